Background: an optimization exercise with open tools, aiming at small area. Do not read the settings as production practice. Where RTL was checked, it was by simulation tests only, not by an equivalence proof against the original. Order is by start time. A run may have started before the one above it ended, and the first run may already hold edits. Not every run is shown, and edits may drop behaviour that the tests do not exercise. The RTL of run 4 was laid out without a check of its function.

==> design/flow/design.v <==
module DinoSprite(input wire [5:0] ps, input wire kv, input wire [6:0] k, input wire [9:0] hc,
                  output wire g, output wire w);
  wire gr, wr;
  assign gr =
      (ps[2] | ps[3] | ps[4]) & (k >= 4) & (k <= 47) & (hc >= 219) & (hc <= 221)
    | ps[0] & (k >= 4) & (k <= 7) & (hc >= 221) & (hc <= 227)
    | ps[0] & (k >= 4) & (k <= 19) & (hc >= 221) & (hc <= 223)
    | (ps[0] | ps[2] | ps[3] | ps[4]) & (k >= 4) & (k <= 19) & (hc >= 221) & (hc <= 221)
    | (ps[0] | ps[2] | ps[3] | ps[4]) & (k >= 4) & (k <= 7) & (hc >= 221) & (hc <= 225)
    | ps[5] & (k >= 4) & (k <= 7) & (hc >= 233) & (hc <= 239)
    | ps[5] & (k >= 4) & (k <= 51) & (hc >= 233) & (hc <= 235)
    | (ps[1] | ps[2] | ps[3]) & (k >= 4) & (k <= 7) & (hc >= 239) & (hc <= 245)
    | (ps[1] | ps[2] | ps[3]) & (k >= 4) & (k <= 85) & (hc >= 239) & (hc <= 241)
    | (ps[2] | ps[3] | ps[4] | ps[5]) & (k >= 12) & (k <= 19) & (hc >= 221) & (hc <= 223)
    | ps[1] & (k >= 12) & (k <= 15) & (hc >= 223) & (hc <= 229)
    | (ps[1] | ps[5]) & (k >= 12) & (k <= 15) & (hc >= 223) & (hc <= 227)
    | ps[0] & (k >= 12) & (k <= 47) & (hc >= 223) & (hc <= 227)
    | (ps[0] | ps[1] | ps[2] | ps[3] | ps[4]) & (k >= 12) & (k <= 47) & (hc >= 223) & (hc <= 225)
    | ps[5] & (k >= 12) & (k <= 51) & (hc >= 233) & (hc <= 239)
    | (ps[0] | ps[5]) & (k >= 14) & (k <= 17) & (hc >= 257) & (hc <= 263)
    | (ps[0] | ps[5]) & (k >= 14) & (k <= 51) & (hc >= 257) & (hc <= 259)
    | (ps[1] | ps[2] | ps[3] | ps[4]) & (k >= 16) & (k <= 47) & (hc >= 219) & (hc <= 225)
    | (ps[0] | ps[2] | ps[3] | ps[4]) & (k >= 16) & (k <= 47) & (hc >= 223) & (hc <= 229)
    | ps[0] & (k >= 16) & (k <= 51) & (hc >= 227) & (hc <= 231)
    | (ps[1] | ps[2] | ps[3] | ps[5]) & (k >= 16) & (k <= 51) & (hc >= 235) & (hc <= 241)
    | ps[4] & (k >= 16) & (k <= 85) & (hc >= 239) & (hc <= 241)
    | ps[0] & (k >= 16) & (k <= 19) & (hc >= 241) & (hc <= 249)
    | (ps[0] | ps[4]) & (k >= 16) & (k <= 19) & (hc >= 241) & (hc <= 247)
    | (ps[0] | ps[5]) & (k >= 16) & (k <= 51) & (hc >= 241) & (hc <= 243)
    | (ps[1] | ps[2] | ps[3] | ps[4]) & (k >= 20) & (k <= 43) & (hc >= 215) & (hc <= 241)
    | (ps[1] | ps[5]) & (k >= 20) & (k <= 47) & (hc >= 223) & (hc <= 241)
    | (ps[0] | ps[5]) & (k >= 20) & (k <= 51) & (hc >= 227) & (hc <= 245)
    | (k >= 20) & (k <= 51) & (hc >= 227) & (hc <= 241)
    | (ps[0] | ps[5]) & (k >= 22) & (k <= 47) & (hc >= 223) & (hc <= 263)
    | (ps[0] | ps[5]) & (k >= 22) & (k <= 51) & (hc >= 227) & (hc <= 259)
    | (ps[1] | ps[2] | ps[3] | ps[4]) & (k >= 24) & (k <= 43) & (hc >= 211) & (hc <= 245)
    | (k >= 24) & (k <= 47) & (hc >= 219) & (hc <= 245)
    | (ps[1] | ps[2] | ps[3] | ps[4]) & (k >= 24) & (k <= 59) & (hc >= 235) & (hc <= 245)
    | (ps[1] | ps[2] | ps[3] | ps[4]) & (k >= 24) & (k <= 85) & (hc >= 239) & (hc <= 245)
    | (ps[0] | ps[5]) & (k >= 24) & (k <= 27) & (hc >= 273) & (hc <= 299)
    | (ps[0] | ps[5]) & (k >= 24) & (k <= 43) & (hc >= 273) & (hc <= 287)
    | (ps[1] | ps[2] | ps[3] | ps[4]) & (k >= 28) & (k <= 43) & (hc >= 207) & (hc <= 249)
    | (k >= 28) & (k <= 43) & (hc >= 215) & (hc <= 249)
    | (ps[0] | ps[5]) & (k >= 28) & (k <= 47) & (hc >= 215) & (hc <= 275)
    | (ps[1] | ps[2] | ps[3] | ps[4]) & (k >= 28) & (k <= 51) & (hc >= 223) & (hc <= 249)
    | (ps[1] | ps[2] | ps[3] | ps[4]) & (k >= 28) & (k <= 75) & (hc >= 239) & (hc <= 249)
    | (ps[1] | ps[2] | ps[3] | ps[4]) & (k >= 32) & (k <= 43) & (hc >= 203) & (hc <= 249)
    | (k >= 32) & (k <= 43) & (hc >= 211) & (hc <= 249)
    | (ps[0] | ps[5]) & (k >= 32) & (k <= 49) & (hc >= 281) & (hc <= 307)
    | (ps[1] | ps[2] | ps[3] | ps[4]) & (k >= 34) & (k <= 55) & (hc >= 229) & (hc <= 253)
    | ps[2] & (k >= 34) & (k <= 59) & (hc >= 235) & (hc <= 253)
    | ps[2] & (k >= 34) & (k <= 75) & (hc >= 239) & (hc <= 253)
    | (ps[1] | ps[3] | ps[4]) & (k >= 34) & (k <= 79) & (hc >= 239) & (hc <= 253)
    | (ps[1] | ps[2] | ps[3] | ps[4]) & (k >= 36) & (k <= 59) & (hc >= 199) & (hc <= 201)
    | (ps[1] | ps[2] | ps[3] | ps[4]) & (k >= 36) & (k <= 47) & (hc >= 199) & (hc <= 209)
    | (k >= 36) & (k <= 43) & (hc >= 207) & (hc <= 253)
    | (ps[0] | ps[5]) & (k >= 40) & (k <= 47) & (hc >= 203) & (hc <= 275)
    | (k >= 40) & (k <= 47) & (hc >= 203) & (hc <= 209)
    | (ps[0] | ps[5]) & (k >= 44) & (k <= 51) & (hc >= 199) & (hc <= 209)
    | (k >= 44) & (k <= 55) & (hc >= 199) & (hc <= 201)
    | (k >= 44) & (k <= 51) & (hc >= 199) & (hc <= 205)
    | (ps[1] | ps[2] | ps[3] | ps[4]) & (k >= 44) & (k <= 51) & (hc >= 259) & (hc <= 261)
    | (ps[1] | ps[2] | ps[3] | ps[4]) & (k >= 48) & (k <= 51) & (hc >= 223) & (hc <= 261)
    | (ps[0] | ps[5]) & (k >= 48) & (k <= 49) & (hc >= 269) & (hc <= 307)
    | (ps[0] | ps[5]) & (k >= 48) & (k <= 53) & (hc >= 273) & (hc <= 303)
    | (ps[1] | ps[2] | ps[3] | ps[4]) & (k >= 60) & (k <= 63) & (hc >= 239) & (hc <= 269)
    | (ps[1] | ps[3] | ps[4]) & (k >= 60) & (k <= 89) & (hc >= 251) & (hc <= 257)
    | ps[2] & (k >= 64) & (k <= 75) & (hc >= 239) & (hc <= 277)
    | (ps[1] | ps[2] | ps[3] | ps[4]) & (k >= 68) & (k <= 85) & (hc >= 255) & (hc <= 277)
    | ps[2] & (k >= 78) & (k <= 81) & (hc >= 249) & (hc <= 251)
    | (ps[1] | ps[2] | ps[3] | ps[4]) & (k >= 84) & (k <= 89) & (hc >= 243) & (hc <= 273);
  assign wr =
      (ps[2] | ps[3] | ps[4]) & (k >= 1) & (k <= 19) & (hc >= 214) & (hc <= 218)
    | ps[0] & (k >= 1) & (k <= 23) & (hc >= 216) & (hc <= 220)
    | (ps[0] | ps[2] | ps[3] | ps[4]) & (k >= 1) & (k <= 3) & (hc >= 216) & (hc <= 230)
    | (ps[0] | ps[2] | ps[3] | ps[4]) & (k >= 1) & (k <= 19) & (hc >= 216) & (hc <= 218)
    | (ps[2] | ps[3] | ps[4]) & (k >= 1) & (k <= 7) & (hc >= 226) & (hc <= 230)
    | ps[5] & (k >= 1) & (k <= 3) & (hc >= 228) & (hc <= 244)
    | (ps[0] | ps[5]) & (k >= 1) & (k <= 15) & (hc >= 228) & (hc <= 232)
    | ps[5] & (k >= 1) & (k <= 7) & (hc >= 240) & (hc <= 244)
    | ps[5] & (k >= 8) & (k <= 23) & (hc >= 216) & (hc <= 220)
    | ps[5] & (k >= 8) & (k <= 23) & (hc >= 216) & (hc <= 220)
    | ps[1] & (k >= 8) & (k <= 15) & (hc >= 218) & (hc <= 222)
    | (ps[1] | ps[5]) & (k >= 8) & (k <= 11) & (hc >= 218) & (hc <= 230)
    | (ps[2] | ps[3] | ps[4]) & (k >= 8) & (k <= 11) & (hc >= 222) & (hc <= 226)
    | (ps[0] | ps[1] | ps[5]) & (k >= 8) & (k <= 11) & (hc >= 224) & (hc <= 230)
    | (k >= 8) & (k <= 11) & (hc >= 224) & (hc <= 226)
    | ps[5] & (k >= 8) & (k <= 11) & (hc >= 236) & (hc <= 240)
    | (ps[0] | ps[5]) & (k >= 10) & (k <= 13) & (hc >= 252) & (hc <= 262)
    | (ps[0] | ps[5]) & (k >= 10) & (k <= 21) & (hc >= 252) & (hc <= 256)
    | (ps[1] | ps[2] | ps[3] | ps[4]) & (k >= 12) & (k <= 19) & (hc >= 214) & (hc <= 218)
    | (ps[1] | ps[5]) & (k >= 12) & (k <= 15) & (hc >= 216) & (hc <= 220)
    | (ps[2] | ps[3] | ps[4]) & (k >= 12) & (k <= 15) & (hc >= 226) & (hc <= 230)
    | (ps[1] | ps[5]) & (k >= 12) & (k <= 19) & (hc >= 230) & (hc <= 232)
    | ps[5] & (k >= 12) & (k <= 15) & (hc >= 240) & (hc <= 244)
    | ps[0] & (k >= 12) & (k <= 15) & (hc >= 240) & (hc <= 256)
    | ps[0] & (k >= 12) & (k <= 21) & (hc >= 250) & (hc <= 256)
    | (ps[0] | ps[5]) & (k >= 14) & (k <= 17) & (hc >= 212) & (hc <= 220)
    | (ps[1] | ps[2] | ps[3] | ps[4]) & (k >= 16) & (k <= 23) & (hc >= 210) & (hc <= 214)
    | ps[5] & (k >= 16) & (k <= 19) & (hc >= 224) & (hc <= 232)
    | (ps[1] | ps[5]) & (k >= 16) & (k <= 19) & (hc >= 226) & (hc <= 232)
    | (ps[2] | ps[3] | ps[4]) & (k >= 16) & (k <= 19) & (hc >= 230) & (hc <= 232)
    | ps[0] & (k >= 16) & (k <= 19) & (hc >= 232) & (hc <= 240)
    | ps[5] & (k >= 16) & (k <= 19) & (hc >= 244) & (hc <= 248)
    | ps[5] & (k >= 18) & (k <= 21) & (hc >= 246) & (hc <= 256)
    | (ps[0] | ps[5]) & (k >= 18) & (k <= 21) & (hc >= 260) & (hc <= 262)
    | (ps[0] | ps[5]) & (k >= 20) & (k <= 23) & (hc >= 216) & (hc <= 222)
    | (ps[0] | ps[5]) & (k >= 20) & (k <= 21) & (hc >= 246) & (hc <= 256)
    | (ps[1] | ps[2] | ps[3] | ps[4]) & (k >= 24) & (k <= 27) & (hc >= 206) & (hc <= 210)
    | (ps[0] | ps[5]) & (k >= 24) & (k <= 27) & (hc >= 210) & (hc <= 218)
    | (ps[0] | ps[5]) & (k >= 24) & (k <= 31) & (hc >= 210) & (hc <= 214)
    | (ps[1] | ps[2] | ps[3] | ps[4]) & (k >= 28) & (k <= 31) & (hc >= 202) & (hc <= 206)
    | (ps[0] | ps[5]) & (k >= 28) & (k <= 35) & (hc >= 206) & (hc <= 210)
    | (ps[1] | ps[2] | ps[3] | ps[4]) & (k >= 32) & (k <= 35) & (hc >= 198) & (hc <= 202)
    | (ps[0] | ps[5]) & (k >= 32) & (k <= 39) & (hc >= 202) & (hc <= 206)
    | (ps[1] | ps[2] | ps[3] | ps[4]) & (k >= 36) & (k <= 59) & (hc >= 195) & (hc <= 198)
    | (ps[0] | ps[5]) & (k >= 36) & (k <= 43) & (hc >= 198) & (hc <= 202)
    | (k >= 36) & (k <= 60) & (hc >= 198) & (hc <= 198)
    | (k >= 40) & (k <= 59) & (hc >= 195) & (hc <= 198)
    | (ps[1] | ps[2] | ps[3] | ps[4]) & (k >= 44) & (k <= 51) & (hc >= 210) & (hc <= 218)
    | (ps[1] | ps[2] | ps[3] | ps[4]) & (k >= 48) & (k <= 51) & (hc >= 206) & (hc <= 222)
    | (k >= 48) & (k <= 51) & (hc >= 210) & (hc <= 222)
    | (ps[0] | ps[5]) & (k >= 48) & (k <= 55) & (hc >= 222) & (hc <= 226)
    | (ps[0] | ps[5]) & (k >= 48) & (k <= 55) & (hc >= 260) & (hc <= 262)
    | (ps[0] | ps[5]) & (k >= 52) & (k <= 55) & (hc >= 202) & (hc <= 214)
    | (k >= 52) & (k <= 60) & (hc >= 202) & (hc <= 206)
    | (ps[1] | ps[2] | ps[3] | ps[4]) & (k >= 52) & (k <= 55) & (hc >= 218) & (hc <= 228)
    | (ps[0] | ps[5]) & (k >= 52) & (k <= 55) & (hc >= 222) & (hc <= 262)
    | (ps[0] | ps[5]) & (k >= 56) & (k <= 60) & (hc >= 195) & (hc <= 206)
    | (ps[0] | ps[5]) & (k >= 56) & (k <= 60) & (hc >= 195) & (hc <= 206)
    | (ps[1] | ps[2] | ps[3] | ps[4]) & (k >= 56) & (k <= 59) & (hc >= 224) & (hc <= 232)
    | (ps[1] | ps[2] | ps[3] | ps[4]) & (k >= 56) & (k <= 63) & (hc >= 230) & (hc <= 232)
    | (ps[0] | ps[5]) & (k >= 60) & (k <= 60) & (hc >= 195) & (hc <= 262)
    | (ps[1] | ps[2] | ps[3] | ps[4]) & (k >= 60) & (k <= 63) & (hc >= 198) & (hc <= 206);
  assign g = kv & gr;
  assign w = kv & wr;
endmodule
module ObstacleSprite(input wire cv, input wire [5:0] c, input wire [9:0] vc,
                      output wire g, output wire w);
  wire gr, wr;
  assign gr =
      (vc <= 389) & (vc >= 326) & (c >= 13) & (c <= 21)
    | (vc <= 389) & (vc >= 324) & (c >= 15) & (c <= 19)
    | (vc <= 367) & (vc >= 362) & (c >= 7) & (c <= 21)
    | (vc <= 365) & (vc >= 340) & (c >= 5) & (c <= 5)
    | (vc <= 365) & (vc >= 342) & (c >= 5) & (c <= 7)
    | (vc <= 363) & (vc >= 342) & (c >= 3) & (c <= 7)
    | (vc <= 359) & (vc >= 354) & (c >= 13) & (c <= 27)
    | (vc <= 357) & (vc >= 334) & (c >= 27) & (c <= 29)
    | (vc <= 357) & (vc >= 332) & (c >= 29) & (c <= 29)
    | (vc <= 355) & (vc >= 334) & (c >= 27) & (c <= 31);
  assign wr =
      (vc <= 390) & (vc >= 390) & (c >= 12) & (c <= 22)
    | (vc <= 390) & (vc >= 368) & (c >= 12) & (c <= 12)
    | (vc <= 390) & (vc >= 264) & (c >= 34) & (c <= 34)
    | (vc <= 389) & (vc >= 368) & (c >= 10) & (c <= 12)
    | (vc <= 389) & (vc >= 360) & (c >= 22) & (c <= 24)
    | (vc <= 369) & (vc >= 368) & (c >= 6) & (c <= 12)
    | (vc <= 367) & (vc >= 366) & (c >= 4) & (c <= 6)
    | (vc <= 365) & (vc >= 364) & (c >= 2) & (c <= 4);
  assign g = cv & gr;
  assign w = cv & wr;
endmodule
module GroundSprite(input wire [11:0] v, input wire [9:0] vc, output wire g);
  assign g =
      (vc <= 389) & (vc >= 388) & (v >= 1) & (v <= 7)
    | (vc <= 389) & (vc >= 388) & (v >= 29) & (v <= 31)
    | (vc <= 389) & (vc >= 388) & (v >= 97) & (v <= 103)
    | (vc <= 389) & (vc >= 388) & (v >= 245) & (v <= 245)
    | (vc <= 389) & (vc >= 388) & (v >= 671) & (v <= 675)
    | (vc <= 389) & (vc >= 388) & (v >= 833) & (v <= 839)
    | (vc <= 389) & (vc >= 388) & (v >= 857) & (v <= 857)
    | (vc <= 389) & (vc >= 388) & (v >= 1049) & (v <= 1051)
    | (vc <= 389) & (vc >= 388) & (v >= 1177) & (v <= 1177)
    | (vc <= 389) & (vc >= 388) & (v >= 1201) & (v <= 1207)
    | (vc <= 389) & (vc >= 388) & (v >= 1229) & (v <= 1231)
    | (vc <= 389) & (vc >= 388) & (v >= 1297) & (v <= 1303)
    | (vc <= 389) & (vc >= 388) & (v >= 1445) & (v <= 1445)
    | (vc <= 389) & (vc >= 388) & (v >= 1871) & (v <= 1875)
    | (vc <= 389) & (vc >= 388) & (v >= 2033) & (v <= 2039)
    | (vc <= 389) & (vc >= 388) & (v >= 2057) & (v <= 2057)
    | (vc <= 389) & (vc >= 388) & (v >= 2249) & (v <= 2251)
    | (vc <= 389) & (vc >= 388) & (v >= 2377) & (v <= 2377)
    | (vc <= 387) & (vc >= 386) & (v >= 83) & (v <= 83)
    | (vc <= 387) & (vc >= 386) & (v >= 141) & (v <= 143)
    | (vc <= 387) & (vc >= 386) & (v >= 181) & (v <= 187)
    | (vc <= 387) & (vc >= 386) & (v >= 275) & (v <= 277)
    | (vc <= 387) & (vc >= 386) & (v >= 357) & (v <= 357)
    | (vc <= 387) & (vc >= 386) & (v >= 377) & (v <= 381)
    | (vc <= 387) & (vc >= 386) & (v >= 525) & (v <= 525)
    | (vc <= 387) & (vc >= 386) & (v >= 533) & (v <= 535)
    | (vc <= 387) & (vc >= 386) & (v >= 565) & (v <= 569)
    | (vc <= 387) & (vc >= 386) & (v >= 929) & (v <= 931)
    | (vc <= 387) & (vc >= 386) & (v >= 1145) & (v <= 1145)
    | (vc <= 387) & (vc >= 386) & (v >= 1283) & (v <= 1283)
    | (vc <= 387) & (vc >= 386) & (v >= 1341) & (v <= 1343)
    | (vc <= 387) & (vc >= 386) & (v >= 1381) & (v <= 1387)
    | (vc <= 387) & (vc >= 386) & (v >= 1475) & (v <= 1477)
    | (vc <= 387) & (vc >= 386) & (v >= 1557) & (v <= 1557)
    | (vc <= 387) & (vc >= 386) & (v >= 1577) & (v <= 1581)
    | (vc <= 387) & (vc >= 386) & (v >= 1725) & (v <= 1725)
    | (vc <= 387) & (vc >= 386) & (v >= 1733) & (v <= 1735)
    | (vc <= 387) & (vc >= 386) & (v >= 1765) & (v <= 1769)
    | (vc <= 387) & (vc >= 386) & (v >= 2129) & (v <= 2131)
    | (vc <= 387) & (vc >= 386) & (v >= 2345) & (v <= 2345)
    | (vc <= 385) & (vc >= 384) & (v >= 463) & (v <= 463)
    | (vc <= 385) & (vc >= 384) & (v >= 599) & (v <= 599)
    | (vc <= 385) & (vc >= 384) & (v >= 821) & (v <= 823)
    | (vc <= 385) & (vc >= 384) & (v >= 983) & (v <= 983)
    | (vc <= 385) & (vc >= 384) & (v >= 1031) & (v <= 1035)
    | (vc <= 385) & (vc >= 384) & (v >= 1663) & (v <= 1663)
    | (vc <= 385) & (vc >= 384) & (v >= 1799) & (v <= 1799)
    | (vc <= 385) & (vc >= 384) & (v >= 2021) & (v <= 2023)
    | (vc <= 385) & (vc >= 384) & (v >= 2183) & (v <= 2183)
    | (vc <= 385) & (vc >= 384) & (v >= 2231) & (v <= 2235)
    | (vc <= 383) & (vc >= 382) & (v >= 13) & (v <= 19)
    | (vc <= 383) & (vc >= 382) & (v >= 171) & (v <= 171)
    | (vc <= 383) & (vc >= 382) & (v >= 205) & (v <= 207)
    | (vc <= 383) & (vc >= 382) & (v >= 365) & (v <= 367)
    | (vc <= 383) & (vc >= 382) & (v >= 431) & (v <= 431)
    | (vc <= 383) & (vc >= 382) & (v >= 493) & (v <= 493)
    | (vc <= 383) & (vc >= 382) & (v >= 643) & (v <= 645)
    | (vc <= 383) & (vc >= 382) & (v >= 725) & (v <= 725)
    | (vc <= 383) & (vc >= 382) & (v >= 763) & (v <= 767)
    | (vc <= 383) & (vc >= 382) & (v >= 877) & (v <= 881)
    | (vc <= 383) & (vc >= 382) & (v >= 995) & (v <= 999)
    | (vc <= 383) & (vc >= 382) & (v >= 1091) & (v <= 1091)
    | (vc <= 383) & (vc >= 382) & (v >= 1099) & (v <= 1101)
    | (vc <= 383) & (vc >= 382) & (v >= 1127) & (v <= 1131)
    | (vc <= 383) & (vc >= 382) & (v >= 1213) & (v <= 1219)
    | (vc <= 383) & (vc >= 382) & (v >= 1371) & (v <= 1371)
    | (vc <= 383) & (vc >= 382) & (v >= 1405) & (v <= 1407)
    | (vc <= 383) & (vc >= 382) & (v >= 1565) & (v <= 1567)
    | (vc <= 383) & (vc >= 382) & (v >= 1631) & (v <= 1631)
    | (vc <= 383) & (vc >= 382) & (v >= 1693) & (v <= 1693)
    | (vc <= 383) & (vc >= 382) & (v >= 1843) & (v <= 1845)
    | (vc <= 383) & (vc >= 382) & (v >= 1925) & (v <= 1925)
    | (vc <= 383) & (vc >= 382) & (v >= 1963) & (v <= 1967)
    | (vc <= 383) & (vc >= 382) & (v >= 2077) & (v <= 2081)
    | (vc <= 383) & (vc >= 382) & (v >= 2195) & (v <= 2199)
    | (vc <= 383) & (vc >= 382) & (v >= 2291) & (v <= 2291)
    | (vc <= 383) & (vc >= 382) & (v >= 2299) & (v <= 2301)
    | (vc <= 383) & (vc >= 382) & (v >= 2327) & (v <= 2331)
    | (vc <= 381) & (vc >= 380) & (v >= 111) & (v <= 115)
    | (vc <= 381) & (vc >= 380) & (v >= 303) & (v <= 309)
    | (vc <= 381) & (vc >= 380) & (v >= 453) & (v <= 457)
    | (vc <= 381) & (vc >= 380) & (v >= 707) & (v <= 713)
    | (vc <= 381) & (vc >= 380) & (v >= 1151) & (v <= 1157)
    | (vc <= 381) & (vc >= 380) & (v >= 1311) & (v <= 1315)
    | (vc <= 381) & (vc >= 380) & (v >= 1503) & (v <= 1509)
    | (vc <= 381) & (vc >= 380) & (v >= 1653) & (v <= 1657)
    | (vc <= 381) & (vc >= 380) & (v >= 1907) & (v <= 1913)
    | (vc <= 381) & (vc >= 380) & (v >= 2351) & (v <= 2357)
    | (vc <= 379) & (vc >= 378) & (v >= 1520) & (v <= 1545)
    | (vc <= 377) & (vc >= 376) & (v >= 1517) & (v <= 1521)
    | (vc <= 377) & (vc >= 376) & (v >= 1544) & (v <= 1548)
    | (vc <= 375) & (vc >= 374) & (v >= 1) & (v <= 1199)
    | (vc <= 375) & (vc >= 374) & (v >= 1201) & (v <= 1459)
    | (vc <= 375) & (vc >= 374) & (v >= 1486) & (v <= 1518)
    | (vc <= 375) & (vc >= 374) & (v >= 1547) & (v <= 2101)
    | (vc <= 375) & (vc >= 374) & (v >= 2128) & (v <= 2149)
    | (vc <= 375) & (vc >= 374) & (v >= 2176)
    | (vc <= 373) & (vc >= 372) & (v >= 1459) & (v <= 1461)
    | (vc <= 373) & (vc >= 372) & (v >= 1482) & (v <= 1486)
    | (vc <= 373) & (vc >= 372) & (v >= 2101) & (v <= 2103)
    | (vc <= 373) & (vc >= 372) & (v >= 2124) & (v <= 2128)
    | (vc <= 373) & (vc >= 372) & (v >= 2149) & (v <= 2151)
    | (vc <= 373) & (vc >= 372) & (v >= 2172) & (v <= 2176)
    | (vc <= 371) & (vc >= 370) & (v >= 1461) & (v <= 1465)
    | (vc <= 371) & (vc >= 370) & (v >= 1480) & (v <= 1482)
    | (vc <= 371) & (vc >= 370) & (v >= 2103) & (v <= 2107)
    | (vc <= 371) & (vc >= 370) & (v >= 2122) & (v <= 2124)
    | (vc <= 371) & (vc >= 370) & (v >= 2151) & (v <= 2155)
    | (vc <= 371) & (vc >= 370) & (v >= 2170) & (v <= 2172)
    | (vc <= 369) & (vc >= 368) & (v >= 1465) & (v <= 1467)
    | (vc <= 369) & (vc >= 368) & (v >= 1478) & (v <= 1480)
    | (vc <= 369) & (vc >= 368) & (v >= 2107) & (v <= 2109)
    | (vc <= 369) & (vc >= 368) & (v >= 2120) & (v <= 2122)
    | (vc <= 369) & (vc >= 368) & (v >= 2155) & (v <= 2157)
    | (vc <= 369) & (vc >= 368) & (v >= 2168) & (v <= 2170)
    | (vc <= 367) & (vc >= 366) & (v >= 1467) & (v <= 1478)
    | (vc <= 367) & (vc >= 366) & (v >= 2109) & (v <= 2120)
    | (vc <= 367) & (vc >= 366) & (v >= 2157) & (v <= 2168);
endmodule
module DigitSprite(input wire [3:0] d, input wire [4:0] cg, input wire [9:0] vc, output wire g);
  assign g =
      ((d == 4'd2)) & (vc >= 77) & (cg <= 6)
    | ((d == 4'd1) | (d == 4'd2)) & (vc >= 80) & (cg >= 2) & (cg <= 16)
    | ((d == 4'd1) | (d == 4'd2) | (d == 4'd3) | (d == 4'd5) | (d == 4'd6) | (d == 4'd8) | (d == 4'd9)) & (vc >= 80) & (cg >= 2) & (cg <= 11)
    | ((d == 4'd7)) & (vc >= 74) & (cg >= 5) & (cg <= 8)
    | ((d == 4'd0) | (d == 4'd1) | (d == 4'd2) | (d == 4'd3) | (d == 4'd5) | (d == 4'd6) | (d == 4'd8) | (d == 4'd9)) & (vc >= 80) & (cg >= 5) & (cg <= 11)
    | ((d == 4'd1)) & (cg >= 7) & (cg <= 11)
    | ((d == 4'd4) | (d == 4'd9)) & (vc >= 77) & (cg >= 10) & (cg <= 11)
    | ((d == 4'd1) | (d == 4'd2) | (d == 4'd3) | (d == 4'd4) | (d == 4'd5) | (d == 4'd6) | (d == 4'd8)) & (vc >= 80) & (cg >= 10) & (cg <= 13)
    | ((d == 4'd8)) & (vc <= 79) & (vc >= 74) & (cg <= 1)
    | ((d == 4'd3) | (d == 4'd5) | (d == 4'd6)) & (vc <= 79) & (vc >= 77) & (cg <= 3)
    | ((d == 4'd0) | (d == 4'd2)) & (vc <= 79) & (vc >= 77) & (cg >= 2) & (cg <= 6)
    | ((d == 4'd0) | (d == 4'd6)) & (vc <= 79) & (vc >= 65) & (cg >= 2) & (cg <= 3)
    | ((d == 4'd5)) & (vc <= 79) & (vc >= 71) & (cg >= 12) & (cg <= 16)
    | ((d == 4'd3) | (d == 4'd5) | (d == 4'd6) | (d == 4'd8)) & (vc <= 79) & (vc >= 74) & (cg >= 12) & (cg <= 16)
    | ((d == 4'd0) | (d == 4'd3) | (d == 4'd4) | (d == 4'd5) | (d == 4'd6) | (d == 4'd9)) & (vc <= 79) & (vc >= 71) & (cg >= 12) & (cg <= 13)
    | ((d == 4'd0) | (d == 4'd4) | (d == 4'd6)) & (vc <= 76) & (vc >= 71) & (cg <= 3)
    | ((d == 4'd2) | (d == 4'd4)) & (vc <= 76) & (vc >= 74) & (cg >= 2) & (cg <= 11)
    | ((d == 4'd8)) & (vc <= 76) & (vc >= 71) & (cg >= 7) & (cg <= 11)
    | ((d == 4'd0) | (d == 4'd9)) & (vc <= 76) & (vc >= 68) & (cg >= 12) & (cg <= 16)
    | ((d == 4'd0) | (d == 4'd3) | (d == 4'd4) | (d == 4'd5) | (d == 4'd6) | (d == 4'd8) | (d == 4'd9)) & (vc <= 76) & (vc >= 74) & (cg >= 12) & (cg <= 16)
    | ((d == 4'd6) | (d == 4'd8) | (d == 4'd9)) & (vc <= 73) & (vc >= 71) & (cg >= 2) & (cg <= 11)
    | ((d == 4'd2) | (d == 4'd3) | (d == 4'd6) | (d == 4'd8) | (d == 4'd9)) & (vc <= 73) & (vc >= 71) & (cg >= 5) & (cg <= 11)
    | ((d == 4'd7)) & (vc <= 73) & (vc >= 71) & (cg >= 7) & (cg <= 11)
    | ((d == 4'd2) | (d == 4'd4)) & (vc <= 73) & (vc >= 68) & (cg >= 10) & (cg <= 13)
    | ((d == 4'd0) | (d == 4'd5) | (d == 4'd6) | (d == 4'd8) | (d == 4'd9)) & (vc <= 70) & (vc >= 68) & (cg <= 3)
    | ((d == 4'd4) | (d == 4'd5) | (d == 4'd8)) & (vc <= 70) & (vc >= 68) & (cg >= 2) & (cg <= 6)
    | ((d == 4'd3) | (d == 4'd5)) & (vc <= 70) & (vc >= 68) & (cg >= 7) & (cg <= 11)
    | ((d == 4'd5) | (d == 4'd7)) & (vc <= 70) & (vc >= 68) & (cg >= 10) & (cg <= 13)
    | ((d == 4'd2) | (d == 4'd9)) & (vc <= 70) & (vc >= 65) & (cg >= 12) & (cg <= 16)
    | ((d == 4'd0) | (d == 4'd2) | (d == 4'd4) | (d == 4'd7) | (d == 4'd8) | (d == 4'd9)) & (vc <= 70) & (vc >= 65) & (cg >= 12) & (cg <= 13)
    | ((d == 4'd5) | (d == 4'd7)) & (vc <= 67) & (cg <= 3)
    | ((d == 4'd2) | (d == 4'd5) | (d == 4'd7) | (d == 4'd8) | (d == 4'd9)) & (vc <= 67) & (vc >= 65) & (cg <= 3)
    | ((d == 4'd6)) & (vc <= 67) & (vc >= 65) & (cg >= 2) & (cg <= 6)
    | ((d == 4'd1) | (d == 4'd4)) & (vc <= 67) & (vc >= 65) & (cg >= 5) & (cg <= 11)
    | ((d == 4'd4)) & (vc <= 67) & (cg >= 7) & (cg <= 13)
    | ((d == 4'd3)) & (vc <= 67) & (cg >= 10) & (cg <= 13)
    | ((d == 4'd0) | (d == 4'd1) | (d == 4'd3) | (d == 4'd4)) & (vc <= 67) & (cg >= 10) & (cg <= 11)
    | ((d == 4'd7)) & (vc <= 67) & (cg >= 12) & (cg <= 16)
    | ((d == 4'd3) | (d == 4'd7)) & (vc <= 64) & (cg >= 2) & (cg <= 16)
    | ((d == 4'd2) | (d == 4'd3) | (d == 4'd5) | (d == 4'd7) | (d == 4'd8) | (d == 4'd9)) & (vc <= 64) & (cg >= 2) & (cg <= 11)
    | ((d == 4'd0) | (d == 4'd2) | (d == 4'd3) | (d == 4'd5) | (d == 4'd6) | (d == 4'd7) | (d == 4'd8) | (d == 4'd9)) & (vc <= 64) & (cg >= 5) & (cg <= 11)
    | ((d == 4'd2) | (d == 4'd3) | (d == 4'd4) | (d == 4'd5) | (d == 4'd6) | (d == 4'd7) | (d == 4'd9)) & (vc <= 64) & (cg >= 7) & (cg <= 13);
endmodule
module TRexTop(
    input  wire       clk,
    input  wire       btnR,
    input  wire       duckButton,
    input  wire       jumpButton,
    input  wire       restart,
    output wire       Hsync,
    output wire       Vsync,
    output wire [2:0] vgaRed,
    output wire [2:0] vgaGreen,
    output wire [1:0] vgaBlue,
    output wire       led,
    output wire       run,
    output wire       dead);
   wire rst = btnR;
   reg [9:0] hc;    
   reg [9:0] vc;    
   wire hend = (hc == 10'd799);
   always @(posedge clk) begin
      if (rst) begin
         hc <= 10'd0;
         vc <= 10'd0;
      end else if (hend) begin
         hc <= 10'd0;
         vc <= (vc == 10'd520) ? 10'd0 : vc + 10'd1;
      end else
         hc <= hc + 10'd1;
   end
   assign Hsync = (hc >= 10'd96);
   assign Vsync = (vc >= 10'd2);
   reg [2:0] q;
   reg [1:0] m3;
   always @(posedge clk) begin
      if (rst) begin
         q  <= 3'd0;
         m3 <= 2'd0;
      end else begin
         if (hend) q <= q + 3'd1;
         m3 <= (m3 == 2'd2) ? 2'd0 : m3 + 2'd1;
      end
   end
   wire anim      = q[0];                                   
   wire released  = q[2];                                   
   wire lo31      = (hc[4:0] == 5'd31);
   wire scoreTick = lo31 & ~(q[0] ^ hc[5]);                  
   wire [1:0] fph = q[1:0] + hc[6:5];
   wire frameTick = lo31 & (fph == 2'd1);                    
   wire moveTick  = (hc[1:0] == 2'd1) & (m3 == 2'd2);        
   reg js0, js1, jump; reg [5:0] jcnt;
   reg ds0, ds1, duck; reg [5:0] dcnt;
   always @(posedge clk) begin
      if (rst) begin
         js0 <= 1'b0; js1 <= 1'b0; ds0 <= 1'b0; ds1 <= 1'b0;
      end else begin
         js0 <= jumpButton; js1 <= js0;
         ds0 <= duckButton; ds1 <= ds0;
      end
   end
   always @(posedge clk) begin
      if (rst) begin
         jcnt <= 6'd0; jump <= 1'b0;
      end else if (js1 == jump)
         jcnt <= 6'd0;
      else begin
         jcnt <= jcnt + 6'd1;
         if (jcnt == 6'h3f) jump <= ~jump;
      end
   end
   always @(posedge clk) begin
      if (rst) begin
         dcnt <= 6'd0; duck <= 1'b0;
      end else if (ds1 == duck)
         dcnt <= 6'd0;
      else begin
         dcnt <= dcnt + 6'd1;
         if (dcnt == 6'h3f) duck <= ~duck;
      end
   end
   reg [1:0] st;      
   reg collided;
   always @(posedge clk) begin
      if (rst)
         st <= 2'b00;
      else case (st)
         2'b00: if (jump) st <= 2'b10;
         2'b10: if (collided) st <= 2'b01;
         2'b01: if (restart) st <= 2'b00;
         default: st <= 2'b00;
      endcase
   end
   assign run  = st[1];
   assign dead = st[0];
   assign led  = collided;
   reg [8:0] dy;
   reg signed [5:0] vel;
   reg isJumping;
   wire onGround = (dy >= 9'd391);
   always @(posedge clk) begin
      if (rst) begin
         dy <= 9'd391; isJumping <= 1'b0; vel <= 6'sd0;
      end else if (frameTick) begin
         case (st)
            2'b00: dy <= 9'd391;
            2'b10: begin
               if (isJumping) begin
                  if (onGround) begin
                     dy <= 9'd391; vel <= 6'sd0; isJumping <= 1'b0;
                  end else begin
                     vel <= vel + 6'sd1;
                     dy <= dy + {{3{vel[5]}}, vel};
                  end
               end else if (jump) begin
                  isJumping <= 1'b1; vel <= -6'sd17; dy <= dy - 9'd17;
               end else
                  dy <= 9'd391;
            end
            default: ;
         endcase
      end
   end
   wire runPose = ~rst & (st == 2'b10) & onGround;
   wire [5:0] pose;
   assign pose[0] = rst | (runPose & ~anim & duck);
   assign pose[1] = runPose & anim & ~duck;
   assign pose[2] = ~rst & (st == 2'b01);
   assign pose[3] = ~rst & ~(st == 2'b01) & ~runPose;
   assign pose[4] = runPose & ~anim & ~duck;
   assign pose[5] = runPose & anim & duck;
   wire [9:0] kd = {1'b0, dy} - vc;
   wire dkv = (kd[9:7] == 3'b000);
   wire dino_g, dino_w;
   DinoSprite dino(.ps(pose), .kv(dkv), .k(kd[6:0]), .hc(hc), .g(dino_g), .w(dino_w));
   reg [10:0] ox;
   wire oxInRange = (ox != 11'd0) && (ox <= 11'd640);
   always @(posedge clk) begin
      if (rst)
         ox <= 11'd680;
      else if (moveTick) begin
         case (st)
            2'b00: ox <= 11'd680;
            2'b10: if (oxInRange || released) ox <= ox - 11'd1;
                   else ox <= 11'd640;
            default: ;
         endcase
      end
   end
   wire [12:0] oc = {3'b000, hc} - 13'd144 - {2'b00, ox};
   wire ocv = (oc[12:6] == 7'd0) & (oc[5:0] != 6'd0);
   wire obs_g, obs_w0;
   ObstacleSprite obs(.cv(ocv), .c(oc[5:0]), .vc(vc), .g(obs_g), .w(obs_w0));
   wire obs_w = obs_w0 & (hc <= 10'd178);    
   reg [11:0] gp;
   always @(posedge clk) begin
      if (rst)
         gp <= 12'd2256;
      else if (moveTick) begin
         case (st)
            2'b10: gp <= (gp == 12'd2399) ? 12'd0 : gp + 12'd1;
            2'b01: ;
            default: gp <= 12'd2256;
         endcase
      end
   end
   wire [12:0] gs = {3'b000, hc} + {1'b0, gp};
   wire gwrap = (gs >= 13'd2400);
   wire [11:0] gv = gwrap ? (gs[11:0] - 12'd2400) : gs[11:0];
   wire gnd_g;
   GroundSprite gnd(.v(gv), .vc(vc), .g(gnd_g));
   reg [3:0] n1, n2, n3, n4;    
   always @(posedge clk) begin
      if (rst) begin
         n1 <= 4'd0; n2 <= 4'd0; n3 <= 4'd0; n4 <= 4'd0;
      end else if (scoreTick & st[1]) begin
         if (n4 == 4'd9) begin
            n4 <= 4'd0;
            if (n3 == 4'd9) begin
               n3 <= 4'd0;
               if (n2 == 4'd9) begin
                  n2 <= 4'd0;
                  n1 <= (n1 == 4'd9) ? 4'd0 : n1 + 4'd1;
               end else n2 <= n2 + 4'd1;
            end else n3 <= n3 + 4'd1;
         end else n4 <= n4 + 4'd1;
      end
   end
   wire [9:0] du = hc - 10'd645;
   wire r1 = (hc >= 10'd675), r2 = (hc >= 10'd705), r3 = (hc >= 10'd735);
   wire [6:0] dcg = du[6:0] - (r3 ? 7'd90 : r2 ? 7'd60 : r1 ? 7'd30 : 7'd0);
   wire [3:0] dsel = r3 ? n4 : r2 ? n3 : r1 ? n2 : n1;
   wire dval = (hc >= 10'd645) & (hc <= 10'd754) & (dcg <= 7'd19) & (vc >= 10'd62) & (vc <= 10'd82);
   wire num_g0;
   DigitSprite num(.d(dsel), .cg(dcg[4:0]), .vc(vc), .g(num_g0));
   wire num_g = dval & num_g0;
   wire inScreen = (hc >= 10'd145) & (hc <= 10'd784) & (vc >= 10'd32) & (vc <= 10'd511);
   wire grey  = dino_g | obs_g | gnd_g | num_g;
   wire white = dino_w | obs_w;
   reg pix;
   always @(posedge clk) begin
      pix <= inScreen & (white | ~grey);
      if (rst) collided <= 1'b0;
      else     collided <= dino_g & obs_g;
   end
   assign vgaRed   = {3{pix}};
   assign vgaGreen = {3{pix}};
   assign vgaBlue  = {2{pix}};
endmodule
==> design/flow/run.sh <==
#!/bin/bash
# synth_recipe.tcl (not shown) runs the flow's synth.tcl, then flattens the netlist and writes it again
# the make line also repeats each setting of config.mk as NAME=value (left out here)
make -C /OpenROAD-flow-scripts/flow DESIGN_CONFIG=/design/flow/config.mk WORK_HOME=/design/flow/orfs CLKGATE_MAP_FILE= SYNTH_SCRIPT=/design/flow/synth_recipe.tcl finish
==> design/flow/config.mk <==
export PLATFORM = sky130hd
export DESIGN_NAME = TRexTop
export DESIGN_NICKNAME = TRexTop
export VERILOG_FILES = /design/flow/design.v
export SDC_FILE = /design/flow/constraint.sdc
export NUM_CORES = 4
export LEC_CHECK = 0
export CAP_MARGIN = 35
export CORE_MARGIN = 2
export CORE_UTILIZATION = 30
export SLEW_MARGIN = 35
==> design/flow/constraint.sdc <==
create_clock -name core_clock -period 40.0 [get_ports {clk}]
set_input_delay 8.0000 -clock core_clock [delete_from_list [all_inputs] [get_ports {clk}]]
set_output_delay 8.0000 -clock core_clock [all_outputs]
set_load 0.01 [all_outputs]
==> results.ini, run 1 <==
[critical_path]
cpPeakStageDelay_ns=0.71
worst_setup_path_start_kind=input pin
worstPathBufferInverterCount=2
path_cells=buf_4 > buf_6 > a41oi_1 > a211oi_1 > o21ai_0 > a211o_1 > o2111ai_1 > a2111oi_0 > a41oi_1 > a41o_1 > nor3_1 > nand4_1 > nor3_1 > nand3b_1 > o21ai_1
timing.setup.critical_path_class=in -> reg
cpMaxStageDelayCell=a41oi_1
cp_top_family=compound AO/OA/AOI/OAI gates
path_max_fanout=81
required_time_at_the_endpoint_of_the_critical_path_ns=40.31
worstSetupEndpointType=flop
timing.critical_path.arrival_ns=11.99

[placed_design]
placedInstanceArea_mm2=0.0175
detailedPlacementHpwl_mm=57.6
place_congestion=1.01
port_buffers=17

[grt]
grt_antenna_before_repair=1
grt_first_pass_wirelength_mm=118
grt.overflow.total=0
global_route.usage.total_pct=26.4
via_count_of_the_first_global_routing_pass=19066
grt_start_max_net_pins=82

[die]
die_x_um=239
num_rows=86
total_core_area_mm2=0.0548
floorplan.io_pins=18
design.die.area_mm2=0.0571
die_boundary_height_um=239
floorplan.initialDensity_pct=30.2

[timing]
max_freq_ghz=0.0856
grt_setup_unrepaired=no
layout_worst_path_cycle_share_pct=29.2
tns_ns=0
maxSlewHeadroom_pct=28.0
timing.final.hold_violations=0
fin_worst_skew_ns=0.0108
finalSetupViolCount=0
final.min_clock_period_ns=11.68
slew_violations=0
worst_pin_slew_ns=1.08

[outcome]
outcome=timing/DRC/antenna clean

[clock_network]
cts_max_path_buffers=2
clockRootBuffer=clkbuf_16
cts_buffers=9
clock-sinks=102
postCtsSetupRepairBufs=0
cts_tree=done
cts-htree-levels=3
post_cts.resized_instances=0
path_clk_slew_ns=0.07
cts_hold_buf=0
clk-insertion-delay-late_ns=0.39

[route]
dr_total_vias=20858
drc_viols=0
drt_iter0_markers=3072
post_drt_wl_per_cell_um=24.7
route.antenna.remaining_nets=0
initial_drt_pass_iterations=6
detail_route.wirelength_mm=77.7
routed_via_density=6.64

[yosys]
post_synth_inst_count=2511
ys_seq_area_share_pct=12.3
synth_area_per_inst_um2=6.59
ys.warnings.count=1
ys_ff_latch=102
netlist_area_mm2=0.0165
synth.net_count=2598
ys_types=109
synth-edff-count=0
postSynth.asyncResetShare_pct=0
synth_ff_type=dfxtp_1

[run]
maxCapViolations=0

[layout]
stdcell_area_mm2=0.0178
diodes=0
nets=2523
layout_commonest_cell=nor2_1
layout_common_cells=nor2_1 (291), nand2_1 (219), a21oi_1 (188)
post_route_cells_drive_above_1_share_pct=7.01
area_delta_synth_final_pct=7.48

[min_path]
hold_class=reg -> reg

## stage by stage
step	hold slack [ns]	cells	util [%]	worst slack, ns
finish	0.421	3143	32.5	28.32
global route	0.435	3143	32.5	28.15
CTS	0.425	3143	32.5	28.49
detailed placement	0.414	3129	31.9	28.09
global placement	0.410	3129	31.8	27.80
floorplan	0.401	2511	-	29.40
## synthesized netlist by cell type (all sizes together) (21+ instances only)
master	count	area share [%]
or2	25	0.95
a2111oi	23	1.4
xnor2	49	2.6
ha	77	5.8
nand2	220	5.0
buf	42	1.4
xor2	33	1.7
nor3	120	3.9
clkbuf	125	2.8
and3	32	1.2
o2111ai	25	1.3
a21o	35	1.6
a21oi	192	5.9
mux2i	21	1.3
a211oi	42	2.1
nor4	42	1.8
dfxtp	102	12
o22ai	42	1.6
nand3	113	3.4
nand4	63	2.4
o21ai	196	5.9
o211ai	30	1.4
nor2b	29	1.1
nand2b	37	1.4
a31oi	55	2.1
inv	80	1.8
nor2	294	6.7
or3	21	0.79
a22oi	35	1.6
## registers in the layout (all words and copies together), names as in the netlist, 6 cells and up
| signal | count |
|---|---|
| dcnt | 6 |
| dy | 9 |
| gp | 12 |
| hc | 10 |
| jcnt | 6 |
| ox | 11 |
| vc | 10 |
| vel | 6 |
## cell type report
class | count | area (µm²)
inverters | 82 | 308
clock inverters | 4 | 57.6
clock buffers | 10 | 229
flip-flops and latches | 102 | 2040
well taps | 704 | 881
multi-input cells | 2160 | 13600
fillers | 6043 | 37000
repair buffers | 81 | 652
## per-layer routing
layer	global-route usage [%]	part of all wire (%)	wire length, µm
met1	36.2	42	33000
met2	38.4	41	31700
met3	6.93	12	9010
met4	11.7	5.1	3980
met5	0	0	0
## cells by family (layout without fill, tap and decap cells)
group / count (synthesis) / in the layout / share of synthesized area [%]
adder cells (fa/ha/maj): 82 / 82 / 6.43
AND/OR/NAND/NOR: 1078 / 1078 / 32.5
flip-flops: 102 / 102 / 12.3
AO/OA/AOI/OAI: 891 / 891 / 36.6
buffers and inverters: 249 / 177 / 6.08
multiplexers: 27 / 27 / 1.75
XOR/XNOR: 82 / 82 / 4.34
## final timing paths
path | from | endpoint | slack (ns) | cells past startpoint
setup / recovery | btnR | pix | 28.32 | 15
hold / removal | m3[0] | m3[0] | 0.42 | 1
setup reg to reg | hc[4] | pix | 32.12 | 25
hold reg to reg | m3[0] | m3[0] | 0.42 | 1
Power of run 1 is not shown: the default activity estimate is doubtful for this run.
==> run 2, diff against run 1 <==
==> design/flow/design.v (replaced) <==
module DinoSprite(input wire [5:0] ps, input wire kv, input wire [6:0] k, input wire [9:0] hc,
                  output wire g, output wire w);
  wire gr, wr;
  wire hc_ge194 = (hc[9] | (hc[8] | (hc[7] & (hc[6] & (hc[5] | (hc[4] | (hc[3] | (hc[2] | hc[1]))))))));
  wire hc_ge195 = (hc[9] | (hc[8] | (hc[7] & (hc[6] & (hc[5] | (hc[4] | (hc[3] | (hc[2] | (hc[1] & hc[0])))))))));
  wire hc_ge198 = (hc[9] | (hc[8] | (hc[7] & (hc[6] & (hc[5] | (hc[4] | (hc[3] | (hc[2] & hc[1]))))))));
  wire hc_ge199 = (hc[9] | (hc[8] | (hc[7] & (hc[6] & (hc[5] | (hc[4] | (hc[3] | (hc[2] & (hc[1] & hc[0])))))))));
  wire hc_ge202 = (hc[9] | (hc[8] | (hc[7] & (hc[6] & (hc[5] | (hc[4] | (hc[3] & (hc[2] | hc[1]))))))));
  wire hc_ge203 = (hc[9] | (hc[8] | (hc[7] & (hc[6] & (hc[5] | (hc[4] | (hc[3] & (hc[2] | (hc[1] & hc[0])))))))));
  wire hc_ge206 = (hc[9] | (hc[8] | (hc[7] & (hc[6] & (hc[5] | (hc[4] | (hc[3] & (hc[2] & hc[1]))))))));
  wire hc_ge207 = (hc[9] | (hc[8] | (hc[7] & (hc[6] & (hc[5] | (hc[4] | (hc[3] & (hc[2] & (hc[1] & hc[0])))))))));
  wire hc_ge210 = (hc[9] | (hc[8] | (hc[7] & (hc[6] & (hc[5] | (hc[4] & (hc[3] | (hc[2] | hc[1]))))))));
  wire hc_ge211 = (hc[9] | (hc[8] | (hc[7] & (hc[6] & (hc[5] | (hc[4] & (hc[3] | (hc[2] | (hc[1] & hc[0])))))))));
  wire hc_ge212 = (hc[9] | (hc[8] | (hc[7] & (hc[6] & (hc[5] | (hc[4] & (hc[3] | hc[2])))))));
  wire hc_ge214 = (hc[9] | (hc[8] | (hc[7] & (hc[6] & (hc[5] | (hc[4] & (hc[3] | (hc[2] & hc[1]))))))));
  wire hc_ge215 = (hc[9] | (hc[8] | (hc[7] & (hc[6] & (hc[5] | (hc[4] & (hc[3] | (hc[2] & (hc[1] & hc[0])))))))));
  wire hc_ge216 = (hc[9] | (hc[8] | (hc[7] & (hc[6] & (hc[5] | (hc[4] & hc[3]))))));
  wire hc_ge218 = (hc[9] | (hc[8] | (hc[7] & (hc[6] & (hc[5] | (hc[4] & (hc[3] & (hc[2] | hc[1]))))))));
  wire hc_ge219 = (hc[9] | (hc[8] | (hc[7] & (hc[6] & (hc[5] | (hc[4] & (hc[3] & (hc[2] | (hc[1] & hc[0])))))))));
  wire hc_ge221 = (hc[9] | (hc[8] | (hc[7] & (hc[6] & (hc[5] | (hc[4] & (hc[3] & (hc[2] & (hc[1] | hc[0])))))))));
  wire hc_ge222 = (hc[9] | (hc[8] | (hc[7] & (hc[6] & (hc[5] | (hc[4] & (hc[3] & (hc[2] & hc[1]))))))));
  wire hc_ge223 = (hc[9] | (hc[8] | (hc[7] & (hc[6] & (hc[5] | (hc[4] & (hc[3] & (hc[2] & (hc[1] & hc[0])))))))));
  wire hc_ge224 = (hc[9] | (hc[8] | (hc[7] & (hc[6] & hc[5]))));
  wire hc_ge226 = (hc[9] | (hc[8] | (hc[7] & (hc[6] & (hc[5] & (hc[4] | (hc[3] | (hc[2] | hc[1]))))))));
  wire hc_ge227 = (hc[9] | (hc[8] | (hc[7] & (hc[6] & (hc[5] & (hc[4] | (hc[3] | (hc[2] | (hc[1] & hc[0])))))))));
  wire hc_ge228 = (hc[9] | (hc[8] | (hc[7] & (hc[6] & (hc[5] & (hc[4] | (hc[3] | hc[2])))))));
  wire hc_ge229 = (hc[9] | (hc[8] | (hc[7] & (hc[6] & (hc[5] & (hc[4] | (hc[3] | (hc[2] & (hc[1] | hc[0])))))))));
  wire hc_ge230 = (hc[9] | (hc[8] | (hc[7] & (hc[6] & (hc[5] & (hc[4] | (hc[3] | (hc[2] & hc[1]))))))));
  wire hc_ge231 = (hc[9] | (hc[8] | (hc[7] & (hc[6] & (hc[5] & (hc[4] | (hc[3] | (hc[2] & (hc[1] & hc[0])))))))));
  wire hc_ge232 = (hc[9] | (hc[8] | (hc[7] & (hc[6] & (hc[5] & (hc[4] | hc[3]))))));
  wire hc_ge233 = (hc[9] | (hc[8] | (hc[7] & (hc[6] & (hc[5] & (hc[4] | (hc[3] & (hc[2] | (hc[1] | hc[0])))))))));
  wire hc_ge235 = (hc[9] | (hc[8] | (hc[7] & (hc[6] & (hc[5] & (hc[4] | (hc[3] & (hc[2] | (hc[1] & hc[0])))))))));
  wire hc_ge236 = (hc[9] | (hc[8] | (hc[7] & (hc[6] & (hc[5] & (hc[4] | (hc[3] & hc[2])))))));
  wire hc_ge239 = (hc[9] | (hc[8] | (hc[7] & (hc[6] & (hc[5] & (hc[4] | (hc[3] & (hc[2] & (hc[1] & hc[0])))))))));
  wire hc_ge240 = (hc[9] | (hc[8] | (hc[7] & (hc[6] & (hc[5] & hc[4])))));
  wire hc_ge241 = (hc[9] | (hc[8] | (hc[7] & (hc[6] & (hc[5] & (hc[4] & (hc[3] | (hc[2] | (hc[1] | hc[0])))))))));
  wire hc_ge242 = (hc[9] | (hc[8] | (hc[7] & (hc[6] & (hc[5] & (hc[4] & (hc[3] | (hc[2] | hc[1]))))))));
  wire hc_ge243 = (hc[9] | (hc[8] | (hc[7] & (hc[6] & (hc[5] & (hc[4] & (hc[3] | (hc[2] | (hc[1] & hc[0])))))))));
  wire hc_ge244 = (hc[9] | (hc[8] | (hc[7] & (hc[6] & (hc[5] & (hc[4] & (hc[3] | hc[2])))))));
  wire hc_ge245 = (hc[9] | (hc[8] | (hc[7] & (hc[6] & (hc[5] & (hc[4] & (hc[3] | (hc[2] & (hc[1] | hc[0])))))))));
  wire hc_ge246 = (hc[9] | (hc[8] | (hc[7] & (hc[6] & (hc[5] & (hc[4] & (hc[3] | (hc[2] & hc[1]))))))));
  wire hc_ge248 = (hc[9] | (hc[8] | (hc[7] & (hc[6] & (hc[5] & (hc[4] & hc[3]))))));
  wire hc_ge249 = (hc[9] | (hc[8] | (hc[7] & (hc[6] & (hc[5] & (hc[4] & (hc[3] & (hc[2] | (hc[1] | hc[0])))))))));
  wire hc_ge250 = (hc[9] | (hc[8] | (hc[7] & (hc[6] & (hc[5] & (hc[4] & (hc[3] & (hc[2] | hc[1]))))))));
  wire hc_ge251 = (hc[9] | (hc[8] | (hc[7] & (hc[6] & (hc[5] & (hc[4] & (hc[3] & (hc[2] | (hc[1] & hc[0])))))))));
  wire hc_ge252 = (hc[9] | (hc[8] | (hc[7] & (hc[6] & (hc[5] & (hc[4] & (hc[3] & hc[2])))))));
  wire hc_ge254 = (hc[9] | (hc[8] | (hc[7] & (hc[6] & (hc[5] & (hc[4] & (hc[3] & (hc[2] & hc[1]))))))));
  wire hc_ge255 = (hc[9] | (hc[8] | (hc[7] & (hc[6] & (hc[5] & (hc[4] & (hc[3] & (hc[2] & (hc[1] & hc[0])))))))));
  wire hc_ge257 = (hc[9] | (hc[8] & (hc[7] | (hc[6] | (hc[5] | (hc[4] | (hc[3] | (hc[2] | (hc[1] | hc[0])))))))));
  wire hc_ge258 = (hc[9] | (hc[8] & (hc[7] | (hc[6] | (hc[5] | (hc[4] | (hc[3] | (hc[2] | hc[1]))))))));
  wire hc_ge259 = (hc[9] | (hc[8] & (hc[7] | (hc[6] | (hc[5] | (hc[4] | (hc[3] | (hc[2] | (hc[1] & hc[0])))))))));
  wire hc_ge260 = (hc[9] | (hc[8] & (hc[7] | (hc[6] | (hc[5] | (hc[4] | (hc[3] | hc[2])))))));
  wire hc_ge262 = (hc[9] | (hc[8] & (hc[7] | (hc[6] | (hc[5] | (hc[4] | (hc[3] | (hc[2] & hc[1]))))))));
  wire hc_ge263 = (hc[9] | (hc[8] & (hc[7] | (hc[6] | (hc[5] | (hc[4] | (hc[3] | (hc[2] & (hc[1] & hc[0])))))))));
  wire hc_ge264 = (hc[9] | (hc[8] & (hc[7] | (hc[6] | (hc[5] | (hc[4] | hc[3]))))));
  wire hc_ge269 = (hc[9] | (hc[8] & (hc[7] | (hc[6] | (hc[5] | (hc[4] | (hc[3] & (hc[2] & (hc[1] | hc[0])))))))));
  wire hc_ge270 = (hc[9] | (hc[8] & (hc[7] | (hc[6] | (hc[5] | (hc[4] | (hc[3] & (hc[2] & hc[1]))))))));
  wire hc_ge273 = (hc[9] | (hc[8] & (hc[7] | (hc[6] | (hc[5] | (hc[4] & (hc[3] | (hc[2] | (hc[1] | hc[0])))))))));
  wire hc_ge274 = (hc[9] | (hc[8] & (hc[7] | (hc[6] | (hc[5] | (hc[4] & (hc[3] | (hc[2] | hc[1]))))))));
  wire hc_ge276 = (hc[9] | (hc[8] & (hc[7] | (hc[6] | (hc[5] | (hc[4] & (hc[3] | hc[2])))))));
  wire hc_ge278 = (hc[9] | (hc[8] & (hc[7] | (hc[6] | (hc[5] | (hc[4] & (hc[3] | (hc[2] & hc[1]))))))));
  wire hc_ge281 = (hc[9] | (hc[8] & (hc[7] | (hc[6] | (hc[5] | (hc[4] & (hc[3] & (hc[2] | (hc[1] | hc[0])))))))));
  wire hc_ge288 = (hc[9] | (hc[8] & (hc[7] | (hc[6] | hc[5]))));
  wire hc_ge300 = (hc[9] | (hc[8] & (hc[7] | (hc[6] | (hc[5] & (hc[4] | (hc[3] & hc[2])))))));
  wire hc_ge304 = (hc[9] | (hc[8] & (hc[7] | (hc[6] | (hc[5] & hc[4])))));
  wire hc_ge308 = (hc[9] | (hc[8] & (hc[7] | (hc[6] | (hc[5] & (hc[4] & (hc[3] | hc[2])))))));
  wire hc_ge322 = (hc[9] | (hc[8] & (hc[7] | (hc[6] & (hc[5] | (hc[4] | (hc[3] | (hc[2] | hc[1]))))))));
  wire k_ge1 = (k[6] | (k[5] | (k[4] | (k[3] | (k[2] | (k[1] | k[0]))))));
  wire k_ge10 = (k[6] | (k[5] | (k[4] | (k[3] & (k[2] | k[1])))));
  wire k_ge12 = (k[6] | (k[5] | (k[4] | (k[3] & k[2]))));
  wire k_ge14 = (k[6] | (k[5] | (k[4] | (k[3] & (k[2] & k[1])))));
  wire k_ge16 = (k[6] | (k[5] | k[4]));
  wire k_ge18 = (k[6] | (k[5] | (k[4] & (k[3] | (k[2] | k[1])))));
  wire k_ge20 = (k[6] | (k[5] | (k[4] & (k[3] | k[2]))));
  wire k_ge22 = (k[6] | (k[5] | (k[4] & (k[3] | (k[2] & k[1])))));
  wire k_ge24 = (k[6] | (k[5] | (k[4] & k[3])));
  wire k_ge28 = (k[6] | (k[5] | (k[4] & (k[3] & k[2]))));
  wire k_ge32 = (k[6] | k[5]);
  wire k_ge34 = (k[6] | (k[5] & (k[4] | (k[3] | (k[2] | k[1])))));
  wire k_ge36 = (k[6] | (k[5] & (k[4] | (k[3] | k[2]))));
  wire k_ge4 = (k[6] | (k[5] | (k[4] | (k[3] | k[2]))));
  wire k_ge40 = (k[6] | (k[5] & (k[4] | k[3])));
  wire k_ge44 = (k[6] | (k[5] & (k[4] | (k[3] & k[2]))));
  wire k_ge48 = (k[6] | (k[5] & k[4]));
  wire k_ge50 = (k[6] | (k[5] & (k[4] & (k[3] | (k[2] | k[1])))));
  wire k_ge52 = (k[6] | (k[5] & (k[4] & (k[3] | k[2]))));
  wire k_ge54 = (k[6] | (k[5] & (k[4] & (k[3] | (k[2] & k[1])))));
  wire k_ge56 = (k[6] | (k[5] & (k[4] & k[3])));
  wire k_ge60 = (k[6] | (k[5] & (k[4] & (k[3] & k[2]))));
  wire k_ge61 = (k[6] | (k[5] & (k[4] & (k[3] & (k[2] & (k[1] | k[0]))))));
  wire k_ge64 = k[6];
  wire k_ge68 = (k[6] & (k[5] | (k[4] | (k[3] | k[2]))));
  wire k_ge70 = (k[6] & (k[5] | (k[4] | (k[3] | (k[2] & k[1])))));
  wire k_ge76 = (k[6] & (k[5] | (k[4] | (k[3] & k[2]))));
  wire k_ge78 = (k[6] & (k[5] | (k[4] | (k[3] & (k[2] & k[1])))));
  wire k_ge8 = (k[6] | (k[5] | (k[4] | k[3])));
  wire k_ge80 = (k[6] & (k[5] | k[4]));
  wire k_ge82 = (k[6] & (k[5] | (k[4] & (k[3] | (k[2] | k[1])))));
  wire k_ge84 = (k[6] & (k[5] | (k[4] & (k[3] | k[2]))));
  wire k_ge86 = (k[6] & (k[5] | (k[4] & (k[3] | (k[2] & k[1])))));
  wire k_ge90 = (k[6] & (k[5] | (k[4] & (k[3] & (k[2] | k[1])))));
  assign gr =
      (ps[2] | ps[3] | ps[4]) & k_ge4 & ~k_ge48 & hc_ge219 & ~hc_ge222
    | ps[0] & k_ge4 & ~k_ge8 & hc_ge221 & ~hc_ge228
    | ps[0] & k_ge4 & ~k_ge20 & hc_ge221 & ~hc_ge224
    | (ps[0] | ps[2] | ps[3] | ps[4]) & k_ge4 & ~k_ge20 & hc_ge221 & ~hc_ge222
    | (ps[0] | ps[2] | ps[3] | ps[4]) & k_ge4 & ~k_ge8 & hc_ge221 & ~hc_ge226
    | ps[5] & k_ge4 & ~k_ge8 & hc_ge233 & ~hc_ge240
    | ps[5] & k_ge4 & ~k_ge52 & hc_ge233 & ~hc_ge236
    | (ps[1] | ps[2] | ps[3]) & k_ge4 & ~k_ge8 & hc_ge239 & ~hc_ge246
    | (ps[1] | ps[2] | ps[3]) & k_ge4 & ~k_ge86 & hc_ge239 & ~hc_ge242
    | (ps[2] | ps[3] | ps[4] | ps[5]) & k_ge12 & ~k_ge20 & hc_ge221 & ~hc_ge224
    | ps[1] & k_ge12 & ~k_ge16 & hc_ge223 & ~hc_ge230
    | (ps[1] | ps[5]) & k_ge12 & ~k_ge16 & hc_ge223 & ~hc_ge228
    | ps[0] & k_ge12 & ~k_ge48 & hc_ge223 & ~hc_ge228
    | (ps[0] | ps[1] | ps[2] | ps[3] | ps[4]) & k_ge12 & ~k_ge48 & hc_ge223 & ~hc_ge226
    | ps[5] & k_ge12 & ~k_ge52 & hc_ge233 & ~hc_ge240
    | (ps[0] | ps[5]) & k_ge14 & ~k_ge18 & hc_ge257 & ~hc_ge264
    | (ps[0] | ps[5]) & k_ge14 & ~k_ge52 & hc_ge257 & ~hc_ge260
    | (ps[1] | ps[2] | ps[3] | ps[4]) & k_ge16 & ~k_ge48 & hc_ge219 & ~hc_ge226
    | (ps[0] | ps[2] | ps[3] | ps[4]) & k_ge16 & ~k_ge48 & hc_ge223 & ~hc_ge230
    | ps[0] & k_ge16 & ~k_ge52 & hc_ge227 & ~hc_ge232
    | (ps[1] | ps[2] | ps[3] | ps[5]) & k_ge16 & ~k_ge52 & hc_ge235 & ~hc_ge242
    | ps[4] & k_ge16 & ~k_ge86 & hc_ge239 & ~hc_ge242
    | ps[0] & k_ge16 & ~k_ge20 & hc_ge241 & ~hc_ge250
    | (ps[0] | ps[4]) & k_ge16 & ~k_ge20 & hc_ge241 & ~hc_ge248
    | (ps[0] | ps[5]) & k_ge16 & ~k_ge52 & hc_ge241 & ~hc_ge244
    | (ps[1] | ps[2] | ps[3] | ps[4]) & k_ge20 & ~k_ge44 & hc_ge215 & ~hc_ge242
    | (ps[1] | ps[5]) & k_ge20 & ~k_ge48 & hc_ge223 & ~hc_ge242
    | (ps[0] | ps[5]) & k_ge20 & ~k_ge52 & hc_ge227 & ~hc_ge246
    | k_ge20 & ~k_ge52 & hc_ge227 & ~hc_ge242
    | (ps[0] | ps[5]) & k_ge22 & ~k_ge48 & hc_ge223 & ~hc_ge264
    | (ps[0] | ps[5]) & k_ge22 & ~k_ge52 & hc_ge227 & ~hc_ge260
    | (ps[1] | ps[2] | ps[3] | ps[4]) & k_ge24 & ~k_ge44 & hc_ge211 & ~hc_ge246
    | k_ge24 & ~k_ge48 & hc_ge219 & ~hc_ge246
    | (ps[1] | ps[2] | ps[3] | ps[4]) & k_ge24 & ~k_ge60 & hc_ge235 & ~hc_ge246
    | (ps[1] | ps[2] | ps[3] | ps[4]) & k_ge24 & ~k_ge86 & hc_ge239 & ~hc_ge246
    | (ps[0] | ps[5]) & k_ge24 & ~k_ge28 & hc_ge273 & ~hc_ge300
    | (ps[0] | ps[5]) & k_ge24 & ~k_ge44 & hc_ge273 & ~hc_ge288
    | (ps[1] | ps[2] | ps[3] | ps[4]) & k_ge28 & ~k_ge44 & hc_ge207 & ~hc_ge250
    | k_ge28 & ~k_ge44 & hc_ge215 & ~hc_ge250
    | (ps[0] | ps[5]) & k_ge28 & ~k_ge48 & hc_ge215 & ~hc_ge276
    | (ps[1] | ps[2] | ps[3] | ps[4]) & k_ge28 & ~k_ge52 & hc_ge223 & ~hc_ge250
    | (ps[1] | ps[2] | ps[3] | ps[4]) & k_ge28 & ~k_ge76 & hc_ge239 & ~hc_ge250
    | (ps[1] | ps[2] | ps[3] | ps[4]) & k_ge32 & ~k_ge44 & hc_ge203 & ~hc_ge250
    | k_ge32 & ~k_ge44 & hc_ge211 & ~hc_ge250
    | (ps[0] | ps[5]) & k_ge32 & ~k_ge50 & hc_ge281 & ~hc_ge308
    | (ps[1] | ps[2] | ps[3] | ps[4]) & k_ge34 & ~k_ge56 & hc_ge229 & ~hc_ge254
    | ps[2] & k_ge34 & ~k_ge60 & hc_ge235 & ~hc_ge254
    | ps[2] & k_ge34 & ~k_ge76 & hc_ge239 & ~hc_ge254
    | (ps[1] | ps[3] | ps[4]) & k_ge34 & ~k_ge80 & hc_ge239 & ~hc_ge254
    | (ps[1] | ps[2] | ps[3] | ps[4]) & k_ge36 & ~k_ge60 & hc_ge199 & ~hc_ge202
    | (ps[1] | ps[2] | ps[3] | ps[4]) & k_ge36 & ~k_ge48 & hc_ge199 & ~hc_ge210
    | k_ge36 & ~k_ge44 & hc_ge207 & ~hc_ge254
    | (ps[0] | ps[5]) & k_ge40 & ~k_ge48 & hc_ge203 & ~hc_ge276
    | k_ge40 & ~k_ge48 & hc_ge203 & ~hc_ge210
    | (ps[0] | ps[5]) & k_ge44 & ~k_ge52 & hc_ge199 & ~hc_ge210
    | k_ge44 & ~k_ge56 & hc_ge199 & ~hc_ge202
    | k_ge44 & ~k_ge52 & hc_ge199 & ~hc_ge206
    | (ps[1] | ps[2] | ps[3] | ps[4]) & k_ge44 & ~k_ge52 & hc_ge259 & ~hc_ge262
    | (ps[1] | ps[2] | ps[3] | ps[4]) & k_ge48 & ~k_ge52 & hc_ge223 & ~hc_ge262
    | (ps[0] | ps[5]) & k_ge48 & ~k_ge50 & hc_ge269 & ~hc_ge308
    | (ps[0] | ps[5]) & k_ge48 & ~k_ge54 & hc_ge273 & ~hc_ge304
    | (ps[1] | ps[2] | ps[3] | ps[4]) & k_ge60 & ~k_ge64 & hc_ge239 & ~hc_ge270
    | (ps[1] | ps[3] | ps[4]) & k_ge60 & ~k_ge90 & hc_ge251 & ~hc_ge258
    | ps[2] & k_ge64 & ~k_ge76 & hc_ge239 & ~hc_ge278
    | (ps[1] | ps[2] | ps[3] | ps[4]) & k_ge68 & ~k_ge86 & hc_ge255 & ~hc_ge278
    | ps[2] & k_ge78 & ~k_ge82 & hc_ge249 & ~hc_ge252
    | (ps[1] | ps[2] | ps[3] | ps[4]) & k_ge84 & ~k_ge90 & hc_ge243 & ~hc_ge274;
  assign wr =
      (ps[0] | ps[5]) & ~k_ge14 & hc_ge194 & ~hc_ge216
    | ps[1] & ~k_ge12 & hc_ge194 & ~hc_ge218
    | (ps[0] | ps[5]) & ~k_ge40 & hc_ge194 & ~hc_ge198
    | (ps[0] | ps[5]) & ~k_ge28 & hc_ge194 & ~hc_ge210
    | (ps[0] | ps[5]) & ~k_ge32 & hc_ge194 & ~hc_ge206
    | (ps[0] | ps[5]) & ~k_ge36 & hc_ge194 & ~hc_ge202
    | (ps[1] | ps[2] | ps[3] | ps[4]) & ~k_ge16 & hc_ge194 & ~hc_ge214
    | ps[1] & ~k_ge8 & hc_ge194 & ~hc_ge322
    | (ps[0] | ps[5]) & ~k_ge24 & hc_ge194 & ~hc_ge212
    | (ps[0] | ps[1] | ps[5]) & ~k_ge12 & hc_ge194 & ~hc_ge216
    | ~k_ge36 & hc_ge194 & ~hc_ge198
    | ~k_ge28 & hc_ge194 & ~hc_ge206
    | (ps[1] | ps[5]) & ~k_ge8 & hc_ge194 & ~hc_ge228
    | ~k_ge14 & hc_ge194 & ~hc_ge214
    | ~k_ge32 & hc_ge194 & ~hc_ge202
    | ~k_ge24 & hc_ge194 & ~hc_ge210
    | (ps[2] | ps[3] | ps[4]) & ~k_ge16 & hc_ge231 & ~hc_ge322
    | (ps[1] | ps[2] | ps[3] | ps[4]) & ~k_ge12 & hc_ge231 & ~hc_ge322
    | ps[0] & ~k_ge16 & hc_ge233 & ~hc_ge240
    | ps[0] & ~k_ge12 & hc_ge233 & ~hc_ge252
    | ps[5] & ~k_ge16 & hc_ge245 & ~hc_ge252
    | (ps[0] | ps[5]) & ~k_ge10 & hc_ge245 & ~hc_ge322
    | ps[5] & ~k_ge18 & hc_ge249 & ~hc_ge252
    | (ps[2] | ps[3] | ps[4]) & k_ge8 & ~k_ge12 & hc_ge227 & ~hc_ge322
    | ps[5] & k_ge8 & ~k_ge12 & hc_ge241 & ~hc_ge252
    | (ps[0] | ps[5]) & k_ge18 & ~k_ge24 & hc_ge194 & ~hc_ge216
    | (ps[1] | ps[2] | ps[3] | ps[4]) & k_ge52 & hc_ge207 & ~hc_ge218
    | (ps[0] | ps[5]) & k_ge52 & ~k_ge60 & hc_ge215 & ~hc_ge222
    | k_ge52 & ~k_ge60 & hc_ge215 & ~hc_ge218
    | k_ge56 & ~k_ge60 & hc_ge207 & ~hc_ge224
    | (ps[0] | ps[5]) & k_ge56 & ~k_ge60 & hc_ge207 & ~hc_ge322
    | (ps[1] | ps[2] | ps[3] | ps[4]) & k_ge56 & hc_ge207 & ~hc_ge224
    | (ps[1] | ps[2] | ps[3] | ps[4]) & k_ge60 & hc_ge194 & ~hc_ge198
    | (ps[1] | ps[2] | ps[3] | ps[4]) & k_ge60 & hc_ge207 & ~hc_ge230
    | (ps[1] | ps[2] | ps[3] | ps[4]) & k_ge64 & hc_ge194 & ~hc_ge322
    | (ps[1] | ps[2] | ps[3] | ps[4]) & k_ge64 & hc_ge194 & ~hc_ge322;
  wire hb = hc_ge195 & ((ps[0] | ps[5]) ? (~hc_ge263 & k_ge1 & ~k_ge61) : (~hc_ge233 & k_ge1 & ~k_ge70));
  assign g = kv & gr;
  assign w = kv & hb & ~gr & ~wr;
endmodule
module ObstacleSprite(input wire cv, input wire [5:0] c, input wire [9:0] vc,
                      output wire g, output wire w);
  wire gr, wr;
  wire c_ge10 = (c[5] | (c[4] | (c[3] & (c[2] | c[1]))));
  wire c_ge12 = (c[5] | (c[4] | (c[3] & c[2])));
  wire c_ge13 = (c[5] | (c[4] | (c[3] & (c[2] & (c[1] | c[0])))));
  wire c_ge15 = (c[5] | (c[4] | (c[3] & (c[2] & (c[1] & c[0])))));
  wire c_ge2 = (c[5] | (c[4] | (c[3] | (c[2] | c[1]))));
  wire c_ge20 = (c[5] | (c[4] & (c[3] | c[2])));
  wire c_ge22 = (c[5] | (c[4] & (c[3] | (c[2] & c[1]))));
  wire c_ge23 = (c[5] | (c[4] & (c[3] | (c[2] & (c[1] & c[0])))));
  wire c_ge25 = (c[5] | (c[4] & (c[3] & (c[2] | (c[1] | c[0])))));
  wire c_ge27 = (c[5] | (c[4] & (c[3] & (c[2] | (c[1] & c[0])))));
  wire c_ge28 = (c[5] | (c[4] & (c[3] & c[2])));
  wire c_ge29 = (c[5] | (c[4] & (c[3] & (c[2] & (c[1] | c[0])))));
  wire c_ge3 = (c[5] | (c[4] | (c[3] | (c[2] | (c[1] & c[0])))));
  wire c_ge30 = (c[5] | (c[4] & (c[3] & (c[2] & c[1]))));
  wire c_ge32 = c[5];
  wire c_ge34 = (c[5] & (c[4] | (c[3] | (c[2] | c[1]))));
  wire c_ge4 = (c[5] | (c[4] | (c[3] | c[2])));
  wire c_ge5 = (c[5] | (c[4] | (c[3] | (c[2] & (c[1] | c[0])))));
  wire c_ge6 = (c[5] | (c[4] | (c[3] | (c[2] & c[1]))));
  wire c_ge7 = (c[5] | (c[4] | (c[3] | (c[2] & (c[1] & c[0])))));
  wire c_ge8 = (c[5] | (c[4] | c[3]));
  wire vc_ge264 = (vc[9] | (vc[8] & (vc[7] | (vc[6] | (vc[5] | (vc[4] | vc[3]))))));
  wire vc_ge321 = (vc[9] | (vc[8] & (vc[7] | (vc[6] & (vc[5] | (vc[4] | (vc[3] | (vc[2] | (vc[1] | vc[0])))))))));
  wire vc_ge324 = (vc[9] | (vc[8] & (vc[7] | (vc[6] & (vc[5] | (vc[4] | (vc[3] | vc[2])))))));
  wire vc_ge326 = (vc[9] | (vc[8] & (vc[7] | (vc[6] & (vc[5] | (vc[4] | (vc[3] | (vc[2] & vc[1]))))))));
  wire vc_ge332 = (vc[9] | (vc[8] & (vc[7] | (vc[6] & (vc[5] | (vc[4] | (vc[3] & vc[2])))))));
  wire vc_ge334 = (vc[9] | (vc[8] & (vc[7] | (vc[6] & (vc[5] | (vc[4] | (vc[3] & (vc[2] & vc[1]))))))));
  wire vc_ge340 = (vc[9] | (vc[8] & (vc[7] | (vc[6] & (vc[5] | (vc[4] & (vc[3] | vc[2])))))));
  wire vc_ge342 = (vc[9] | (vc[8] & (vc[7] | (vc[6] & (vc[5] | (vc[4] & (vc[3] | (vc[2] & vc[1]))))))));
  wire vc_ge354 = (vc[9] | (vc[8] & (vc[7] | (vc[6] & (vc[5] & (vc[4] | (vc[3] | (vc[2] | vc[1]))))))));
  wire vc_ge356 = (vc[9] | (vc[8] & (vc[7] | (vc[6] & (vc[5] & (vc[4] | (vc[3] | vc[2])))))));
  wire vc_ge358 = (vc[9] | (vc[8] & (vc[7] | (vc[6] & (vc[5] & (vc[4] | (vc[3] | (vc[2] & vc[1]))))))));
  wire vc_ge360 = (vc[9] | (vc[8] & (vc[7] | (vc[6] & (vc[5] & (vc[4] | vc[3]))))));
  wire vc_ge362 = (vc[9] | (vc[8] & (vc[7] | (vc[6] & (vc[5] & (vc[4] | (vc[3] & (vc[2] | vc[1]))))))));
  wire vc_ge364 = (vc[9] | (vc[8] & (vc[7] | (vc[6] & (vc[5] & (vc[4] | (vc[3] & vc[2])))))));
  wire vc_ge366 = (vc[9] | (vc[8] & (vc[7] | (vc[6] & (vc[5] & (vc[4] | (vc[3] & (vc[2] & vc[1]))))))));
  wire vc_ge368 = (vc[9] | (vc[8] & (vc[7] | (vc[6] & (vc[5] & vc[4])))));
  wire vc_ge370 = (vc[9] | (vc[8] & (vc[7] | (vc[6] & (vc[5] & (vc[4] & (vc[3] | (vc[2] | vc[1]))))))));
  wire vc_ge390 = (vc[9] | (vc[8] & (vc[7] & (vc[6] | (vc[5] | (vc[4] | (vc[3] | (vc[2] & vc[1]))))))));
  wire vc_ge391 = (vc[9] | (vc[8] & (vc[7] & (vc[6] | (vc[5] | (vc[4] | (vc[3] | (vc[2] & (vc[1] & vc[0])))))))));
  wire vc_ge392 = (vc[9] | (vc[8] & (vc[7] & (vc[6] | (vc[5] | (vc[4] | vc[3]))))));
  assign gr =
      ~vc_ge390 & vc_ge326 & c_ge13 & ~c_ge22
    | ~vc_ge390 & vc_ge324 & c_ge15 & ~c_ge20
    | ~vc_ge368 & vc_ge362 & c_ge7 & ~c_ge22
    | ~vc_ge366 & vc_ge340 & c_ge5 & ~c_ge6
    | ~vc_ge366 & vc_ge342 & c_ge5 & ~c_ge8
    | ~vc_ge364 & vc_ge342 & c_ge3 & ~c_ge8
    | ~vc_ge360 & vc_ge354 & c_ge13 & ~c_ge28
    | ~vc_ge358 & vc_ge334 & c_ge27 & ~c_ge30
    | ~vc_ge358 & vc_ge332 & c_ge29 & ~c_ge30
    | ~vc_ge356 & vc_ge334 & c_ge27 & ~c_ge32;
  assign wr =
      ~vc_ge392 & vc_ge264 & ~c_ge2
    | ~vc_ge392 & vc_ge390 & ~c_ge12
    | ~vc_ge392 & vc_ge368 & ~c_ge6
    | ~vc_ge392 & vc_ge366 & ~c_ge4
    | ~vc_ge392 & vc_ge370 & ~c_ge10
    | ~vc_ge392 & vc_ge390 & c_ge23 & ~c_ge34
    | ~vc_ge392 & vc_ge264 & c_ge25 & ~c_ge34;
  assign g = cv & gr;
  assign w = cv & ~vc_ge391 & vc_ge321 & ~gr & ~wr;    
endmodule
module GroundSprite(input wire [10:0] u, input wire h, input wire [9:0] vc, output wire g);
  wire u_ge1 = (u[10] | (u[9] | (u[8] | (u[7] | (u[6] | (u[5] | (u[4] | (u[3] | (u[2] | (u[1] | u[0]))))))))));
  wire u_ge1000 = (u[10] | (u[9] & (u[8] & (u[7] & (u[6] & (u[5] & (u[4] | u[3])))))));
  wire u_ge1031 = (u[10] & (u[9] | (u[8] | (u[7] | (u[6] | (u[5] | (u[4] | (u[3] | (u[2] & (u[1] & u[0]))))))))));
  wire u_ge1036 = (u[10] & (u[9] | (u[8] | (u[7] | (u[6] | (u[5] | (u[4] | (u[3] & u[2]))))))));
  wire u_ge104 = (u[10] | (u[9] | (u[8] | (u[7] | (u[6] & (u[5] & (u[4] | u[3])))))));
  wire u_ge1049 = (u[10] & (u[9] | (u[8] | (u[7] | (u[6] | (u[5] | (u[4] & (u[3] & (u[2] | (u[1] | u[0]))))))))));
  wire u_ge1052 = (u[10] & (u[9] | (u[8] | (u[7] | (u[6] | (u[5] | (u[4] & (u[3] & u[2]))))))));
  wire u_ge1091 = (u[10] & (u[9] | (u[8] | (u[7] | (u[6] & (u[5] | (u[4] | (u[3] | (u[2] | (u[1] & u[0]))))))))));
  wire u_ge1092 = (u[10] & (u[9] | (u[8] | (u[7] | (u[6] & (u[5] | (u[4] | (u[3] | u[2]))))))));
  wire u_ge1099 = (u[10] & (u[9] | (u[8] | (u[7] | (u[6] & (u[5] | (u[4] | (u[3] & (u[2] | (u[1] & u[0]))))))))));
  wire u_ge1102 = (u[10] & (u[9] | (u[8] | (u[7] | (u[6] & (u[5] | (u[4] | (u[3] & (u[2] & u[1])))))))));
  wire u_ge111 = (u[10] | (u[9] | (u[8] | (u[7] | (u[6] & (u[5] & (u[4] | (u[3] & (u[2] & (u[1] & u[0]))))))))));
  wire u_ge1127 = (u[10] & (u[9] | (u[8] | (u[7] | (u[6] & (u[5] & (u[4] | (u[3] | (u[2] & (u[1] & u[0]))))))))));
  wire u_ge1132 = (u[10] & (u[9] | (u[8] | (u[7] | (u[6] & (u[5] & (u[4] | (u[3] & u[2]))))))));
  wire u_ge1145 = (u[10] & (u[9] | (u[8] | (u[7] | (u[6] & (u[5] & (u[4] & (u[3] & (u[2] | (u[1] | u[0]))))))))));
  wire u_ge1146 = (u[10] & (u[9] | (u[8] | (u[7] | (u[6] & (u[5] & (u[4] & (u[3] & (u[2] | u[1])))))))));
  wire u_ge1151 = (u[10] & (u[9] | (u[8] | (u[7] | (u[6] & (u[5] & (u[4] & (u[3] & (u[2] & (u[1] & u[0]))))))))));
  wire u_ge1158 = (u[10] & (u[9] | (u[8] | (u[7] & (u[6] | (u[5] | (u[4] | (u[3] | (u[2] & u[1])))))))));
  wire u_ge116 = (u[10] | (u[9] | (u[8] | (u[7] | (u[6] & (u[5] & (u[4] & (u[3] | u[2]))))))));
  wire u_ge1177 = (u[10] & (u[9] | (u[8] | (u[7] & (u[6] | (u[5] | (u[4] & (u[3] & (u[2] | (u[1] | u[0]))))))))));
  wire u_ge1178 = (u[10] & (u[9] | (u[8] | (u[7] & (u[6] | (u[5] | (u[4] & (u[3] & (u[2] | u[1])))))))));
  wire u_ge13 = (u[10] | (u[9] | (u[8] | (u[7] | (u[6] | (u[5] | (u[4] | (u[3] & (u[2] & (u[1] | u[0]))))))))));
  wire u_ge141 = (u[10] | (u[9] | (u[8] | (u[7] & (u[6] | (u[5] | (u[4] | (u[3] & (u[2] & (u[1] | u[0]))))))))));
  wire u_ge144 = (u[10] | (u[9] | (u[8] | (u[7] & (u[6] | (u[5] | u[4]))))));
  wire u_ge171 = (u[10] | (u[9] | (u[8] | (u[7] & (u[6] | (u[5] & (u[4] | (u[3] & (u[2] | (u[1] & u[0]))))))))));
  wire u_ge172 = (u[10] | (u[9] | (u[8] | (u[7] & (u[6] | (u[5] & (u[4] | (u[3] & u[2]))))))));
  wire u_ge181 = (u[10] | (u[9] | (u[8] | (u[7] & (u[6] | (u[5] & (u[4] & (u[3] | (u[2] & (u[1] | u[0]))))))))));
  wire u_ge188 = (u[10] | (u[9] | (u[8] | (u[7] & (u[6] | (u[5] & (u[4] & (u[3] & u[2]))))))));
  wire u_ge20 = (u[10] | (u[9] | (u[8] | (u[7] | (u[6] | (u[5] | (u[4] & (u[3] | u[2]))))))));
  wire u_ge205 = (u[10] | (u[9] | (u[8] | (u[7] & (u[6] & (u[5] | (u[4] | (u[3] & (u[2] & (u[1] | u[0]))))))))));
  wire u_ge208 = (u[10] | (u[9] | (u[8] | (u[7] & (u[6] & (u[5] | u[4]))))));
  wire u_ge245 = (u[10] | (u[9] | (u[8] | (u[7] & (u[6] & (u[5] & (u[4] & (u[3] | (u[2] & (u[1] | u[0]))))))))));
  wire u_ge246 = (u[10] | (u[9] | (u[8] | (u[7] & (u[6] & (u[5] & (u[4] & (u[3] | (u[2] & u[1])))))))));
  wire u_ge259 = (u[10] | (u[9] | (u[8] & (u[7] | (u[6] | (u[5] | (u[4] | (u[3] | (u[2] | (u[1] & u[0]))))))))));
  wire u_ge260 = (u[10] | (u[9] | (u[8] & (u[7] | (u[6] | (u[5] | (u[4] | (u[3] | u[2]))))))));
  wire u_ge261 = (u[10] | (u[9] | (u[8] & (u[7] | (u[6] | (u[5] | (u[4] | (u[3] | (u[2] & (u[1] | u[0]))))))))));
  wire u_ge262 = (u[10] | (u[9] | (u[8] & (u[7] | (u[6] | (u[5] | (u[4] | (u[3] | (u[2] & u[1])))))))));
  wire u_ge265 = (u[10] | (u[9] | (u[8] & (u[7] | (u[6] | (u[5] | (u[4] | (u[3] & (u[2] | (u[1] | u[0]))))))))));
  wire u_ge266 = (u[10] | (u[9] | (u[8] & (u[7] | (u[6] | (u[5] | (u[4] | (u[3] & (u[2] | u[1])))))))));
  wire u_ge267 = (u[10] | (u[9] | (u[8] & (u[7] | (u[6] | (u[5] | (u[4] | (u[3] & (u[2] | (u[1] & u[0]))))))))));
  wire u_ge268 = (u[10] | (u[9] | (u[8] & (u[7] | (u[6] | (u[5] | (u[4] | (u[3] & u[2]))))))));
  wire u_ge275 = (u[10] | (u[9] | (u[8] & (u[7] | (u[6] | (u[5] | (u[4] & (u[3] | (u[2] | (u[1] & u[0]))))))))));
  wire u_ge278 = (u[10] | (u[9] | (u[8] & (u[7] | (u[6] | (u[5] | (u[4] & (u[3] | (u[2] & u[1])))))))));
  wire u_ge279 = (u[10] | (u[9] | (u[8] & (u[7] | (u[6] | (u[5] | (u[4] & (u[3] | (u[2] & (u[1] & u[0]))))))))));
  wire u_ge280 = (u[10] | (u[9] | (u[8] & (u[7] | (u[6] | (u[5] | (u[4] & u[3])))))));
  wire u_ge281 = (u[10] | (u[9] | (u[8] & (u[7] | (u[6] | (u[5] | (u[4] & (u[3] & (u[2] | (u[1] | u[0]))))))))));
  wire u_ge282 = (u[10] | (u[9] | (u[8] & (u[7] | (u[6] | (u[5] | (u[4] & (u[3] & (u[2] | u[1])))))))));
  wire u_ge283 = (u[10] | (u[9] | (u[8] & (u[7] | (u[6] | (u[5] | (u[4] & (u[3] & (u[2] | (u[1] & u[0]))))))))));
  wire u_ge286 = (u[10] | (u[9] | (u[8] & (u[7] | (u[6] | (u[5] | (u[4] & (u[3] & (u[2] & u[1])))))))));
  wire u_ge287 = (u[10] | (u[9] | (u[8] & (u[7] | (u[6] | (u[5] | (u[4] & (u[3] & (u[2] & (u[1] & u[0]))))))))));
  wire u_ge29 = (u[10] | (u[9] | (u[8] | (u[7] | (u[6] | (u[5] | (u[4] & (u[3] & (u[2] & (u[1] | u[0]))))))))));
  wire u_ge303 = (u[10] | (u[9] | (u[8] & (u[7] | (u[6] | (u[5] & (u[4] | (u[3] & (u[2] & (u[1] & u[0]))))))))));
  wire u_ge310 = (u[10] | (u[9] | (u[8] & (u[7] | (u[6] | (u[5] & (u[4] & (u[3] | (u[2] & u[1])))))))));
  wire u_ge317 = (u[10] | (u[9] | (u[8] & (u[7] | (u[6] | (u[5] & (u[4] & (u[3] & (u[2] & (u[1] | u[0]))))))))));
  wire u_ge319 = (u[10] | (u[9] | (u[8] & (u[7] | (u[6] | (u[5] & (u[4] & (u[3] & (u[2] & (u[1] & u[0]))))))))));
  wire u_ge32 = (u[10] | (u[9] | (u[8] | (u[7] | (u[6] | u[5])))));
  wire u_ge320 = (u[10] | (u[9] | (u[8] & (u[7] | u[6]))));
  wire u_ge322 = (u[10] | (u[9] | (u[8] & (u[7] | (u[6] & (u[5] | (u[4] | (u[3] | (u[2] | u[1])))))))));
  wire u_ge344 = (u[10] | (u[9] | (u[8] & (u[7] | (u[6] & (u[5] | (u[4] & u[3])))))));
  wire u_ge346 = (u[10] | (u[9] | (u[8] & (u[7] | (u[6] & (u[5] | (u[4] & (u[3] & (u[2] | u[1])))))))));
  wire u_ge347 = (u[10] | (u[9] | (u[8] & (u[7] | (u[6] & (u[5] | (u[4] & (u[3] & (u[2] | (u[1] & u[0]))))))))));
  wire u_ge349 = (u[10] | (u[9] | (u[8] & (u[7] | (u[6] & (u[5] | (u[4] & (u[3] & (u[2] & (u[1] | u[0]))))))))));
  wire u_ge357 = (u[10] | (u[9] | (u[8] & (u[7] | (u[6] & (u[5] & (u[4] | (u[3] | (u[2] & (u[1] | u[0]))))))))));
  wire u_ge358 = (u[10] | (u[9] | (u[8] & (u[7] | (u[6] & (u[5] & (u[4] | (u[3] | (u[2] & u[1])))))))));
  wire u_ge365 = (u[10] | (u[9] | (u[8] & (u[7] | (u[6] & (u[5] & (u[4] | (u[3] & (u[2] & (u[1] | u[0]))))))))));
  wire u_ge368 = (u[10] | (u[9] | (u[8] & (u[7] | (u[6] & (u[5] & u[4]))))));
  wire u_ge377 = (u[10] | (u[9] | (u[8] & (u[7] | (u[6] & (u[5] & (u[4] & (u[3] & (u[2] | (u[1] | u[0]))))))))));
  wire u_ge382 = (u[10] | (u[9] | (u[8] & (u[7] | (u[6] & (u[5] & (u[4] & (u[3] & (u[2] & u[1])))))))));
  wire u_ge431 = (u[10] | (u[9] | (u[8] & (u[7] & (u[6] | (u[5] & (u[4] | (u[3] & (u[2] & (u[1] & u[0]))))))))));
  wire u_ge432 = (u[10] | (u[9] | (u[8] & (u[7] & (u[6] | (u[5] & u[4]))))));
  wire u_ge453 = (u[10] | (u[9] | (u[8] & (u[7] & (u[6] & (u[5] | (u[4] | (u[3] | (u[2] & (u[1] | u[0]))))))))));
  wire u_ge458 = (u[10] | (u[9] | (u[8] & (u[7] & (u[6] & (u[5] | (u[4] | (u[3] & (u[2] | u[1])))))))));
  wire u_ge463 = (u[10] | (u[9] | (u[8] & (u[7] & (u[6] & (u[5] | (u[4] | (u[3] & (u[2] & (u[1] & u[0]))))))))));
  wire u_ge464 = (u[10] | (u[9] | (u[8] & (u[7] & (u[6] & (u[5] | u[4]))))));
  wire u_ge493 = (u[10] | (u[9] | (u[8] & (u[7] & (u[6] & (u[5] & (u[4] | (u[3] & (u[2] & (u[1] | u[0]))))))))));
  wire u_ge494 = (u[10] | (u[9] | (u[8] & (u[7] & (u[6] & (u[5] & (u[4] | (u[3] & (u[2] & u[1])))))))));
  wire u_ge525 = (u[10] | (u[9] & (u[8] | (u[7] | (u[6] | (u[5] | (u[4] | (u[3] & (u[2] & (u[1] | u[0]))))))))));
  wire u_ge526 = (u[10] | (u[9] & (u[8] | (u[7] | (u[6] | (u[5] | (u[4] | (u[3] & (u[2] & u[1])))))))));
  wire u_ge533 = (u[10] | (u[9] & (u[8] | (u[7] | (u[6] | (u[5] | (u[4] & (u[3] | (u[2] & (u[1] | u[0]))))))))));
  wire u_ge536 = (u[10] | (u[9] & (u[8] | (u[7] | (u[6] | (u[5] | (u[4] & u[3])))))));
  wire u_ge565 = (u[10] | (u[9] & (u[8] | (u[7] | (u[6] | (u[5] & (u[4] & (u[3] | (u[2] & (u[1] | u[0]))))))))));
  wire u_ge570 = (u[10] | (u[9] & (u[8] | (u[7] | (u[6] | (u[5] & (u[4] & (u[3] & (u[2] | u[1])))))))));
  wire u_ge599 = (u[10] | (u[9] & (u[8] | (u[7] | (u[6] & (u[5] | (u[4] & (u[3] | (u[2] & (u[1] & u[0]))))))))));
  wire u_ge600 = (u[10] | (u[9] & (u[8] | (u[7] | (u[6] & (u[5] | (u[4] & u[3])))))));
  wire u_ge643 = (u[10] | (u[9] & (u[8] | (u[7] & (u[6] | (u[5] | (u[4] | (u[3] | (u[2] | (u[1] & u[0]))))))))));
  wire u_ge646 = (u[10] | (u[9] & (u[8] | (u[7] & (u[6] | (u[5] | (u[4] | (u[3] | (u[2] & u[1])))))))));
  wire u_ge671 = (u[10] | (u[9] & (u[8] | (u[7] & (u[6] | (u[5] | (u[4] & (u[3] & (u[2] & (u[1] & u[0]))))))))));
  wire u_ge676 = (u[10] | (u[9] & (u[8] | (u[7] & (u[6] | (u[5] & (u[4] | (u[3] | u[2]))))))));
  wire u_ge707 = (u[10] | (u[9] & (u[8] | (u[7] & (u[6] & (u[5] | (u[4] | (u[3] | (u[2] | (u[1] & u[0]))))))))));
  wire u_ge714 = (u[10] | (u[9] & (u[8] | (u[7] & (u[6] & (u[5] | (u[4] | (u[3] & (u[2] | u[1])))))))));
  wire u_ge725 = (u[10] | (u[9] & (u[8] | (u[7] & (u[6] & (u[5] | (u[4] & (u[3] | (u[2] & (u[1] | u[0]))))))))));
  wire u_ge726 = (u[10] | (u[9] & (u[8] | (u[7] & (u[6] & (u[5] | (u[4] & (u[3] | (u[2] & u[1])))))))));
  wire u_ge763 = (u[10] | (u[9] & (u[8] | (u[7] & (u[6] & (u[5] & (u[4] & (u[3] & (u[2] | (u[1] & u[0]))))))))));
  wire u_ge768 = (u[10] | (u[9] & u[8]));
  wire u_ge8 = (u[10] | (u[9] | (u[8] | (u[7] | (u[6] | (u[5] | (u[4] | u[3])))))));
  wire u_ge821 = (u[10] | (u[9] & (u[8] & (u[7] | (u[6] | (u[5] & (u[4] & (u[3] | (u[2] & (u[1] | u[0]))))))))));
  wire u_ge824 = (u[10] | (u[9] & (u[8] & (u[7] | (u[6] | (u[5] & (u[4] & u[3])))))));
  wire u_ge83 = (u[10] | (u[9] | (u[8] | (u[7] | (u[6] & (u[5] | (u[4] & (u[3] | (u[2] | (u[1] & u[0]))))))))));
  wire u_ge833 = (u[10] | (u[9] & (u[8] & (u[7] | (u[6] & (u[5] | (u[4] | (u[3] | (u[2] | (u[1] | u[0]))))))))));
  wire u_ge84 = (u[10] | (u[9] | (u[8] | (u[7] | (u[6] & (u[5] | (u[4] & (u[3] | u[2]))))))));
  wire u_ge840 = (u[10] | (u[9] & (u[8] & (u[7] | (u[6] & (u[5] | (u[4] | u[3])))))));
  wire u_ge857 = (u[10] | (u[9] & (u[8] & (u[7] | (u[6] & (u[5] | (u[4] & (u[3] & (u[2] | (u[1] | u[0]))))))))));
  wire u_ge858 = (u[10] | (u[9] & (u[8] & (u[7] | (u[6] & (u[5] | (u[4] & (u[3] & (u[2] | u[1])))))))));
  wire u_ge877 = (u[10] | (u[9] & (u[8] & (u[7] | (u[6] & (u[5] & (u[4] | (u[3] & (u[2] & (u[1] | u[0]))))))))));
  wire u_ge882 = (u[10] | (u[9] & (u[8] & (u[7] | (u[6] & (u[5] & (u[4] & (u[3] | (u[2] | u[1])))))))));
  wire u_ge901 = (u[10] | (u[9] & (u[8] & (u[7] & (u[6] | (u[5] | (u[4] | (u[3] | (u[2] & (u[1] | u[0]))))))))));
  wire u_ge902 = (u[10] | (u[9] & (u[8] & (u[7] & (u[6] | (u[5] | (u[4] | (u[3] | (u[2] & u[1])))))))));
  wire u_ge903 = (u[10] | (u[9] & (u[8] & (u[7] & (u[6] | (u[5] | (u[4] | (u[3] | (u[2] & (u[1] & u[0]))))))))));
  wire u_ge904 = (u[10] | (u[9] & (u[8] & (u[7] & (u[6] | (u[5] | (u[4] | u[3])))))));
  wire u_ge907 = (u[10] | (u[9] & (u[8] & (u[7] & (u[6] | (u[5] | (u[4] | (u[3] & (u[2] | (u[1] & u[0]))))))))));
  wire u_ge908 = (u[10] | (u[9] & (u[8] & (u[7] & (u[6] | (u[5] | (u[4] | (u[3] & u[2]))))))));
  wire u_ge909 = (u[10] | (u[9] & (u[8] & (u[7] & (u[6] | (u[5] | (u[4] | (u[3] & (u[2] & (u[1] | u[0]))))))))));
  wire u_ge910 = (u[10] | (u[9] & (u[8] & (u[7] & (u[6] | (u[5] | (u[4] | (u[3] & (u[2] & u[1])))))))));
  wire u_ge920 = (u[10] | (u[9] & (u[8] & (u[7] & (u[6] | (u[5] | (u[4] & u[3])))))));
  wire u_ge921 = (u[10] | (u[9] & (u[8] & (u[7] & (u[6] | (u[5] | (u[4] & (u[3] & (u[2] | (u[1] | u[0]))))))))));
  wire u_ge922 = (u[10] | (u[9] & (u[8] & (u[7] & (u[6] | (u[5] | (u[4] & (u[3] & (u[2] | u[1])))))))));
  wire u_ge923 = (u[10] | (u[9] & (u[8] & (u[7] & (u[6] | (u[5] | (u[4] & (u[3] & (u[2] | (u[1] & u[0]))))))))));
  wire u_ge924 = (u[10] | (u[9] & (u[8] & (u[7] & (u[6] | (u[5] | (u[4] & (u[3] & u[2]))))))));
  wire u_ge925 = (u[10] | (u[9] & (u[8] & (u[7] & (u[6] | (u[5] | (u[4] & (u[3] & (u[2] & (u[1] | u[0]))))))))));
  wire u_ge928 = (u[10] | (u[9] & (u[8] & (u[7] & (u[6] | u[5])))));
  wire u_ge929 = (u[10] | (u[9] & (u[8] & (u[7] & (u[6] | (u[5] & (u[4] | (u[3] | (u[2] | (u[1] | u[0]))))))))));
  wire u_ge932 = (u[10] | (u[9] & (u[8] & (u[7] & (u[6] | (u[5] & (u[4] | (u[3] | u[2]))))))));
  wire u_ge949 = (u[10] | (u[9] & (u[8] & (u[7] & (u[6] | (u[5] & (u[4] & (u[3] | (u[2] & (u[1] | u[0]))))))))));
  wire u_ge950 = (u[10] | (u[9] & (u[8] & (u[7] & (u[6] | (u[5] & (u[4] & (u[3] | (u[2] & u[1])))))))));
  wire u_ge951 = (u[10] | (u[9] & (u[8] & (u[7] & (u[6] | (u[5] & (u[4] & (u[3] | (u[2] & (u[1] & u[0]))))))))));
  wire u_ge952 = (u[10] | (u[9] & (u[8] & (u[7] & (u[6] | (u[5] & (u[4] & u[3])))))));
  wire u_ge955 = (u[10] | (u[9] & (u[8] & (u[7] & (u[6] | (u[5] & (u[4] & (u[3] & (u[2] | (u[1] & u[0]))))))))));
  wire u_ge956 = (u[10] | (u[9] & (u[8] & (u[7] & (u[6] | (u[5] & (u[4] & (u[3] & u[2]))))))));
  wire u_ge957 = (u[10] | (u[9] & (u[8] & (u[7] & (u[6] | (u[5] & (u[4] & (u[3] & (u[2] & (u[1] | u[0]))))))))));
  wire u_ge958 = (u[10] | (u[9] & (u[8] & (u[7] & (u[6] | (u[5] & (u[4] & (u[3] & (u[2] & u[1])))))))));
  wire u_ge968 = (u[10] | (u[9] & (u[8] & (u[7] & (u[6] & (u[5] | (u[4] | u[3])))))));
  wire u_ge969 = (u[10] | (u[9] & (u[8] & (u[7] & (u[6] & (u[5] | (u[4] | (u[3] & (u[2] | (u[1] | u[0]))))))))));
  wire u_ge97 = (u[10] | (u[9] | (u[8] | (u[7] | (u[6] & (u[5] & (u[4] | (u[3] | (u[2] | (u[1] | u[0]))))))))));
  wire u_ge970 = (u[10] | (u[9] & (u[8] & (u[7] & (u[6] & (u[5] | (u[4] | (u[3] & (u[2] | u[1])))))))));
  wire u_ge971 = (u[10] | (u[9] & (u[8] & (u[7] & (u[6] & (u[5] | (u[4] | (u[3] & (u[2] | (u[1] & u[0]))))))))));
  wire u_ge972 = (u[10] | (u[9] & (u[8] & (u[7] & (u[6] & (u[5] | (u[4] | (u[3] & u[2]))))))));
  wire u_ge973 = (u[10] | (u[9] & (u[8] & (u[7] & (u[6] & (u[5] | (u[4] | (u[3] & (u[2] & (u[1] | u[0]))))))))));
  wire u_ge976 = (u[10] | (u[9] & (u[8] & (u[7] & (u[6] & (u[5] | u[4]))))));
  wire u_ge977 = (u[10] | (u[9] & (u[8] & (u[7] & (u[6] & (u[5] | (u[4] & (u[3] | (u[2] | (u[1] | u[0]))))))))));
  wire u_ge983 = (u[10] | (u[9] & (u[8] & (u[7] & (u[6] & (u[5] | (u[4] & (u[3] | (u[2] & (u[1] & u[0]))))))))));
  wire u_ge984 = (u[10] | (u[9] & (u[8] & (u[7] & (u[6] & (u[5] | (u[4] & u[3])))))));
  wire u_ge995 = (u[10] | (u[9] & (u[8] & (u[7] & (u[6] & (u[5] & (u[4] | (u[3] | (u[2] | (u[1] & u[0]))))))))));
  wire vc_ge366 = (vc[9] | (vc[8] & (vc[7] | (vc[6] & (vc[5] & (vc[4] | (vc[3] & (vc[2] & vc[1]))))))));
  wire vc_ge368 = (vc[9] | (vc[8] & (vc[7] | (vc[6] & (vc[5] & vc[4])))));
  wire vc_ge370 = (vc[9] | (vc[8] & (vc[7] | (vc[6] & (vc[5] & (vc[4] & (vc[3] | (vc[2] | vc[1]))))))));
  wire vc_ge372 = (vc[9] | (vc[8] & (vc[7] | (vc[6] & (vc[5] & (vc[4] & (vc[3] | vc[2])))))));
  wire vc_ge374 = (vc[9] | (vc[8] & (vc[7] | (vc[6] & (vc[5] & (vc[4] & (vc[3] | (vc[2] & vc[1]))))))));
  wire vc_ge376 = (vc[9] | (vc[8] & (vc[7] | (vc[6] & (vc[5] & (vc[4] & vc[3]))))));
  wire vc_ge378 = (vc[9] | (vc[8] & (vc[7] | (vc[6] & (vc[5] & (vc[4] & (vc[3] & (vc[2] | vc[1]))))))));
  wire vc_ge380 = (vc[9] | (vc[8] & (vc[7] | (vc[6] & (vc[5] & (vc[4] & (vc[3] & vc[2])))))));
  wire vc_ge382 = (vc[9] | (vc[8] & (vc[7] | (vc[6] & (vc[5] & (vc[4] & (vc[3] & (vc[2] & vc[1]))))))));
  wire vc_ge384 = (vc[9] | (vc[8] & vc[7]));
  wire vc_ge386 = (vc[9] | (vc[8] & (vc[7] & (vc[6] | (vc[5] | (vc[4] | (vc[3] | (vc[2] | vc[1]))))))));
  wire vc_ge388 = (vc[9] | (vc[8] & (vc[7] & (vc[6] | (vc[5] | (vc[4] | (vc[3] | vc[2])))))));
  wire vc_ge390 = (vc[9] | (vc[8] & (vc[7] & (vc[6] | (vc[5] | (vc[4] | (vc[3] | (vc[2] & vc[1]))))))));
  assign g =
      ~vc_ge390 & vc_ge388 & u_ge1 & ~u_ge8
    | ~vc_ge390 & vc_ge388 & u_ge29 & ~u_ge32
    | ~vc_ge390 & vc_ge388 & u_ge97 & ~u_ge104
    | ~vc_ge390 & vc_ge388 & u_ge245 & ~u_ge246
    | ~vc_ge390 & vc_ge388 & u_ge671 & ~u_ge676
    | ~vc_ge390 & vc_ge388 & u_ge833 & ~u_ge840
    | ~vc_ge390 & vc_ge388 & u_ge857 & ~u_ge858
    | ~vc_ge390 & vc_ge388 & u_ge1049 & ~u_ge1052
    | ~vc_ge390 & vc_ge388 & u_ge1177 & ~u_ge1178
    | ~vc_ge388 & vc_ge386 & u_ge83 & ~u_ge84
    | ~vc_ge388 & vc_ge386 & u_ge141 & ~u_ge144
    | ~vc_ge388 & vc_ge386 & u_ge181 & ~u_ge188
    | ~vc_ge388 & vc_ge386 & u_ge275 & ~u_ge278
    | ~vc_ge388 & vc_ge386 & u_ge357 & ~u_ge358
    | ~vc_ge388 & vc_ge386 & u_ge377 & ~u_ge382
    | ~vc_ge388 & vc_ge386 & u_ge525 & ~u_ge526
    | ~vc_ge388 & vc_ge386 & u_ge533 & ~u_ge536
    | ~vc_ge388 & vc_ge386 & u_ge565 & ~u_ge570
    | ~vc_ge388 & vc_ge386 & u_ge929 & ~u_ge932
    | ~vc_ge388 & vc_ge386 & u_ge1145 & ~u_ge1146
    | ~vc_ge386 & vc_ge384 & u_ge463 & ~u_ge464
    | ~vc_ge386 & vc_ge384 & u_ge599 & ~u_ge600
    | ~vc_ge386 & vc_ge384 & u_ge821 & ~u_ge824
    | ~vc_ge386 & vc_ge384 & u_ge983 & ~u_ge984
    | ~vc_ge386 & vc_ge384 & u_ge1031 & ~u_ge1036
    | ~vc_ge384 & vc_ge382 & u_ge13 & ~u_ge20
    | ~vc_ge384 & vc_ge382 & u_ge171 & ~u_ge172
    | ~vc_ge384 & vc_ge382 & u_ge205 & ~u_ge208
    | ~vc_ge384 & vc_ge382 & u_ge365 & ~u_ge368
    | ~vc_ge384 & vc_ge382 & u_ge431 & ~u_ge432
    | ~vc_ge384 & vc_ge382 & u_ge493 & ~u_ge494
    | ~vc_ge384 & vc_ge382 & u_ge643 & ~u_ge646
    | ~vc_ge384 & vc_ge382 & u_ge725 & ~u_ge726
    | ~vc_ge384 & vc_ge382 & u_ge763 & ~u_ge768
    | ~vc_ge384 & vc_ge382 & u_ge877 & ~u_ge882
    | ~vc_ge384 & vc_ge382 & u_ge995 & ~u_ge1000
    | ~vc_ge384 & vc_ge382 & u_ge1091 & ~u_ge1092
    | ~vc_ge384 & vc_ge382 & u_ge1099 & ~u_ge1102
    | ~vc_ge384 & vc_ge382 & u_ge1127 & ~u_ge1132
    | ~vc_ge382 & vc_ge380 & u_ge111 & ~u_ge116
    | ~vc_ge382 & vc_ge380 & u_ge303 & ~u_ge310
    | ~vc_ge382 & vc_ge380 & u_ge453 & ~u_ge458
    | ~vc_ge382 & vc_ge380 & u_ge707 & ~u_ge714
    | ~vc_ge382 & vc_ge380 & u_ge1151 & ~u_ge1158
    | h & ~vc_ge380 & vc_ge378 & u_ge320 & ~u_ge346
    | h & ~vc_ge378 & vc_ge376 & u_ge317 & ~u_ge322
    | h & ~vc_ge378 & vc_ge376 & u_ge344 & ~u_ge349
    | h & ~vc_ge376 & vc_ge374 & u_ge1 & ~u_ge260
    | ~h & ~vc_ge376 & vc_ge374 & u_ge1
    | h & ~vc_ge376 & vc_ge374 & u_ge286 & ~u_ge319
    | h & ~vc_ge376 & vc_ge374 & u_ge347 & ~u_ge902
    | h & ~vc_ge376 & vc_ge374 & u_ge928 & ~u_ge950
    | h & ~vc_ge376 & vc_ge374 & u_ge976
    | h & ~vc_ge374 & vc_ge372 & u_ge259 & ~u_ge262
    | h & ~vc_ge374 & vc_ge372 & u_ge282 & ~u_ge287
    | h & ~vc_ge374 & vc_ge372 & u_ge901 & ~u_ge904
    | h & ~vc_ge374 & vc_ge372 & u_ge924 & ~u_ge929
    | h & ~vc_ge374 & vc_ge372 & u_ge949 & ~u_ge952
    | h & ~vc_ge374 & vc_ge372 & u_ge972 & ~u_ge977
    | h & ~vc_ge372 & vc_ge370 & u_ge261 & ~u_ge266
    | h & ~vc_ge372 & vc_ge370 & u_ge280 & ~u_ge283
    | h & ~vc_ge372 & vc_ge370 & u_ge903 & ~u_ge908
    | h & ~vc_ge372 & vc_ge370 & u_ge922 & ~u_ge925
    | h & ~vc_ge372 & vc_ge370 & u_ge951 & ~u_ge956
    | h & ~vc_ge372 & vc_ge370 & u_ge970 & ~u_ge973
    | h & ~vc_ge370 & vc_ge368 & u_ge265 & ~u_ge268
    | h & ~vc_ge370 & vc_ge368 & u_ge278 & ~u_ge281
    | h & ~vc_ge370 & vc_ge368 & u_ge907 & ~u_ge910
    | h & ~vc_ge370 & vc_ge368 & u_ge920 & ~u_ge923
    | h & ~vc_ge370 & vc_ge368 & u_ge955 & ~u_ge958
    | h & ~vc_ge370 & vc_ge368 & u_ge968 & ~u_ge971
    | h & ~vc_ge368 & vc_ge366 & u_ge267 & ~u_ge279
    | h & ~vc_ge368 & vc_ge366 & u_ge909 & ~u_ge921
    | h & ~vc_ge368 & vc_ge366 & u_ge957 & ~u_ge969;
endmodule
module DigitSprite(input wire [3:0] d, input wire [4:0] cg, input wire [9:0] vc, output wire g);
  wire cg_ge10 = (cg[4] | (cg[3] & (cg[2] | cg[1])));
  wire cg_ge12 = (cg[4] | (cg[3] & cg[2]));
  wire cg_ge14 = (cg[4] | (cg[3] & (cg[2] & cg[1])));
  wire cg_ge17 = (cg[4] & (cg[3] | (cg[2] | (cg[1] | cg[0]))));
  wire cg_ge2 = (cg[4] | (cg[3] | (cg[2] | cg[1])));
  wire cg_ge4 = (cg[4] | (cg[3] | cg[2]));
  wire cg_ge5 = (cg[4] | (cg[3] | (cg[2] & (cg[1] | cg[0]))));
  wire cg_ge7 = (cg[4] | (cg[3] | (cg[2] & (cg[1] & cg[0]))));
  wire cg_ge9 = (cg[4] | (cg[3] & (cg[2] | (cg[1] | cg[0]))));
  wire vc_ge65 = (vc[9] | (vc[8] | (vc[7] | (vc[6] & (vc[5] | (vc[4] | (vc[3] | (vc[2] | (vc[1] | vc[0])))))))));
  wire vc_ge68 = (vc[9] | (vc[8] | (vc[7] | (vc[6] & (vc[5] | (vc[4] | (vc[3] | vc[2])))))));
  wire vc_ge71 = (vc[9] | (vc[8] | (vc[7] | (vc[6] & (vc[5] | (vc[4] | (vc[3] | (vc[2] & (vc[1] & vc[0])))))))));
  wire vc_ge74 = (vc[9] | (vc[8] | (vc[7] | (vc[6] & (vc[5] | (vc[4] | (vc[3] & (vc[2] | vc[1]))))))));
  wire vc_ge77 = (vc[9] | (vc[8] | (vc[7] | (vc[6] & (vc[5] | (vc[4] | (vc[3] & (vc[2] & (vc[1] | vc[0])))))))));
  wire vc_ge80 = (vc[9] | (vc[8] | (vc[7] | (vc[6] & (vc[5] | vc[4])))));
  assign g =
      ((d == 4'd2)) & vc_ge77 & ~cg_ge7
    | ((d == 4'd1) | (d == 4'd2)) & vc_ge80 & cg_ge2 & ~cg_ge17
    | ((d == 4'd1) | (d == 4'd2) | (d == 4'd3) | (d == 4'd5) | (d == 4'd6) | (d == 4'd8) | (d == 4'd9)) & vc_ge80 & cg_ge2 & ~cg_ge12
    | ((d == 4'd7)) & vc_ge74 & cg_ge5 & ~cg_ge9
    | ((d == 4'd0) | (d == 4'd1) | (d == 4'd2) | (d == 4'd3) | (d == 4'd5) | (d == 4'd6) | (d == 4'd8) | (d == 4'd9)) & vc_ge80 & cg_ge5 & ~cg_ge12
    | ((d == 4'd1)) & cg_ge7 & ~cg_ge12
    | ((d == 4'd4) | (d == 4'd9)) & vc_ge77 & cg_ge10 & ~cg_ge12
    | ((d == 4'd1) | (d == 4'd2) | (d == 4'd3) | (d == 4'd4) | (d == 4'd5) | (d == 4'd6) | (d == 4'd8)) & vc_ge80 & cg_ge10 & ~cg_ge14
    | ((d == 4'd8)) & ~vc_ge80 & vc_ge74 & ~cg_ge2
    | ((d == 4'd3) | (d == 4'd5) | (d == 4'd6)) & ~vc_ge80 & vc_ge77 & ~cg_ge4
    | ((d == 4'd0) | (d == 4'd2)) & ~vc_ge80 & vc_ge77 & cg_ge2 & ~cg_ge7
    | ((d == 4'd0) | (d == 4'd6)) & ~vc_ge80 & vc_ge65 & cg_ge2 & ~cg_ge4
    | ((d == 4'd5)) & ~vc_ge80 & vc_ge71 & cg_ge12 & ~cg_ge17
    | ((d == 4'd3) | (d == 4'd5) | (d == 4'd6) | (d == 4'd8)) & ~vc_ge80 & vc_ge74 & cg_ge12 & ~cg_ge17
    | ((d == 4'd0) | (d == 4'd3) | (d == 4'd4) | (d == 4'd5) | (d == 4'd6) | (d == 4'd9)) & ~vc_ge80 & vc_ge71 & cg_ge12 & ~cg_ge14
    | ((d == 4'd0) | (d == 4'd4) | (d == 4'd6)) & ~vc_ge77 & vc_ge71 & ~cg_ge4
    | ((d == 4'd2) | (d == 4'd4)) & ~vc_ge77 & vc_ge74 & cg_ge2 & ~cg_ge12
    | ((d == 4'd8)) & ~vc_ge77 & vc_ge71 & cg_ge7 & ~cg_ge12
    | ((d == 4'd0) | (d == 4'd9)) & ~vc_ge77 & vc_ge68 & cg_ge12 & ~cg_ge17
    | ((d == 4'd0) | (d == 4'd3) | (d == 4'd4) | (d == 4'd5) | (d == 4'd6) | (d == 4'd8) | (d == 4'd9)) & ~vc_ge77 & vc_ge74 & cg_ge12 & ~cg_ge17
    | ((d == 4'd6) | (d == 4'd8) | (d == 4'd9)) & ~vc_ge74 & vc_ge71 & cg_ge2 & ~cg_ge12
    | ((d == 4'd2) | (d == 4'd3) | (d == 4'd6) | (d == 4'd8) | (d == 4'd9)) & ~vc_ge74 & vc_ge71 & cg_ge5 & ~cg_ge12
    | ((d == 4'd7)) & ~vc_ge74 & vc_ge71 & cg_ge7 & ~cg_ge12
    | ((d == 4'd2) | (d == 4'd4)) & ~vc_ge74 & vc_ge68 & cg_ge10 & ~cg_ge14
    | ((d == 4'd0) | (d == 4'd5) | (d == 4'd6) | (d == 4'd8) | (d == 4'd9)) & ~vc_ge71 & vc_ge68 & ~cg_ge4
    | ((d == 4'd4) | (d == 4'd5) | (d == 4'd8)) & ~vc_ge71 & vc_ge68 & cg_ge2 & ~cg_ge7
    | ((d == 4'd3) | (d == 4'd5)) & ~vc_ge71 & vc_ge68 & cg_ge7 & ~cg_ge12
    | ((d == 4'd5) | (d == 4'd7)) & ~vc_ge71 & vc_ge68 & cg_ge10 & ~cg_ge14
    | ((d == 4'd2) | (d == 4'd9)) & ~vc_ge71 & vc_ge65 & cg_ge12 & ~cg_ge17
    | ((d == 4'd0) | (d == 4'd2) | (d == 4'd4) | (d == 4'd7) | (d == 4'd8) | (d == 4'd9)) & ~vc_ge71 & vc_ge65 & cg_ge12 & ~cg_ge14
    | ((d == 4'd5) | (d == 4'd7)) & ~vc_ge68 & ~cg_ge4
    | ((d == 4'd2) | (d == 4'd5) | (d == 4'd7) | (d == 4'd8) | (d == 4'd9)) & ~vc_ge68 & vc_ge65 & ~cg_ge4
    | ((d == 4'd6)) & ~vc_ge68 & vc_ge65 & cg_ge2 & ~cg_ge7
    | ((d == 4'd1) | (d == 4'd4)) & ~vc_ge68 & vc_ge65 & cg_ge5 & ~cg_ge12
    | ((d == 4'd4)) & ~vc_ge68 & cg_ge7 & ~cg_ge14
    | ((d == 4'd3)) & ~vc_ge68 & cg_ge10 & ~cg_ge14
    | ((d == 4'd0) | (d == 4'd1) | (d == 4'd3) | (d == 4'd4)) & ~vc_ge68 & cg_ge10 & ~cg_ge12
    | ((d == 4'd7)) & ~vc_ge68 & cg_ge12 & ~cg_ge17
    | ((d == 4'd3) | (d == 4'd7)) & ~vc_ge65 & cg_ge2 & ~cg_ge17
    | ((d == 4'd2) | (d == 4'd3) | (d == 4'd5) | (d == 4'd7) | (d == 4'd8) | (d == 4'd9)) & ~vc_ge65 & cg_ge2 & ~cg_ge12
    | ((d == 4'd0) | (d == 4'd2) | (d == 4'd3) | (d == 4'd5) | (d == 4'd6) | (d == 4'd7) | (d == 4'd8) | (d == 4'd9)) & ~vc_ge65 & cg_ge5 & ~cg_ge12
    | ((d == 4'd2) | (d == 4'd3) | (d == 4'd4) | (d == 4'd5) | (d == 4'd6) | (d == 4'd7) | (d == 4'd9)) & ~vc_ge65 & cg_ge7 & ~cg_ge14;
endmodule
module TRexTop(
    input  wire       clk,
    input  wire       btnR,
    input  wire       duckButton,
    input  wire       jumpButton,
    input  wire       restart,
    output wire       Hsync,
    output wire       Vsync,
    output wire [2:0] vgaRed,
    output wire [2:0] vgaGreen,
    output wire [1:0] vgaBlue,
    output wire       led,
    output wire       run,
    output wire       dead);
   wire rst = btnR;
   reg [9:0] hc;    
   reg [9:0] vc;    
   wire hend = (hc == 10'd799);
   always @(posedge clk) begin
      if (rst) begin
         hc <= 10'd0;
         vc <= 10'd0;
      end else if (hend) begin
         hc <= 10'd0;
         vc <= (vc == 10'd520) ? 10'd0 : vc + 10'd1;
      end else
         hc <= hc + 10'd1;
   end
   assign Hsync = (hc >= 10'd96);
   assign Vsync = (vc >= 10'd2);
   reg [2:0] q;
   reg [1:0] m3;
   always @(posedge clk) begin
      if (rst) begin
         q  <= 3'd0;
         m3 <= 2'd0;
      end else begin
         if (hend) q <= q + 3'd1;
         m3 <= (m3 == 2'd2) ? 2'd0 : m3 + 2'd1;
      end
   end
   wire anim      = q[0];                                   
   wire released  = q[2];                                   
   wire lo31      = (hc[4:0] == 5'd31);
   wire scoreTick = lo31 & ~(q[0] ^ hc[5]);                  
   wire [1:0] fph = q[1:0] + hc[6:5];
   wire frameTick = lo31 & (fph == 2'd1);                    
   wire moveTick  = (hc[1:0] == 2'd1) & (m3 == 2'd2);        
   reg js0, js1, jump; reg [5:0] jcnt;
   reg ds0, ds1, duck; reg [5:0] dcnt;
   always @(posedge clk) begin
      if (rst) begin
         js0 <= 1'b0; js1 <= 1'b0; ds0 <= 1'b0; ds1 <= 1'b0;
      end else begin
         js0 <= jumpButton; js1 <= js0;
         ds0 <= duckButton; ds1 <= ds0;
      end
   end
   always @(posedge clk) begin
      if (rst) begin
         jcnt <= 6'd0; jump <= 1'b0;
      end else if (js1 == jump)
         jcnt <= 6'd0;
      else begin
         jcnt <= jcnt + 6'd1;
         if (jcnt == 6'h3f) jump <= ~jump;
      end
   end
   always @(posedge clk) begin
      if (rst) begin
         dcnt <= 6'd0; duck <= 1'b0;
      end else if (ds1 == duck)
         dcnt <= 6'd0;
      else begin
         dcnt <= dcnt + 6'd1;
         if (dcnt == 6'h3f) duck <= ~duck;
      end
   end
   reg [1:0] st;      
   reg collided;
   always @(posedge clk) begin
      if (rst)
         st <= 2'b00;
      else case (st)
         2'b00: if (jump) st <= 2'b10;
         2'b10: if (collided) st <= 2'b01;
         2'b01: if (restart) st <= 2'b00;
         default: st <= 2'b00;
      endcase
   end
   assign run  = st[1];
   assign dead = st[0];
   assign led  = collided;
   reg [8:0] dy;
   reg signed [5:0] vel;
   reg isJumping;
   wire onGround = (dy >= 9'd391);
   always @(posedge clk) begin
      if (rst) begin
         dy <= 9'd391; isJumping <= 1'b0; vel <= 6'sd0;
      end else if (frameTick) begin
         case (st)
            2'b00: dy <= 9'd391;
            2'b10: begin
               if (isJumping) begin
                  if (onGround) begin
                     dy <= 9'd391; vel <= 6'sd0; isJumping <= 1'b0;
                  end else begin
                     vel <= vel + 6'sd1;
                     dy <= dy + {{3{vel[5]}}, vel};
                  end
               end else if (jump) begin
                  isJumping <= 1'b1; vel <= -6'sd17; dy <= dy - 9'd17;
               end else
                  dy <= 9'd391;
            end
            default: ;
         endcase
      end
   end
   wire runPose = ~rst & (st == 2'b10) & onGround;
   wire [5:0] pose;
   assign pose[0] = rst | (runPose & ~anim & duck);
   assign pose[1] = runPose & anim & ~duck;
   assign pose[2] = ~rst & (st == 2'b01);
   assign pose[3] = ~rst & ~(st == 2'b01) & ~runPose;
   assign pose[4] = runPose & ~anim & ~duck;
   assign pose[5] = runPose & anim & duck;
   wire [9:0] kd = {1'b0, dy} - vc;
   wire dkv = (kd[9:7] == 3'b000);
   wire dino_g, dino_w;
   DinoSprite dino(.ps(pose), .kv(dkv), .k(kd[6:0]), .hc(hc), .g(dino_g), .w(dino_w));
   reg [11:0] oz;
   wire ozInRange = (oz >= 12'd145) && (oz <= 12'd784);    
   always @(posedge clk) begin
      if (rst)
         oz <= 12'd824;
      else if (moveTick) begin
         case (st)
            2'b00: oz <= 12'd824;
            2'b10: if (ozInRange || released) oz <= (oz == 12'd144) ? 12'd2191 : oz - 12'd1;
                   else oz <= 12'd784;
            default: ;
         endcase
      end
   end
   wire [12:0] oc = {3'b000, hc} - {1'b0, oz};
   wire ocv = (oc[12:6] == 7'd0) & (oc[5:0] != 6'd0);
   wire obs_g, obs_w0;
   ObstacleSprite obs(.cv(ocv), .c(oc[5:0]), .vc(vc), .g(obs_g), .w(obs_w0));
   wire obs_w = obs_w0 & (hc <= 10'd178);    
   reg        gh;
   reg [10:0] gq;
   always @(posedge clk) begin
      if (rst) begin
         gh <= 1'b1; gq <= 11'd1056;
      end else if (moveTick) begin
         case (st)
            2'b10: if (gq == 11'd1199) begin gq <= 11'd0; gh <= ~gh; end
                   else gq <= gq + 11'd1;
            2'b01: ;
            default: begin gh <= 1'b1; gq <= 11'd1056; end
         endcase
      end
   end
   wire [11:0] gs = {2'b00, hc} + {1'b0, gq};
   wire gwrap = (gs >= 12'd1200);
   wire [10:0] gu = gwrap ? (gs[10:0] - 11'd1200) : gs[10:0];
   wire gnd_g;
   GroundSprite gnd(.u(gu), .h(gh ^ gwrap), .vc(vc), .g(gnd_g));
   reg [3:0] n1, n2, n3, n4;    
   always @(posedge clk) begin
      if (rst) begin
         n1 <= 4'd0; n2 <= 4'd0; n3 <= 4'd0; n4 <= 4'd0;
      end else if (scoreTick & st[1]) begin
         if (n4 == 4'd9) begin
            n4 <= 4'd0;
            if (n3 == 4'd9) begin
               n3 <= 4'd0;
               if (n2 == 4'd9) begin
                  n2 <= 4'd0;
                  n1 <= (n1 == 4'd9) ? 4'd0 : n1 + 4'd1;
               end else n2 <= n2 + 4'd1;
            end else n3 <= n3 + 4'd1;
         end else n4 <= n4 + 4'd1;
      end
   end
   wire [9:0] du = hc - 10'd645;
   wire r1 = (hc >= 10'd675), r2 = (hc >= 10'd705), r3 = (hc >= 10'd735);
   wire [6:0] dcg = du[6:0] - (r3 ? 7'd90 : r2 ? 7'd60 : r1 ? 7'd30 : 7'd0);
   wire [3:0] dsel = r3 ? n4 : r2 ? n3 : r1 ? n2 : n1;
   wire dval = (hc >= 10'd645) & (hc <= 10'd754) & (dcg <= 7'd19) & (vc >= 10'd62) & (vc <= 10'd82);
   wire num_g0;
   DigitSprite num(.d(dsel), .cg(dcg[4:0]), .vc(vc), .g(num_g0));
   wire num_g = dval & num_g0;
   wire inScreen = (hc >= 10'd145) & (hc <= 10'd784) & (vc >= 10'd32) & (vc <= 10'd511);
   wire grey  = dino_g | obs_g | gnd_g | num_g;
   wire white = dino_w | obs_w;
   reg pix;
   always @(posedge clk) begin
      pix <= inScreen & (white | ~grey);
      if (rst) collided <= 1'b0;
      else     collided <= dino_g & obs_g;
   end
   assign vgaRed   = {3{pix}};
   assign vgaGreen = {3{pix}};
   assign vgaBlue  = {2{pix}};
endmodule
--- a/design/flow/config.mk
+++ b/design/flow/config.mk
@@ -9,3 +9,4 @@
 export CORE_MARGIN = 2
 export CORE_UTILIZATION = 30
 export SLEW_MARGIN = 35
+export SYNTH_HIERARCHICAL = 1
==> results.ini, run 2 <==
[timing]
final.min_clock_period_ns=11.03
tns_ns=0
timing.final.ws_setup_ns=28.97
layout_worst_path_cycle_share_pct=27.6
fin_worst_skew_ns=0.0200
grt_setup_unrepaired=no
finalSetupViolCount=0
maxSlewHeadroom_pct=35.6
max_freq_ghz=0.0907
slew_violations=0
timing.final.hold_violations=0
worst_pin_slew_ns=0.963

[die]
num_rows=78
total_core_area_mm2=0.0456
floorplan.io_pins=18
floorplan.initialDensity_pct=30.5
design.die.area_mm2=0.0480
die_x_um=219
die_boundary_height_um=219

[yosys]
synthXorXnorAreaFrac_pct=5.53
synth_area_per_inst_um2=6.99
post_synth_fa_ha_maj_area_fraction_pct=6.99
postSynth.asyncResetShare_pct=0
library_cell_with_the_largest_summed_area_after_synthesis=dfxtp_1
synth_ff_type=dfxtp_1
ys_ff_latch=103
synthTopCellsByArea=dfxtp_1 (15%), ha_1 (6.1%), nor2_1 (5.7%)
ys.warnings.count=7
synth-simple-area-share_pct=33.6
netlist_area_mm2=0.0139
ys_types=110
synth_commonest_cells=nor2_1 (211), a21oi_1 (148), nand2_1 (138)
largest_family_of_logic_cells_by_synthesized_area=simple AND/OR/NAND/NOR gates
synth-edff-count=0
post_synth_inst_count=1986
synth-compound-area-share_pct=29.9
ys_seq_area_share_pct=14.8
synth.area.mux_share_pct=1.22
synth.net_count=2064
synthMostInstantiatedCell=nor2_1
synth_top_area_share_pct=14.8

[layout]
fin_cells=2518
largest_register=oz
largest_reg_flops=12
utilization_pct=32.4
reg_top3=oz x12, gq x11
diodes=0
layout_commonest_cell=nor2_1
nets=1992
post_route_cells_drive_above_1_share_pct=7.56
area_delta_synth_final_pct=6.28
layout_common_cells=nor2_1 (209), a21oi_1 (143), nand2_1 (138)

[outcome]
outcome=timing/DRC/antenna clean

[critical_path]
timing.setup.critical_path_class=in -> reg
reg2reg_setup_slack_ns=33.37
path_cells=buf_2 > nor3_1 > and3_1 > nor2_2 > nor2_1 > a31oi_1 > o311ai_0 > a2111oi_0 > a31oi_1 > nor3_1 > o21ai_0 > a21oi_1
worst_setup_path_start_kind=input pin
ff2ff_path_depth=24
timing.critical_path.arrival_ns=11.32
reg2reg_from=hc[1]
cpMaxStageDelayCell=a2111oi_0
rr_endpoint=pix
cpPeakStageDelay_ns=0.74
required_time_at_the_endpoint_of_the_critical_path_ns=40.29
path_max_fanout=11
worstSetupEndpointType=flop

[grt]
global_route.usage.total_pct=22.0
grt.overflow.total=0
grt_use_met2_pct=34.0
grt_antenna_before_repair=0
via_count_of_the_first_global_routing_pass=14678
top_usage_layer=met2
global_route.usage.met3_pct=4.16
grt_start_max_net_pins=68
grt_first_pass_wirelength_mm=84.4
global_route.usage.met1_pct=30.2

[route]
initial_drt_pass_iterations=9
route.antenna.remaining_nets=0
drc_viols=0
routed_via_density=6.30
drt_iter0_markers=1957
post_drt_wl_per_cell_um=21.3
dr_total_vias=15859
detail_route.wirelength_mm=53.8

[placed_design]
place_congestion=1.01
port_buffers=17
setup_slack_after_placement_ns=28.58
dp_cells=2503
detailedPlacementHpwl_mm=39.0

[clock_network]
cts_tree=done
clk-insertion-delay-late_ns=0.38
cts_hold_buf=0
path_clk_slew_ns=0.08
cts_max_path_buffers=2
clockRootBuffer=clkbuf_16
post_cts.resized_instances=0
postCtsSetupRepairBufs=0
clock-sinks=103
cts_buffers=9
cts-htree-levels=3

[min_path]
holdPathStages=1
hold-path-endpoint=m3[0]
hold_class=reg -> reg
hp-start=m3[0]

[run]
maxCapViolations=0

-- run 2: worst max-delay path: cells and delay by family --
kind / cells / cell delay [ns]
AND/OR/NAND/NOR: 5 / 1.39
buffers and inverters: 1 / 0.17
AO/OA/AOI/OAI: 6 / 1.75
-- run 2: logic make-up (layout without fill, tap and decap cells) --
| logic type | Yosys count | count (layout) |
|---|---|---|
| AOI/OAI and AO/OA | 598 | 598 |
| xor gates and xnor gates | 86 | 86 |
| adders and majority gates | 75 | 75 |
| buffers and inverters | 237 | 169 |
| DFF | 103 | 103 |
| muxes | 16 | 16 |
| and+or+nand+nor | 871 | 871 |
-- run 2: layout make-up --
cell class	instances	area, µm²
Multi-Input combinational cell	1646	10800
Inverter	96	360
Timing Repair Buffer	58	473
Clock inverter	5	48.8
Sequential cell	103	2060
Fill cell	4900	30800
Clock buffer	10	239
Tap cell	600	751
-- run 2: worst max-delay path by stage --
| stage | from | to | slack (ns) |
|---|---|---|---|
| finish | btnR | pix | 28.97 |
| global route | btnR | pix | 28.86 |
| global placement | btnR | pix | 28.48 |
| CTS | btnR | pix | 28.91 |
| detailed placement | btnR | pix | 28.58 |
| floorplan | btnR | pix | 28.85 |
-- run 2: layer usage --
| metal | routed length [µm] | vias to the layer above | share of wire (%) |
|---|---|---|---|
| met5 | 0 | - | 0 |
| met4 | 1950 | 0 | 3.6 |
| met3 | 4880 | 156 | 9.1 |
| met2 | 23200 | 902 | 43 |
| met1 | 23700 | 7486 | 44 |
| li1 | - | 7315 | - |
-- run 2: per-stage QoR --
stage	hold slack (ns)	cell area, µm²
after floorplan	0.397	13900
after global placement	0.406	14400
after detailed placement	0.413	14500
after CTS	0.424	14700
after global routing	0.442	14800
final	0.419	14800
-- run 2: modules after synthesis (local to each module, per instance) --
module	flip-flops and latches	times used
ObstacleSprite	0	1
TRexTop	103	1
GroundSprite	0	1
DinoSprite	0	1
DigitSprite	0	1
Power of run 2 is not shown: the default activity estimate is doubtful for this run.
==> run 3, diff against run 2 <==
==> design/flow/config.mk (replaced) <==
export PLATFORM = sky130hd
export DESIGN_NAME = TRexTop
export DESIGN_NICKNAME = TRexTop
export VERILOG_FILES = /design/flow/design.v
export SDC_FILE = /design/flow/constraint.sdc
export NUM_CORES = 4
export LEC_CHECK = 0
export CAP_MARGIN = 10
export CORE_MARGIN = 2
export CORE_UTILIZATION = 60
export SLEW_MARGIN = 10
export SYNTH_HIERARCHICAL = 1
==> results.ini, run 3 <==
[outcome]
outcome=timing/DRC/antenna clean

[yosys]
synth-edff-count=0
library_cell_with_the_largest_summed_area_after_synthesis=dfxtp_1
synth_area_per_inst_um2=6.99
synth.net_count=2064
ys_ff_latch=103
ys.warnings.count=7
postSynth.asyncResetShare_pct=0
synthTopCellsByArea=dfxtp_1 (15%), ha_1 (6.1%), nor2_1 (5.7%)
ys_types=110
post_synth_inst_count=1986
synth_commonest_cells=nor2_1 (211), a21oi_1 (148), nand2_1 (138)
synth_top_area_share_pct=14.8
synthMostInstantiatedCell=nor2_1
netlist_area_mm2=0.0139
ys_seq_area_share_pct=14.8
synth_ff_type=dfxtp_1

[min_path]
hold_class=reg -> reg
hp-start=m3[0]

[timing]
maxSlewHeadroom_pct=24.4
slew_violations=0
tns_ns=0
finalSetupViolCount=0
timing.final.hold_violations=0
fin_worst_skew_ns=0.0153
worst_pin_slew_ns=1.12
max_freq_ghz=0.0841
final.min_clock_period_ns=11.89
layout_worst_path_cycle_share_pct=29.7
grt_setup_unrepaired=no

[placed_design]
dp_cells=2185
place_congestion=1.06
port_buffers=17
placedInstanceArea_mm2=0.0140
detailedPlacementHpwl_mm=36.0

[grt]
grt_antenna_before_repair=0
grt.overflow.total=0
global_route.usage.total_pct=40.7
grt_first_pass_wirelength_mm=80.3
grt_start_max_net_pins=72
via_count_of_the_first_global_routing_pass=14899

[clock_network]
cts_max_path_buffers=2
cts-htree-levels=3
cts_hold_buf=0
path_clk_slew_ns=0.08
postCtsSetupRepairBufs=0
clk-insertion-delay-late_ns=0.37
clockRootBuffer=clkbuf_16
cts_buffers=9
post_cts.resized_instances=0
clock-sinks=103
cts_tree=done

[layout]
fin_cells=2201
stdcell_area_mm2=0.0143
reg_top3=oz x12, gq x11
utilization_pct=63.1
nets=1989
area_delta_synth_final_pct=3.14
diodes=0
largest_register=oz
layout_commonest_cell=nor2_1
layout_common_cells=nor2_1 (211), a21oi_1 (143), nand2_1 (138)
post_route_cells_drive_above_1_share_pct=6.99
largest_reg_flops=12

[critical_path]
worst_setup_path_start_kind=input pin
path_max_fanout=71
timing.critical_path.arrival_ns=12.19
worstSetupEndpointType=flop
required_time_at_the_endpoint_of_the_critical_path_ns=40.30
reg2reg_from=hc[0]
crit_path_start=btnR
timing.setup.critical_path_class=in -> reg

[route]
post_drt_wl_per_cell_um=22.9
drt_iter0_markers=2711
dr_total_vias=16137
route.antenna.remaining_nets=0
initial_drt_pass_iterations=7
detail_route.wirelength_mm=50.4
drc_viols=0
routed_via_density=7.33

[run]
maxCapViolations=0

[die]
floorplan.initialDensity_pct=61.2
die_boundary_height_um=156
floorplan.io_pins=18
design.die.area_mm2=0.0244
num_rows=55
total_core_area_mm2=0.0227
die_x_um=156

-- run 3: cell counts after synthesis --
Identical to the previous run, type by type.
-- run 3: modules after synthesis, one instance, submodules excluded --
module	cells inside	flops+latches	copies in the design	area (µm²)
DinoSprite	420	0	1	2600
TRexTop	981	103	1	7640
GroundSprite	304	0	1	1890
DigitSprite	189	0	1	1130
ObstacleSprite	92	0	1	628
-- run 3: area by class of cell --
cell class	instances	area [µm²]
Inverter	96	360
Sequential cell	103	2060
Tap cell	285	357
Multi-Input combinational cell	1646	10800
Timing Repair Buffer	55	450
Clock buffer	9	225
Fill cell	2082	8380
Clock inverter	7	85.1
-- run 3: kinds of logic after synthesis --
| logic type | after synthesis | share of synthesized area, % |
|---|---|---|
| AO/OA/AOI/OAI | 598 | 29.9 |
| XOR/XNOR | 86 | 5.53 |
| adder cells (fa/ha/maj) | 75 | 6.99 |
| buffers and inverters | 237 | 7.94 |
| flip-flops | 103 | 14.8 |
| multiplexers | 16 | 1.22 |
| AND/OR/NAND/NOR | 871 | 33.6 |
-- run 3: final timing paths --
check             endpoint  slack, ns  cells past startpoint
setup reg to reg       pix      33.42                     23
setup / recovery       pix      28.11                     13
hold reg to reg      m3[0]       0.43                      1
hold / removal       m3[0]       0.43                      1
-- run 3: metrics by stage --
stage / hold slack [ns] / setup slack [ns]
after floorplan: 0.397 / 28.85
after global placement: 0.406 / 28.13
after detailed placement: 0.423 / 28.08
after CTS: 0.434 / 28.45
after global routing: 0.448 / 28.05
final: 0.433 / 28.11
-- run 3: critical path, stage by stage --
cell       delay [ns]
buf_2            0.08
buf_4            0.57
nor3_1           0.19
and3_1           0.34
nor2_1           0.77
nor2_1           0.26
a31oi_1          0.23
o311ai_0         0.16
a2111oi_0        0.78
a31oi_1          0.29
nor3_1           0.24
o21ai_0          0.12
a21oi_1          0.14
-- run 3: metal layers --
metal	track usage, %	wire length (µm)	up-vias
met5	0	0	-
met3	7.61	5200	270
li1	-	-	7308
met4	23.8	3280	0
met2	63.8	22100	1088
met1	52.1	19800	7471
Power of run 3 is not shown: the default activity estimate is doubtful for this run.
==> run 4, diff against run 3 <==
--- a/design/flow/design.v
+++ b/design/flow/design.v
@@ -101,109 +101,91 @@
   wire k_ge90 = (k[6] & (k[5] | (k[4] & (k[3] & (k[2] | k[1])))));
   assign gr =
       (ps[2] | ps[3] | ps[4]) & k_ge4 & ~k_ge48 & hc_ge219 & ~hc_ge222
+    | (ps[2] | ps[3] | ps[4]) & k_ge4 & ~k_ge8 & hc_ge219 & ~hc_ge226
     | ps[0] & k_ge4 & ~k_ge8 & hc_ge221 & ~hc_ge228
     | ps[0] & k_ge4 & ~k_ge20 & hc_ge221 & ~hc_ge224
-    | (ps[0] | ps[2] | ps[3] | ps[4]) & k_ge4 & ~k_ge20 & hc_ge221 & ~hc_ge222
-    | (ps[0] | ps[2] | ps[3] | ps[4]) & k_ge4 & ~k_ge8 & hc_ge221 & ~hc_ge226
-    | ps[5] & k_ge4 & ~k_ge8 & hc_ge233 & ~hc_ge240
     | ps[5] & k_ge4 & ~k_ge52 & hc_ge233 & ~hc_ge236
-    | (ps[1] | ps[2] | ps[3]) & k_ge4 & ~k_ge8 & hc_ge239 & ~hc_ge246
+    | ps[5] & k_ge4 & ~k_ge8 & hc_ge233 & ~hc_ge240
     | (ps[1] | ps[2] | ps[3]) & k_ge4 & ~k_ge86 & hc_ge239 & ~hc_ge242
-    | (ps[2] | ps[3] | ps[4] | ps[5]) & k_ge12 & ~k_ge20 & hc_ge221 & ~hc_ge224
+    | (ps[1] | ps[2] | ps[3]) & k_ge4 & ~k_ge8 & hc_ge239 & ~hc_ge246
+    | (ps[2] | ps[3] | ps[4]) & k_ge12 & ~k_ge48 & hc_ge219 & ~hc_ge226
+    | (ps[0] | ps[5]) & k_ge12 & ~k_ge16 & hc_ge221 & ~hc_ge228
     | ps[1] & k_ge12 & ~k_ge16 & hc_ge223 & ~hc_ge230
-    | (ps[1] | ps[5]) & k_ge12 & ~k_ge16 & hc_ge223 & ~hc_ge228
-    | ps[0] & k_ge12 & ~k_ge48 & hc_ge223 & ~hc_ge228
-    | (ps[0] | ps[1] | ps[2] | ps[3] | ps[4]) & k_ge12 & ~k_ge48 & hc_ge223 & ~hc_ge226
     | ps[5] & k_ge12 & ~k_ge52 & hc_ge233 & ~hc_ge240
-    | (ps[0] | ps[5]) & k_ge14 & ~k_ge18 & hc_ge257 & ~hc_ge264
     | (ps[0] | ps[5]) & k_ge14 & ~k_ge52 & hc_ge257 & ~hc_ge260
+    | (ps[0] | ps[5]) & k_ge14 & ~k_ge18 & hc_ge257 & ~hc_ge264
     | (ps[1] | ps[2] | ps[3] | ps[4]) & k_ge16 & ~k_ge48 & hc_ge219 & ~hc_ge226
-    | (ps[0] | ps[2] | ps[3] | ps[4]) & k_ge16 & ~k_ge48 & hc_ge223 & ~hc_ge230
-    | ps[0] & k_ge16 & ~k_ge52 & hc_ge227 & ~hc_ge232
-    | (ps[1] | ps[2] | ps[3] | ps[5]) & k_ge16 & ~k_ge52 & hc_ge235 & ~hc_ge242
-    | ps[4] & k_ge16 & ~k_ge86 & hc_ge239 & ~hc_ge242
+    | k_ge16 & ~k_ge20 & hc_ge221 & ~hc_ge224
+    | ps[0] & k_ge16 & ~k_ge48 & hc_ge223 & ~hc_ge232
+    | (ps[2] | ps[3] | ps[4]) & k_ge16 & ~k_ge52 & hc_ge223 & ~hc_ge230
+    | ps[5] & k_ge16 & ~k_ge52 & hc_ge233 & ~hc_ge244
+    | (ps[1] | ps[2] | ps[3]) & k_ge16 & ~k_ge60 & hc_ge235 & ~hc_ge242
+    | ps[4] & k_ge16 & ~k_ge20 & hc_ge239 & ~hc_ge248
     | ps[0] & k_ge16 & ~k_ge20 & hc_ge241 & ~hc_ge250
-    | (ps[0] | ps[4]) & k_ge16 & ~k_ge20 & hc_ge241 & ~hc_ge248
-    | (ps[0] | ps[5]) & k_ge16 & ~k_ge52 & hc_ge241 & ~hc_ge244
     | (ps[1] | ps[2] | ps[3] | ps[4]) & k_ge20 & ~k_ge44 & hc_ge215 & ~hc_ge242
-    | (ps[1] | ps[5]) & k_ge20 & ~k_ge48 & hc_ge223 & ~hc_ge242
-    | (ps[0] | ps[5]) & k_ge20 & ~k_ge52 & hc_ge227 & ~hc_ge246
-    | k_ge20 & ~k_ge52 & hc_ge227 & ~hc_ge242
+    | (ps[0] | ps[5]) & k_ge20 & ~k_ge48 & hc_ge223 & ~hc_ge246
+    | (ps[1] | ps[2] | ps[3] | ps[4]) & k_ge20 & ~k_ge56 & hc_ge229 & ~hc_ge242
     | (ps[0] | ps[5]) & k_ge22 & ~k_ge48 & hc_ge223 & ~hc_ge264
-    | (ps[0] | ps[5]) & k_ge22 & ~k_ge52 & hc_ge227 & ~hc_ge260
     | (ps[1] | ps[2] | ps[3] | ps[4]) & k_ge24 & ~k_ge44 & hc_ge211 & ~hc_ge246
     | k_ge24 & ~k_ge48 & hc_ge219 & ~hc_ge246
-    | (ps[1] | ps[2] | ps[3] | ps[4]) & k_ge24 & ~k_ge60 & hc_ge235 & ~hc_ge246
     | (ps[1] | ps[2] | ps[3] | ps[4]) & k_ge24 & ~k_ge86 & hc_ge239 & ~hc_ge246
     | (ps[0] | ps[5]) & k_ge24 & ~k_ge28 & hc_ge273 & ~hc_ge300
-    | (ps[0] | ps[5]) & k_ge24 & ~k_ge44 & hc_ge273 & ~hc_ge288
     | (ps[1] | ps[2] | ps[3] | ps[4]) & k_ge28 & ~k_ge44 & hc_ge207 & ~hc_ge250
-    | k_ge28 & ~k_ge44 & hc_ge215 & ~hc_ge250
-    | (ps[0] | ps[5]) & k_ge28 & ~k_ge48 & hc_ge215 & ~hc_ge276
-    | (ps[1] | ps[2] | ps[3] | ps[4]) & k_ge28 & ~k_ge52 & hc_ge223 & ~hc_ge250
-    | (ps[1] | ps[2] | ps[3] | ps[4]) & k_ge28 & ~k_ge76 & hc_ge239 & ~hc_ge250
-    | (ps[1] | ps[2] | ps[3] | ps[4]) & k_ge32 & ~k_ge44 & hc_ge203 & ~hc_ge250
+    | (ps[0] | ps[5]) & k_ge28 & ~k_ge44 & hc_ge215 & ~hc_ge288
+    | (ps[0] | ps[5]) & k_ge28 & ~k_ge50 & hc_ge269 & ~hc_ge276
+    | (ps[1] | ps[2] | ps[3] | ps[4]) & k_ge32 & ~k_ge48 & hc_ge203 & ~hc_ge210
     | k_ge32 & ~k_ge44 & hc_ge211 & ~hc_ge250
     | (ps[0] | ps[5]) & k_ge32 & ~k_ge50 & hc_ge281 & ~hc_ge308
-    | (ps[1] | ps[2] | ps[3] | ps[4]) & k_ge34 & ~k_ge56 & hc_ge229 & ~hc_ge254
-    | ps[2] & k_ge34 & ~k_ge60 & hc_ge235 & ~hc_ge254
-    | ps[2] & k_ge34 & ~k_ge76 & hc_ge239 & ~hc_ge254
+    | (ps[1] | ps[2] | ps[3] | ps[4]) & k_ge34 & ~k_ge60 & hc_ge235 & ~hc_ge254
     | (ps[1] | ps[3] | ps[4]) & k_ge34 & ~k_ge80 & hc_ge239 & ~hc_ge254
     | (ps[1] | ps[2] | ps[3] | ps[4]) & k_ge36 & ~k_ge60 & hc_ge199 & ~hc_ge202
-    | (ps[1] | ps[2] | ps[3] | ps[4]) & k_ge36 & ~k_ge48 & hc_ge199 & ~hc_ge210
+    | (ps[1] | ps[2] | ps[3] | ps[4]) & k_ge36 & ~k_ge52 & hc_ge199 & ~hc_ge206
     | k_ge36 & ~k_ge44 & hc_ge207 & ~hc_ge254
     | (ps[0] | ps[5]) & k_ge40 & ~k_ge48 & hc_ge203 & ~hc_ge276
-    | k_ge40 & ~k_ge48 & hc_ge203 & ~hc_ge210
-    | (ps[0] | ps[5]) & k_ge44 & ~k_ge52 & hc_ge199 & ~hc_ge210
     | k_ge44 & ~k_ge56 & hc_ge199 & ~hc_ge202
-    | k_ge44 & ~k_ge52 & hc_ge199 & ~hc_ge206
-    | (ps[1] | ps[2] | ps[3] | ps[4]) & k_ge44 & ~k_ge52 & hc_ge259 & ~hc_ge262
+    | (ps[0] | ps[5]) & k_ge44 & ~k_ge52 & hc_ge199 & ~hc_ge210
+    | k_ge44 & ~k_ge48 & hc_ge259 & ~hc_ge262
     | (ps[1] | ps[2] | ps[3] | ps[4]) & k_ge48 & ~k_ge52 & hc_ge223 & ~hc_ge262
-    | (ps[0] | ps[5]) & k_ge48 & ~k_ge50 & hc_ge269 & ~hc_ge308
+    | k_ge48 & ~k_ge52 & hc_ge227 & ~hc_ge260
     | (ps[0] | ps[5]) & k_ge48 & ~k_ge54 & hc_ge273 & ~hc_ge304
     | (ps[1] | ps[2] | ps[3] | ps[4]) & k_ge60 & ~k_ge64 & hc_ge239 & ~hc_ge270
-    | (ps[1] | ps[3] | ps[4]) & k_ge60 & ~k_ge90 & hc_ge251 & ~hc_ge258
-    | ps[2] & k_ge64 & ~k_ge76 & hc_ge239 & ~hc_ge278
-    | (ps[1] | ps[2] | ps[3] | ps[4]) & k_ge68 & ~k_ge86 & hc_ge255 & ~hc_ge278
+    | (ps[1] | ps[2] | ps[3] | ps[4]) & k_ge60 & ~k_ge76 & hc_ge239 & ~hc_ge258
+    | ps[2] & k_ge64 & ~k_ge86 & hc_ge255 & ~hc_ge278
+    | (ps[1] | ps[3] | ps[4]) & k_ge68 & ~k_ge86 & hc_ge251 & ~hc_ge278
     | ps[2] & k_ge78 & ~k_ge82 & hc_ge249 & ~hc_ge252
     | (ps[1] | ps[2] | ps[3] | ps[4]) & k_ge84 & ~k_ge90 & hc_ge243 & ~hc_ge274;
   assign wr =
-      (ps[0] | ps[5]) & ~k_ge14 & hc_ge194 & ~hc_ge216
-    | ps[1] & ~k_ge12 & hc_ge194 & ~hc_ge218
-    | (ps[0] | ps[5]) & ~k_ge40 & hc_ge194 & ~hc_ge198
-    | (ps[0] | ps[5]) & ~k_ge28 & hc_ge194 & ~hc_ge210
-    | (ps[0] | ps[5]) & ~k_ge32 & hc_ge194 & ~hc_ge206
+      (ps[0] | ps[5]) & ~k_ge32 & hc_ge194 & ~hc_ge206
     | (ps[0] | ps[5]) & ~k_ge36 & hc_ge194 & ~hc_ge202
-    | (ps[1] | ps[2] | ps[3] | ps[4]) & ~k_ge16 & hc_ge194 & ~hc_ge214
-    | ps[1] & ~k_ge8 & hc_ge194 & ~hc_ge322
+    | (ps[0] | ps[5]) & ~k_ge40 & hc_ge194 & ~hc_ge198
     | (ps[0] | ps[5]) & ~k_ge24 & hc_ge194 & ~hc_ge212
-    | (ps[0] | ps[1] | ps[5]) & ~k_ge12 & hc_ge194 & ~hc_ge216
-    | ~k_ge36 & hc_ge194 & ~hc_ge198
+    | (ps[0] | ps[5]) & ~k_ge14 & hc_ge194 & ~hc_ge216
+    | (ps[0] | ps[5]) & ~k_ge28 & hc_ge194 & ~hc_ge210
     | ~k_ge28 & hc_ge194 & ~hc_ge206
-    | (ps[1] | ps[5]) & ~k_ge8 & hc_ge194 & ~hc_ge228
-    | ~k_ge14 & hc_ge194 & ~hc_ge214
     | ~k_ge32 & hc_ge194 & ~hc_ge202
     | ~k_ge24 & hc_ge194 & ~hc_ge210
-    | (ps[2] | ps[3] | ps[4]) & ~k_ge16 & hc_ge231 & ~hc_ge322
+    | ps[1] & ~k_ge12 & hc_ge194 & ~hc_ge218
+    | ~k_ge36 & hc_ge194 & ~hc_ge198
+    | (ps[1] | ps[2] | ps[3] | ps[4]) & ~k_ge16 & hc_ge194 & ~hc_ge214
+    | ps[1] & ~k_ge8 & hc_ge194 & ~hc_ge322
+    | (ps[1] | ps[5]) & ~k_ge8 & hc_ge194 & ~hc_ge228
     | (ps[1] | ps[2] | ps[3] | ps[4]) & ~k_ge12 & hc_ge231 & ~hc_ge322
-    | ps[0] & ~k_ge16 & hc_ge233 & ~hc_ge240
-    | ps[0] & ~k_ge12 & hc_ge233 & ~hc_ge252
-    | ps[5] & ~k_ge16 & hc_ge245 & ~hc_ge252
-    | (ps[0] | ps[5]) & ~k_ge10 & hc_ge245 & ~hc_ge322
-    | ps[5] & ~k_ge18 & hc_ge249 & ~hc_ge252
+    | (ps[2] | ps[3] | ps[4]) & ~k_ge16 & hc_ge231 & ~hc_ge322
+    | (ps[0] | ps[1] | ps[2] | ps[3] | ps[4]) & ~k_ge16 & hc_ge233 & ~hc_ge240
+    | (ps[0] | ps[1] | ps[2] | ps[3] | ps[4]) & ~k_ge12 & hc_ge233 & ~hc_ge252
+    | ~k_ge10 & hc_ge245 & ~hc_ge322
+    | (ps[1] | ps[2] | ps[3] | ps[4] | ps[5]) & ~k_ge16 & hc_ge245 & ~hc_ge252
+    | (ps[1] | ps[2] | ps[3] | ps[4] | ps[5]) & ~k_ge18 & hc_ge249 & ~hc_ge252
     | (ps[2] | ps[3] | ps[4]) & k_ge8 & ~k_ge12 & hc_ge227 & ~hc_ge322
-    | ps[5] & k_ge8 & ~k_ge12 & hc_ge241 & ~hc_ge252
+    | k_ge8 & ~k_ge12 & hc_ge241 & ~hc_ge252
     | (ps[0] | ps[5]) & k_ge18 & ~k_ge24 & hc_ge194 & ~hc_ge216
     | (ps[1] | ps[2] | ps[3] | ps[4]) & k_ge52 & hc_ge207 & ~hc_ge218
     | (ps[0] | ps[5]) & k_ge52 & ~k_ge60 & hc_ge215 & ~hc_ge222
-    | k_ge52 & ~k_ge60 & hc_ge215 & ~hc_ge218
-    | k_ge56 & ~k_ge60 & hc_ge207 & ~hc_ge224
     | (ps[0] | ps[5]) & k_ge56 & ~k_ge60 & hc_ge207 & ~hc_ge322
-    | (ps[1] | ps[2] | ps[3] | ps[4]) & k_ge56 & hc_ge207 & ~hc_ge224
+    | k_ge56 & ~k_ge60 & hc_ge207 & ~hc_ge224
     | (ps[1] | ps[2] | ps[3] | ps[4]) & k_ge60 & hc_ge194 & ~hc_ge198
     | (ps[1] | ps[2] | ps[3] | ps[4]) & k_ge60 & hc_ge207 & ~hc_ge230
-    | (ps[1] | ps[2] | ps[3] | ps[4]) & k_ge64 & hc_ge194 & ~hc_ge322
-    | (ps[1] | ps[2] | ps[3] | ps[4]) & k_ge64 & hc_ge194 & ~hc_ge322;
+    | k_ge64 & hc_ge194 & ~hc_ge322;
   wire hb = hc_ge195 & ((ps[0] | ps[5]) ? (~hc_ge263 & k_ge1 & ~k_ge61) : (~hc_ge233 & k_ge1 & ~k_ge70));
   assign g = kv & gr;
   assign w = kv & hb & ~gr & ~wr;
@@ -257,18 +239,18 @@
     | ~vc_ge390 & vc_ge324 & c_ge15 & ~c_ge20
     | ~vc_ge368 & vc_ge362 & c_ge7 & ~c_ge22
     | ~vc_ge366 & vc_ge340 & c_ge5 & ~c_ge6
-    | ~vc_ge366 & vc_ge342 & c_ge5 & ~c_ge8
+    | ~vc_ge366 & vc_ge362 & c_ge5 & ~c_ge22
     | ~vc_ge364 & vc_ge342 & c_ge3 & ~c_ge8
     | ~vc_ge360 & vc_ge354 & c_ge13 & ~c_ge28
     | ~vc_ge358 & vc_ge334 & c_ge27 & ~c_ge30
     | ~vc_ge358 & vc_ge332 & c_ge29 & ~c_ge30
     | ~vc_ge356 & vc_ge334 & c_ge27 & ~c_ge32;
   assign wr =
-      ~vc_ge392 & vc_ge264 & ~c_ge2
-    | ~vc_ge392 & vc_ge390 & ~c_ge12
+      ~vc_ge392 & vc_ge390 & ~c_ge12
+    | ~vc_ge392 & vc_ge370 & ~c_ge10
+    | ~vc_ge392 & vc_ge264 & ~c_ge2
     | ~vc_ge392 & vc_ge368 & ~c_ge6
     | ~vc_ge392 & vc_ge366 & ~c_ge4
-    | ~vc_ge392 & vc_ge370 & ~c_ge10
     | ~vc_ge392 & vc_ge390 & c_ge23 & ~c_ge34
     | ~vc_ge392 & vc_ge264 & c_ge25 & ~c_ge34;
   assign g = cv & gr;
@@ -478,12 +460,12 @@
     | h & ~vc_ge380 & vc_ge378 & u_ge320 & ~u_ge346
     | h & ~vc_ge378 & vc_ge376 & u_ge317 & ~u_ge322
     | h & ~vc_ge378 & vc_ge376 & u_ge344 & ~u_ge349
-    | h & ~vc_ge376 & vc_ge374 & u_ge1 & ~u_ge260
     | ~h & ~vc_ge376 & vc_ge374 & u_ge1
-    | h & ~vc_ge376 & vc_ge374 & u_ge286 & ~u_ge319
-    | h & ~vc_ge376 & vc_ge374 & u_ge347 & ~u_ge902
-    | h & ~vc_ge376 & vc_ge374 & u_ge928 & ~u_ge950
-    | h & ~vc_ge376 & vc_ge374 & u_ge976
+    | ~vc_ge376 & vc_ge374 & u_ge1 & ~u_ge260
+    | ~vc_ge376 & vc_ge374 & u_ge286 & ~u_ge319
+    | ~vc_ge376 & vc_ge374 & u_ge347 & ~u_ge902
+    | ~vc_ge376 & vc_ge374 & u_ge928 & ~u_ge950
+    | ~vc_ge376 & vc_ge374 & u_ge976
     | h & ~vc_ge374 & vc_ge372 & u_ge259 & ~u_ge262
     | h & ~vc_ge374 & vc_ge372 & u_ge282 & ~u_ge287
     | h & ~vc_ge374 & vc_ge372 & u_ge901 & ~u_ge904
@@ -526,41 +508,36 @@
       ((d == 4'd2)) & vc_ge77 & ~cg_ge7
     | ((d == 4'd1) | (d == 4'd2)) & vc_ge80 & cg_ge2 & ~cg_ge17
     | ((d == 4'd1) | (d == 4'd2) | (d == 4'd3) | (d == 4'd5) | (d == 4'd6) | (d == 4'd8) | (d == 4'd9)) & vc_ge80 & cg_ge2 & ~cg_ge12
-    | ((d == 4'd7)) & vc_ge74 & cg_ge5 & ~cg_ge9
     | ((d == 4'd0) | (d == 4'd1) | (d == 4'd2) | (d == 4'd3) | (d == 4'd5) | (d == 4'd6) | (d == 4'd8) | (d == 4'd9)) & vc_ge80 & cg_ge5 & ~cg_ge12
+    | ((d == 4'd7)) & vc_ge74 & cg_ge5 & ~cg_ge9
     | ((d == 4'd1)) & cg_ge7 & ~cg_ge12
-    | ((d == 4'd4) | (d == 4'd9)) & vc_ge77 & cg_ge10 & ~cg_ge12
-    | ((d == 4'd1) | (d == 4'd2) | (d == 4'd3) | (d == 4'd4) | (d == 4'd5) | (d == 4'd6) | (d == 4'd8)) & vc_ge80 & cg_ge10 & ~cg_ge14
-    | ((d == 4'd8)) & ~vc_ge80 & vc_ge74 & ~cg_ge2
-    | ((d == 4'd3) | (d == 4'd5) | (d == 4'd6)) & ~vc_ge80 & vc_ge77 & ~cg_ge4
+    | ((d == 4'd1) | (d == 4'd4) | (d == 4'd9)) & vc_ge77 & cg_ge10 & ~cg_ge12
+    | ((d == 4'd3) | (d == 4'd4) | (d == 4'd5) | (d == 4'd6) | (d == 4'd8)) & vc_ge74 & cg_ge12 & ~cg_ge14
+    | ((d == 4'd2) | (d == 4'd3) | (d == 4'd5) | (d == 4'd6)) & ~vc_ge80 & vc_ge77 & ~cg_ge4
+    | ((d == 4'd6) | (d == 4'd8)) & ~vc_ge80 & vc_ge74 & ~cg_ge2
     | ((d == 4'd0) | (d == 4'd2)) & ~vc_ge80 & vc_ge77 & cg_ge2 & ~cg_ge7
-    | ((d == 4'd0) | (d == 4'd6)) & ~vc_ge80 & vc_ge65 & cg_ge2 & ~cg_ge4
-    | ((d == 4'd5)) & ~vc_ge80 & vc_ge71 & cg_ge12 & ~cg_ge17
     | ((d == 4'd3) | (d == 4'd5) | (d == 4'd6) | (d == 4'd8)) & ~vc_ge80 & vc_ge74 & cg_ge12 & ~cg_ge17
-    | ((d == 4'd0) | (d == 4'd3) | (d == 4'd4) | (d == 4'd5) | (d == 4'd6) | (d == 4'd9)) & ~vc_ge80 & vc_ge71 & cg_ge12 & ~cg_ge14
+    | ((d == 4'd0) | (d == 4'd4) | (d == 4'd5) | (d == 4'd9)) & ~vc_ge80 & vc_ge68 & cg_ge12 & ~cg_ge14
     | ((d == 4'd0) | (d == 4'd4) | (d == 4'd6)) & ~vc_ge77 & vc_ge71 & ~cg_ge4
     | ((d == 4'd2) | (d == 4'd4)) & ~vc_ge77 & vc_ge74 & cg_ge2 & ~cg_ge12
-    | ((d == 4'd8)) & ~vc_ge77 & vc_ge71 & cg_ge7 & ~cg_ge12
-    | ((d == 4'd0) | (d == 4'd9)) & ~vc_ge77 & vc_ge68 & cg_ge12 & ~cg_ge17
-    | ((d == 4'd0) | (d == 4'd3) | (d == 4'd4) | (d == 4'd5) | (d == 4'd6) | (d == 4'd8) | (d == 4'd9)) & ~vc_ge77 & vc_ge74 & cg_ge12 & ~cg_ge17
+    | ((d == 4'd4) | (d == 4'd8)) & ~vc_ge77 & vc_ge74 & cg_ge7 & ~cg_ge17
+    | ((d == 4'd0) | (d == 4'd5) | (d == 4'd9)) & ~vc_ge77 & vc_ge71 & cg_ge12 & ~cg_ge17
     | ((d == 4'd6) | (d == 4'd8) | (d == 4'd9)) & ~vc_ge74 & vc_ge71 & cg_ge2 & ~cg_ge12
-    | ((d == 4'd2) | (d == 4'd3) | (d == 4'd6) | (d == 4'd8) | (d == 4'd9)) & ~vc_ge74 & vc_ge71 & cg_ge5 & ~cg_ge12
-    | ((d == 4'd7)) & ~vc_ge74 & vc_ge71 & cg_ge7 & ~cg_ge12
-    | ((d == 4'd2) | (d == 4'd4)) & ~vc_ge74 & vc_ge68 & cg_ge10 & ~cg_ge14
+    | ((d == 4'd2) | (d == 4'd3) | (d == 4'd6) | (d == 4'd9)) & ~vc_ge74 & vc_ge71 & cg_ge5 & ~cg_ge14
+    | ((d == 4'd1) | (d == 4'd2) | (d == 4'd3) | (d == 4'd6) | (d == 4'd7) | (d == 4'd8) | (d == 4'd9)) & ~vc_ge74 & vc_ge71 & cg_ge7 & ~cg_ge12
+    | ((d == 4'd1) | (d == 4'd2) | (d == 4'd3) | (d == 4'd4) | (d == 4'd7)) & ~vc_ge74 & vc_ge68 & cg_ge10 & ~cg_ge12
     | ((d == 4'd0) | (d == 4'd5) | (d == 4'd6) | (d == 4'd8) | (d == 4'd9)) & ~vc_ge71 & vc_ge68 & ~cg_ge4
     | ((d == 4'd4) | (d == 4'd5) | (d == 4'd8)) & ~vc_ge71 & vc_ge68 & cg_ge2 & ~cg_ge7
-    | ((d == 4'd3) | (d == 4'd5)) & ~vc_ge71 & vc_ge68 & cg_ge7 & ~cg_ge12
-    | ((d == 4'd5) | (d == 4'd7)) & ~vc_ge71 & vc_ge68 & cg_ge10 & ~cg_ge14
-    | ((d == 4'd2) | (d == 4'd9)) & ~vc_ge71 & vc_ge65 & cg_ge12 & ~cg_ge17
+    | ((d == 4'd0) | (d == 4'd5) | (d == 4'd6) | (d == 4'd8) | (d == 4'd9)) & ~vc_ge71 & vc_ge65 & cg_ge2 & ~cg_ge4
+    | ((d == 4'd1) | (d == 4'd3) | (d == 4'd5)) & ~vc_ge71 & vc_ge68 & cg_ge7 & ~cg_ge12
     | ((d == 4'd0) | (d == 4'd2) | (d == 4'd4) | (d == 4'd7) | (d == 4'd8) | (d == 4'd9)) & ~vc_ge71 & vc_ge65 & cg_ge12 & ~cg_ge14
-    | ((d == 4'd5) | (d == 4'd7)) & ~vc_ge68 & ~cg_ge4
+    | ((d == 4'd0) | (d == 4'd2) | (d == 4'd9)) & ~vc_ge71 & vc_ge68 & cg_ge12 & ~cg_ge17
     | ((d == 4'd2) | (d == 4'd5) | (d == 4'd7) | (d == 4'd8) | (d == 4'd9)) & ~vc_ge68 & vc_ge65 & ~cg_ge4
+    | ((d == 4'd5) | (d == 4'd7)) & ~vc_ge68 & ~cg_ge4
     | ((d == 4'd6)) & ~vc_ge68 & vc_ge65 & cg_ge2 & ~cg_ge7
     | ((d == 4'd1) | (d == 4'd4)) & ~vc_ge68 & vc_ge65 & cg_ge5 & ~cg_ge12
-    | ((d == 4'd4)) & ~vc_ge68 & cg_ge7 & ~cg_ge14
-    | ((d == 4'd3)) & ~vc_ge68 & cg_ge10 & ~cg_ge14
-    | ((d == 4'd0) | (d == 4'd1) | (d == 4'd3) | (d == 4'd4)) & ~vc_ge68 & cg_ge10 & ~cg_ge12
-    | ((d == 4'd7)) & ~vc_ge68 & cg_ge12 & ~cg_ge17
+    | ((d == 4'd0) | (d == 4'd3) | (d == 4'd4)) & ~vc_ge68 & vc_ge65 & cg_ge10 & ~cg_ge14
+    | ((d == 4'd2) | (d == 4'd7) | (d == 4'd9)) & ~vc_ge68 & vc_ge65 & cg_ge12 & ~cg_ge17
     | ((d == 4'd3) | (d == 4'd7)) & ~vc_ge65 & cg_ge2 & ~cg_ge17
     | ((d == 4'd2) | (d == 4'd3) | (d == 4'd5) | (d == 4'd7) | (d == 4'd8) | (d == 4'd9)) & ~vc_ge65 & cg_ge2 & ~cg_ge12
     | ((d == 4'd0) | (d == 4'd2) | (d == 4'd3) | (d == 4'd5) | (d == 4'd6) | (d == 4'd7) | (d == 4'd8) | (d == 4'd9)) & ~vc_ge65 & cg_ge5 & ~cg_ge12
==> design/flow/flow/run.sh (new file) <==
#!/bin/bash
# Own layout flow: the standard ORFS flow, with one change in synthesis:
# the combinational logic is mapped by ABC with an area-oriented script
# (flow/abc.script) instead of ORFS's delay-oriented abc_speed script.
# Everything else (the yosys passes, flip-flop mapping, flattening and
# renaming, floorplan, placement, CTS, routing) is the standard flow.
set -euo pipefail
W=$(pwd)
LOG=$W/own_flow.log
{
  echo "own flow: $(date)"
  # ORFS's synth.tcl with the ABC script argument replaced
  python3 - "$FLOW_HOME/scripts/synth.tcl" "$W/own_synth_orfs.tcl" <<'PY'
import sys
s = open(sys.argv[1]).read()
old = "  log_cmd abc {*}$abc_args\n"
assert s.count(old) == 1, "synth.tcl abc call not found"
new = ("  set abc_args [lreplace $abc_args 1 1 $::env(OWN_ABC_SCRIPT)]\n"
       "  log_cmd abc {*}$abc_args\n")
open(sys.argv[2], "w").write(s.replace(old, new))
PY
  # The standard flow's synthesis script, sourcing the patched synth.tcl
  grep -q 'source $::env(SCRIPTS_DIR)/synth.tcl' synth_recipe.tcl
  sed 's#source $::env(SCRIPTS_DIR)/synth.tcl#source '"$W"'/own_synth_orfs.tcl#' synth_recipe.tcl > own_synth.tcl
  # The standard layout command, with our synthesis script
  grep -q 'SYNTH_SCRIPT=' standard.sh
  sed 's#SYNTH_SCRIPT=[^ ]*#SYNTH_SCRIPT='"$W"'/own_synth.tcl#' standard.sh > own_standard.sh
  cat own_synth.tcl own_standard.sh
} > "$LOG" 2>&1
export OWN_ABC_SCRIPT=$W/flow/abc.script
bash own_standard.sh finish > "$W/own_make.log" 2>&1
echo "own flow done: $(date)" >> "$LOG"
==> design/flow/flow/abc.script (new file) <==
strash
&get -n
&fraig -x
&put
scorr
dc2
dretime
strash
&get -n
&dch -f
&nf -R 1000 -p
&put
strash
dc2
&get -n
&dch -f
&nf -R 1000 -p
&put
strash
dc2
&get -n
&dch -f
&nf -R 1000 -p
&put
strash
dc2
&get -n
&dch -f
&nf -R 1000 -p
&put
==> design/flow/standard.sh (new file) <==
#!/bin/bash
# synth_recipe.tcl (not shown) runs the flow's synth.tcl, then flattens the netlist and writes it again
# the make line also repeats each setting of config.mk as NAME=value (left out here)
make -C /OpenROAD-flow-scripts/flow DESIGN_CONFIG=/design/flow/config.mk WORK_HOME=/design/flow/orfs CLKGATE_MAP_FILE= SYNTH_SCRIPT=/design/flow/synth_recipe.tcl "${@:-finish}"
removed: design/flow/run.sh
==> results.ini, run 4 <==
[outcome]
outcome=timing/DRC/antenna clean

[grt]
grt_first_pass_wirelength_mm=68.6
via_count_of_the_first_global_routing_pass=13206
grt.overflow.total=0
global_route.usage.total_pct=42.8
grt_start_max_net_pins=68
grt_antenna_before_repair=1

[die]
die_boundary_height_um=140
floorplan.initialDensity_pct=61.2
floorplan.io_pins=18
design.die.area_mm2=0.0195
num_rows=49
total_core_area_mm2=0.0180
die_x_um=140

[yosys]
synth_ff_type=dfxtp_1
ys_seq_area_share_pct=18.7
synth_commonest_cells=nor2_1 (199), a21oi_1 (150), nand2_1 (150)
netlist_area_mm2=0.0110
synth_area_per_inst_um2=6.84
postSynth.asyncResetShare_pct=0
synth-edff-count=0
ys_types=63
synthMostInstantiatedCell=nor2_1
ys_ff_latch=103
synth_top_area_share_pct=18.7
post_synth_inst_count=1613
ys.warnings.count=7
synth.net_count=1691
library_cell_with_the_largest_summed_area_after_synthesis=dfxtp_1
synthTopCellsByArea=dfxtp_1 (19%), ha_1 (7.7%), a21oi_1 (6.8%)

[clock_network]
clock-sinks=103
path_clk_slew_ns=0.07
post_cts.resized_instances=0
cts_buffers=9
postCtsSetupRepairBufs=0
clk-insertion-delay-late_ns=0.36
cts-htree-levels=3
cts_tree=done
cts_max_path_buffers=2
cts_hold_buf=0
clockRootBuffer=clkbuf_16

[critical_path]
timing.setup.critical_path_class=in -> reg
crit_path_start=btnR
worst_setup_path_start_kind=input pin
path_cells=buf_2 > buf_4 > nor3_1 > a31o_1 > nor2_1 > nor2_1 > a32o_1 > a221o_1 > a2111oi_0 > nand3_1 > and2_0 > nor3_1 > a21oi_1 > a21oi_1
required_time_at_the_endpoint_of_the_critical_path_ns=40.29
cpMaxStageDelayCell=nor2_1
timing.critical_path.arrival_ns=12.51
cpPeakStageDelay_ns=0.69
worstSetupEndpointType=flop
path_max_fanout=67
reg2reg_from=hc[1]

[timing]
fin_worst_skew_ns=0.0106
grt_setup_unrepaired=no
timing.final.ws_setup_ns=27.77
final.min_clock_period_ns=12.23
slew_violations=0
maxSlewHeadroom_pct=25.0
layout_worst_path_cycle_share_pct=30.6
finalSetupViolCount=0
timing.final.hold_violations=0
max_freq_ghz=0.0818
worst_pin_slew_ns=1.12
tns_ns=0

[route]
initial_drt_pass_iterations=10
detail_route.wirelength_mm=43.4
drt_iter0_markers=2509
dr_total_vias=14215
post_drt_wl_per_cell_um=22.8
route.antenna.remaining_nets=0
routed_via_density=7.47
drc_viols=0

[layout]
reg_top3=oz x12, gq x11
post_route_cells_drive_above_1_share_pct=3.23
largest_register=oz
layout_common_cells=nor2_1 (199), nand2_1 (150), a21oi_1 (150)
layout_commonest_cell=nor2_1
num-fill-cells=1501
regArea_mm2=0.00206
largest_reg_flops=12
multiInputGateArea_mm2=0.00868
nets=1746
area_delta_synth_final_pct=9.02

[placed_design]
detailedPlacementHpwl_mm=30.7
port_buffers=17
setup_slack_after_placement_ns=27.66
place_congestion=1.07

[run]
maxCapViolations=0

[min_path]
hp-start=hc[0]
hold_class=reg -> reg

-- run 4: changes by cell type in the layout (fill, tap and decap cells not counted), sizes merged, moves of 19 or more --
cell / delta
a31oi: +23
nand4: -25
nor3: +19
nand3: -22
inv: -94
clkinv: +64
o21ai: +22
-- run 4: area by class of cell --
| class | instances | share of cell area (%) |
|---|---|---|
| antenna | 1 | 0.0208 |
| clock buffer | 9 | 1.87 |
| clock inverter | 7 | 0.811 |
| inverter | 66 | 2.06 |
| multi-input combinational | 1436 | 72.2 |
| sequential | 103 | 17.1 |
| tap | 229 | 2.38 |
| timing repair buffer | 52 | 3.56 |
-- run 4: critical path: cells and delay by family --
| kind | cells | cell delay [ns] |
|---|---|---|
| AO/OA/AOI/OAI | 6 | 1.99 |
| buffers and inverters | 2 | 0.67 |
| AND/OR/NAND/NOR | 6 | 1.79 |
-- run 4: per-module statistics from Yosys, one instance, submodules excluded --
module | copies in the design | cells | area (µm²)
GroundSprite | 1 | 242 | 1300
DigitSprite | 1 | 134 | 733
DinoSprite | 1 | 315 | 1680
ObstacleSprite | 1 | 93 | 528
TRexTop | 1 | 829 | 6790
-- run 4: cells by family after synthesis --
logic type / Yosys count / synth area share (%)
AOI/OAI and AO/OA: 523 / 29.5
xor gates and xnor gates: 63 / 5.00
adders and majority gates: 73 / 8.62
buffers and inverters: 74 / 2.79
DFF: 103 / 18.7
muxes: 7 / 0.646
and+or+nand+nor: 770 / 34.7
-- run 4: final timing paths --
path | cells after the start | to | slack (ns)
max | 14 | pix | 27.77
min | 1 | hc[0] | 0.42
max reg2reg | 27 | pix | 33.27
min reg2reg | 1 | hc[0] | 0.42
-- run 4: layer usage --
| layer | GRT usage (%) | vias to the layer above | share of wire [%] |
|---|---|---|---|
| met5 | 0 | - | 0 |
| met4 | 22.4 | 0 | 6.3 |
| met3 | 13.8 | 312 | 15 |
| met2 | 64.7 | 1239 | 42 |
| met1 | 54.6 | 6423 | 37 |
| li1 | - | 6241 | - |
-- run 4: per-stage QoR --
step           cells  cell area [µm²]  utilization, %  hold slack, ns
2_1_floorplan   1613            11000               -           0.406
3_5_place_dp    1886            11700            64.9           0.412
4_1_cts         1902            12000            66.7           0.422
3_3_place_gp    1886            11700            64.9           0.401
5_1_grt         1902            12000            66.7           0.448
6_report        1903            12000            66.7           0.423
Power of run 4 is not shown: the default activity estimate is doubtful for this run.
==> run 5, diff against run 4 <==
--- a/design/flow/design.v
+++ b/design/flow/design.v
@@ -1,70 +1,71 @@
 module DinoSprite(input wire [5:0] ps, input wire kv, input wire [6:0] k, input wire [9:0] hc,
                   output wire g, output wire w);
   wire gr, wr;
-  wire hc_ge194 = (hc[9] | (hc[8] | (hc[7] & (hc[6] & (hc[5] | (hc[4] | (hc[3] | (hc[2] | hc[1]))))))));
-  wire hc_ge195 = (hc[9] | (hc[8] | (hc[7] & (hc[6] & (hc[5] | (hc[4] | (hc[3] | (hc[2] | (hc[1] & hc[0])))))))));
-  wire hc_ge198 = (hc[9] | (hc[8] | (hc[7] & (hc[6] & (hc[5] | (hc[4] | (hc[3] | (hc[2] & hc[1]))))))));
-  wire hc_ge199 = (hc[9] | (hc[8] | (hc[7] & (hc[6] & (hc[5] | (hc[4] | (hc[3] | (hc[2] & (hc[1] & hc[0])))))))));
-  wire hc_ge202 = (hc[9] | (hc[8] | (hc[7] & (hc[6] & (hc[5] | (hc[4] | (hc[3] & (hc[2] | hc[1]))))))));
-  wire hc_ge203 = (hc[9] | (hc[8] | (hc[7] & (hc[6] & (hc[5] | (hc[4] | (hc[3] & (hc[2] | (hc[1] & hc[0])))))))));
-  wire hc_ge206 = (hc[9] | (hc[8] | (hc[7] & (hc[6] & (hc[5] | (hc[4] | (hc[3] & (hc[2] & hc[1]))))))));
-  wire hc_ge207 = (hc[9] | (hc[8] | (hc[7] & (hc[6] & (hc[5] | (hc[4] | (hc[3] & (hc[2] & (hc[1] & hc[0])))))))));
-  wire hc_ge210 = (hc[9] | (hc[8] | (hc[7] & (hc[6] & (hc[5] | (hc[4] & (hc[3] | (hc[2] | hc[1]))))))));
-  wire hc_ge211 = (hc[9] | (hc[8] | (hc[7] & (hc[6] & (hc[5] | (hc[4] & (hc[3] | (hc[2] | (hc[1] & hc[0])))))))));
-  wire hc_ge212 = (hc[9] | (hc[8] | (hc[7] & (hc[6] & (hc[5] | (hc[4] & (hc[3] | hc[2])))))));
-  wire hc_ge214 = (hc[9] | (hc[8] | (hc[7] & (hc[6] & (hc[5] | (hc[4] & (hc[3] | (hc[2] & hc[1]))))))));
-  wire hc_ge215 = (hc[9] | (hc[8] | (hc[7] & (hc[6] & (hc[5] | (hc[4] & (hc[3] | (hc[2] & (hc[1] & hc[0])))))))));
-  wire hc_ge216 = (hc[9] | (hc[8] | (hc[7] & (hc[6] & (hc[5] | (hc[4] & hc[3]))))));
-  wire hc_ge218 = (hc[9] | (hc[8] | (hc[7] & (hc[6] & (hc[5] | (hc[4] & (hc[3] & (hc[2] | hc[1]))))))));
-  wire hc_ge219 = (hc[9] | (hc[8] | (hc[7] & (hc[6] & (hc[5] | (hc[4] & (hc[3] & (hc[2] | (hc[1] & hc[0])))))))));
-  wire hc_ge221 = (hc[9] | (hc[8] | (hc[7] & (hc[6] & (hc[5] | (hc[4] & (hc[3] & (hc[2] & (hc[1] | hc[0])))))))));
-  wire hc_ge222 = (hc[9] | (hc[8] | (hc[7] & (hc[6] & (hc[5] | (hc[4] & (hc[3] & (hc[2] & hc[1]))))))));
-  wire hc_ge223 = (hc[9] | (hc[8] | (hc[7] & (hc[6] & (hc[5] | (hc[4] & (hc[3] & (hc[2] & (hc[1] & hc[0])))))))));
-  wire hc_ge224 = (hc[9] | (hc[8] | (hc[7] & (hc[6] & hc[5]))));
-  wire hc_ge226 = (hc[9] | (hc[8] | (hc[7] & (hc[6] & (hc[5] & (hc[4] | (hc[3] | (hc[2] | hc[1]))))))));
-  wire hc_ge227 = (hc[9] | (hc[8] | (hc[7] & (hc[6] & (hc[5] & (hc[4] | (hc[3] | (hc[2] | (hc[1] & hc[0])))))))));
-  wire hc_ge228 = (hc[9] | (hc[8] | (hc[7] & (hc[6] & (hc[5] & (hc[4] | (hc[3] | hc[2])))))));
-  wire hc_ge229 = (hc[9] | (hc[8] | (hc[7] & (hc[6] & (hc[5] & (hc[4] | (hc[3] | (hc[2] & (hc[1] | hc[0])))))))));
-  wire hc_ge230 = (hc[9] | (hc[8] | (hc[7] & (hc[6] & (hc[5] & (hc[4] | (hc[3] | (hc[2] & hc[1]))))))));
-  wire hc_ge231 = (hc[9] | (hc[8] | (hc[7] & (hc[6] & (hc[5] & (hc[4] | (hc[3] | (hc[2] & (hc[1] & hc[0])))))))));
-  wire hc_ge232 = (hc[9] | (hc[8] | (hc[7] & (hc[6] & (hc[5] & (hc[4] | hc[3]))))));
-  wire hc_ge233 = (hc[9] | (hc[8] | (hc[7] & (hc[6] & (hc[5] & (hc[4] | (hc[3] & (hc[2] | (hc[1] | hc[0])))))))));
-  wire hc_ge235 = (hc[9] | (hc[8] | (hc[7] & (hc[6] & (hc[5] & (hc[4] | (hc[3] & (hc[2] | (hc[1] & hc[0])))))))));
-  wire hc_ge236 = (hc[9] | (hc[8] | (hc[7] & (hc[6] & (hc[5] & (hc[4] | (hc[3] & hc[2])))))));
-  wire hc_ge239 = (hc[9] | (hc[8] | (hc[7] & (hc[6] & (hc[5] & (hc[4] | (hc[3] & (hc[2] & (hc[1] & hc[0])))))))));
-  wire hc_ge240 = (hc[9] | (hc[8] | (hc[7] & (hc[6] & (hc[5] & hc[4])))));
-  wire hc_ge241 = (hc[9] | (hc[8] | (hc[7] & (hc[6] & (hc[5] & (hc[4] & (hc[3] | (hc[2] | (hc[1] | hc[0])))))))));
-  wire hc_ge242 = (hc[9] | (hc[8] | (hc[7] & (hc[6] & (hc[5] & (hc[4] & (hc[3] | (hc[2] | hc[1]))))))));
-  wire hc_ge243 = (hc[9] | (hc[8] | (hc[7] & (hc[6] & (hc[5] & (hc[4] & (hc[3] | (hc[2] | (hc[1] & hc[0])))))))));
-  wire hc_ge244 = (hc[9] | (hc[8] | (hc[7] & (hc[6] & (hc[5] & (hc[4] & (hc[3] | hc[2])))))));
-  wire hc_ge245 = (hc[9] | (hc[8] | (hc[7] & (hc[6] & (hc[5] & (hc[4] & (hc[3] | (hc[2] & (hc[1] | hc[0])))))))));
-  wire hc_ge246 = (hc[9] | (hc[8] | (hc[7] & (hc[6] & (hc[5] & (hc[4] & (hc[3] | (hc[2] & hc[1]))))))));
-  wire hc_ge248 = (hc[9] | (hc[8] | (hc[7] & (hc[6] & (hc[5] & (hc[4] & hc[3]))))));
-  wire hc_ge249 = (hc[9] | (hc[8] | (hc[7] & (hc[6] & (hc[5] & (hc[4] & (hc[3] & (hc[2] | (hc[1] | hc[0])))))))));
-  wire hc_ge250 = (hc[9] | (hc[8] | (hc[7] & (hc[6] & (hc[5] & (hc[4] & (hc[3] & (hc[2] | hc[1]))))))));
-  wire hc_ge251 = (hc[9] | (hc[8] | (hc[7] & (hc[6] & (hc[5] & (hc[4] & (hc[3] & (hc[2] | (hc[1] & hc[0])))))))));
-  wire hc_ge252 = (hc[9] | (hc[8] | (hc[7] & (hc[6] & (hc[5] & (hc[4] & (hc[3] & hc[2])))))));
-  wire hc_ge254 = (hc[9] | (hc[8] | (hc[7] & (hc[6] & (hc[5] & (hc[4] & (hc[3] & (hc[2] & hc[1]))))))));
-  wire hc_ge255 = (hc[9] | (hc[8] | (hc[7] & (hc[6] & (hc[5] & (hc[4] & (hc[3] & (hc[2] & (hc[1] & hc[0])))))))));
-  wire hc_ge257 = (hc[9] | (hc[8] & (hc[7] | (hc[6] | (hc[5] | (hc[4] | (hc[3] | (hc[2] | (hc[1] | hc[0])))))))));
-  wire hc_ge258 = (hc[9] | (hc[8] & (hc[7] | (hc[6] | (hc[5] | (hc[4] | (hc[3] | (hc[2] | hc[1]))))))));
-  wire hc_ge259 = (hc[9] | (hc[8] & (hc[7] | (hc[6] | (hc[5] | (hc[4] | (hc[3] | (hc[2] | (hc[1] & hc[0])))))))));
-  wire hc_ge260 = (hc[9] | (hc[8] & (hc[7] | (hc[6] | (hc[5] | (hc[4] | (hc[3] | hc[2])))))));
-  wire hc_ge262 = (hc[9] | (hc[8] & (hc[7] | (hc[6] | (hc[5] | (hc[4] | (hc[3] | (hc[2] & hc[1]))))))));
-  wire hc_ge263 = (hc[9] | (hc[8] & (hc[7] | (hc[6] | (hc[5] | (hc[4] | (hc[3] | (hc[2] & (hc[1] & hc[0])))))))));
-  wire hc_ge264 = (hc[9] | (hc[8] & (hc[7] | (hc[6] | (hc[5] | (hc[4] | hc[3]))))));
-  wire hc_ge269 = (hc[9] | (hc[8] & (hc[7] | (hc[6] | (hc[5] | (hc[4] | (hc[3] & (hc[2] & (hc[1] | hc[0])))))))));
-  wire hc_ge270 = (hc[9] | (hc[8] & (hc[7] | (hc[6] | (hc[5] | (hc[4] | (hc[3] & (hc[2] & hc[1]))))))));
-  wire hc_ge273 = (hc[9] | (hc[8] & (hc[7] | (hc[6] | (hc[5] | (hc[4] & (hc[3] | (hc[2] | (hc[1] | hc[0])))))))));
-  wire hc_ge274 = (hc[9] | (hc[8] & (hc[7] | (hc[6] | (hc[5] | (hc[4] & (hc[3] | (hc[2] | hc[1]))))))));
-  wire hc_ge276 = (hc[9] | (hc[8] & (hc[7] | (hc[6] | (hc[5] | (hc[4] & (hc[3] | hc[2])))))));
-  wire hc_ge278 = (hc[9] | (hc[8] & (hc[7] | (hc[6] | (hc[5] | (hc[4] & (hc[3] | (hc[2] & hc[1]))))))));
-  wire hc_ge281 = (hc[9] | (hc[8] & (hc[7] | (hc[6] | (hc[5] | (hc[4] & (hc[3] & (hc[2] | (hc[1] | hc[0])))))))));
-  wire hc_ge288 = (hc[9] | (hc[8] & (hc[7] | (hc[6] | hc[5]))));
-  wire hc_ge300 = (hc[9] | (hc[8] & (hc[7] | (hc[6] | (hc[5] & (hc[4] | (hc[3] & hc[2])))))));
-  wire hc_ge304 = (hc[9] | (hc[8] & (hc[7] | (hc[6] | (hc[5] & hc[4])))));
-  wire hc_ge308 = (hc[9] | (hc[8] & (hc[7] | (hc[6] | (hc[5] & (hc[4] & (hc[3] | hc[2])))))));
-  wire hc_ge322 = (hc[9] | (hc[8] & (hc[7] | (hc[6] & (hc[5] | (hc[4] | (hc[3] | (hc[2] | hc[1]))))))));
+  wire [9:0] cx = hc - 10'd194;    
+  wire cv = (cx[9:7] == 3'd0);
+  wire [6:0] cd = cx[6:0];
+  wire cd_ge1 = (cd[6] | (cd[5] | (cd[4] | (cd[3] | (cd[2] | (cd[1] | cd[0]))))));
+  wire cd_ge106 = (cd[6] & (cd[5] & (cd[4] | (cd[3] & (cd[2] | cd[1])))));
+  wire cd_ge110 = (cd[6] & (cd[5] & (cd[4] | (cd[3] & (cd[2] & cd[1])))));
+  wire cd_ge114 = (cd[6] & (cd[5] & (cd[4] & (cd[3] | (cd[2] | cd[1])))));
+  wire cd_ge12 = (cd[6] | (cd[5] | (cd[4] | (cd[3] & cd[2]))));
+  wire cd_ge13 = (cd[6] | (cd[5] | (cd[4] | (cd[3] & (cd[2] & (cd[1] | cd[0]))))));
+  wire cd_ge16 = (cd[6] | (cd[5] | cd[4]));
+  wire cd_ge17 = (cd[6] | (cd[5] | (cd[4] & (cd[3] | (cd[2] | (cd[1] | cd[0]))))));
+  wire cd_ge18 = (cd[6] | (cd[5] | (cd[4] & (cd[3] | (cd[2] | cd[1])))));
+  wire cd_ge20 = (cd[6] | (cd[5] | (cd[4] & (cd[3] | cd[2]))));
+  wire cd_ge21 = (cd[6] | (cd[5] | (cd[4] & (cd[3] | (cd[2] & (cd[1] | cd[0]))))));
+  wire cd_ge22 = (cd[6] | (cd[5] | (cd[4] & (cd[3] | (cd[2] & cd[1])))));
+  wire cd_ge24 = (cd[6] | (cd[5] | (cd[4] & cd[3])));
+  wire cd_ge25 = (cd[6] | (cd[5] | (cd[4] & (cd[3] & (cd[2] | (cd[1] | cd[0]))))));
+  wire cd_ge27 = (cd[6] | (cd[5] | (cd[4] & (cd[3] & (cd[2] | (cd[1] & cd[0]))))));
+  wire cd_ge28 = (cd[6] | (cd[5] | (cd[4] & (cd[3] & cd[2]))));
+  wire cd_ge29 = (cd[6] | (cd[5] | (cd[4] & (cd[3] & (cd[2] & (cd[1] | cd[0]))))));
+  wire cd_ge30 = (cd[6] | (cd[5] | (cd[4] & (cd[3] & (cd[2] & cd[1])))));
+  wire cd_ge32 = (cd[6] | cd[5]);
+  wire cd_ge33 = (cd[6] | (cd[5] & (cd[4] | (cd[3] | (cd[2] | (cd[1] | cd[0]))))));
+  wire cd_ge34 = (cd[6] | (cd[5] & (cd[4] | (cd[3] | (cd[2] | cd[1])))));
+  wire cd_ge35 = (cd[6] | (cd[5] & (cd[4] | (cd[3] | (cd[2] | (cd[1] & cd[0]))))));
+  wire cd_ge36 = (cd[6] | (cd[5] & (cd[4] | (cd[3] | cd[2]))));
+  wire cd_ge37 = (cd[6] | (cd[5] & (cd[4] | (cd[3] | (cd[2] & (cd[1] | cd[0]))))));
+  wire cd_ge38 = (cd[6] | (cd[5] & (cd[4] | (cd[3] | (cd[2] & cd[1])))));
+  wire cd_ge39 = (cd[6] | (cd[5] & (cd[4] | (cd[3] | (cd[2] & (cd[1] & cd[0]))))));
+  wire cd_ge4 = (cd[6] | (cd[5] | (cd[4] | (cd[3] | cd[2]))));
+  wire cd_ge41 = (cd[6] | (cd[5] & (cd[4] | (cd[3] & (cd[2] | (cd[1] | cd[0]))))));
+  wire cd_ge42 = (cd[6] | (cd[5] & (cd[4] | (cd[3] & (cd[2] | cd[1])))));
+  wire cd_ge45 = (cd[6] | (cd[5] & (cd[4] | (cd[3] & (cd[2] & (cd[1] | cd[0]))))));
+  wire cd_ge46 = (cd[6] | (cd[5] & (cd[4] | (cd[3] & (cd[2] & cd[1])))));
+  wire cd_ge47 = (cd[6] | (cd[5] & (cd[4] | (cd[3] & (cd[2] & (cd[1] & cd[0]))))));
+  wire cd_ge48 = (cd[6] | (cd[5] & cd[4]));
+  wire cd_ge49 = (cd[6] | (cd[5] & (cd[4] & (cd[3] | (cd[2] | (cd[1] | cd[0]))))));
+  wire cd_ge5 = (cd[6] | (cd[5] | (cd[4] | (cd[3] | (cd[2] & (cd[1] | cd[0]))))));
+  wire cd_ge50 = (cd[6] | (cd[5] & (cd[4] & (cd[3] | (cd[2] | cd[1])))));
+  wire cd_ge51 = (cd[6] | (cd[5] & (cd[4] & (cd[3] | (cd[2] | (cd[1] & cd[0]))))));
+  wire cd_ge52 = (cd[6] | (cd[5] & (cd[4] & (cd[3] | cd[2]))));
+  wire cd_ge54 = (cd[6] | (cd[5] & (cd[4] & (cd[3] | (cd[2] & cd[1])))));
+  wire cd_ge55 = (cd[6] | (cd[5] & (cd[4] & (cd[3] | (cd[2] & (cd[1] & cd[0]))))));
+  wire cd_ge56 = (cd[6] | (cd[5] & (cd[4] & cd[3])));
+  wire cd_ge57 = (cd[6] | (cd[5] & (cd[4] & (cd[3] & (cd[2] | (cd[1] | cd[0]))))));
+  wire cd_ge58 = (cd[6] | (cd[5] & (cd[4] & (cd[3] & (cd[2] | cd[1])))));
+  wire cd_ge60 = (cd[6] | (cd[5] & (cd[4] & (cd[3] & cd[2]))));
+  wire cd_ge61 = (cd[6] | (cd[5] & (cd[4] & (cd[3] & (cd[2] & (cd[1] | cd[0]))))));
+  wire cd_ge63 = (cd[6] | (cd[5] & (cd[4] & (cd[3] & (cd[2] & (cd[1] & cd[0]))))));
+  wire cd_ge64 = cd[6];
+  wire cd_ge65 = (cd[6] & (cd[5] | (cd[4] | (cd[3] | (cd[2] | (cd[1] | cd[0]))))));
+  wire cd_ge66 = (cd[6] & (cd[5] | (cd[4] | (cd[3] | (cd[2] | cd[1])))));
+  wire cd_ge68 = (cd[6] & (cd[5] | (cd[4] | (cd[3] | cd[2]))));
+  wire cd_ge69 = (cd[6] & (cd[5] | (cd[4] | (cd[3] | (cd[2] & (cd[1] | cd[0]))))));
+  wire cd_ge70 = (cd[6] & (cd[5] | (cd[4] | (cd[3] | (cd[2] & cd[1])))));
+  wire cd_ge75 = (cd[6] & (cd[5] | (cd[4] | (cd[3] & (cd[2] | (cd[1] & cd[0]))))));
+  wire cd_ge76 = (cd[6] & (cd[5] | (cd[4] | (cd[3] & cd[2]))));
+  wire cd_ge79 = (cd[6] & (cd[5] | (cd[4] | (cd[3] & (cd[2] & (cd[1] & cd[0]))))));
+  wire cd_ge8 = (cd[6] | (cd[5] | (cd[4] | cd[3])));
+  wire cd_ge80 = (cd[6] & (cd[5] | cd[4]));
+  wire cd_ge82 = (cd[6] & (cd[5] | (cd[4] & (cd[3] | (cd[2] | cd[1])))));
+  wire cd_ge84 = (cd[6] & (cd[5] | (cd[4] & (cd[3] | cd[2]))));
+  wire cd_ge87 = (cd[6] & (cd[5] | (cd[4] & (cd[3] | (cd[2] & (cd[1] & cd[0]))))));
+  wire cd_ge9 = (cd[6] | (cd[5] | (cd[4] | (cd[3] & (cd[2] | (cd[1] | cd[0]))))));
+  wire cd_ge94 = (cd[6] & (cd[5] | (cd[4] & (cd[3] & (cd[2] & cd[1])))));
   wire k_ge1 = (k[6] | (k[5] | (k[4] | (k[3] | (k[2] | (k[1] | k[0]))))));
   wire k_ge10 = (k[6] | (k[5] | (k[4] | (k[3] & (k[2] | k[1])))));
   wire k_ge12 = (k[6] | (k[5] | (k[4] | (k[3] & k[2]))));
@@ -100,95 +101,95 @@
   wire k_ge86 = (k[6] & (k[5] | (k[4] & (k[3] | (k[2] & k[1])))));
   wire k_ge90 = (k[6] & (k[5] | (k[4] & (k[3] & (k[2] | k[1])))));
   assign gr =
-      (ps[2] | ps[3] | ps[4]) & k_ge4 & ~k_ge48 & hc_ge219 & ~hc_ge222
-    | (ps[2] | ps[3] | ps[4]) & k_ge4 & ~k_ge8 & hc_ge219 & ~hc_ge226
-    | ps[0] & k_ge4 & ~k_ge8 & hc_ge221 & ~hc_ge228
-    | ps[0] & k_ge4 & ~k_ge20 & hc_ge221 & ~hc_ge224
-    | ps[5] & k_ge4 & ~k_ge52 & hc_ge233 & ~hc_ge236
-    | ps[5] & k_ge4 & ~k_ge8 & hc_ge233 & ~hc_ge240
-    | (ps[1] | ps[2] | ps[3]) & k_ge4 & ~k_ge86 & hc_ge239 & ~hc_ge242
-    | (ps[1] | ps[2] | ps[3]) & k_ge4 & ~k_ge8 & hc_ge239 & ~hc_ge246
-    | (ps[2] | ps[3] | ps[4]) & k_ge12 & ~k_ge48 & hc_ge219 & ~hc_ge226
-    | (ps[0] | ps[5]) & k_ge12 & ~k_ge16 & hc_ge221 & ~hc_ge228
-    | ps[1] & k_ge12 & ~k_ge16 & hc_ge223 & ~hc_ge230
-    | ps[5] & k_ge12 & ~k_ge52 & hc_ge233 & ~hc_ge240
-    | (ps[0] | ps[5]) & k_ge14 & ~k_ge52 & hc_ge257 & ~hc_ge260
-    | (ps[0] | ps[5]) & k_ge14 & ~k_ge18 & hc_ge257 & ~hc_ge264
-    | (ps[1] | ps[2] | ps[3] | ps[4]) & k_ge16 & ~k_ge48 & hc_ge219 & ~hc_ge226
-    | k_ge16 & ~k_ge20 & hc_ge221 & ~hc_ge224
-    | ps[0] & k_ge16 & ~k_ge48 & hc_ge223 & ~hc_ge232
-    | (ps[2] | ps[3] | ps[4]) & k_ge16 & ~k_ge52 & hc_ge223 & ~hc_ge230
-    | ps[5] & k_ge16 & ~k_ge52 & hc_ge233 & ~hc_ge244
-    | (ps[1] | ps[2] | ps[3]) & k_ge16 & ~k_ge60 & hc_ge235 & ~hc_ge242
-    | ps[4] & k_ge16 & ~k_ge20 & hc_ge239 & ~hc_ge248
-    | ps[0] & k_ge16 & ~k_ge20 & hc_ge241 & ~hc_ge250
-    | (ps[1] | ps[2] | ps[3] | ps[4]) & k_ge20 & ~k_ge44 & hc_ge215 & ~hc_ge242
-    | (ps[0] | ps[5]) & k_ge20 & ~k_ge48 & hc_ge223 & ~hc_ge246
-    | (ps[1] | ps[2] | ps[3] | ps[4]) & k_ge20 & ~k_ge56 & hc_ge229 & ~hc_ge242
-    | (ps[0] | ps[5]) & k_ge22 & ~k_ge48 & hc_ge223 & ~hc_ge264
-    | (ps[1] | ps[2] | ps[3] | ps[4]) & k_ge24 & ~k_ge44 & hc_ge211 & ~hc_ge246
-    | k_ge24 & ~k_ge48 & hc_ge219 & ~hc_ge246
-    | (ps[1] | ps[2] | ps[3] | ps[4]) & k_ge24 & ~k_ge86 & hc_ge239 & ~hc_ge246
-    | (ps[0] | ps[5]) & k_ge24 & ~k_ge28 & hc_ge273 & ~hc_ge300
-    | (ps[1] | ps[2] | ps[3] | ps[4]) & k_ge28 & ~k_ge44 & hc_ge207 & ~hc_ge250
-    | (ps[0] | ps[5]) & k_ge28 & ~k_ge44 & hc_ge215 & ~hc_ge288
-    | (ps[0] | ps[5]) & k_ge28 & ~k_ge50 & hc_ge269 & ~hc_ge276
-    | (ps[1] | ps[2] | ps[3] | ps[4]) & k_ge32 & ~k_ge48 & hc_ge203 & ~hc_ge210
-    | k_ge32 & ~k_ge44 & hc_ge211 & ~hc_ge250
-    | (ps[0] | ps[5]) & k_ge32 & ~k_ge50 & hc_ge281 & ~hc_ge308
-    | (ps[1] | ps[2] | ps[3] | ps[4]) & k_ge34 & ~k_ge60 & hc_ge235 & ~hc_ge254
-    | (ps[1] | ps[3] | ps[4]) & k_ge34 & ~k_ge80 & hc_ge239 & ~hc_ge254
-    | (ps[1] | ps[2] | ps[3] | ps[4]) & k_ge36 & ~k_ge60 & hc_ge199 & ~hc_ge202
-    | (ps[1] | ps[2] | ps[3] | ps[4]) & k_ge36 & ~k_ge52 & hc_ge199 & ~hc_ge206
-    | k_ge36 & ~k_ge44 & hc_ge207 & ~hc_ge254
-    | (ps[0] | ps[5]) & k_ge40 & ~k_ge48 & hc_ge203 & ~hc_ge276
-    | k_ge44 & ~k_ge56 & hc_ge199 & ~hc_ge202
-    | (ps[0] | ps[5]) & k_ge44 & ~k_ge52 & hc_ge199 & ~hc_ge210
-    | k_ge44 & ~k_ge48 & hc_ge259 & ~hc_ge262
-    | (ps[1] | ps[2] | ps[3] | ps[4]) & k_ge48 & ~k_ge52 & hc_ge223 & ~hc_ge262
-    | k_ge48 & ~k_ge52 & hc_ge227 & ~hc_ge260
-    | (ps[0] | ps[5]) & k_ge48 & ~k_ge54 & hc_ge273 & ~hc_ge304
-    | (ps[1] | ps[2] | ps[3] | ps[4]) & k_ge60 & ~k_ge64 & hc_ge239 & ~hc_ge270
-    | (ps[1] | ps[2] | ps[3] | ps[4]) & k_ge60 & ~k_ge76 & hc_ge239 & ~hc_ge258
-    | ps[2] & k_ge64 & ~k_ge86 & hc_ge255 & ~hc_ge278
-    | (ps[1] | ps[3] | ps[4]) & k_ge68 & ~k_ge86 & hc_ge251 & ~hc_ge278
-    | ps[2] & k_ge78 & ~k_ge82 & hc_ge249 & ~hc_ge252
-    | (ps[1] | ps[2] | ps[3] | ps[4]) & k_ge84 & ~k_ge90 & hc_ge243 & ~hc_ge274;
+      (ps[2] | ps[3] | ps[4]) & k_ge4 & ~k_ge48 & cd_ge25 & ~cd_ge28
+    | (ps[2] | ps[3] | ps[4]) & k_ge4 & ~k_ge8 & cd_ge25 & ~cd_ge32
+    | ps[0] & k_ge4 & ~k_ge8 & cd_ge27 & ~cd_ge34
+    | ps[0] & k_ge4 & ~k_ge20 & cd_ge27 & ~cd_ge30
+    | ps[5] & k_ge4 & ~k_ge52 & cd_ge39 & ~cd_ge42
+    | ps[5] & k_ge4 & ~k_ge8 & cd_ge39 & ~cd_ge46
+    | (ps[1] | ps[2] | ps[3]) & k_ge4 & ~k_ge86 & cd_ge45 & ~cd_ge48
+    | (ps[1] | ps[2] | ps[3]) & k_ge4 & ~k_ge8 & cd_ge45 & ~cd_ge52
+    | (ps[2] | ps[3] | ps[4]) & k_ge12 & ~k_ge48 & cd_ge25 & ~cd_ge32
+    | (ps[0] | ps[5]) & k_ge12 & ~k_ge16 & cd_ge27 & ~cd_ge34
+    | ps[1] & k_ge12 & ~k_ge16 & cd_ge29 & ~cd_ge36
+    | ps[5] & k_ge12 & ~k_ge52 & cd_ge39 & ~cd_ge46
+    | (ps[0] | ps[5]) & k_ge14 & ~k_ge52 & cd_ge63 & ~cd_ge66
+    | (ps[0] | ps[5]) & k_ge14 & ~k_ge18 & cd_ge63 & ~cd_ge70
+    | (ps[1] | ps[2] | ps[3] | ps[4]) & k_ge16 & ~k_ge48 & cd_ge25 & ~cd_ge32
+    | k_ge16 & ~k_ge20 & cd_ge27 & ~cd_ge30
+    | ps[0] & k_ge16 & ~k_ge48 & cd_ge29 & ~cd_ge38
+    | (ps[2] | ps[3] | ps[4]) & k_ge16 & ~k_ge52 & cd_ge29 & ~cd_ge36
+    | ps[5] & k_ge16 & ~k_ge52 & cd_ge39 & ~cd_ge50
+    | (ps[1] | ps[2] | ps[3]) & k_ge16 & ~k_ge60 & cd_ge41 & ~cd_ge48
+    | ps[4] & k_ge16 & ~k_ge20 & cd_ge45 & ~cd_ge54
+    | ps[0] & k_ge16 & ~k_ge20 & cd_ge47 & ~cd_ge56
+    | (ps[1] | ps[2] | ps[3] | ps[4]) & k_ge20 & ~k_ge44 & cd_ge21 & ~cd_ge48
+    | (ps[0] | ps[5]) & k_ge20 & ~k_ge48 & cd_ge29 & ~cd_ge52
+    | (ps[1] | ps[2] | ps[3] | ps[4]) & k_ge20 & ~k_ge56 & cd_ge35 & ~cd_ge48
+    | (ps[0] | ps[5]) & k_ge22 & ~k_ge48 & cd_ge29 & ~cd_ge70
+    | (ps[1] | ps[2] | ps[3] | ps[4]) & k_ge24 & ~k_ge44 & cd_ge17 & ~cd_ge52
+    | k_ge24 & ~k_ge48 & cd_ge25 & ~cd_ge52
+    | (ps[1] | ps[2] | ps[3] | ps[4]) & k_ge24 & ~k_ge86 & cd_ge45 & ~cd_ge52
+    | (ps[0] | ps[5]) & k_ge24 & ~k_ge28 & cd_ge79 & ~cd_ge106
+    | (ps[1] | ps[2] | ps[3] | ps[4]) & k_ge28 & ~k_ge44 & cd_ge13 & ~cd_ge56
+    | (ps[0] | ps[5]) & k_ge28 & ~k_ge44 & cd_ge21 & ~cd_ge94
+    | (ps[0] | ps[5]) & k_ge28 & ~k_ge50 & cd_ge75 & ~cd_ge82
+    | (ps[1] | ps[2] | ps[3] | ps[4]) & k_ge32 & ~k_ge48 & cd_ge9 & ~cd_ge16
+    | k_ge32 & ~k_ge44 & cd_ge17 & ~cd_ge56
+    | (ps[0] | ps[5]) & k_ge32 & ~k_ge50 & cd_ge87 & ~cd_ge114
+    | (ps[1] | ps[2] | ps[3] | ps[4]) & k_ge34 & ~k_ge60 & cd_ge41 & ~cd_ge60
+    | (ps[1] | ps[3] | ps[4]) & k_ge34 & ~k_ge80 & cd_ge45 & ~cd_ge60
+    | (ps[1] | ps[2] | ps[3] | ps[4]) & k_ge36 & ~k_ge60 & cd_ge5 & ~cd_ge8
+    | (ps[1] | ps[2] | ps[3] | ps[4]) & k_ge36 & ~k_ge52 & cd_ge5 & ~cd_ge12
+    | k_ge36 & ~k_ge44 & cd_ge13 & ~cd_ge60
+    | (ps[0] | ps[5]) & k_ge40 & ~k_ge48 & cd_ge9 & ~cd_ge82
+    | k_ge44 & ~k_ge56 & cd_ge5 & ~cd_ge8
+    | (ps[0] | ps[5]) & k_ge44 & ~k_ge52 & cd_ge5 & ~cd_ge16
+    | k_ge44 & ~k_ge48 & cd_ge65 & ~cd_ge68
+    | (ps[1] | ps[2] | ps[3] | ps[4]) & k_ge48 & ~k_ge52 & cd_ge29 & ~cd_ge68
+    | k_ge48 & ~k_ge52 & cd_ge33 & ~cd_ge66
+    | (ps[0] | ps[5]) & k_ge48 & ~k_ge54 & cd_ge79 & ~cd_ge110
+    | (ps[1] | ps[2] | ps[3] | ps[4]) & k_ge60 & ~k_ge64 & cd_ge45 & ~cd_ge76
+    | (ps[1] | ps[2] | ps[3] | ps[4]) & k_ge60 & ~k_ge76 & cd_ge45 & ~cd_ge64
+    | ps[2] & k_ge64 & ~k_ge86 & cd_ge61 & ~cd_ge84
+    | (ps[1] | ps[3] | ps[4]) & k_ge68 & ~k_ge86 & cd_ge57 & ~cd_ge84
+    | ps[2] & k_ge78 & ~k_ge82 & cd_ge55 & ~cd_ge58
+    | (ps[1] | ps[2] | ps[3] | ps[4]) & k_ge84 & ~k_ge90 & cd_ge49 & ~cd_ge80;
   assign wr =
-      (ps[0] | ps[5]) & ~k_ge32 & hc_ge194 & ~hc_ge206
-    | (ps[0] | ps[5]) & ~k_ge36 & hc_ge194 & ~hc_ge202
-    | (ps[0] | ps[5]) & ~k_ge40 & hc_ge194 & ~hc_ge198
-    | (ps[0] | ps[5]) & ~k_ge24 & hc_ge194 & ~hc_ge212
-    | (ps[0] | ps[5]) & ~k_ge14 & hc_ge194 & ~hc_ge216
-    | (ps[0] | ps[5]) & ~k_ge28 & hc_ge194 & ~hc_ge210
-    | ~k_ge28 & hc_ge194 & ~hc_ge206
-    | ~k_ge32 & hc_ge194 & ~hc_ge202
-    | ~k_ge24 & hc_ge194 & ~hc_ge210
-    | ps[1] & ~k_ge12 & hc_ge194 & ~hc_ge218
-    | ~k_ge36 & hc_ge194 & ~hc_ge198
-    | (ps[1] | ps[2] | ps[3] | ps[4]) & ~k_ge16 & hc_ge194 & ~hc_ge214
-    | ps[1] & ~k_ge8 & hc_ge194 & ~hc_ge322
-    | (ps[1] | ps[5]) & ~k_ge8 & hc_ge194 & ~hc_ge228
-    | (ps[1] | ps[2] | ps[3] | ps[4]) & ~k_ge12 & hc_ge231 & ~hc_ge322
-    | (ps[2] | ps[3] | ps[4]) & ~k_ge16 & hc_ge231 & ~hc_ge322
-    | (ps[0] | ps[1] | ps[2] | ps[3] | ps[4]) & ~k_ge16 & hc_ge233 & ~hc_ge240
-    | (ps[0] | ps[1] | ps[2] | ps[3] | ps[4]) & ~k_ge12 & hc_ge233 & ~hc_ge252
-    | ~k_ge10 & hc_ge245 & ~hc_ge322
-    | (ps[1] | ps[2] | ps[3] | ps[4] | ps[5]) & ~k_ge16 & hc_ge245 & ~hc_ge252
-    | (ps[1] | ps[2] | ps[3] | ps[4] | ps[5]) & ~k_ge18 & hc_ge249 & ~hc_ge252
-    | (ps[2] | ps[3] | ps[4]) & k_ge8 & ~k_ge12 & hc_ge227 & ~hc_ge322
-    | k_ge8 & ~k_ge12 & hc_ge241 & ~hc_ge252
-    | (ps[0] | ps[5]) & k_ge18 & ~k_ge24 & hc_ge194 & ~hc_ge216
-    | (ps[1] | ps[2] | ps[3] | ps[4]) & k_ge52 & hc_ge207 & ~hc_ge218
-    | (ps[0] | ps[5]) & k_ge52 & ~k_ge60 & hc_ge215 & ~hc_ge222
-    | (ps[0] | ps[5]) & k_ge56 & ~k_ge60 & hc_ge207 & ~hc_ge322
-    | k_ge56 & ~k_ge60 & hc_ge207 & ~hc_ge224
-    | (ps[1] | ps[2] | ps[3] | ps[4]) & k_ge60 & hc_ge194 & ~hc_ge198
-    | (ps[1] | ps[2] | ps[3] | ps[4]) & k_ge60 & hc_ge207 & ~hc_ge230
-    | k_ge64 & hc_ge194 & ~hc_ge322;
-  wire hb = hc_ge195 & ((ps[0] | ps[5]) ? (~hc_ge263 & k_ge1 & ~k_ge61) : (~hc_ge233 & k_ge1 & ~k_ge70));
-  assign g = kv & gr;
-  assign w = kv & hb & ~gr & ~wr;
+      (ps[0] | ps[5]) & ~k_ge32 & ~cd_ge12
+    | (ps[0] | ps[5]) & ~k_ge36 & ~cd_ge8
+    | (ps[0] | ps[5]) & ~k_ge40 & ~cd_ge4
+    | (ps[0] | ps[5]) & ~k_ge24 & ~cd_ge18
+    | (ps[0] | ps[5]) & ~k_ge14 & ~cd_ge22
+    | (ps[0] | ps[5]) & ~k_ge28 & ~cd_ge16
+    | ~k_ge28 & ~cd_ge12
+    | ~k_ge32 & ~cd_ge8
+    | ~k_ge24 & ~cd_ge16
+    | ps[1] & ~k_ge12 & ~cd_ge24
+    | ~k_ge36 & ~cd_ge4
+    | (ps[1] | ps[2] | ps[3] | ps[4]) & ~k_ge16 & ~cd_ge20
+    | ps[1] & ~k_ge8
+    | (ps[1] | ps[5]) & ~k_ge8 & ~cd_ge34
+    | (ps[1] | ps[2] | ps[3] | ps[4]) & ~k_ge12 & cd_ge37
+    | (ps[2] | ps[3] | ps[4]) & ~k_ge16 & cd_ge37
+    | (ps[0] | ps[1] | ps[2] | ps[3] | ps[4]) & ~k_ge16 & cd_ge39 & ~cd_ge46
+    | (ps[0] | ps[1] | ps[2] | ps[3] | ps[4]) & ~k_ge12 & cd_ge39 & ~cd_ge58
+    | ~k_ge10 & cd_ge51
+    | (ps[1] | ps[2] | ps[3] | ps[4] | ps[5]) & ~k_ge16 & cd_ge51 & ~cd_ge58
+    | (ps[1] | ps[2] | ps[3] | ps[4] | ps[5]) & ~k_ge18 & cd_ge55 & ~cd_ge58
+    | (ps[2] | ps[3] | ps[4]) & k_ge8 & ~k_ge12 & cd_ge33
+    | k_ge8 & ~k_ge12 & cd_ge47 & ~cd_ge58
+    | (ps[0] | ps[5]) & k_ge18 & ~k_ge24 & ~cd_ge22
+    | (ps[1] | ps[2] | ps[3] | ps[4]) & k_ge52 & cd_ge13 & ~cd_ge24
+    | (ps[0] | ps[5]) & k_ge52 & ~k_ge60 & cd_ge21 & ~cd_ge28
+    | (ps[0] | ps[5]) & k_ge56 & ~k_ge60 & cd_ge13
+    | k_ge56 & ~k_ge60 & cd_ge13 & ~cd_ge30
+    | (ps[1] | ps[2] | ps[3] | ps[4]) & k_ge60 & ~cd_ge4
+    | (ps[1] | ps[2] | ps[3] | ps[4]) & k_ge60 & cd_ge13 & ~cd_ge36
+    | k_ge64;
+  wire hb = cd_ge1 & ((ps[0] | ps[5]) ? (~cd_ge69 & k_ge1 & ~k_ge61) : (~cd_ge39 & k_ge1 & ~k_ge70));
+  assign g = kv & cv & gr;
+  assign w = kv & cv & hb & ~gr & ~wr;
 endmodule
 module ObstacleSprite(input wire cv, input wire [5:0] c, input wire [9:0] vc,
                       output wire g, output wire w);
@@ -601,14 +602,16 @@
          ds0 <= duckButton; ds1 <= ds0;
       end
    end
+   wire jz = (jcnt[4:0] == 5'd0);
+   wire dz = (dcnt[4:0] == 5'd0);
    always @(posedge clk) begin
       if (rst) begin
          jcnt <= 6'd0; jump <= 1'b0;
       end else if (js1 == jump)
          jcnt <= 6'd0;
       else begin
-         jcnt <= jcnt + 6'd1;
-         if (jcnt == 6'h3f) jump <= ~jump;
+         jcnt <= {jcnt[4:0], jcnt[5] ^ jcnt[4] ^ jz};
+         if (jcnt[5] & jz) jump <= ~jump;
       end
    end
    always @(posedge clk) begin
@@ -617,8 +620,8 @@
       end else if (ds1 == duck)
          dcnt <= 6'd0;
       else begin
-         dcnt <= dcnt + 6'd1;
-         if (dcnt == 6'h3f) duck <= ~duck;
+         dcnt <= {dcnt[4:0], dcnt[5] ^ dcnt[4] ^ dz};
+         if (dcnt[5] & dz) duck <= ~duck;
       end
    end
    reg [1:0] st;      
@@ -636,33 +639,64 @@
    assign run  = st[1];
    assign dead = st[0];
    assign led  = collided;
-   reg [8:0] dy;
-   reg signed [5:0] vel;
-   reg isJumping;
-   wire onGround = (dy >= 9'd391);
+   reg [5:0] jp;
+   wire onGround = (jp == 6'd0) | (jp == 6'd37) | (jp == 6'd38);    
    always @(posedge clk) begin
-      if (rst) begin
-         dy <= 9'd391; isJumping <= 1'b0; vel <= 6'sd0;
-      end else if (frameTick) begin
+      if (rst)
+         jp <= 6'd0;
+      else if (frameTick) begin
          case (st)
-            2'b00: dy <= 9'd391;
-            2'b10: begin
-               if (isJumping) begin
-                  if (onGround) begin
-                     dy <= 9'd391; vel <= 6'sd0; isJumping <= 1'b0;
-                  end else begin
-                     vel <= vel + 6'sd1;
-                     dy <= dy + {{3{vel[5]}}, vel};
-                  end
-               end else if (jump) begin
-                  isJumping <= 1'b1; vel <= -6'sd17; dy <= dy - 9'd17;
-               end else
-                  dy <= 9'd391;
-            end
+            2'b00: if (jp != 6'd0) jp <= 6'd38;
+            2'b10: if (jp == 6'd0) begin
+                      if (jump) jp <= 6'd1;
+                   end else if (jp >= 6'd37)
+                      jp <= 6'd0;
+                   else
+                      jp <= jp + 6'd1;
             default: ;
          endcase
       end
    end
+   wire [8:0] dy =
+      ({9{jp == 6'd0}} & 9'd391) |
+      ({9{jp == 6'd1}} & 9'd374) |
+      ({9{jp == 6'd2}} & 9'd357) |
+      ({9{jp == 6'd3}} & 9'd341) |
+      ({9{jp == 6'd4}} & 9'd326) |
+      ({9{jp == 6'd5}} & 9'd312) |
+      ({9{jp == 6'd6}} & 9'd299) |
+      ({9{jp == 6'd7}} & 9'd287) |
+      ({9{jp == 6'd8}} & 9'd276) |
+      ({9{jp == 6'd9}} & 9'd266) |
+      ({9{jp == 6'd10}} & 9'd257) |
+      ({9{jp == 6'd11}} & 9'd249) |
+      ({9{jp == 6'd12}} & 9'd242) |
+      ({9{jp == 6'd13}} & 9'd236) |
+      ({9{jp == 6'd14}} & 9'd231) |
+      ({9{jp == 6'd15}} & 9'd227) |
+      ({9{jp == 6'd16}} & 9'd224) |
+      ({9{jp == 6'd17}} & 9'd222) |
+      ({9{jp == 6'd18}} & 9'd221) |
+      ({9{jp == 6'd19}} & 9'd221) |
+      ({9{jp == 6'd20}} & 9'd222) |
+      ({9{jp == 6'd21}} & 9'd224) |
+      ({9{jp == 6'd22}} & 9'd227) |
+      ({9{jp == 6'd23}} & 9'd231) |
+      ({9{jp == 6'd24}} & 9'd236) |
+      ({9{jp == 6'd25}} & 9'd242) |
+      ({9{jp == 6'd26}} & 9'd249) |
+      ({9{jp == 6'd27}} & 9'd257) |
+      ({9{jp == 6'd28}} & 9'd266) |
+      ({9{jp == 6'd29}} & 9'd276) |
+      ({9{jp == 6'd30}} & 9'd287) |
+      ({9{jp == 6'd31}} & 9'd299) |
+      ({9{jp == 6'd32}} & 9'd312) |
+      ({9{jp == 6'd33}} & 9'd326) |
+      ({9{jp == 6'd34}} & 9'd341) |
+      ({9{jp == 6'd35}} & 9'd357) |
+      ({9{jp == 6'd36}} & 9'd374) |
+      ({9{jp == 6'd37}} & 9'd392) |
+      ({9{jp == 6'd38}} & 9'd391);
    wire runPose = ~rst & (st == 2'b10) & onGround;
    wire [5:0] pose;
    assign pose[0] = rst | (runPose & ~anim & duck);
@@ -689,8 +723,8 @@
          endcase
       end
    end
-   wire [12:0] oc = {3'b000, hc} - {1'b0, oz};
-   wire ocv = (oc[12:6] == 7'd0) & (oc[5:0] != 6'd0);
+   wire [10:0] oc = {1'b0, hc} - {1'b0, oz[9:0]};
+   wire ocv = (oz[11:10] == 2'b00) & (oc[10:6] == 5'd0) & (oc[5:0] != 6'd0);
    wire obs_g, obs_w0;
    ObstacleSprite obs(.cv(ocv), .c(oc[5:0]), .vc(vc), .g(obs_g), .w(obs_w0));
    wire obs_w = obs_w0 & (hc <= 10'd178);    
--- a/design/flow/flow/run.sh
+++ b/design/flow/flow/run.sh
@@ -1,7 +1,8 @@
 #!/bin/bash
 # Own layout flow: the standard ORFS flow, with one change in synthesis:
 # the combinational logic is mapped by ABC with an area-oriented script
-# (flow/abc.script) instead of ORFS's delay-oriented abc_speed script.
+# (flow/abc.script: &deepsyn, then repeated choice computation and area-
+# recovering mapping) instead of ORFS's delay-oriented abc_speed script.
 # Everything else (the yosys passes, flip-flop mapping, flattening and
 # renaming, floorplan, placement, CTS, routing) is the standard flow.
 set -euo pipefail
--- a/design/flow/flow/abc.script
+++ b/design/flow/flow/abc.script
@@ -1,3 +1,7 @@
+strash
+&get -n
+&deepsyn -T 180
+&put
 strash
 &get -n
 &fraig -x
--- a/design/flow/config.mk
+++ b/design/flow/config.mk
@@ -8,5 +8,5 @@
 export CAP_MARGIN = 10
 export CORE_MARGIN = 2
 export CORE_UTILIZATION = 60
+export GPL_TIMING_DRIVEN = 0
 export SLEW_MARGIN = 10
-export SYNTH_HIERARCHICAL = 1
==> results.ini, run 5 <==
[outcome]
outcome=timing/DRC/antenna clean

[yosys]
synth_area_per_inst_um2=6.87
synth_ff_type=dfxtp_1
synthXorXnorAreaFrac_pct=5.75
library_cell_with_the_largest_summed_area_after_synthesis=dfxtp_1
ys_types=60
synth_top_area_share_pct=19.7
largest_family_of_logic_cells_by_synthesized_area=simple AND/OR/NAND/NOR gates
synth_commonest_cells=nor2_1 (174), nand2_1 (167), a21oi_1 (136)
synth-simple-area-share_pct=32.9
postSynth.asyncResetShare_pct=0
netlist_area_mm2=0.00945
synthMostInstantiatedCell=nor2_1
ys.warnings.count=1
synth-compound-area-share_pct=28.3
post_synth_fa_ha_maj_area_fraction_pct=9.86
ys_ff_latch=93
synth.net_count=1452
ys_seq_area_share_pct=19.7
synth-edff-count=0
post_synth_inst_count=1375
synth.area.mux_share_pct=0.450
synthTopCellsByArea=dfxtp_1 (20%), ha_1 (9.0%), a21oi_1 (7.2%)

[route]
routed_via_density=6.97
drt_iter0_markers=1948
detail_route.wirelength_mm=32.1
route.antenna.remaining_nets=0
dr_total_vias=11295
drc_viols=0
post_drt_wl_per_cell_um=19.8
initial_drt_pass_iterations=8

[critical_path]
worst_setup_path_start_kind=input pin
crit_path_end=pix
reg2reg_from=jp[0]
ff2ff_path_depth=26
worstSetupPathDepth=16
rr_endpoint=pix
reg2reg_setup_slack_ns=32.86
worstSetupEndpointType=flop
crit_path_start=btnR
timing.setup.critical_path_class=in -> reg
worstPathBufferInverterCount=2
path_max_fanout=38
required_time_at_the_endpoint_of_the_critical_path_ns=40.27
cp_top_family=simple AND/OR/NAND/NOR gates
timing.critical_path.arrival_ns=11.52
cpPeakStageDelay_ns=0.63
path_cells=buf_2 > buf_12 > nor2b_1 > and2_0 > o22ai_1 > a221oi_1 > nand4_1 > o21ai_0 > nand4_1 > a21oi_1 > o32ai_1 > nand2_1 > nand4_1 > a21oi_1 > o211ai_1 > a21oi_1
cpMaxStageDelayCell=and2_0

[timing]
finalSetupViolCount=0
maxSlewHeadroom_pct=20.5
grt_setup_unrepaired=no
layout_worst_path_cycle_share_pct=28.1
final.min_clock_period_ns=11.26
slew_violations=0
tns_ns=0
fin_worst_skew_ns=0.0103
timing.final.hold_violations=0
max_freq_ghz=0.0888
worst_pin_slew_ns=1.18

[die]
floorplan.io_pins=18
design.die.area_mm2=0.0168
floorplan.initialDensity_pct=61.7
die_boundary_height_um=129
num_rows=45
total_core_area_mm2=0.0153
die_x_um=129

[clock_network]
clk-insertion-delay-late_ns=0.36
post_cts.resized_instances=0
cts_hold_buf=0
postCtsSetupRepairBufs=0
cts-htree-levels=3
cts_tree=done
path_clk_slew_ns=0.08
clock-sinks=93
cts_buffers=9
cts_max_path_buffers=2
clockRootBuffer=clkbuf_16

[grt]
global_route.usage.total_pct=37.9
grt_first_pass_wirelength_mm=51.4
via_count_of_the_first_global_routing_pass=10182
grt.overflow.total=0
grt_antenna_before_repair=0
grt_start_max_net_pins=39

[layout]
largest_reg_flops=12
layout_commonest_cell=nor2_1
largest_register=oz
reg_top3=oz x12, gq x11
diodes=0
nets=1481
area_delta_synth_final_pct=8.28
layout_common_cells=nor2_1 (174), nand2_1 (167), a21oi_1 (136)
num-fill-cells=1380
post_route_cells_drive_above_1_share_pct=2.06

[min_path]
hold_class=reg -> reg

[run]
maxCapViolations=0

[placed_design]
detailedPlacementHpwl_mm=23.7
place_congestion=1.12
port_buffers=17

==> run 5: worst min-delay path by stage <==
stage	from	to	slack, ns	depth (start not counted)
final	ds0	ds1	0.44	1
after global routing	js0	js1	0.47	1
after CTS	ds0	ds1	0.44	1
after detailed placement	ds0	ds1	0.42	1
after global placement	m3[0]	m3[0]	0.41	1
after floorplan	m3[0]	m3[0]	0.41	1
==> run 5: metrics by stage <==
stage / hold WS, ns / setup WS, ns / instance area [µm²] / utilization [%] / cells
6_report: 0.438 / 28.74 / 10200 / 66.8 / 1620
5_1_grt: 0.473 / 28.72 / 10200 / 66.8 / 1620
4_1_cts: 0.443 / 29.02 / 10200 / 66.7 / 1620
3_5_place_dp: 0.425 / 28.68 / 9900 / 64.7 / 1604
3_3_place_gp: 0.414 / 27.03 / 9880 / 64.5 / 1603
2_1_floorplan: 0.405 / 30.15 / 9450 / - / 1375
==> run 5: kinds of logic (layout without fill, tap and decap cells) <==
kind of cell | after synthesis | after routing
mux | 4 | 4
xor+xnor | 62 | 62
flops | 93 | 93
fa+ha+maj | 72 | 72
buf+inv | 69 | 103
compound gates | 424 | 424
simple gates | 651 | 651
==> run 5: layout make-up <==
type                    instances  area [µm²]  area share (%)
plain buffers                   8        60.1           0.587
clock buffers                   9         225            2.20
clock inverters                 7        86.3           0.844
inverters                      61         229            2.24
multi-input cells            1213        7320            71.5
flip-flops and latches         93        1860            18.2
well taps                     211         264            2.58
repair buffers                 18         185            1.81
==> run 5: layer usage <==
layer	global-route usage, %	wire, µm	up-vias
met1	50.2	12700	5080
li1	-	-	5180
met2	59.8	13900	837
met3	6.81	3720	198
met4	18.5	1770	0
met5	0	0	-
Power of run 5 is not shown: the default activity estimate is doubtful for this run.
==> run 6, diff against run 5 <==
--- a/design/flow/config.mk
+++ b/design/flow/config.mk
@@ -8,5 +8,6 @@
 export CAP_MARGIN = 10
 export CORE_MARGIN = 2
 export CORE_UTILIZATION = 60
+export CTS_BUF_LIST = sky130_fd_sc_hd__clkbuf_8
 export GPL_TIMING_DRIVEN = 0
 export SLEW_MARGIN = 10
==> results.ini, run 6 <==
[outcome]
outcome=timing/DRC/antenna clean

[layout]
diodes=0
nets=1481
area_delta_synth_final_pct=7.21
post_route_cells_drive_above_1_share_pct=2.06
largest_register=oz
layout_common_cells=nor2_1 (174), nand2_1 (167), a21oi_1 (136)
fin_cells=1620
layout_commonest_cell=nor2_1
reg_top3=oz x12, gq x11
stdcell_area_mm2=0.0101
largest_reg_flops=12

[critical_path]
ff2ff_path_depth=26
timing.critical_path.arrival_ns=11.49
required_time_at_the_endpoint_of_the_critical_path_ns=40.31
cpMaxStageDelayCell=and2_0
cpPeakStageDelay_ns=0.62
path_cells=buf_2 > buf_12 > nor2b_1 > and2_0 > o22ai_1 > a221oi_1 > nand4_1 > o21ai_0 > nand4_1 > a21oi_1 > o32ai_1 > nand2_1 > nand4_1 > a21oi_1 > o211ai_1 > a21oi_1
worst_setup_path_start_kind=input pin
worstSetupEndpointType=flop
timing.setup.critical_path_class=in -> reg
path_max_fanout=38

[die]
die_x_um=129
floorplan.io_pins=18
design.die.area_mm2=0.0168
num_rows=45
floorplan.initialDensity_pct=61.7
die_boundary_height_um=129
total_core_area_mm2=0.0153

[yosys]
synth-edff-count=0
ys.warnings.count=1
ys_ff_latch=93
synth_commonest_cells=nor2_1 (174), nand2_1 (167), a21oi_1 (136)
synth.area.mux_share_pct=0.450
synthTopCellsByArea=dfxtp_1 (20%), ha_1 (9.0%), a21oi_1 (7.2%)
synth.net_count=1452
synthMostInstantiatedCell=nor2_1
synth_top_area_share_pct=19.7
largest_family_of_logic_cells_by_synthesized_area=simple AND/OR/NAND/NOR gates
synth_area_per_inst_um2=6.87
synth-compound-area-share_pct=28.3
synthXorXnorAreaFrac_pct=5.75
synth_ff_type=dfxtp_1
library_cell_with_the_largest_summed_area_after_synthesis=dfxtp_1
ys_seq_area_share_pct=19.7
synth-simple-area-share_pct=32.9
postSynth.asyncResetShare_pct=0
post_synth_fa_ha_maj_area_fraction_pct=9.86
netlist_area_mm2=0.00945
post_synth_inst_count=1375
ys_types=60

[route]
drc_viols=0
initial_drt_pass_iterations=8
routed_via_density=6.94
drt_iter0_markers=1954
post_drt_wl_per_cell_um=19.6
route.antenna.remaining_nets=0
detail_route.wirelength_mm=31.8
dr_total_vias=11247

[grt]
grt_antenna_before_repair=0
global_route.usage.total_pct=37.8
grt.overflow.total=0
grt_first_pass_wirelength_mm=51.0
via_count_of_the_first_global_routing_pass=10105
grt_start_max_net_pins=39

[min_path]
hold_class=reg -> reg
holdPathStages=1

[clock_network]
clockRootBuffer=clkbuf_8
cts_buffers=9
path_clk_slew_ns=0.11
clock-sinks=93
cts_hold_buf=0
postCtsSetupRepairBufs=0
post_cts.resized_instances=0
cts_max_path_buffers=2
cts-htree-levels=3
cts_tree=done
clk-insertion-delay-late_ns=0.40

[timing]
max_freq_ghz=0.0895
tns_ns=0
grt_setup_unrepaired=no
layout_worst_path_cycle_share_pct=27.9
fin_worst_skew_ns=0.0152
worst_hold_slack_ns=0.447
slew_violations=0
worst_pin_slew_ns=1.22
final.min_clock_period_ns=11.17
timing.final.hold_violations=0
finalSetupViolCount=0
maxSlewHeadroom_pct=18.5

[placed_design]
placedInstanceArea_mm2=0.00990
port_buffers=17
dp_cells=1604
detailedPlacementHpwl_mm=23.7
place_congestion=1.12

[run]
maxCapViolations=0

-- run 6: cell counts after synthesis --
Identical to the previous run, type by type.
-- run 6: final cells by class --
| class | count | area, µm² |
|---|---|---|
| sequential | 93 | 1860 |
| tap | 211 | 264 |
| timing repair buffer | 18 | 185 |
| multi-input combinational | 1213 | 7320 |
| inverter | 61 | 229 |
| clock buffer | 9 | 124 |
| clock inverter | 7 | 86.3 |
| fill | 1397 | 5190 |
| buffer | 8 | 60.1 |
-- run 6: routing by layer --
layer	global-route usage, %	up-vias	routed length, µm
li1	-	5171	-
met1	49.5	5075	12700
met2	60.0	817	13900
met3	7.39	184	3530
met4	17.6	0	1670
met5	0	-	0
-- run 6: kinds of logic (layout without fill, tap and decap cells) --
kind of cell,count (synthesis),in the layout
compound gates,424,424
xor+xnor,62,62
fa+ha+maj,72,72
buf+inv,69,103
mux,4,4
simple gates,651,651
flops,93,93
-- run 6: final timing paths --
kind,slack (ns),startpoint,endpoint
max reg2reg,32.85,jp[0],pix
min,0.45,ds0,ds1
min reg2reg,0.45,ds0,ds1
max,28.83,btnR,pix
-- run 6: per-stage QoR --
stage	setup WS, ns	util, %
global route	28.75	66.1
floorplan	30.15	-
CTS	29.08	66.0
global placement	27.03	64.5
finish	28.83	66.1
detailed placement	28.68	64.7
-- run 6: worst max-delay path: cells and delay by family --
family / cells / cell delay [ns]
AOI/OAI and AO/OA: 8 / 1.51
buffers and inverters: 2 / 0.41
and+or+nand+nor: 6 / 1.56
Power of run 6 is not shown: the default activity estimate is doubtful for this run.
==> run 7, diff against run 6 <==
--- a/design/flow/design.v
+++ b/design/flow/design.v
@@ -2,7 +2,7 @@
                   output wire g, output wire w);
   wire gr, wr;
   wire [9:0] cx = hc - 10'd194;    
-  wire cv = (cx[9:7] == 3'd0);
+  wire cv = (cx[9:7] == 3'd0) & (cx[6:3] != 4'b1111);    
   wire [6:0] cd = cx[6:0];
   wire cd_ge1 = (cd[6] | (cd[5] | (cd[4] | (cd[3] | (cd[2] | (cd[1] | cd[0]))))));
   wire cd_ge106 = (cd[6] & (cd[5] & (cd[4] | (cd[3] & (cd[2] | cd[1])))));
@@ -706,25 +706,29 @@
    assign pose[4] = runPose & ~anim & ~duck;
    assign pose[5] = runPose & anim & duck;
    wire [9:0] kd = {1'b0, dy} - vc;
-   wire dkv = (kd[9:7] == 3'b000);
+   wire dkv = (kd[9:7] == 3'b000) & ~(kd[6] & kd[5]);    
    wire dino_g, dino_w;
    DinoSprite dino(.ps(pose), .kv(dkv), .k(kd[6:0]), .hc(hc), .g(dino_g), .w(dino_w));
-   reg [11:0] oz;
-   wire ozInRange = (oz >= 12'd145) && (oz <= 12'd784);    
+   reg [9:0] oz;
+   wire ozInRange = (oz >= 10'd145) && (oz <= 10'd784);    
+   wire ozWrapped = (oz[9:5] == 5'b11111);
    always @(posedge clk) begin
       if (rst)
-         oz <= 12'd824;
+         oz <= 10'd824;
       else if (moveTick) begin
          case (st)
-            2'b00: oz <= 12'd824;
-            2'b10: if (ozInRange || released) oz <= (oz == 12'd144) ? 12'd2191 : oz - 12'd1;
-                   else oz <= 12'd784;
+            2'b00: oz <= 10'd824;
+            2'b10: if (ozInRange || released) begin
+                      if (oz == 10'd144) oz <= 10'd1023;
+                      else if (!ozWrapped) oz <= oz - 10'd1;
+                   end else
+                      oz <= 10'd784;
             default: ;
          endcase
       end
    end
-   wire [10:0] oc = {1'b0, hc} - {1'b0, oz[9:0]};
-   wire ocv = (oz[11:10] == 2'b00) & (oc[10:6] == 5'd0) & (oc[5:0] != 6'd0);
+   wire [10:0] oc = {1'b0, hc} - {1'b0, oz};
+   wire ocv = (oc[10:6] == 5'd0) & (oc[5:0] != 6'd0);
    wire obs_g, obs_w0;
    ObstacleSprite obs(.cv(ocv), .c(oc[5:0]), .vc(vc), .g(obs_g), .w(obs_w0));
    wire obs_w = obs_w0 & (hc <= 10'd178);    
--- a/design/flow/flow/abc.script
+++ b/design/flow/flow/abc.script
@@ -1,6 +1,6 @@
 strash
 &get -n
-&deepsyn -T 180
+&deepsyn -T 300
 &put
 strash
 &get -n
==> results.ini, run 7 <==
[yosys]
ys.warnings.count=1
ys_seq_area_share_pct=19.3
netlist_area_mm2=0.00945
synth.net_count=1445
ys_ff_latch=91
ys_types=61
synthMostInstantiatedCell=nor2_1
synth-edff-count=0
post_synth_inst_count=1368
postSynth.asyncResetShare_pct=0
synth_top_area_share_pct=19.3
synthTopCellsByArea=dfxtp_1 (19%), ha_1 (9.0%), a21oi_1 (7.2%)
synth_area_per_inst_um2=6.91
library_cell_with_the_largest_summed_area_after_synthesis=dfxtp_1
synth_commonest_cells=nor2_1 (178), nand2_1 (143), a21oi_1 (135)
synth_ff_type=dfxtp_1

[layout]
regArea_mm2=0.00182
stdcell_area_mm2=0.0101
nets=1477
diodes=0
largest_reg_flops=11
layout_commonest_cell=nor2_1
num-fill-cells=1389
largest_register=gq
post_route_cells_drive_above_1_share_pct=2.21
multiInputGateArea_mm2=0.00735
area_delta_synth_final_pct=7.19
utilization_pct=66.1
layout_common_cells=nor2_1 (178), nand2_1 (143), a21oi_1 (135)

[clock_network]
cts_max_path_buffers=2
cts_tree=done
cts_hold_buf=0
clock-sinks=91
path_clk_slew_ns=0.11
cts-htree-levels=3
clockRootBuffer=clkbuf_8
post_cts.resized_instances=0
postCtsSetupRepairBufs=0
cts_buffers=9
clk-insertion-delay-late_ns=0.39

[timing]
finalSetupViolCount=0
max_freq_ghz=0.0710
fin_worst_skew_ns=0.0169
maxSlewHeadroom_pct=12.2
final.min_clock_period_ns=14.09
layout_worst_path_cycle_share_pct=35.2
slew_violations=0
worst_pin_slew_ns=1.28
timing.final.hold_violations=0
worst_hold_slack_ns=0.435
grt_setup_unrepaired=no
tns_ns=0

[critical_path]
crit_top_cell=a21oi_1
worstPathBufferInverterCount=2
reg2reg_from=jp[0]
cpPeakStageDelay_ns=0.85
crit_path_end=pix
cp_top_family=compound AO/OA/AOI/OAI gates
worstSetupEndpointType=flop
crit_path_start=btnR
ff2ff_path_depth=26
reg2reg_setup_slack_ns=31.81
timing.setup.critical_path_class=in -> reg
worst_setup_path_start_kind=input pin
timing.critical_path.arrival_ns=14.29
path_max_fanout=41
path_cells=buf_2 > buf_12 > nand2b_1 > nor3_1 > a21oi_1 > a2111oi_0 > a21oi_1 > nor2_1 > o32ai_1 > o311a_1 > a21oi_1 > nor4_1 > nand3b_1 > nand3_1 > nand3_1 > a31oi_1 > o31ai_1 > nor4_1 > o31ai_1 > nor2_1 > nor3_1 > a2111oi_0
worstSetupPathDepth=22
rr_endpoint=pix
cpMaxStageDelayCell=a21oi_1
required_time_at_the_endpoint_of_the_critical_path_ns=40.20

[grt]
grt.overflow.total=0
via_count_of_the_first_global_routing_pass=10318
grt_antenna_before_repair=0
grt_start_max_net_pins=42
global_route.usage.total_pct=38.3
grt_first_pass_wirelength_mm=52.0

[placed_design]
port_buffers=17
detailedPlacementHpwl_mm=24.0
placedInstanceArea_mm2=0.00993
place_congestion=1.08

[die]
num_rows=45
total_core_area_mm2=0.0153
die_x_um=129
floorplan.initialDensity_pct=61.7
die_boundary_height_um=129
design.die.area_mm2=0.0168
floorplan.io_pins=18

[route]
routed_via_density=7.08
route.antenna.remaining_nets=0
drt_iter0_markers=2418
post_drt_wl_per_cell_um=20.0
initial_drt_pass_iterations=8
detail_route.wirelength_mm=32.2
drc_viols=0
dr_total_vias=11439

[outcome]
outcome=timing/DRC/antenna clean

[run]
maxCapViolations=0

[min_path]
hold_class=reg -> reg

==> run 7: worst min path at each step <==
stage | start | end | cells past startpoint
detailed placement | m3[0] | m3[0] | 1
finish | m3[0] | m3[0] | 1
global placement | m3[0] | m3[0] | 1
floorplan | m3[0] | m3[0] | 1
CTS | m3[0] | m3[0] | 1
global route | js0 | js1 | 1
==> run 7: cell families (layout without fill, tap and decap cells) <==
| group | count (synthesis) | after routing | synth area share (%) |
|---|---|---|---|
| AND/OR/NAND/NOR | 614 | 614 | 31.0 |
| AO/OA/AOI/OAI | 447 | 447 | 29.7 |
| flip-flops | 91 | 91 | 19.3 |
| adder cells (fa/ha/maj) | 72 | 72 | 9.85 |
| XOR/XNOR | 71 | 71 | 6.58 |
| buffers and inverters | 68 | 105 | 3.02 |
| multiplexers | 5 | 5 | 0.543 |
==> run 7: area by class of cell <==
cell class              instances  share of cell area (%)
clock buffers                  10                    1.36
repair buffers                 21                    2.06
clock inverters                 6                   0.531
well taps                     211                    2.61
plain buffers                   8                   0.593
multi-input cells            1209                    72.6
flip-flops and latches         91                    18.0
inverters                      60                    2.22
==> run 7: metrics by stage <==
stage	worst slack [ns]	instances
2_1_floorplan	28.67	1368
5_1_grt	25.65	1616
3_3_place_gp	24.31	1596
4_1_cts	26.32	1615
6_report	25.91	1616
3_5_place_dp	25.95	1599
==> run 7: routing by layer <==
| metal | share of wire (%) | routed length, µm | global-route usage (%) |
|---|---|---|---|
| met1 | 39 | 12700 | 51.1 |
| met2 | 43 | 13700 | 59.4 |
| met3 | 13 | 4270 | 10.2 |
| met4 | 4.9 | 1570 | 14.6 |
| met5 | 0 | 0 | 0 |
==> run 7: worst register-to-register path, cell delays in order, from the launching register on <==
cell and delay [ns]:
dfxtp_1 0.45, clkinv_1 0.18, ha_1 0.38, o21ai_0 0.43
o22ai_1 0.22, a31o_1 0.25, ha_1 0.36, a21o_1 0.13
a21oi_1 0.13, xnor2_1 1.00, a31oi_1 0.11, a2111oi_0 1.14
nor2b_1 0.23, o32ai_1 0.08, nand2_1 0.08, a21oi_1 0.07
nor4_1 0.26, nand3b_1 0.20, nand3_1 0.21, nand3_1 0.23
a31oi_1 0.21, o31ai_1 0.10, nor4_1 0.30, o31ai_1 0.11
nor2_1 0.29, nor3_1 0.10, a2111oi_0 0.73
Power of run 7 is not shown: the default activity estimate is doubtful for this run.
==> run 8, diff against run 7 <==
--- a/design/flow/design.v
+++ b/design/flow/design.v
@@ -768,11 +768,11 @@
          end else n4 <= n4 + 4'd1;
       end
    end
-   wire [9:0] du = hc - 10'd645;
    wire r1 = (hc >= 10'd675), r2 = (hc >= 10'd705), r3 = (hc >= 10'd735);
-   wire [6:0] dcg = du[6:0] - (r3 ? 7'd90 : r2 ? 7'd60 : r1 ? 7'd30 : 7'd0);
+   wire [1:0] di = r3 ? 2'd3 : r2 ? 2'd2 : r1 ? 2'd1 : 2'd0;
+   wire [4:0] dcg = hc[4:0] + 5'd27 + {3'b000, di, 1'b0};
    wire [3:0] dsel = r3 ? n4 : r2 ? n3 : r1 ? n2 : n1;
-   wire dval = (hc >= 10'd645) & (hc <= 10'd754) & (dcg <= 7'd19) & (vc >= 10'd62) & (vc <= 10'd82);
+   wire dval = (hc >= 10'd645) & (hc <= 10'd754) & (dcg <= 5'd19) & (vc >= 10'd62) & (vc <= 10'd82);
    wire num_g0;
    DigitSprite num(.d(dsel), .cg(dcg[4:0]), .vc(vc), .g(num_g0));
    wire num_g = dval & num_g0;
==> design/flow/flow/run.sh (replaced) <==
#!/bin/bash
# Own layout flow: the standard ORFS flow, with two changes in synthesis:
# adders are not extracted into half/full adder cells but left to ABC, and
# instead of one ABC run with ORFS's delay-oriented abc_speed script, the
# combinational logic is mapped by four ABC runs in parallel, each with the
# area-oriented flow/abc.script (&deepsyn with its own seed, then repeated
# choice computation and area-recovering mapping), and the smallest result is
# kept (flow/own_abc.tcl). Everything else (the yosys passes before and after
# ABC, flip-flop mapping, flattening and renaming, floorplan, placement, CTS,
# routing) is the standard flow.
set -euo pipefail
W=$(pwd)
LOG=$W/own_flow.log
{
  echo "own flow: $(date)"
  # ORFS's synth.tcl with the ABC call replaced by own_abc
  python3 - "$FLOW_HOME/scripts/synth.tcl" "$W/own_synth_orfs.tcl" <<'PY'
import sys
s = open(sys.argv[1]).read()
old = "  log_cmd abc {*}$abc_args\n"
assert s.count(old) == 1, "synth.tcl abc call not found"
new = ("  set abc_args [lreplace $abc_args 1 1 $::env(OWN_ABC_SCRIPT)]\n"
       "  source $::env(OWN_ABC_TCL)\n"
       "  own_abc $abc_args\n")
s = s.replace(old, new)
# no separate half/full adder cells: the adders go to ABC with the rest
a = s.index("# Technology mapping of adders")
b = s.index("# Technology mapping of latches")
s = s[:a] + "# (adder extraction left out: adders are mapped by ABC)\n\n" + s[b:]
open(sys.argv[2], "w").write(s)
PY
  # The standard flow's synthesis script, sourcing the patched synth.tcl
  grep -q 'source $::env(SCRIPTS_DIR)/synth.tcl' synth_recipe.tcl
  sed 's#source $::env(SCRIPTS_DIR)/synth.tcl#source '"$W"'/own_synth_orfs.tcl#' synth_recipe.tcl > own_synth.tcl
  # The standard layout command, with our synthesis script
  grep -q 'SYNTH_SCRIPT=' standard.sh
  sed 's#SYNTH_SCRIPT=[^ ]*#SYNTH_SCRIPT='"$W"'/own_synth.tcl#' standard.sh > own_standard.sh
  cat own_synth.tcl own_standard.sh
} > "$LOG" 2>&1
export OWN_WORK=$W
export OWN_ABC_N=4
export OWN_ABC_TCL=$W/flow/own_abc.tcl
export OWN_ABC_SCRIPT=$W/flow/abc.script
bash own_standard.sh finish > "$W/own_make.log" 2>&1
grep -h "own_abc" orfs/logs/*/*/*/1_2_yosys.log >> "$LOG" 2>&1 || true
echo "own flow done: $(date)" >> "$LOG"
--- a/design/flow/flow/abc.script
+++ b/design/flow/flow/abc.script
@@ -1,6 +1,6 @@
 strash
 &get -n
-&deepsyn -T 300
+&deepsyn -T 900
 &put
 strash
 &get -n
==> design/flow/flow/own_abc.tcl (new file) <==
# own_abc: runs ABC on the design several times in parallel, each with its own
# &deepsyn seed, and keeps the smallest result.
proc own_abc {abc_args} {
  set d $::env(OWN_WORK)/abc_par
  file mkdir $d
  yosys write_rtlil $d/pre.il
  set n $::env(OWN_ABC_N)
  set rest [lrange $abc_args 2 end]
  set f [open $::env(OWN_ABC_SCRIPT) r]; set s [read $f]; close $f
  for {set i 1} {$i <= $n} {incr i} {
    set g [open $d/abc_$i.script w]
    puts -nonewline $g [string map [list "&deepsyn" "&deepsyn -S $i"] $s]
    close $g
    set g [open $d/run_$i.ys w]
    puts $g "read_rtlil $d/pre.il"
    puts $g "abc -script $d/abc_$i.script $rest"
    puts $g "tee -o $d/stat_$i.txt stat $::lib_args"
    puts $g "write_rtlil $d/post_$i.il"
    close $g
  }
  set sh "for i in \$(seq 1 $n); do yosys -s $d/run_\$i.ys > $d/log_\$i.txt 2>&1 & done; wait"
  exec sh -c $sh
  set best 0
  set bestarea 0
  for {set i 1} {$i <= $n} {incr i} {
    if {![file exists $d/post_$i.il] || ![file exists $d/stat_$i.txt]} { continue }
    set g [open $d/stat_$i.txt r]; set t [read $g]; close $g
    if {[regexp {Chip area for (?:top )?module '[^']*': ([0-9.]+)} $t -> a]} {
      puts "own_abc: run $i area $a"
      if {$best == 0 || $a < $bestarea} { set best $i; set bestarea $a }
    }
  }
  if {$best == 0} { error "own_abc: no ABC run finished" }
  puts "own_abc: keeping run $best (area $bestarea)"
  yosys design -reset
  yosys read_rtlil $d/post_$best.il
}
==> results.ini, run 8 <==
[outcome]
outcome=timing/DRC/antenna clean

[clock_network]
cts_max_path_buffers=2
cts-htree-levels=3
postCtsSetupRepairBufs=0
cts_hold_buf=0
clock-sinks=91
path_clk_slew_ns=0.12
clk-insertion-delay-late_ns=0.41
post_cts.resized_instances=0
cts_tree=done
cts_buffers=9
clockRootBuffer=clkbuf_8

[route]
initial_drt_pass_iterations=9
dr_total_vias=9925
post_drt_wl_per_cell_um=19.3
drc_viols=0
drt_iter0_markers=1584
routed_via_density=6.94
detail_route.wirelength_mm=27.6
route.antenna.remaining_nets=0

[layout]
area_delta_synth_final_pct=8.19
diodes=0
largest_register=gq
largest_reg_flops=11
layout_commonest_cell=nor2_1
num-fill-cells=1228
post_route_cells_drive_above_1_share_pct=2.71
nets=1255
layout_common_cells=nor2_1 (168), nand2_1 (146), a21oi_1 (136)

[timing]
tns_ns=0
max_freq_ghz=0.0865
fin_worst_skew_ns=0.0256
finalSetupViolCount=0
timing.final.hold_violations=0
grt_setup_unrepaired=no
worst_pin_slew_ns=1.26
final.min_clock_period_ns=11.57
layout_worst_path_cycle_share_pct=28.9
maxSlewHeadroom_pct=16.0
slew_violations=0

[critical_path]
timing.critical_path.arrival_ns=11.90
worst_setup_path_start_kind=input pin
required_time_at_the_endpoint_of_the_critical_path_ns=40.34
path_max_fanout=18
worstSetupEndpointType=flop
timing.setup.critical_path_class=in -> reg

[yosys]
synth_ff_type=dfxtp_1
ys_ff_latch=91
ys_seq_area_share_pct=22.5
synthMostInstantiatedCell=nor2_1
ys_types=62
synthTopCellsByArea=dfxtp_1 (23%), a21oi_1 (8.4%), nor2_1 (7.8%)
post_synth_inst_count=1218
netlist_area_mm2=0.00809
postSynth.asyncResetShare_pct=0
synth_area_per_inst_um2=6.64
synth.net_count=1223
synth-edff-count=0
synth_commonest_cells=nor2_1 (168), nand2_1 (146), a21oi_1 (136)
ys.warnings.count=1
library_cell_with_the_largest_summed_area_after_synthesis=dfxtp_1
synth_top_area_share_pct=22.5

[placed_design]
detailedPlacementHpwl_mm=19.6
place_congestion=1.08
port_buffers=17

[grt]
grt_start_max_net_pins=41
grt_first_pass_wirelength_mm=43.9
grt.overflow.total=0
via_count_of_the_first_global_routing_pass=8948
grt_antenna_before_repair=1
global_route.usage.total_pct=37.5

[die]
total_core_area_mm2=0.0132
die_boundary_height_um=120
design.die.area_mm2=0.0144
floorplan.io_pins=18
die_x_um=120
floorplan.initialDensity_pct=61.3
num_rows=42

[run]
maxCapViolations=0

[min_path]
hold_class=reg -> reg

-- run 8: cell types whose count changed in the layout (fill, tap and decap cells not counted), moves of 8 or more --
cell / delta
ha_1: -68
nor4_1: -9
nor2_1: -10
nand2b_1: +11
maj3_1: +12
o21bai_1: -10
clkinv_1: -43
nand3_1: +8
and2_0: +9
-- run 8: final timing paths --
| path | slack (ns) | end | from | depth (start not counted) |
|---|---|---|---|---|
| hold reg to reg | 0.44 | ds1 | ds0 | 1 |
| setup reg to reg | 30.93 | pix | hc[1] | 27 |
| hold / removal | 0.44 | ds1 | ds0 | 1 |
| setup / recovery | 28.43 | pix | btnR | 20 |
-- run 8: cells by family (layout without fill, tap and decap cells) --
family | Yosys count | count (layout) | synth area share, %
multiplexers | 2 | 2 | 0.248
AND/OR/NAND/NOR | 624 | 624 | 37.2
adder cells (fa/ha/maj) | 12 | 12 | 1.49
AO/OA/AOI/OAI | 392 | 392 | 29.2
flip-flops | 91 | 91 | 22.5
buffers and inverters | 25 | 62 | 1.53
XOR/XNOR | 72 | 72 | 7.80
-- run 8: through the flow --
| step | hold slack, ns | worst slack, ns | cells | cell area, µm² | utilization (%) |
|---|---|---|---|---|---|
| 6_report | 0.445 | 28.43 | 1431 | 8750 | 66.3 |
| 5_1_grt | 0.440 | 28.18 | 1431 | 8750 | 66.3 |
| 4_1_cts | 0.443 | 28.56 | 1431 | 8740 | 66.3 |
| 3_5_place_dp | 0.434 | 28.19 | 1415 | 8540 | 64.7 |
| 3_3_place_gp | 0.418 | 26.42 | 1411 | 8480 | 64.3 |
| 2_1_floorplan | 0.414 | 29.59 | 1218 | 8090 | - |
-- run 8: worst max-delay path: stages --
cell and delay (ns):
buf_2 0.32, a21o_1 0.41, nand2_1 0.20, a21oi_1 0.22
o31ai_1 0.09, o21ai_0 0.09, nand3_1 0.10, o21bai_1 0.16
a22oi_1 0.10, a311oi_1 0.33, a31oi_1 0.08, a21oi_1 0.16
nand2_1 0.11, and3_1 0.18, nor3_1 0.39, o21ai_0 0.16
nor3_1 0.20, o221ai_1 0.23, o211ai_1 0.14, and3_1 0.22
-- run 8: metal layers --
metal / global-route usage (%) / routed length, µm / vias up
met1: 47.5 / 10900 / 4476
met3: 8.56 / 3020 / 173
met5: 0 / 0 / -
met4: 23.9 / 1790 / 0
met2: 57.4 / 11900 / 668
li1: - / - / 4608
-- run 8: final cells by class --
class / instances / area [µm²] / area share (%)
clock inverter: 7 / 81.3 / 0.930
clock buffer: 9 / 124 / 1.42
sequential: 91 / 1820 / 20.9
buffer: 8 / 60.1 / 0.687
inverter: 17 / 63.8 / 0.730
multi-input combinational: 1102 / 6160 / 70.4
tap: 176 / 220 / 2.52
timing repair buffer: 21 / 213 / 2.43
Power of run 8 is not shown: the default activity estimate is doubtful for this run.
==> run 9, diff against run 8 <==
--- a/design/flow/flow/abc.script
+++ b/design/flow/flow/abc.script
@@ -1,6 +1,6 @@
 strash
 &get -n
-&deepsyn -T 900
+&deepsyn -T 1800
 &put
 strash
 &get -n
==> results.ini, run 9 <==
[grt]
global_route.usage.met1_pct=53.2
grt_start_max_net_pins=40
top_usage_layer=met2
grt_use_met2_pct=57.2
grt.overflow.total=0
via_count_of_the_first_global_routing_pass=8767
global_route.usage.met3_pct=9.20
global_route.usage.total_pct=38.5
grt_first_pass_wirelength_mm=44.6
grt_antenna_before_repair=0

[timing]
finalSetupViolCount=0
timing.final.hold_violations=0
slew_violations=0
max_freq_ghz=0.0899
fin_worst_skew_ns=0.0138
final.min_clock_period_ns=11.13
worst_hold_slack_ns=0.447
tns_ns=0
maxSlewHeadroom_pct=7.89
layout_worst_path_cycle_share_pct=27.8
worst_pin_slew_ns=1.35
timing.final.ws_setup_ns=28.87
grt_setup_unrepaired=no

[route]
route.antenna.remaining_nets=0
detail_route.wirelength_mm=27.6
drc_viols=0
dr_total_vias=9755
post_drt_wl_per_cell_um=19.8
initial_drt_pass_iterations=8
drt_iter0_markers=1551
routed_via_density=6.98

[die]
floorplan.initialDensity_pct=60.8
die_boundary_height_um=119
floorplan.io_pins=18
total_core_area_mm2=0.0131
die_x_um=119
design.die.area_mm2=0.0142
num_rows=42

[clock_network]
clockRootBuffer=clkbuf_8
cts_tree=done
cts_hold_buf=0
clock-sinks=91
postCtsSetupRepairBufs=0
path_clk_slew_ns=0.10
post_cts.resized_instances=0
cts_buffers=9
clk-insertion-delay-late_ns=0.39
cts-htree-levels=3
cts_max_path_buffers=2

[yosys]
synth-edff-count=0
library_cell_with_the_largest_summed_area_after_synthesis=dfxtp_1
netlist_area_mm2=0.00796
synth_area_per_inst_um2=6.70
synthMostInstantiatedCell=nand2_1
synthTopCellsByArea=dfxtp_1 (23%), a21oi_1 (7.4%), nand2_1 (7.3%)
synth.net_count=1193
synth_top_area_share_pct=22.9
ys_seq_area_share_pct=22.9
post_synth_inst_count=1188
ys_ff_latch=91
ys.warnings.count=1
synth_ff_type=dfxtp_1
ys_types=59
synth_commonest_cells=nand2_1 (155), nor2_1 (151), a21oi_1 (118)
postSynth.asyncResetShare_pct=0

[layout]
diodes=0
layout_common_cells=nand2_1 (155), nor2_1 (151), a21oi_1 (118)
area_delta_synth_final_pct=7.50
nets=1222
layout_commonest_cell=nand2_1
largest_register=gq
post_route_cells_drive_above_1_share_pct=2.21
fin_cells=1397
largest_reg_flops=11

[critical_path]
worstSetupEndpointType=flop
worst_setup_path_start_kind=input pin
crit_path_start=btnR
timing.critical_path.arrival_ns=11.44
required_time_at_the_endpoint_of_the_critical_path_ns=40.32
timing.setup.critical_path_class=in -> reg
reg2reg_from=hc[0]
path_max_fanout=37

[min_path]
hold_class=reg -> reg
hp-start=js0

[placed_design]
port_buffers=17
setup_slack_after_placement_ns=28.60
detailedPlacementHpwl_mm=20.6
dp_cells=1382
place_congestion=1.06

[outcome]
outcome=timing/DRC/antenna clean

[run]
maxCapViolations=0

-- run 9: changes by cell type after synthesis, sizes merged, moves of 6 or more --
cell and delta:
nor2b +6, a21oi -18, or2 -9, a211oi +8, nand3 -9, nand2 +9, nor2 -17, nor3b -10
and3 +6, xnor2 -7, or4 +6, o21ai -6
-- run 9: metrics by stage --
step	utilization, %	instance area [µm²]
after floorplan	-	7960
after global placement	63.8	8350
after detailed placement	64.0	8370
after CTS	65.3	8550
after global routing	65.4	8560
final	65.4	8560
-- run 9: routing by layer --
| metal | part of all wire [%] | vias to the layer above |
|---|---|---|
| met5 | 0 | - |
| met3 | 13 | 126 |
| met1 | 41 | 4408 |
| li1 | - | 4494 |
| met2 | 42 | 727 |
| met4 | 3.9 | 0 |
-- run 9: final cells by class --
type / count / area (µm²)
multi-input combinational: 1067 / 6000
fill: 1210 / 4530
sequential: 91 / 1820
tap: 176 / 220
timing repair buffer: 18 / 185
clock buffer: 10 / 138
inverter: 22 / 82.6
buffer: 8 / 60.1
clock inverter: 5 / 45.0
-- run 9: logic make-up (layout without fill, tap and decap cells) --
group           Yosys count  in the layout  synth area share [%]
simple gates            602            602                  36.4
compound gates          382            382                  29.5
flops                    91             91                  22.9
xor+xnor                 69             69                  7.59
buf+inv                  30             63                  1.79
fa+ha+maj                10             10                  1.26
mux                       4              4                 0.503
-- run 9: final timing paths --
check         to  slack (ns)  cells after the start
max          pix       28.87                     13
min          js1        0.45                      1
max reg2reg  pix       30.97                     31
min reg2reg  js1        0.45                      1
-- run 9: worst max-delay path, cell delays in order --
cell	delay [ns]
buf_2	0.26
buf_12	0.24
a21oi_1	0.74
and2_0	0.29
o21ai_0	0.10
o211ai_1	0.15
a31oi_1	0.10
o31a_1	0.34
or4_1	0.52
nor3_1	0.20
a21oi_1	0.11
o22ai_1	0.14
and3_1	0.22
Power of run 9 is not shown: the default activity estimate is doubtful for this run.

[static timing again, ports no longer ideal]
The results above use ideal ports. As a check the final layouts listed here were re-extracted and re-timed, cells and wires unchanged. Step 1 (the two cells are an assumption about what drives the block):
set clk [get_ports {clk}]
set_driving_cell -lib_cell sky130_fd_sc_hd__clkbuf_16 $clk
set_driving_cell -lib_cell sky130_fd_sc_hd__buf_2 [delete_from_list [all_inputs] $clk]
Step 2 adds t to the input delays and takes it off the output delays; t is the mean of the earliest and latest rising clock arrival at the registers after step 1. Input paths then give back, and output paths get back, about the clock's delay inside the block. Slacks: ideal ports / drivers / drivers and shift; pairs: ideal ports / drivers.
run	t, ns	setup WS [ns]	hold WS [ns]	worst setup path at the end	worst register clock-pin slew, ns
run 1	0.431	28.321 / 28.347 / 27.916	0.421 / 0.421 / 0.421	input to register	0.08 / 0.08
run 2	0.410	28.973 / 28.988 / 28.578	0.419 / 0.419 / 0.419	input to register	0.09 / 0.09
run 3	0.403	28.109 / 28.134 / 27.731	0.433 / 0.433 / 0.433	input to register	0.08 / 0.08
run 4	0.399	27.774 / 27.793 / 27.394	0.423 / 0.423 / 0.423	input to register	0.08 / 0.08
run 5	0.402	28.744 / 28.771 / 28.368	0.438 / 0.438 / 0.438	input to register	0.08 / 0.08
run 6	0.437	28.826 / 28.848 / 28.411	0.447 / 0.447 / 0.447	input to register	0.11 / 0.11
run 7	0.429	25.914 / 25.938 / 25.509	0.435 / 0.435 / 0.435	input to register	0.11 / 0.11
run 8	0.440	28.433 / 28.453 / 28.013	0.445 / 0.445 / 0.445	input to register	0.12 / 0.12
run 9	0.418	28.873 / 28.892 / 28.474	0.447 / 0.447 / 0.447	input to register	0.11 / 0.11
After both steps every run listed still meets setup and hold. For run 8, which loses most, drivers alone change the setup slack by +0.020 ns; drivers and shift together by -0.420 ns.
